Context: an optimization exercise on an open-source flow, tuned for small area, a short achievable clock period and few clock cycles. The choices shown serve that exercise and are no tape-out recipe. Function was checked by simulation only, so behaviour that the tests miss may differ from the original. Runs are listed by start time; runs that overlapped did not see each other's results, and the first one shown may already differ from the original design. Some runs may be left out. An edit can pass the tests and still lose a function that they never use. No driver is modelled on the clock port, so clocking that relies on it looks cheaper here than on a real chip. Power is estimated from default activity; no workload was simulated.

<file path="config.mk">
export PLATFORM = sky130hd
export DESIGN_NAME = cpu_top
export DESIGN_NICKNAME = cpu_top
export VERILOG_FILES = /design/flow/design.v
export SDC_FILE = /design/flow/constraint.sdc
export NUM_CORES = 8
export LEC_CHECK = 0
export CAP_MARGIN = 20
export CORE_MARGIN = 2
export CORE_UTILIZATION = 40
export SLEW_MARGIN = 20
</file>
<file path="constraint.sdc">
create_clock -name core_clock -period 10.0 [get_ports {clk}]
set_input_delay 2.0000 -clock core_clock [delete_from_list [all_inputs] [get_ports {clk}]]
set_output_delay 2.0000 -clock core_clock [all_outputs]
set_load 0.01 [all_outputs]
</file>
<file path="design.v">
module rv32i_alu (
    input [3:0] op,
    input [31:0] a,
    input [31:0] b,
    output reg [31:0] result
);
    localparam ADD  = 4'b0000;   
    localparam SLL  = 4'b0001;   
    localparam SLT  = 4'b0010;   
    localparam SLTU = 4'b0011;   
    localparam XOR  = 4'b0100;   
    localparam SRL  = 4'b0101;   
    localparam OR   = 4'b0110;   
    localparam AND  = 4'b0111;   
    localparam SUB  = 4'b1000;   
    localparam SRA  = 4'b1101;   
    wire [31:0] add_result, sub_result;
    wire [4:0] shift_amount;
    wire [31:0] sll_result, srl_result, sra_result;
    assign shift_amount = b[4:0];
    assign add_result = a + b;
    assign sub_result = a - b;
    assign sll_result = a << shift_amount;
    assign srl_result = a >> shift_amount;
    assign sra_result = $signed(a) >>> shift_amount;
    wire sign_a = a[31];
    wire sign_b = b[31];
    wire lt_signed = (sign_a ^ sign_b) ? sign_a : sub_result[31];  
    always @(*) begin
        case (op)
            ADD:  result = add_result;
            SUB:  result = sub_result;
            AND:  result = a & b;
            OR:   result = a | b;
            XOR:  result = a ^ b;
            SLL:  result = sll_result;
            SRL:  result = srl_result;
            SRA:  result = sra_result;
            SLT:  result = lt_signed ? 32'd1 : 32'd0;
            SLTU: result = (a < b) ? 32'd1 : 32'd0;
            default: result = 32'd0;
        endcase
    end
    always @(*) begin
        case (op)
            ADD:  
;
            SUB:  
;
            AND:  
;
            OR:   
;
            XOR:  
;
            SLL:  
;
            SRL:  
;
            SRA:  
;
            SLT:  
;
            SLTU: 
;
            default: 
;
        endcase
    end
endmodule 
module rv32i_register #(
    parameter REG_NUM = 32
) (
    input wire clk,
    input wire rst_n,
    input wire [4:0] rs1_addr,     
    input wire [4:0] rs2_addr,     
    output wire [31:0] rs1_data,   
    output wire [31:0] rs2_data,   
    input wire [4:0] rd_addr,      
    input wire [31:0] rd_data,     
    input wire rd_we               
);
    wire [4:0] rs1_addr_internal = REG_NUM == 16 ? {1'b0, rs1_addr[3:0]} : rs1_addr;
    wire [4:0] rs2_addr_internal = REG_NUM == 16 ? {1'b0, rs2_addr[3:0]} : rs2_addr;
    wire [4:0] rd_addr_internal = REG_NUM == 16 ? {1'b0, rd_addr[3:0]} : rd_addr;
    reg [31:0] registers [0:31];
    assign rs1_data = (rs1_addr_internal == 5'd0) ? 32'd0 : registers[rs1_addr_internal];
    assign rs2_data = (rs2_addr_internal == 5'd0) ? 32'd0 : registers[rs2_addr_internal];
    always @(posedge clk or negedge rst_n) begin
        if (!rst_n) begin
            registers[0] <= 32'd0;
            registers[1] <= 32'd0;
            registers[2] <= 32'd0;
            registers[3] <= 32'd0;
            registers[4] <= 32'd0;
            registers[5] <= 32'd0;
            registers[6] <= 32'd0;
            registers[7] <= 32'd0;
            registers[8] <= 32'd0;
            registers[9] <= 32'd0;
            registers[10] <= 32'd0;
            registers[11] <= 32'd0;
            registers[12] <= 32'd0;
            registers[13] <= 32'd0;
            registers[14] <= 32'd0;
            registers[15] <= 32'd0;
            registers[16] <= 32'd0;
            registers[17] <= 32'd0;
            registers[18] <= 32'd0;
            registers[19] <= 32'd0;
            registers[20] <= 32'd0;
            registers[21] <= 32'd0;
            registers[22] <= 32'd0;
            registers[23] <= 32'd0;
            registers[24] <= 32'd0;
            registers[25] <= 32'd0;
            registers[26] <= 32'd0;
            registers[27] <= 32'd0;
            registers[28] <= 32'd0;
            registers[29] <= 32'd0;
            registers[30] <= 32'd0;
            registers[31] <= 32'd0;
            ;
        end else if (rd_we && rd_addr_internal != 5'd0) begin
            registers[rd_addr_internal] <= rd_data;
            if (rd_data != registers[rd_addr_internal]) begin
;
            end
        end
    end
endmodule
module rv32i_csr (
    input wire clk,
    input wire rst_n,
    input wire [11:0] csr_addr,       
    input wire [31:0] csr_wdata,      
    input wire csr_we,                
    input wire [2:0] csr_op,          
    output reg [31:0] csr_rdata,      
    output reg csr_illegal,           
    input wire [47:0] mtime,
    input wire exception_trigger,        
    input wire [31:0] exception_cause,   
    input wire [31:0] exception_pc,      
    input wire [31:0] exception_value,   
    input wire mret_trigger,             
    output wire [31:0] mstatus_out,      
    output wire [31:0] mie_out,          
    output wire [31:0] mtvec_out,        
    output wire [31:0] mepc_out,         
    output wire [31:0] mip_out,          
    input wire timer_interrupt,          
    input wire external_interrupt        
);
    localparam MASK_ADDR = 32'h00FFFFFF;
    localparam MASK_MSTATUS = 32'h00001FFF;
    localparam MASK_MIE = 32'h00000880;   
    localparam MASK_MCAUSE = 32'h8000000F;
    reg [31:0] mstatus;       
    reg [31:0] mie;           
    reg [31:0] mtvec;         
    reg [31:0] mscratch;      
    reg [31:0] mepc;          
    reg [31:0] mcause;        
    reg [31:0] mtval;         
    reg mip_tip;              
    reg mip_eip;              
    wire [31:0] mip = {20'h0, mip_eip, 3'b0, mip_tip, 7'h0};
    assign mstatus_out = mstatus & MASK_MSTATUS;
    assign mie_out = mie & MASK_MIE;
    assign mtvec_out = mtvec & MASK_ADDR;  
    assign mepc_out = mepc & MASK_ADDR;  
    assign mip_out = mip;
    always @(*) begin
        csr_rdata = 32'd0;
        csr_illegal = 1'b0;
        case (csr_addr)
            12'h300: csr_rdata = mstatus;                      
            12'h301: csr_rdata = 32'h40000104;                 
            12'h302: csr_rdata = 32'd0;                        
            12'h303: csr_rdata = 32'd0;                        
            12'h304: csr_rdata = mie & MASK_MIE;               
            12'h305: csr_rdata = mtvec & MASK_ADDR;            
            12'h340: csr_rdata = mscratch;                     
            12'h341: csr_rdata = mepc & MASK_ADDR;             
            12'h342: csr_rdata = mcause;                       
            12'h343: csr_rdata = mtval;                        
            12'h344: csr_rdata = mip;                          
            12'h180: csr_rdata = 32'd0;         
            12'h3a0: csr_rdata = 32'd0;         
            12'h3b0: csr_rdata = 32'd0;         
            12'hc00: csr_rdata = mtime[31:0];        
            12'hc01: csr_rdata = mtime[31:0];        
            12'hc02: csr_rdata = mtime[31:0];        
            12'hc80: csr_rdata = {16'd0, mtime[47:32]};         
            12'hc81: csr_rdata = {16'd0, mtime[47:32]};         
            12'hc82: csr_rdata = {16'd0, mtime[47:32]};         
            12'hf11: csr_rdata = 32'd0;         
            12'hf12: csr_rdata = 32'd0;         
            12'hf13: csr_rdata = 32'd0;         
            12'hf14: csr_rdata = 32'd0;         
            default: begin
                csr_rdata = 32'd0;
                csr_illegal = 1'b1;             
            end
        endcase
    end
    always @(posedge clk or negedge rst_n) begin
        if (!rst_n) begin
            mstatus <= 32'h00001800;   
            mie <= 32'd0;
            mtvec <= 32'd0;
            mscratch <= 32'd0;
            mepc <= 32'd0;
            mcause <= 32'd0;
            mtval <= 32'd0;
            mip_tip <= 1'b0;
            mip_eip <= 1'b0;
            ;
        end else begin
            mip_tip <= timer_interrupt;
            mip_eip <= external_interrupt;
            if (exception_trigger) begin
                mstatus <= {mstatus[31:13], 2'b11, mstatus[10:8], mstatus[3], mstatus[6:4], 1'b0, mstatus[2:0]} & MASK_MSTATUS;
                mepc <= exception_pc & MASK_ADDR;
                mcause <= exception_cause & MASK_MCAUSE;
                mtval <= exception_value;
            end else if (mret_trigger) begin
                mstatus <= {mstatus[31:13], 2'b00, mstatus[10:8], 1'b1, mstatus[6:4], mstatus[7], mstatus[2:0]} & MASK_MSTATUS;
            end
            if (csr_we && !csr_illegal) begin
                case (csr_op)
                    3'b001: begin  
                        case (csr_addr)
                            12'h300: mstatus <= csr_wdata & MASK_MSTATUS;
                            12'h301: ;  
                            12'h302: ;  
                            12'h303: ;  
                            12'h304: mie <= csr_wdata & MASK_MIE;
                            12'h305: mtvec <= csr_wdata & MASK_ADDR;
                            12'h340: mscratch <= csr_wdata;
                            12'h341: mepc <= csr_wdata & MASK_ADDR;
                            12'h342: mcause <= csr_wdata & MASK_MCAUSE;
                            12'h343: mtval <= csr_wdata;
                            12'h344: ;  
                            12'h180: ;  
                            12'h3a0: ;  
                            12'h3b0: ;  
                            12'hf11: ;  
                            12'hf12: ;  
                            12'hf13: ;  
                            12'hf14: ;  
                            default: ;
                        endcase
                    end
                    3'b010: begin  
                        case (csr_addr)
                            12'h300: mstatus <= (mstatus | csr_wdata) & MASK_MSTATUS;
                            12'h301: ;  
                            12'h302: ;  
                            12'h303: ;  
                            12'h304: mie <= (mie | csr_wdata) & MASK_MIE;
                            12'h305: mtvec <= (mtvec | csr_wdata) & MASK_ADDR;
                            12'h340: mscratch <= mscratch | csr_wdata;
                            12'h341: mepc <= (mepc | csr_wdata) & MASK_ADDR;
                            12'h342: mcause <= (mcause | csr_wdata) & MASK_MCAUSE;
                            12'h343: mtval <= mtval | csr_wdata;
                            12'h344: ;  
                            12'h180: ;  
                            12'h3a0: ;  
                            12'h3b0: ;  
                            12'hf11: ;  
                            12'hf12: ;  
                            12'hf13: ;  
                            12'hf14: ;  
                            default: ;
                        endcase
                    end
                    3'b011: begin  
                        case (csr_addr)
                            12'h300: mstatus <= (mstatus & ~csr_wdata) & MASK_MSTATUS;
                            12'h301: ;  
                            12'h302: ;  
                            12'h303: ;  
                            12'h304: mie <= (mie & ~csr_wdata) & MASK_MIE;
                            12'h305: mtvec <= (mtvec & ~csr_wdata) & MASK_ADDR;
                            12'h340: mscratch <= mscratch & ~csr_wdata;
                            12'h341: mepc <= (mepc & ~csr_wdata) & MASK_ADDR;
                            12'h342: mcause <= (mcause & ~csr_wdata) & MASK_MCAUSE;
                            12'h343: mtval <= mtval & ~csr_wdata;
                            12'h344: ;  
                            12'h180: ;  
                            12'h3a0: ;  
                            12'h3b0: ;  
                            12'hf11: ;  
                            12'hf12: ;  
                            12'hf13: ;  
                            12'hf14: ;  
                            default: ;
                        endcase
                    end
                    3'b101: begin  
                        case (csr_addr)
                            12'h300: mstatus <= ({27'd0, csr_wdata[4:0]} & MASK_MSTATUS);
                            12'h301: ;  
                            12'h302: ;  
                            12'h303: ;  
                            12'h304: mie <= ({27'd0, csr_wdata[4:0]} & MASK_MIE);
                            12'h305: mtvec <= {27'd0, csr_wdata[4:0]} & MASK_ADDR;
                            12'h340: mscratch <= {27'd0, csr_wdata[4:0]};
                            12'h341: mepc <= {27'd0, csr_wdata[4:0]} & MASK_ADDR;
                            12'h342: mcause <= ({27'd0, csr_wdata[4:0]} & MASK_MCAUSE);
                            12'h343: mtval <= {27'd0, csr_wdata[4:0]};
                            12'h344: ;  
                            12'h180: ;  
                            12'h3a0: ;  
                            12'h3b0: ;  
                            12'hf11: ;  
                            12'hf12: ;  
                            12'hf13: ;  
                            12'hf14: ;  
                            default: ;
                        endcase
                    end
                    3'b110: begin  
                        case (csr_addr)
                            12'h300: mstatus <= (mstatus | {27'd0, csr_wdata[4:0]}) & MASK_MSTATUS;
                            12'h301: ;  
                            12'h302: ;  
                            12'h303: ;  
                            12'h304: mie <= (mie | {27'd0, csr_wdata[4:0]}) & MASK_MIE;
                            12'h305: mtvec <= (mtvec | {27'd0, csr_wdata[4:0]}) & MASK_ADDR;
                            12'h340: mscratch <= mscratch | {27'd0, csr_wdata[4:0]};
                            12'h341: mepc <= (mepc | {27'd0, csr_wdata[4:0]}) & MASK_ADDR;
                            12'h342: mcause <= (mcause | {27'd0, csr_wdata[4:0]}) & MASK_MCAUSE;
                            12'h343: mtval <= mtval | {27'd0, csr_wdata[4:0]};
                            12'h344: ;  
                            12'h180: ;  
                            12'h3a0: ;  
                            12'h3b0: ;  
                            12'hf11: ;  
                            12'hf12: ;  
                            12'hf13: ;  
                            12'hf14: ;  
                            default: ;
                        endcase
                    end
                    3'b111: begin  
                        case (csr_addr)
                            12'h300: mstatus <= (mstatus & ~{27'd0, csr_wdata[4:0]}) & MASK_MSTATUS;
                            12'h301: ;  
                            12'h302: ;  
                            12'h303: ;  
                            12'h304: mie <= (mie & ~{27'd0, csr_wdata[4:0]}) & MASK_MIE;
                            12'h305: mtvec <= mtvec & ~{27'd0, csr_wdata[4:0]} & MASK_ADDR;
                            12'h340: mscratch <= mscratch & ~{27'd0, csr_wdata[4:0]};
                            12'h341: mepc <= (mepc & ~{27'd0, csr_wdata[4:0]}) & MASK_ADDR;
                            12'h342: mcause <= (mcause & ~{27'd0, csr_wdata[4:0]}) & MASK_MCAUSE;
                            12'h343: mtval <= mtval & ~{27'd0, csr_wdata[4:0]};
                            12'h344: ;  
                            12'h180: ;  
                            12'h3a0: ;  
                            12'h3b0: ;  
                            12'hf11: ;  
                            12'hf12: ;  
                            12'hf13: ;  
                            12'hf14: ;  
                            default: ;
                        endcase
                    end
                    default: begin
                    end
                endcase
;
            end
        end
    end
endmodule
module rv32c_decompress (
    input wire [15:0] instr_16bit,       
    output reg [31:0] instr_32bit,       
    output reg is_valid                  
);
    localparam INSTR_INVALID = 32'hFFFFFFFF;
    wire [1:0] op = instr_16bit[1:0];
    wire [2:0] funct3 = instr_16bit[15:13];
    wire [2:0] funct3_sub1 = instr_16bit[12:10];
    wire [1:0] funct2 = instr_16bit[6:5];
    wire [4:0] cr_rs2 = instr_16bit[6:2];
    wire [4:0] cr_rs1 = instr_16bit[11:7];
    wire [4:0] cr_rd = instr_16bit[11:7];
    wire [5:0] ci_imm = {instr_16bit[12], instr_16bit[6:2]};
    wire [4:0] ci_rs1 = instr_16bit[11:7];
    wire [4:0] ci_rd = instr_16bit[11:7];
    wire [9:0] ci_nzimm = {instr_16bit[12], instr_16bit[4:3], instr_16bit[5], instr_16bit[2], instr_16bit[6], 4'b0};
    wire [4:0] ci_shamt = instr_16bit[6:2];
    wire [7:0] ci_imm8 = {instr_16bit[3:2], instr_16bit[12], instr_16bit[6:4], 2'b00};
    wire [7:0] css_imm = {instr_16bit[8:7], instr_16bit[12:9], 2'b00};
    wire [4:0] css_rs2 = instr_16bit[6:2];
    wire [9:0] ciw_nzuimm = {instr_16bit[10:7], instr_16bit[12:11], instr_16bit[5], instr_16bit[6], 2'b00};
    wire [2:0] ciw_rd = instr_16bit[4:2];
    wire [6:0] cl_imm = {instr_16bit[5], instr_16bit[12:10], instr_16bit[6], 2'b00};
    wire [2:0] cl_rd = instr_16bit[4:2];
    wire [2:0] cl_rs1 = instr_16bit[9:7];
    wire [6:0] cs_imm = {instr_16bit[5], instr_16bit[12:10], instr_16bit[6], 2'b00};
    wire [2:0] cs_rd = instr_16bit[9:7];
    wire [2:0] cs_rs2 = instr_16bit[4:2];
    wire [8:0] cb_imm = {instr_16bit[12], instr_16bit[6:5], instr_16bit[2], instr_16bit[11:10], instr_16bit[4:3], 1'b0};
    wire [2:0] cb_rs1 = instr_16bit[9:7];
    wire [4:0] cb_shamt = instr_16bit[6:2];
    wire [5:0] cb_imm6 = {instr_16bit[12], instr_16bit[6:2]};
    wire [11:0] cj_imm = {instr_16bit[12], instr_16bit[8], instr_16bit[10:9], instr_16bit[6], instr_16bit[7], instr_16bit[2], instr_16bit[11], instr_16bit[5:3], 1'b0};
    wire [1:0] _unused = {cb_imm[0], cj_imm[0]};
    always @(*) begin
        is_valid = 1'b1;
        case (op)
            2'b00: begin
                case (funct3)
                    3'b000: begin
                        if (ciw_nzuimm == 10'b0) begin
                            instr_32bit = INSTR_INVALID;
                            is_valid = 1'b0;
                        end else begin
                            instr_32bit = {
                                2'b00,                          
                                ciw_nzuimm,                     
                                5'd2,                           
                                3'b000,                         
                                {2'b01, ciw_rd},                
                                7'b0010011                      
                            };
                        end
                    end
                    3'b010: begin
                        instr_32bit = {
                            {5'b00000},                         
                            cl_imm[6:0],                        
                            {2'b01, cl_rs1},                    
                            3'b010,                             
                            {2'b01, cl_rd},                     
                            7'b0000011                          
                        };
                    end
                    3'b110: begin
                        instr_32bit = {
                            {5'b00000},                         
                            cs_imm[6:5],                        
                            {2'b01, cs_rs2},                    
                            {2'b01, cl_rs1},                    
                            3'b010,                             
                            cs_imm[4:0],                        
                            7'b0100011                          
                        };
                    end
                    default: begin
                        instr_32bit = INSTR_INVALID;
                        is_valid = 1'b0;
                    end
                endcase
            end
            2'b01: begin
                case (funct3)
                    3'b000: begin
                        if (instr_16bit[11:7] == 5'b0) begin
                            instr_32bit = 32'h00000013;  
                        end else begin
                            instr_32bit = {
                                {6{ci_imm[5]}},                  
                                ci_imm[5:0],                     
                                ci_rs1[4:0],                     
                                3'b000,                          
                                ci_rd[4:0],                      
                                7'b0010011                       
                            };
                        end
                    end
                    3'b001: begin
                        instr_32bit = {
                            {cj_imm[11]},                       
                            cj_imm[10:1],
                            cj_imm[11],                         
                            {8{cj_imm[11]}},                    
                            5'd1,                               
                            7'b1101111                          
                        };
                    end
                    3'b010: begin
                        instr_32bit = {
                            {6{ci_imm[5]}},                  
                            ci_imm[5:0],                     
                            5'd0,                            
                            3'b000,                          
                            ci_rd[4:0],                      
                            7'b0010011                       
                        };
                    end
                    3'b011: begin
                        if (ci_rd != 5'd2) begin
                            if (ci_imm == 6'b0) begin
                                instr_32bit = INSTR_INVALID;
                                is_valid = 1'b0;
                            end else begin
                                instr_32bit = {
                                    {14{ci_imm[5]}},            
                                    ci_imm[5:0],               
                                    ci_rd[4:0],                 
                                    7'b0110111                  
                                };
                            end
                        end else begin
                            if (ci_nzimm == 10'b0) begin
                                instr_32bit = INSTR_INVALID;
                                is_valid = 1'b0;
                            end else begin
                                instr_32bit = {
                                    {2{ci_nzimm[9]}},            
                                    ci_nzimm[9:0],
                                    5'd2,                        
                                    3'b000,                      
                                    5'd2,                        
                                    7'b0010011                   
                                };
                            end
                        end
                    end
                    3'b100: begin
                        case (funct3_sub1)
                            3'b000, 3'b100: begin
                                instr_32bit = {
                                    7'b0,                        
                                    cb_shamt,                    
                                    {2'b01, cb_rs1},             
                                    3'b101,                      
                                    {2'b01, cb_rs1},             
                                    7'b0010011                   
                                };
                            end
                            3'b001, 3'b101: begin
                                instr_32bit = {
                                    7'b0100000,                  
                                    cb_shamt,                    
                                    {2'b01, cb_rs1},             
                                    3'b101,                      
                                    {2'b01, cb_rs1},             
                                    7'b0010011                   
                                };
                            end
                            3'b010, 3'b110: begin
                                instr_32bit = {
                                    {6{cb_imm6[5]}},             
                                    cb_imm6,                    
                                    {2'b01, cb_rs1},             
                                    3'b111,                      
                                    {2'b01, cb_rs1},             
                                    7'b0010011                   
                                };
                            end
                            3'b011: begin
                                case (funct2)
                                    2'b00: begin
                                        instr_32bit = {
                                            7'b0100000,          
                                            {2'b01, cs_rs2},     
                                            {2'b01, cs_rd},      
                                            3'b000,              
                                            {2'b01, cs_rd},      
                                            7'b0110011           
                                        };
                                    end
                                    2'b01: begin
                                        instr_32bit = {
                                            7'b0000000,          
                                            {2'b01, cs_rs2},     
                                            {2'b01, cs_rd},      
                                            3'b100,              
                                            {2'b01, cs_rd},      
                                            7'b0110011           
                                        };
                                    end
                                    2'b10: begin
                                        instr_32bit = {
                                            7'b0000000,          
                                            {2'b01, cs_rs2},     
                                            {2'b01, cs_rd},      
                                            3'b110,              
                                            {2'b01, cs_rd},      
                                            7'b0110011           
                                        };
                                    end
                                    2'b11: begin
                                        instr_32bit = {
                                            7'b0000000,          
                                            {2'b01, cs_rs2},     
                                            {2'b01, cs_rd},      
                                            3'b111,              
                                            {2'b01, cs_rd},      
                                            7'b0110011           
                                        };
                                    end
                                    default: begin
                                        instr_32bit = INSTR_INVALID;
                                        is_valid = 1'b0;
                                    end
                                endcase
                            end
                            default: begin
                                instr_32bit = INSTR_INVALID;
                                is_valid = 1'b0;
                            end
                        endcase
                    end
                    3'b101: begin
                        instr_32bit = {
                            {cj_imm[11]},                       
                            cj_imm[10:1],
                            cj_imm[11],                         
                            {8{cj_imm[11]}},                    
                            5'd0,                               
                            7'b1101111                          
                        };
                    end
                    3'b110: begin
                        instr_32bit = {
                            {3{cb_imm[8]}},             
                            cb_imm[8:5],                
                            5'd0,                       
                            {2'b01, cb_rs1},            
                            3'b000,                     
                            {cb_imm[4:1], cb_imm[8]},   
                            7'b1100011                  
                        };
                    end
                    3'b111: begin
                        instr_32bit = {
                            {3{cb_imm[8]}},             
                            cb_imm[8:5],                
                            5'd0,                       
                            {2'b01, cb_rs1},            
                            3'b001,                     
                            {cb_imm[4:1], cb_imm[8]},   
                            7'b1100011                  
                        };
                    end
                    default: begin
                        instr_32bit = INSTR_INVALID;
                        is_valid = 1'b0;
                    end
                endcase
            end
            2'b10: begin
                case (funct3)
                    3'b000: begin
                        instr_32bit = {
                            7'b0000000,                    
                            ci_shamt[4:0],                  
                            ci_rs1[4:0],                    
                            3'b001,                         
                            ci_rd[4:0],                     
                            7'b0010011                      
                        };
                    end
                    3'b010: begin
                        if (ci_rd == 5'd0) begin
                            instr_32bit = INSTR_INVALID;
                            is_valid = 1'b0;
                        end else begin
                            instr_32bit = {
                                {4'b0000},                      
                                ci_imm8[7:0],                   
                                5'd2,                           
                                3'b010,                         
                                ci_rd[4:0],                     
                                7'b0000011                      
                            };
                        end
                    end
                    3'b100: begin
                        if (instr_16bit[12] == 1'b0) begin
                            if (cr_rs2 == 5'd0) begin
                                if (cr_rs1 == 5'd0) begin
                                    instr_32bit = INSTR_INVALID;
                                    is_valid = 1'b0;
                                end else begin
                                    instr_32bit = {
                                        12'b0,                   
                                        cr_rs1[4:0],             
                                        3'b000,                  
                                        5'd0,                    
                                        7'b1100111               
                                    };
                                end
                            end else begin
                                instr_32bit = {
                                    7'b0000000,              
                                    cr_rs2[4:0],             
                                    5'd0,                    
                                    3'b000,                  
                                    cr_rd[4:0],              
                                    7'b0110011               
                                };
                            end
                        end else begin
                            if (cr_rs2 == 5'd0) begin
                                if (cr_rs1 == 5'd0) begin
                                    instr_32bit = 32'h00100073;  
                                end else begin
                                    instr_32bit = {
                                        12'b0000000,            
                                        cr_rs1[4:0],             
                                        3'b000,                  
                                        5'd1,                    
                                        7'b1100111               
                                    };
                                end
                            end else begin
                                instr_32bit = {
                                    7'b0000000,              
                                    cr_rs2[4:0],             
                                    cr_rd[4:0],              
                                    3'b000,                  
                                    cr_rd[4:0],              
                                    7'b0110011               
                                };
                            end
                        end
                    end
                    3'b110: begin
                        instr_32bit = {
                            {4'b0000},                          
                            css_imm[7:5],                      
                            css_rs2[4:0],                       
                            5'd2,                               
                            3'b010,                             
                            css_imm[4:0],                      
                            7'b0100011                          
                        };
                    end
                    default: begin
                        instr_32bit = INSTR_INVALID;
                        is_valid = 1'b0;
                    end
                endcase
            end
            default: begin
                instr_32bit = INSTR_INVALID;
                is_valid = 1'b0;
            end
        endcase
    end
endmodule
module rv32i_core #(
    parameter REG_NUM = 32,
    parameter RESET_ADDR = 32'h00000000
) (
    input wire clk,
    input wire rst_n,
    input wire [31:0] i_instr_data,     
    input wire [31:0] i_mem_data,       
    input wire i_instr_ready,           
    input wire i_mem_ready,             
    output wire [31:0] o_instr_addr,    
    output wire [31:0] o_mem_addr,      
    output wire [31:0] o_mem_wdata,     
    output wire [2:0] o_mem_flag,       
    output wire o_mem_we,               
    output wire o_mem_re,               
    output wire [47:0] o_mtime,
    input wire i_timer_interrupt,       
    input wire i_external_interrupt,    
    output wire o_error_flag            
);
    localparam INSTR_NOP = 32'h00000013;
    localparam PC_FLUSH_ADDR = 32'h00FFFFFF;
    localparam MASK_MCAUSE = 32'h8000000F;
    localparam MASK_ADDR = 32'h00FFFFFF;
    localparam INT_CAUSE_TIMER = 32'h80000007;
    localparam INT_CAUSE_EXTERNAL = 32'h8000000B;
    localparam OPCODE_R        = 7'b0110011;   
    localparam OPCODE_I        = 7'b0010011;   
    localparam OPCODE_L        = 7'b0000011;   
    localparam OPCODE_S        = 7'b0100011;   
    localparam OPCODE_B        = 7'b1100011;   
    localparam OPCODE_JAL      = 7'b1101111;   
    localparam OPCODE_JALR     = 7'b1100111;   
    localparam OPCODE_LUI      = 7'b0110111;   
    localparam OPCODE_AUIPC    = 7'b0010111;   
    localparam OPCODE_SYSTEM   = 7'b1110011;   
    localparam OPCODE_FENCE    = 7'b0001111;   
    reg [31:0] if_instr, if_pc;
    reg if_is_compressed;
    reg [31:0] id_instr, id_pc, id_rs1_data, id_rs2_data, id_imm;
    reg [3:0] id_alu_op;
    reg [31:0] id_alu_a, id_alu_b;
    reg id_is_compressed;
    reg [31:0] ex_instr, ex_pc, ex_rs1_data, ex_rs2_data, ex_alu_result;
    reg ex_mem_we, ex_mem_re, ex_reg_we;
    reg [31:0] pc;
    wire [31:0] pc_next;
    reg [31:0] mem_instr, mem_alu_result, mem_rs1_data, mem_rs2_data;
    reg [4:0] mem_rd_addr;
    reg mem_mem_we, mem_mem_re, mem_reg_we;
    reg error_flag_reg;
    reg [47:0] mtime_counter;
    reg mem_stall;
    wire if_is_i_type, if_is_s_type, if_is_b_type, if_is_j_type, if_is_u_type;
    wire [6:0] if_opcode;
    wire [2:0] if_funct3;
    /*verilator lint_off UNUSEDSIGNAL*/
    wire [6:0] if_funct7;
    wire [11:0] if_imm12;
    wire [31:0] if_imm, imm_i, imm_s, imm_b, imm_u, imm_j;
    wire [4:0] if_rs1_addr, if_rs2_addr;
    wire [31:0] if_rs1_data, if_rs2_data;
    wire [3:0] if_alu_op;
    wire [31:0] if_alu_a, if_alu_b;
    wire [6:0] id_opcode;
    wire [2:0] id_funct3;
    wire [11:0] id_imm12;
    wire id_mem_we, id_mem_re, id_reg_we;
    wire [6:0] ex_opcode;
    wire [4:0] ex_rd_addr;
    wire [2:0] ex_funct3;
    wire [6:0] ex_funct7;
    wire ex_is_valid_opcode;
    wire ex_is_branch;
    wire [6:0] mem_opcode;
    wire [4:0] _unused_mem_rd_addr;
    wire [2:0] mem_funct3;
    wire [31:0] mem_reg_wdata;
    wire [31:0] mem_value;
    wire [31:0] alu_result;
    wire [31:0] decompressed_instr;
    wire decompressed_is_valid;
    wire id_csr_we;
    wire mem_csr_we;
    wire [11:0] mem_csr_addr;
    wire [2:0] mem_csr_op;
    wire [31:0] mem_csr_wdata;
    wire [31:0] csr_rdata;
    wire csr_illegal;
    wire [31:0] csr_mip, csr_mie, csr_mstatus;
    wire id_is_ecall, id_is_ebreak, id_is_mret;
    reg ex_is_ecall, ex_is_ebreak, ex_is_mret;
    wire [31:0] mtvec, mepc;
    wire ex_is_exception;
    wire [31:0] ex_exception_cause;
    wire [31:0] ex_exception_pc;
    wire [31:0] ex_exception_value;
    wire exception_trigger, mret_trigger;
    wire [31:0] exception_cause;
    wire [31:0] exception_pc;
    wire [31:0] exception_value;
    reg id_int_is_interrupt;
    wire int_pending;
    wire int_enabled;
    wire int_is_interrupt;   
    wire [31:0] int_pc_next;
    wire [31:0] int_cause;
    assign if_opcode = if_instr[6:0];
    assign if_funct3 = if_instr[14:12];
    assign if_funct7 = if_instr[31:25];
    assign if_rs1_addr = if_instr[19:15];
    assign if_rs2_addr = if_instr[24:20];
    assign if_is_i_type = (if_opcode == OPCODE_I) || (if_opcode == OPCODE_L) || (if_opcode == OPCODE_JALR);
    assign if_is_s_type = (if_opcode == OPCODE_S);
    assign if_is_b_type = (if_opcode == OPCODE_B);
    assign if_is_j_type = (if_opcode == OPCODE_JAL);
    assign if_is_u_type = (if_opcode == OPCODE_LUI) || (if_opcode == OPCODE_AUIPC);
    assign if_imm12 = if_instr[31:20];
    assign imm_i = {{20{if_imm12[11]}}, if_imm12};
    assign imm_s = {{20{if_instr[31]}}, if_instr[31:25], if_instr[11:7]};
    assign imm_b = {{20{if_instr[31]}}, if_instr[7], if_instr[30:25], if_instr[11:8], 1'b0};
    assign imm_u = {if_instr[31:12], 12'b0};
    assign imm_j = {{12{if_instr[31]}}, if_instr[19:12], if_instr[20], if_instr[30:21], 1'b0};
    assign if_imm = if_is_i_type ? imm_i :
                    if_is_s_type ? imm_s :
                    if_is_b_type ? imm_b :
                    if_is_j_type ? imm_j :
                    if_is_u_type ? imm_u :
                    32'd0;
    assign id_opcode = id_instr[6:0];
    assign id_funct3 = id_instr[14:12];
    assign id_imm12 = id_instr[31:20];
    assign ex_opcode = ex_instr[6:0];
    assign ex_funct3 = ex_instr[14:12];
    assign ex_funct7 = ex_instr[31:25];
    assign ex_rd_addr = ex_instr[11:7];
    assign mem_opcode = mem_instr[6:0];
    assign mem_funct3 = mem_instr[14:12];
    assign _unused_mem_rd_addr = mem_instr[11:7];
    assign o_instr_addr = pc;
    assign o_mtime = mtime_counter;
    rv32c_decompress decompress_unit (
        .instr_16bit(i_instr_data[15:0]),
        .instr_32bit(decompressed_instr),
        .is_valid(decompressed_is_valid)
    );
    rv32i_register #(
        .REG_NUM(REG_NUM)
    ) register_file (
        .clk(clk),
        .rst_n(rst_n),
        .rs1_addr(if_rs1_addr),
        .rs2_addr(if_rs2_addr),
        .rs1_data(if_rs1_data),
        .rs2_data(if_rs2_data),
        .rd_addr(mem_rd_addr),
        .rd_data(mem_reg_wdata),
        .rd_we(mem_reg_we)
    );
    rv32i_alu alu (
        .op(id_alu_op),
        .a(id_alu_a),
        .b(id_alu_b),
        .result(alu_result)
    );
    rv32i_csr csr_file (
        .clk(clk),
        .rst_n(rst_n),
        .csr_addr(mem_csr_addr),
        .csr_wdata(mem_csr_wdata),
        .csr_we(mem_csr_we),
        .csr_op(mem_csr_op),
        .csr_rdata(csr_rdata),
        .csr_illegal(csr_illegal),
        .mtime(mtime_counter),
        .exception_trigger(exception_trigger),
        .exception_cause(exception_cause),
        .exception_pc(exception_pc),
        .exception_value(exception_value),
        .mtvec_out(mtvec),
        .mret_trigger(mret_trigger),
        .mepc_out(mepc),
        .timer_interrupt(i_timer_interrupt),
        .external_interrupt(i_external_interrupt),
        .mip_out(csr_mip),
        .mie_out(csr_mie),
        .mstatus_out(csr_mstatus)
    );
    wire int_timer_pending = csr_mip[7] && csr_mie[7];
    wire int_external_pending = csr_mip[11] && csr_mie[11];
    assign int_pending = int_timer_pending || int_external_pending;
    assign int_enabled = csr_mstatus[3];   
    assign int_cause = (int_timer_pending ? INT_CAUSE_TIMER : INT_CAUSE_EXTERNAL) & MASK_MCAUSE;
    assign int_is_interrupt = int_pending && int_enabled
                                && (if_pc != PC_FLUSH_ADDR);
    assign int_pc_next = id_pc;   
    assign ex_is_valid_opcode = (ex_opcode == OPCODE_R)        
                            || (ex_opcode == OPCODE_I)        
                            || (ex_opcode == OPCODE_L)        
                            || (ex_opcode == OPCODE_S)        
                            || (ex_opcode == OPCODE_B)        
                            || (ex_opcode == OPCODE_JAL)      
                            || (ex_opcode == OPCODE_JALR)     
                            || (ex_opcode == OPCODE_LUI)      
                            || (ex_opcode == OPCODE_AUIPC)    
                            || (ex_opcode == OPCODE_SYSTEM)   
                            || (ex_opcode == OPCODE_FENCE);   
    assign o_error_flag = error_flag_reg;
    assign id_is_ecall = (id_opcode == OPCODE_SYSTEM) && (id_funct3 == 3'b000) && (id_imm12 == 12'h000);
    assign id_is_ebreak = (id_opcode == OPCODE_SYSTEM) && (id_funct3 == 3'b000) && (id_imm12 == 12'h001);
    assign id_is_mret = (id_opcode == OPCODE_SYSTEM) && (id_funct3 == 3'b000) && (id_imm12 == 12'h302);
    assign id_csr_we = (id_opcode == OPCODE_SYSTEM) && (id_funct3 != 3'b000);  
    assign mem_csr_we = (mem_opcode == OPCODE_SYSTEM) && (mem_funct3 != 3'b000);  
    assign mem_csr_addr = mem_instr[31:20];   
    assign mem_csr_op = mem_funct3;   
    wire alu_i_type_bit;
    assign alu_i_type_bit = (if_funct3 == 3'b101) ? if_funct7[5] : 1'b0;
    assign if_alu_op = (if_opcode == OPCODE_R     ) ? {if_funct7[5], if_funct3} :     
                        (if_opcode == OPCODE_I    ) ? {alu_i_type_bit, if_funct3} :   
                        (if_opcode == OPCODE_L    ) ? 4'b0000 :                       
                        (if_opcode == OPCODE_S    ) ? 4'b0000 :                       
                        (if_opcode == OPCODE_JAL  ) ? 4'b0000 :                       
                        (if_opcode == OPCODE_JALR ) ? 4'b0000 :                       
                        (if_opcode == OPCODE_LUI  ) ? 4'b0000 :                       
                        (if_opcode == OPCODE_AUIPC) ? 4'b0000 :                       
                        4'b1111;  
    assign if_alu_a = (if_opcode == OPCODE_R      ) ? if_rs1_data :       
                        (if_opcode == OPCODE_I    ) ? if_rs1_data :       
                        (if_opcode == OPCODE_L    ) ? if_rs1_data :       
                        (if_opcode == OPCODE_S    ) ? if_rs1_data :       
                        (if_opcode == OPCODE_JAL  ) ? if_pc :             
                        (if_opcode == OPCODE_JALR ) ? if_pc :             
                        (if_opcode == OPCODE_LUI  ) ? 32'd0 :             
                        (if_opcode == OPCODE_AUIPC) ? if_pc :             
                        32'd0;
    wire [31:0] if_jump_next_pc_offset = if_is_compressed ? 32'h2 : 32'h4;
    assign if_alu_b = (if_opcode == OPCODE_R      ) ? if_rs2_data :              
                        (if_opcode == OPCODE_I    ) ? if_imm :                   
                        (if_opcode == OPCODE_L    ) ? if_imm :                   
                        (if_opcode == OPCODE_S    ) ? if_imm :                   
                        (if_opcode == OPCODE_JAL  ) ? if_jump_next_pc_offset :   
                        (if_opcode == OPCODE_JALR ) ? if_jump_next_pc_offset :   
                        (if_opcode == OPCODE_LUI  ) ? if_imm :                   
                        (if_opcode == OPCODE_AUIPC) ? if_imm :                   
                        32'd0;
    assign id_mem_we = (id_opcode == OPCODE_S) ? 1'b1 : 1'b0;  
    assign id_mem_re = (id_opcode == OPCODE_L) ? 1'b1 : 1'b0;  
    assign id_reg_we = (id_opcode == OPCODE_R      ) ? 1'b1 :   
                         (id_opcode == OPCODE_I    ) ? 1'b1 :   
                         (id_opcode == OPCODE_L    ) ? 1'b1 :   
                         (id_opcode == OPCODE_JAL  ) ? 1'b1 :   
                         (id_opcode == OPCODE_JALR ) ? 1'b1 :   
                         (id_opcode == OPCODE_LUI  ) ? 1'b1 :   
                         (id_opcode == OPCODE_AUIPC) ? 1'b1 :   
                         (id_csr_we && (id_instr[11:7] != 5'd0)) ? 1'b1 :   
                         1'b0;  
    assign o_mem_addr = mem_alu_result;
    assign o_mem_wdata = mem_rs2_data;
    assign o_mem_flag = mem_funct3;
    assign o_mem_we = mem_mem_we;
    assign o_mem_re = mem_mem_re;
    assign mem_value = (mem_funct3 == 3'b000) ? {{24{i_mem_data[7]}}, i_mem_data[7:0]} :    
                       (mem_funct3 == 3'b001) ? {{16{i_mem_data[15]}}, i_mem_data[15:0]} :  
                       (mem_funct3 == 3'b010) ? i_mem_data :                                
                       (mem_funct3 == 3'b100) ? {{24'b0}, i_mem_data[7:0]} :                
                       (mem_funct3 == 3'b101) ? {{16'b0}, i_mem_data[15:0]} :               
                       0;
    assign mem_csr_wdata = (mem_csr_op[2]) ? {27'd0, mem_instr[19:15]} :   
                            mem_rs1_data;   
    assign mem_reg_wdata = (mem_opcode == OPCODE_L    ) ? mem_value :           
                            (mem_opcode == OPCODE_JAL ) ? mem_alu_result :      
                            (mem_opcode == OPCODE_JALR) ? mem_alu_result :      
                            (mem_opcode == OPCODE_LUI ) ? mem_alu_result :      
                            (mem_csr_we) ? csr_rdata :                          
                            mem_alu_result;                                     
    assign ex_is_branch = (ex_opcode == OPCODE_B) ||        
                          (ex_opcode == OPCODE_JAL) ||      
                          (ex_opcode == OPCODE_JALR);       
    wire        id_sign_rs1 = id_rs1_data[31];
    wire        id_sign_rs2 = id_rs2_data[31];
    wire [31:0] id_diff     = id_rs1_data - id_rs2_data;
    wire        id_lt_s = (id_sign_rs1 ^ id_sign_rs2) ? id_sign_rs1 : id_diff[31];  
    wire        id_ge_s = ~id_lt_s;                                                 
    wire id_eq = (id_rs1_data == id_rs2_data);
    wire id_ne = ~id_eq;
    wire id_lt = (id_rs1_data < id_rs2_data);
    wire id_ge = ~id_lt;
    wire [31:0] id_next_pc_offset = id_is_compressed ? 32'h2 : 32'h4;
    wire [31:0] pc_next_pc_offset = decompressed_is_valid ? 32'h2 : 32'h4;
    wire [31:0] pc_branch_taken = id_pc + id_imm;
    wire [31:0] pc_branch_not_taken = id_pc + id_next_pc_offset;
    reg [31:0] ex_branch_target;
    wire [31:0] id_branch_target = (id_opcode == OPCODE_B) ? (  
                        (id_funct3 == 3'b000) ? ((id_eq) ? pc_branch_taken : pc_branch_not_taken) :    
                        (id_funct3 == 3'b001) ? ((id_ne) ? pc_branch_taken : pc_branch_not_taken) :    
                        (id_funct3 == 3'b100) ? ((id_lt_s) ? pc_branch_taken : pc_branch_not_taken) :  
                        (id_funct3 == 3'b101) ? ((id_ge_s) ? pc_branch_taken : pc_branch_not_taken) :  
                        (id_funct3 == 3'b110) ? ((id_lt) ? pc_branch_taken : pc_branch_not_taken) :    
                        (id_funct3 == 3'b111) ? ((id_ge) ? pc_branch_taken : pc_branch_not_taken) :    
                        pc_branch_not_taken  
                     ) :
                     (id_opcode == OPCODE_JAL) ? pc_branch_taken :  
                     (id_opcode == OPCODE_JALR) ? (id_rs1_data + id_imm) & ~1 :  
                     32'd0;
    wire [31:0] pc_target = ex_is_branch ? ex_branch_target : pc + pc_next_pc_offset;
    wire ex_is_misaligned = ex_is_branch && ex_branch_target[0] != 1'b0;
    wire ex_is_load = (ex_opcode == OPCODE_L);
    wire ex_is_store = (ex_opcode == OPCODE_S);
    wire ex_load_misaligned = ex_is_load && (
        (ex_funct3 == 3'b010 && ex_alu_result[1:0] != 2'b00) ||   
        (ex_funct3 == 3'b001 && ex_alu_result[0] != 1'b0) ||      
        (ex_funct3 == 3'b101 && ex_alu_result[0] != 1'b0)         
    );
    wire ex_store_misaligned = ex_is_store && (
        (ex_funct3 == 3'b010 && ex_alu_result[1:0] != 2'b00) ||   
        (ex_funct3 == 3'b001 && ex_alu_result[0] != 1'b0)         
    );
    wire ex_is_illegal_instruction = !ex_is_valid_opcode;
    assign ex_is_exception = ex_is_misaligned || ex_is_illegal_instruction || ex_load_misaligned || ex_store_misaligned || ex_is_ecall || ex_is_ebreak;
    assign ex_exception_cause = ex_is_misaligned ? 32'd0 :              
                                  ex_load_misaligned ? 32'd4 :          
                                  ex_store_misaligned ? 32'd6 :         
                                  ex_is_illegal_instruction ? 32'd2 :   
                                  ex_is_ecall ? 32'd11 :                
                                  ex_is_ebreak ? 32'd3 :                
                                  32'd0;
    assign ex_exception_pc = ex_is_exception ? ex_pc : 32'd0;
    assign ex_exception_value = ex_is_misaligned ? pc_target :           
                                  ex_is_illegal_instruction ? ex_instr :   
                                  ex_load_misaligned ? ex_alu_result :     
                                  ex_store_misaligned ? ex_alu_result :    
                                  ex_is_ecall ? 32'd0 :                    
                                  ex_is_ebreak ? ex_pc :                   
                                  32'd0;
    assign exception_trigger = ex_is_exception || id_int_is_interrupt;
    assign exception_cause = (ex_is_exception ? ex_exception_cause : int_cause) & MASK_MCAUSE;
    assign exception_pc = ex_is_exception ? ex_exception_pc : int_pc_next;
    assign exception_value = ex_is_exception ? ex_exception_value : 32'd0;
    assign mret_trigger = ex_is_mret;
    assign pc_next = (ex_is_mret) ? mepc :                             
                     (ex_is_exception || id_int_is_interrupt) ? mtvec :   
                     pc_target;
    /*verilator lint_off SYNCASYNCNET*/
    always @(posedge clk or negedge rst_n) begin
        if (!rst_n) begin
            pc <= RESET_ADDR & MASK_ADDR;
            if_instr <= INSTR_NOP;
            if_pc <= RESET_ADDR & MASK_ADDR;
            if_is_compressed <= 1'b0;
            id_instr <= INSTR_NOP;
            id_pc <= RESET_ADDR & MASK_ADDR;
            id_rs1_data <= 32'd0;
            id_rs2_data <= 32'd0;
            id_imm <= 32'd0;
            id_alu_op <= 4'b0000;
            id_alu_a <= 32'd0;
            id_alu_b <= 32'd0;
            id_int_is_interrupt <= 1'b0;
            id_is_compressed <= 1'b0;
            ex_instr <= INSTR_NOP;
            ex_rs1_data <= 32'd0;
            ex_rs2_data <= 32'd0;
            ex_alu_result <= 32'd0;
            ex_pc <= RESET_ADDR & MASK_ADDR;
            ex_mem_we <= 1'b0;
            ex_mem_re <= 1'b0;
            ex_reg_we <= 1'b0;
            ex_is_ecall <= 1'b0;
            ex_is_ebreak <= 1'b0;
            ex_is_mret <= 1'b0;
            ex_branch_target <= 32'd0;
            mem_alu_result <= 32'd0;
            mem_rs1_data <= 32'd0;
            mem_rs2_data <= 32'd0;
            mem_instr <= INSTR_NOP;
            mem_rd_addr <= 5'd0;
            mem_mem_we <= 1'b0;
            mem_mem_re <= 1'b0;
            mem_reg_we <= 1'b0;
            mem_stall <= 1'b0;
            error_flag_reg <= 1'b0;
            mtime_counter <= 48'd0;
            ;
        end else begin
            mtime_counter <= mtime_counter + 1;
            if (mem_stall) begin
                ;
                if (mem_stall) begin
                    mem_mem_we <= 1'b0;
                    mem_mem_re <= 1'b0;
                end
                if (i_mem_ready) begin
                    mem_stall <= 1'b0;
                end
            end else begin
                if (!i_instr_ready || ex_is_branch || ex_is_exception || id_int_is_interrupt || ex_is_mret) begin
                    if_instr <= INSTR_NOP;
                    if_pc <= PC_FLUSH_ADDR & MASK_ADDR;
                    if (ex_is_branch || ex_is_exception || id_int_is_interrupt || ex_is_mret) begin
                        ;
                        pc <= pc_next & MASK_ADDR;
                    end
                end else begin
                    pc <= pc_next & MASK_ADDR;
                    if_instr <= decompressed_is_valid ? decompressed_instr : i_instr_data;
                    if_is_compressed <= decompressed_is_valid;
                    if_pc <= pc & MASK_ADDR;
                end
                if (!error_flag_reg) begin
                    if (ex_is_valid_opcode == 1'b0) begin
                        ;
                    end
                    error_flag_reg <= !ex_is_valid_opcode;
                end
                id_instr <= if_instr;
                id_pc <= if_pc & MASK_ADDR;
                id_rs1_data <= if_rs1_data;
                id_rs2_data <= if_rs2_data;
                id_imm <= if_imm;
                id_alu_op <= if_alu_op;
                id_alu_a <= if_alu_a;
                id_alu_b <= if_alu_b;
                id_int_is_interrupt <= int_is_interrupt;
                id_is_compressed <= if_is_compressed;
                if (int_is_interrupt) begin
                    ;
                    id_instr <= INSTR_NOP;
                    id_rs1_data <= 32'd0;
                    id_rs2_data <= 32'd0;
                    id_imm <= 32'd0;
                    id_alu_op <= 4'b0000;
                    id_alu_a <= 32'd0;
                    id_alu_b <= 32'd0;
                    id_is_compressed <= 1'b0;
                end
                ex_instr <= id_instr;
                ex_rs1_data <= id_rs1_data;
                ex_rs2_data <= id_rs2_data;
                ex_alu_result <= alu_result;
                ex_pc <= id_pc & MASK_ADDR;
                ex_mem_we <= id_mem_we;
                ex_mem_re <= id_mem_re;
                ex_reg_we <= id_reg_we;
                ex_is_ecall <= id_is_ecall;
                ex_is_ebreak <= id_is_ebreak;
                ex_is_mret <= id_is_mret;
                ex_branch_target <= id_branch_target;
                if (id_int_is_interrupt) begin
                    ex_pc <= PC_FLUSH_ADDR & MASK_ADDR;
                end
                mem_alu_result <= ex_alu_result;
                mem_rs1_data <= ex_rs1_data;
                mem_rs2_data <= ex_rs2_data;
                mem_instr <= ex_instr;
                mem_rd_addr <= ex_rd_addr;
                mem_mem_we <= ex_mem_we && !ex_is_exception;
                mem_mem_re <= ex_mem_re && !ex_is_exception;
                mem_reg_we <= ex_reg_we && !ex_is_exception;
                if ((ex_mem_we || ex_mem_re) && !ex_is_exception) begin
                    mem_stall <= 1'b1;
                end
            end  
        end  
    end  
endmodule
module spi_mem (
    input wire clk,
    input wire rst_n,
    input [1:0] boot_mode,
    input wire start,                     
    input wire stop,                      
    input wire write_enable,              
    input wire is_instr,                  
    input wire use_flash_chip,            
    input wire [23:0] addr,               
    input wire [5:0] data_len,            
    input wire [31:0] data_in,            
    output reg [31:0] data_out,           
    output reg done,                      
    output reg spi_clk,                   
    output reg spi_cs_n,                  
    input wire [3:0] spi_io_in,           
    output reg [3:0] spi_io_out,          
    output reg [3:0] spi_io_oe            
);
    parameter FSM_IDLE = 4'b0000;
    parameter FSM_INIT = 4'b0001;
    parameter FSM_SEND_CMD = 4'b0010;
    parameter FSM_SEND_CMD_QUAD = 4'b0011;
    parameter FSM_SEND_ADDR = 4'b0100;
    parameter FSM_DUMMY = 4'b0101;
    parameter FSM_DATA_TRANSFER = 4'b0110;
    parameter FSM_DONE = 4'b0111;
    parameter FSM_RESET_FLASH0 = 4'b1000;
    parameter FSM_RESET_FLASH1 = 4'b1001;
    parameter FSM_RESET_FLASH2 = 4'b1010;
    parameter FSM_RESET_FLASH3 = 4'b1011;
    parameter FSM_RESET_FLASH4 = 4'b1100;
    parameter FSM_RESET_RAM0 = 4'b1101;
    parameter FSM_RESET_RAM1 = 4'b1110;
    parameter FSM_RESET_RAM2 = 4'b1111;
    localparam INIT_CYCLES = 12'd4095;
    reg [3:0] fsm_state;
    reg [3:0] fsm_next_state;
    reg [5:0] bit_counter;                
    reg [31:0] shift_reg_out;
    reg [31:0] shift_reg_in;
    reg spi_clk_en;
    reg is_write_op;
    reg write_mosi;
    reg initialized;
    reg [11:0] init_cnt;
    reg flash_in_cont_mode;
    reg ram_in_quad_mode;
    reg [1:0] boot_mode_reg;
    reg boot_mode_latched;
    reg sample_trigger;
    reg sample_trigger_d1;
    reg sample_trigger_d2;
    reg sample_trigger_d3;
    wire [7:0] cmd_enter_quad_mode = 8'hAC;  
    wire [7:0] cmd = write_enable ? 8'h38 : 8'hEB;
    wire [31:0] cmd_addr = {cmd, addr};
    wire is_compressed_instr = (bit_counter == 12) && (shift_reg_in[5:4] != 2'b11);
    wire is_normal_instr = (bit_counter == 28);
    wire is_instr_complete = is_instr && (fsm_state == FSM_DATA_TRANSFER) && (is_compressed_instr || is_normal_instr);
    wire do_sample = (boot_mode_reg == 2'b00 && sample_trigger) ||
                     (boot_mode_reg == 2'b01 && sample_trigger_d1) ||
                     (boot_mode_reg == 2'b10 && sample_trigger_d2) ||
                     (boot_mode_reg == 2'b11 && sample_trigger_d3);
    always @(posedge clk or negedge rst_n) begin
        if (!rst_n) begin
            fsm_state <= FSM_IDLE;
        end else begin
            fsm_state <= fsm_next_state;
        end
    end
    always @(*) begin
        case (fsm_state)
            FSM_IDLE: begin
                if (start) begin
                    if (initialized) begin
                        if (use_flash_chip) begin
                            if (flash_in_cont_mode) begin
                                fsm_next_state = FSM_SEND_ADDR;
                            end else begin
                                fsm_next_state = FSM_SEND_CMD;
                            end
                        end else begin
                            if (ram_in_quad_mode) begin
                                fsm_next_state = FSM_SEND_CMD_QUAD;
                            end else begin
                                fsm_next_state = FSM_RESET_RAM0;
                            end
                        end
                    end else begin
                        fsm_next_state = FSM_INIT;
                    end
                end else begin
                    fsm_next_state = FSM_IDLE;
                end
            end
            FSM_INIT: begin
                if (init_cnt == INIT_CYCLES) begin
                    fsm_next_state = FSM_RESET_FLASH0;
                end else begin
                    fsm_next_state = FSM_INIT;
                end
            end
            FSM_RESET_FLASH0: begin
                fsm_next_state = FSM_RESET_FLASH1;
            end
            FSM_RESET_FLASH1: begin
                if (bit_counter == 7)
                    fsm_next_state = FSM_RESET_FLASH2;
                else
                    fsm_next_state = FSM_RESET_FLASH1;
            end
            FSM_RESET_FLASH2: begin
                if (bit_counter == 13)
                    fsm_next_state = FSM_RESET_FLASH3;
                else
                    fsm_next_state = FSM_RESET_FLASH2;
            end
            FSM_RESET_FLASH3: begin
                fsm_next_state = FSM_RESET_FLASH4;
            end
            FSM_RESET_FLASH4: begin
                fsm_next_state = FSM_SEND_CMD;
            end
            FSM_RESET_RAM0: begin
                fsm_next_state = FSM_RESET_RAM1;
            end
            FSM_RESET_RAM1: begin
                if (bit_counter == 9)
                    fsm_next_state = FSM_RESET_RAM2;
                else
                    fsm_next_state = FSM_RESET_RAM1;
            end
            FSM_RESET_RAM2: begin
                fsm_next_state = FSM_SEND_CMD_QUAD;
            end
            FSM_SEND_CMD: begin
                if (bit_counter == 8)
                    fsm_next_state = FSM_SEND_ADDR;
                else
                    fsm_next_state = FSM_SEND_CMD;
            end
            FSM_SEND_CMD_QUAD: begin
                if (bit_counter == 8)
                    fsm_next_state = FSM_SEND_ADDR;
                else
                    fsm_next_state = FSM_SEND_CMD_QUAD;
            end
            FSM_SEND_ADDR: begin
                if (bit_counter == 24)
                    if (write_enable) begin
                        fsm_next_state = FSM_DATA_TRANSFER;
                    end else begin
                        fsm_next_state = FSM_DUMMY;
                    end
                else
                    fsm_next_state = FSM_SEND_ADDR;
            end
            FSM_DUMMY: begin
                if (bit_counter == 6)
                    fsm_next_state = FSM_DATA_TRANSFER;
                else
                    fsm_next_state = FSM_DUMMY;
            end
            FSM_DATA_TRANSFER: begin
                if (is_instr) begin
                    fsm_next_state = FSM_DATA_TRANSFER;
                end else begin
                    if (bit_counter == data_len) begin
                        fsm_next_state = FSM_DONE;
                    end else begin
                        fsm_next_state = FSM_DATA_TRANSFER;
                    end
                end
            end
            FSM_DONE: begin
                fsm_next_state = FSM_IDLE;
            end
            default: fsm_next_state = FSM_IDLE;
        endcase
        if (stop) begin  
            fsm_next_state = FSM_IDLE;
        end
    end
    always @(posedge clk or negedge rst_n) begin
        if (!rst_n) begin
            spi_clk <= 1'b0;
            done <= 1'b0;
            spi_cs_n <= 1'b1;
            spi_io_oe <= 4'b0000;
            spi_io_out <= 4'b0000;
            spi_clk_en <= 1'b0;
            bit_counter <= 6'b0;
            shift_reg_out <= 32'b0;
            shift_reg_in <= 32'b0;
            data_out <= 32'b0;
            is_write_op <= 1'b0;
            write_mosi <= 1'b0;
            initialized <= 1'b0;
            init_cnt <= 12'b0;
            flash_in_cont_mode <= 1'b0;
            ram_in_quad_mode <= 1'b0;
            sample_trigger <= 1'b0;
            sample_trigger_d1 <= 1'b0;
            sample_trigger_d2 <= 1'b0;
            sample_trigger_d3 <= 1'b0;
            boot_mode_reg <= 2'b00;
            boot_mode_latched <= 1'b0;
        end else begin
            if (!boot_mode_latched) begin
                boot_mode_reg <= boot_mode;
                boot_mode_latched <= 1'b1;
            end
            sample_trigger <= (fsm_state == FSM_DATA_TRANSFER && !is_write_op && spi_clk == 1'b0);
            sample_trigger_d1 <= sample_trigger;
            sample_trigger_d2 <= sample_trigger_d1;
            sample_trigger_d3 <= sample_trigger_d2;
            if (spi_clk_en) begin
                spi_clk <= ~spi_clk;
            end else begin
                spi_clk <= 1'b0;
            end
            case (fsm_state)
                FSM_IDLE: begin
                    done <= 1'b0;
                    spi_cs_n <= 1'b1;
                    spi_io_oe <= 4'b0000;
                    spi_io_out <= 4'b0000;
                    spi_clk_en <= 1'b0;
                    bit_counter <= 6'b0;
                    write_mosi <= 1'b0;
                    if (start) begin
                        if (initialized) begin
                            spi_cs_n <= 1'b0;
                            spi_io_oe <= 4'b1111;        
                            if (use_flash_chip) begin
                                shift_reg_out <= {addr, 8'h00};    
                            end else begin
                                shift_reg_out <= cmd_addr;    
                            end
                            shift_reg_in <= 32'b0;
                            is_write_op <= write_enable;  
                            write_mosi <= 1'b1;
                        end else begin
                        end
                    end
                end
                FSM_INIT: begin
                    init_cnt <= init_cnt + 1;
                end
                FSM_RESET_FLASH0: begin
                    spi_cs_n <= 1'b0;
                    spi_io_oe <= 4'b1111;        
                    spi_io_out <= 4'b0000;
                    spi_clk_en <= 1'b0;
                    write_mosi <= 1'b1;
                end
                FSM_RESET_FLASH1: begin
                    spi_cs_n <= 1'b0;
                    spi_clk_en <= 1'b1;
                    spi_io_oe <= 4'b1111;        
                    spi_io_out <= 4'b0000;
                    if (write_mosi == 1'b1) begin
                        bit_counter <= bit_counter + 1;
                    end
                    write_mosi <= ~write_mosi;
                end
                FSM_RESET_FLASH2: begin
                    spi_cs_n <= 1'b0;
                    spi_clk_en <= 1'b1;
                    spi_io_oe <= 4'b0000;        
                    if (write_mosi == 1'b1) begin
                        bit_counter <= bit_counter + 1;
                    end
                    write_mosi <= ~write_mosi;
                end
                FSM_RESET_FLASH3: begin
                    initialized <= 1'b1;
                    spi_cs_n <= 1'b1;
                    spi_clk_en <= 1'b0;
                end
                FSM_RESET_FLASH4: begin
                    spi_cs_n <= 1'b0;
                    spi_io_oe <= 4'b1111;        
                    shift_reg_out <= cmd_addr;
                    shift_reg_in <= 32'b0;
                    is_write_op <= write_enable;  
                    spi_clk_en <= 1'b0;
                    bit_counter <= 6'b0;
                    spi_io_out <= 4'b0000;
                    write_mosi <= 1'b1;
                end
                FSM_RESET_RAM0: begin
                    spi_cs_n <= 1'b0;
                    spi_io_oe <= 4'b1111;        
                    spi_io_out <= 4'b0000;
                    spi_clk_en <= 1'b0;
                    bit_counter <= 0;
                    write_mosi <= 1'b1;
                end
                FSM_RESET_RAM1: begin
                    if (bit_counter == 9) begin
                        spi_cs_n <= 1'b1;
                        spi_clk_en <= 1'b0;
                        spi_io_out <= 4'b0000;
                        ram_in_quad_mode <= 1'b1;
                    end else begin
                        spi_cs_n <= 1'b0;
                        spi_clk_en <= 1'b1;
                        if (write_mosi == 1'b1) begin   
                            if (bit_counter == 8) begin
                                spi_cs_n <= 1'b1;
                                spi_clk_en <= 1'b0;
                                spi_io_out <= 4'b0000;
                            end else begin
                                spi_io_out <= {4{cmd_enter_quad_mode[bit_counter[2:0]]}};
                            end
                            bit_counter <= bit_counter + 1;
                        end
                        write_mosi <= ~write_mosi;
                    end
                end
                FSM_RESET_RAM2: begin
                    spi_cs_n <= 1'b0;
                    spi_io_oe <= 4'b1111;        
                    shift_reg_out <= cmd_addr;
                    shift_reg_in <= 32'b0;
                    is_write_op <= write_enable;  
                    spi_clk_en <= 1'b0;
                    bit_counter <= 6'b0;
                    spi_io_out <= 4'b0000;
                    write_mosi <= 1'b1;
                end
                FSM_SEND_CMD: begin
                    spi_clk_en <= 1'b1;
                    spi_cs_n <= 1'b0;
                    if (write_mosi == 1'b1) begin   
                        spi_io_out <= {3'b0, shift_reg_out[31]};
                        shift_reg_out <= {shift_reg_out[30:0], 1'b0};
                        bit_counter <= bit_counter + 1;
                    end
                    if (bit_counter == 8) begin
                        bit_counter <= 6'b0;   
                    end
                    write_mosi <= ~write_mosi;
                end
                FSM_SEND_CMD_QUAD: begin
                    spi_clk_en <= 1'b1;
                    spi_cs_n <= 1'b0;
                    if (write_mosi == 1'b1) begin   
                        spi_io_out <= shift_reg_out[31:28];
                        shift_reg_out <= {shift_reg_out[27:0], 4'b0000};
                        bit_counter <= bit_counter + 4;
                    end
                    if (bit_counter == 8) begin
                        bit_counter <= 6'b0;   
                    end
                    write_mosi <= ~write_mosi;
                end
                FSM_SEND_ADDR: begin
                    spi_clk_en <= 1'b1;
                    spi_cs_n <= 1'b0;
                    if (write_mosi == 1'b1) begin   
                        spi_io_out <= shift_reg_out[31:28];
                        shift_reg_out <= {shift_reg_out[27:0], 4'b0000};
                        bit_counter <= bit_counter + 4;
                    end
                    if (bit_counter == 24) begin
                        if (is_write_op) begin
                            shift_reg_out <= data_in;   
                        end else begin
                            shift_reg_out <= 32'b0;     
                        end
                        bit_counter <= 6'b0;   
                    end
                    write_mosi <= ~write_mosi;
                end
                FSM_DUMMY: begin
                    if (write_mosi == 1'b1) begin
                        if (bit_counter == 0) begin
                            spi_io_oe <= 4'b1111;       
                            spi_io_out <= 4'hA;         
                        end else begin
                            spi_io_oe <= 4'b0000;       
                            spi_io_out <= 4'h0;         
                        end
                        bit_counter <= bit_counter + 1;
                    end
                    if (bit_counter == 6) begin
                        bit_counter <= 6'b0;
                        flash_in_cont_mode <= 1'b1;
                    end
                    write_mosi <= ~write_mosi;
                end
                FSM_DATA_TRANSFER: begin
                    done <= 1'b0;
                    spi_clk_en <= 1'b1;
                    spi_cs_n <= 1'b0;
                    if (is_write_op) begin
                        spi_io_oe <= 4'b1111;        
                        if (write_mosi == 1'b1) begin   
                            spi_io_out <= shift_reg_out[31:28];
                            shift_reg_out <= {shift_reg_out[27:0], 4'b0000};
                            bit_counter <= bit_counter + 4;
                        end
                    end else begin
                        spi_io_oe <= 4'b0000;        
                        spi_io_out <= 4'b0000;       
                        if (do_sample) begin   
                            if (is_instr_complete) begin
                                bit_counter <= 6'b0;
                                done <= 1'b1;
                                if (bit_counter == 12) begin
                                    data_out <= {shift_reg_in[11:0], spi_io_in, 16'b0};
                                end else begin
                                    data_out <= {shift_reg_in[27:0], spi_io_in};
                                end
                            end else begin
                                shift_reg_in <= {shift_reg_in[27:0], spi_io_in};   
                                bit_counter <= bit_counter + 4;
                            end
                        end
                    end
                    write_mosi <= ~write_mosi;
                end
                FSM_DONE: begin
                    done <= 1'b1;
                    spi_cs_n <= 1'b1;
                    spi_clk_en <= 1'b0;
                    bit_counter <= 6'b0;
                    spi_io_oe <= 4'b0000;
                    spi_io_out <= 4'b0000;
                    if (!is_write_op) begin
                        data_out <= shift_reg_in;   
                    end else begin
                        data_out <= 32'h00000000;   
                    end
                end
                default: ;
            endcase
            if (stop) begin  
                spi_cs_n <= 1'b1;
                spi_clk_en <= 1'b0;
                spi_io_oe <= 4'b0000;
            end
        end
    end
endmodule
module mem_ctl #(
    parameter FLASH_BASE_ADDR,
    parameter PSRAM_BASE_ADDR,
    parameter UART_BASE_ADDR,
    parameter UART_NUM = 1,
    parameter GPIO_BASE_ADDR,
    parameter TIMER_BASE_ADDR,
    parameter PWM_BASE_ADDR,
    parameter I2C_BASE_ADDR,
    parameter SPI_BASE_ADDR
) (
    input wire clk,
    input wire rst_n,
    input wire [1:0] boot_mode,
    input wire [31:0] instr_addr,
    output reg [31:0] instr_data,
    output wire instr_ready,
    input wire [31:0] mem_addr,
    input wire [31:0] mem_wdata,
    input wire [2:0] mem_flag,     
    input wire mem_we,
    input wire mem_re,
    output reg [31:0] mem_rdata,
    output reg mem_ready,
    input wire [UART_NUM*32-1:0] uart_mem_rdata,
    input wire [31:0] gpio_mem_rdata,
    input wire [31:0] timer_mem_rdata,
    input wire [31:0] pwm_mem_rdata,
    input wire [31:0] i2c_mem_rdata,
    input wire [31:0] spi_mem_rdata,
    output wire flash_cs_n,
    output wire ram_cs_n,
    output wire spi_sclk,
    input wire [3:0] spi_io_in,
    output wire [3:0] spi_io_out,
    output wire [3:0] spi_io_oe
);
    localparam ACCESS_IDLE = 3'b000;
    localparam ACCESS_ACTIVE = 3'b001;
    localparam ACCESS_PAUSE = 3'b010;
    localparam ACCESS_STOP = 3'b011;
    localparam ACCESS_NEXT_INSTR = 3'b100;
    reg [2:0] access_state;
    reg instr_ready_reg;
    reg [31:0] next_instr_data;
    reg next_instr_ready_reg;
    reg spi_start;
    reg spi_stop;
    reg spi_write_enable;
    reg spi_read_enable;
    reg [23:0] spi_addr;
    reg [31:0] spi_data_in;
    wire [31:0] spi_data_out;
    wire spi_done;
    wire spi_cs_n;
    reg [5:0] spi_data_len;
    reg spi_is_instr;
    wire [1:0] uart_instance_sel = mem_addr[9:8];   
    wire uart_instance_valid = (uart_instance_sel < UART_NUM);
    reg [31:0] uart_mem_rdata_selected;
    always @(*) begin
        if (uart_instance_valid) begin
            uart_mem_rdata_selected = uart_mem_rdata[uart_instance_sel*32 +: 32];
        end else begin
            uart_mem_rdata_selected = 32'h0;
        end
    end
    wire [7:0] _unused_instr_addr = instr_addr[31:24];
    wire use_flash_chip = (spi_is_instr == 1'b1 || (spi_is_instr == 1'b0 && mem_addr[31:24] == FLASH_BASE_ADDR[31:24]));
    spi_mem spi_mem_inst (
        .clk(clk),
        .rst_n(rst_n),
        .boot_mode(boot_mode),
        .start(spi_start),
        .stop(spi_stop),
        .write_enable(spi_write_enable),
        .is_instr(spi_is_instr),
        .use_flash_chip(use_flash_chip),
        .addr(spi_addr),
        .data_len(spi_data_len),
        .data_in(spi_data_in),
        .data_out(spi_data_out),
        .done(spi_done),
        .spi_clk(spi_sclk),
        .spi_cs_n(spi_cs_n),
        .spi_io_in(spi_io_in),
        .spi_io_out(spi_io_out),
        .spi_io_oe(spi_io_oe)
    );
    wire instr_addr_not_changed = instr_addr[23:0] == spi_addr[23:0];
    wire instr_addr_changed = !instr_addr_not_changed;
    assign instr_ready = instr_ready_reg && instr_addr_not_changed;
    assign flash_cs_n = use_flash_chip && spi_stop == 1'b0 ? spi_cs_n : 1'b1;
    assign ram_cs_n = (spi_is_instr == 1'b0 && mem_addr[31:24] == PSRAM_BASE_ADDR[31:24]) && spi_stop == 1'b0 ? spi_cs_n : 1'b1;
    wire mem_write_request = mem_we || spi_write_enable;
    wire mem_read_request = mem_re || spi_read_enable;
    wire data_request = mem_write_request || mem_read_request;
    wire instr_request = instr_addr_changed || !instr_ready_reg;
    wire uart_request = mem_addr[31:8] == UART_BASE_ADDR[31:8] && uart_instance_valid;
    wire gpio_request = mem_addr[31:8] == GPIO_BASE_ADDR[31:8];
    wire timer_request = mem_addr[31:8] == TIMER_BASE_ADDR[31:8];
    wire pwm_request = mem_addr[31:8] == PWM_BASE_ADDR[31:8];
    wire i2c_request = mem_addr[31:8] == I2C_BASE_ADDR[31:8];
    wire spi_request = mem_addr[31:8] == SPI_BASE_ADDR[31:8];
    wire peripheral_request = (mem_we || mem_re) && (uart_request || gpio_request || timer_request || pwm_request || i2c_request || spi_request);
    wire start_data_access = data_request;
    wire start_instr_access = instr_request && (access_state == ACCESS_IDLE) && !data_request;
    wire is_compressed_instr = instr_data[1:0] == 2'b11;
    wire [23:0] next_instr_addr = spi_addr[23:0] + (is_compressed_instr ? 4 : 2);
    always @(posedge clk or negedge rst_n) begin
        if (!rst_n) begin
            instr_data <= 32'h00000000;
            instr_ready_reg <= 1'b0;
            mem_rdata <= 32'h00000000;
            mem_ready <= 1'b0;
            access_state <= ACCESS_IDLE;
            next_instr_data <= 32'h00000000;
            next_instr_ready_reg <= 1'b0;
            spi_start <= 1'b0;
            spi_stop <= 1'b0;
            spi_write_enable <= 1'b0;
            spi_read_enable <= 1'b0;
            spi_addr <= 24'h0;
            spi_data_in <= 32'h0;
            spi_data_len <= 6'b0;
            spi_is_instr <= 1'b0;
        end else begin
            spi_start <= 1'b0;
            spi_stop <= 1'b0;
            if (peripheral_request) begin
                if (uart_request && uart_instance_valid) begin
                    mem_rdata <= uart_mem_rdata_selected;
                    mem_ready <= 1'b1;
                end else if (gpio_request) begin
                    mem_rdata <= gpio_mem_rdata;
                    mem_ready <= 1'b1;
                end else if (timer_request) begin
                    mem_rdata <= timer_mem_rdata;
                    mem_ready <= 1'b1;
                end else if (pwm_request) begin
                    mem_rdata <= pwm_mem_rdata;
                    mem_ready <= 1'b1;
                end else if (i2c_request) begin
                    mem_rdata <= i2c_mem_rdata;
                    mem_ready <= 1'b1;
                end else if (spi_request) begin
                    mem_rdata <= spi_mem_rdata;
                    mem_ready <= 1'b1;
                end
            end else
            if (start_data_access && spi_is_instr == 1'b1) begin
                spi_stop <= 1'b1;
                spi_is_instr <= 1'b0;
                spi_write_enable <= mem_we;
                spi_read_enable <= mem_re;
                access_state <= ACCESS_STOP;
                ;
            end else begin  
                case (access_state)
                    ACCESS_IDLE: begin
                        mem_ready <= 1'b0;
                        if (start_data_access) begin
                            instr_ready_reg <= 1'b0;
                            spi_start <= 1'b1;
                            spi_addr <= mem_addr[23:0];
                            spi_data_in <= (mem_flag == 3'b000) ? {mem_wdata[7:0], 24'h0} :
                                            (mem_flag == 3'b001) ? {mem_wdata[7:0], mem_wdata[15:8], 16'h0} :
                                            (mem_flag == 3'b010) ? {mem_wdata[7:0], mem_wdata[15:8], mem_wdata[23:16], mem_wdata[31:24]} :
                                            {mem_wdata[7:0], mem_wdata[15:8], mem_wdata[23:16], mem_wdata[31:24]};
                            spi_data_len <= (mem_flag == 3'b000) ? 6'h08 :
                                            (mem_flag == 3'b001) ? 6'h10 :
                                            (mem_flag == 3'b010) ? 6'h20 :
                                            (mem_flag == 3'b100) ? 6'h08 :
                                            (mem_flag == 3'b101) ? 6'h10 :
                                            6'h00;
                            spi_write_enable <= mem_write_request;
                            spi_read_enable <= mem_read_request;
                            spi_is_instr <= 1'b0;
                            access_state <= ACCESS_ACTIVE;
                            if (mem_we) begin
                                case (mem_flag)
                                    3'b000: 
;
                                    3'b001: 
;
                                    3'b010: 
;
                                    default: 
;
                                endcase
                            end else begin
;
                            end
                        end
                        else if (start_instr_access) begin
                            instr_ready_reg <= 1'b0;
                            next_instr_data <= 32'h00000000;
                            next_instr_ready_reg <= 1'b0;
                            spi_start <= 1'b1;
                            spi_addr <= instr_addr[23:0];
                            spi_data_in <= 32'h0;
                            spi_data_len <= 6'h00;  
                            spi_write_enable <= 1'b0;
                            spi_is_instr <= 1'b1;
                            access_state <= ACCESS_ACTIVE;
;
                        end
                    end
                    ACCESS_STOP: begin
                        instr_ready_reg <= 1'b0;
                        next_instr_data <= 32'h00000000;
                        next_instr_ready_reg <= 1'b0;
                        mem_ready <= 1'b0;
                        spi_start <= 1'b0;
                        spi_addr <= 24'h0;
                        spi_data_in <= 32'h0;
                        spi_data_len <= 6'b0;
                        spi_is_instr <= 1'b0;
                        spi_stop <= 1'b0;
                        access_state <= ACCESS_IDLE;
                    end
                    ACCESS_ACTIVE: begin
                        if (spi_done == 1'b1) begin
                            if (spi_is_instr) begin
                                instr_data <= {spi_data_out[7:0], spi_data_out[15:8], spi_data_out[23:16], spi_data_out[31:24]};
                                instr_ready_reg <= 1'b1;
                                next_instr_ready_reg <= 1'b0;
                                access_state <= ACCESS_NEXT_INSTR;
;
                            end else begin
                                if (spi_write_enable) begin
                                    case (spi_data_len)
                                        6'h08: 
;
                                        6'h10: 
;
                                        6'h20: 
;
                                        default: 
;
                                    endcase
                                end else begin
                                    mem_rdata <= (mem_flag == 3'b000) ? {24'h0, spi_data_out[7:0]} :
                                                (mem_flag == 3'b001) ? {16'h0, spi_data_out[7:0], spi_data_out[15:8]} :
                                                (mem_flag == 3'b010) ? {spi_data_out[7:0], spi_data_out[15:8], spi_data_out[23:16], spi_data_out[31:24]} :
                                                (mem_flag == 3'b100) ? {24'h0, spi_data_out[7:0]} :
                                                (mem_flag == 3'b101) ? {16'h0, spi_data_out[7:0], spi_data_out[15:8]} :
                                                {spi_data_out[7:0], spi_data_out[15:8], spi_data_out[23:16], spi_data_out[31:24]};
;
                                end
                                mem_ready <= 1'b1;
                                spi_write_enable <= 1'b0;
                                spi_read_enable <= 1'b0;
                                access_state <= ACCESS_IDLE;
                            end
                        end
                    end
                    ACCESS_NEXT_INSTR: begin
                        if (instr_addr_changed && instr_addr[23:0] != next_instr_addr) begin
                            spi_stop <= 1'b1;
                            spi_is_instr <= 1'b0;
                            spi_write_enable <= mem_we;
                            spi_read_enable <= mem_re;
                            access_state <= ACCESS_STOP;
                        end else begin
                            if (spi_done == 1'b1) begin
                                next_instr_data <= {spi_data_out[7:0], spi_data_out[15:8], spi_data_out[23:16], spi_data_out[31:24]};
                                next_instr_ready_reg <= 1'b1;
                                access_state <= ACCESS_PAUSE;
;
                            end
                        end
                    end
                    ACCESS_PAUSE: begin
                        mem_ready <= 1'b0;
                        if (instr_addr_not_changed) begin
                        end else if (instr_addr[23:0] == next_instr_addr) begin
                            if (next_instr_ready_reg) begin
                                instr_data <= next_instr_data;
                                instr_ready_reg <= 1'b1;
                                spi_addr <= instr_addr[23:0];
                                next_instr_ready_reg <= 1'b0;
                                access_state <= ACCESS_NEXT_INSTR;
                            end else begin
;
                            end
                        end else begin
                            instr_ready_reg <= 1'b0;
                            spi_stop <= 1'b1;
                            access_state <= ACCESS_STOP;
                        end
                    end
                    default: access_state <= ACCESS_IDLE;
                endcase
            end  
        end
    end
endmodule 
module cpu_top (
    input  wire       clk,
    input  wire       rst_n,
    input  wire [1:0] boot_mode,      
    output wire       flash_cs_n,
    output wire       ram_cs_n,
    output wire       qspi_sck,
    input  wire [3:0] qspi_io_in,
    output wire [3:0] qspi_io_out,
    output wire [3:0] qspi_io_oe,
    output wire       error_flag
);
    wire [31:0] core_instr_addr;
    wire [31:0] core_instr_data;
    wire [31:0] core_mem_addr;
    wire [31:0] core_mem_wdata;
    wire [31:0] core_mem_rdata;
    wire [2:0]  core_mem_flag;
    wire        core_mem_we;
    wire        core_mem_re;
    wire [47:0] mtime;
    wire        mem_instr_ready;
    wire        mem_data_ready;
    wire [47:0] _unused_mtime = mtime;
    rv32i_core #(
        .REG_NUM(32),
        .RESET_ADDR(32'h00000000)
    ) cpu_core (
        .clk(clk),
        .rst_n(rst_n),
        .o_instr_addr(core_instr_addr),
        .i_instr_data(core_instr_data),
        .i_instr_ready(mem_instr_ready),
        .o_mem_addr(core_mem_addr),
        .o_mem_wdata(core_mem_wdata),
        .o_mem_flag(core_mem_flag),
        .o_mem_we(core_mem_we),
        .o_mem_re(core_mem_re),
        .i_mem_data(core_mem_rdata),
        .i_mem_ready(mem_data_ready),
        .o_mtime(mtime),
        .i_timer_interrupt(1'b0),
        .i_external_interrupt(1'b0),
        .o_error_flag(error_flag)
    );
    mem_ctl #(
        .FLASH_BASE_ADDR(32'h00000000),
        .PSRAM_BASE_ADDR(32'h01000000),
        .UART_BASE_ADDR(32'h40000000),
        .UART_NUM(1),
        .GPIO_BASE_ADDR(32'h40001000),
        .TIMER_BASE_ADDR(32'h40002000),
        .PWM_BASE_ADDR(32'h40003000),
        .I2C_BASE_ADDR(32'h40004000),
        .SPI_BASE_ADDR(32'h40005000)
    ) mem_ctrl (
        .clk(clk),
        .rst_n(rst_n),
        .boot_mode(boot_mode),
        .instr_addr(core_instr_addr),
        .instr_data(core_instr_data),
        .instr_ready(mem_instr_ready),
        .mem_addr(core_mem_addr),
        .mem_wdata(core_mem_wdata),
        .mem_flag(core_mem_flag),
        .mem_we(core_mem_we),
        .mem_re(core_mem_re),
        .mem_rdata(core_mem_rdata),
        .mem_ready(mem_data_ready),
        .uart_mem_rdata(32'h0),
        .gpio_mem_rdata(32'h0),
        .timer_mem_rdata(32'h0),
        .pwm_mem_rdata(32'h0),
        .i2c_mem_rdata(32'h0),
        .spi_mem_rdata(32'h0),
        .flash_cs_n(flash_cs_n),
        .ram_cs_n(ram_cs_n),
        .spi_sclk(qspi_sck),
        .spi_io_in(qspi_io_in),
        .spi_io_out(qspi_io_out),
        .spi_io_oe(qspi_io_oe)
    );
endmodule
</file>
<file path="run.sh">
#!/bin/bash
# synth_recipe.tcl (not shown) runs the flow's synth.tcl, then flattens the netlist and writes it again
# the make line also repeats each setting of config.mk as NAME=value (left out here)
make -C /OpenROAD-flow-scripts/flow DESIGN_CONFIG=/design/flow/config.mk WORK_HOME=/design/flow/orfs CLKGATE_MAP_FILE= SYNTH_SCRIPT=/design/flow/synth_recipe.tcl finish
</file>
==> reports/metrics.cfg, run 1 <==
[min_path]
min_path_type=reg -> reg

[synth]
synth_top_flop_cell=dfrtp_1
synth.top_cell.area_share_pct=46.0
ys_seq_area_share_pct=46.4
synth_async_sr_flop_share_pct=100
synth.area.top_cells=dfrtp_1 46%, o21ai_0 7.7%, nand2_1 6.1%
netlist_instances=12800
synth_area_leader_cell=dfrtp_1
synth-edff-count=0
synth_area_per_cell_sq_um=9.05
synth_area_sq_um=116000
synth_warnings=8
synth.distinct_cells=92
syn-num-nets=13000
ys_seq_elements=2148

[placed_design]
place_area_sq_um=121000
globalplace.congestion=1.05
dp_hpwl_um=381000
port-buffer-count=19

[critical_path]
cp_slowest_cell=o31ai_1
crit_top_cell=o21ai_0
arrival_ps=6860
endpoint_kind=flop
crit_chain=buf_4 > inv_1 > ha_1 > nor3b_1 > o21ai_0 > o21a_1 > a32o_1 > o31ai_1 > a21boi_0 > o21a_1 > o21ai_0 > a21oi_1 > o21ai_0 > fa_1 > a22oi_1 > o2111ai_1 > a21oi_1 > o221ai_1 > a221o_1
setup.worst_path.class=reg -> reg
cp_data_required_time_ps=10840
worst-path-max-fanout=44
start_kind=flop
slowest_delay_ps=560

[sta]
relSlewSlack_pct=8.18
max_freq_mhz=166
worst_pin_slew_ps=1370
finalHoldViolCount=0
finalCritPeriodShare_pct=60.2
maxSlewViolCount=0
finalSetupTns_ps=0
setup_viol=0
rsz0062_at_grt=false
period_minus_slack_ps=6020
clock_skew_ps=92.3

[floorplanning]
die-width_um=543
die_h_um=543
core_area_sq_um=288000
boundaryPins=20
die-area_sq_um=294000
fp-row-count=197
start_util_pct=40.2

[cts]
cts_tree=yes
root_buffer=clkbuf_16
clockBufferDepth=4
cts.sinks=2148
cts_max_level=4
cts_resized=0
cts_buffers=234
cts_hold_buf=0
clkSlewWorstSetupHoldPaths_ps=80
post_cts_buffers=0
clkLatencyLatePin_ps=990

[cells_and_area]
largestRegisters=cpu_core.register_file.registers (992), cpu_core.mtime_counter (48)
largest_register=cpu_core.register_file.registers
drive_gt1_share_pct=10.9
largest_register_ffs=992
synthToLayoutAreaGrowth_pct=10.9
final_net_count=12600
final_area_sq_um=129000

[route]
drc=0
vias_per_cell=6.86
wl_per_cell_um=34.7
ant_nets=0
wirelength_um=567000
dr.pass1.iters=17
dr_total_vias=112000
drt_iter0_markers=20800

[grt]
grt_pass1_vias=105000
grt_overflow=0
grt_pass1_wl_um=798000
grt_max_degree=181
grt_use_total_pct=37.4
antenna_found_initial=50

[run]
maxCapViolations=0

[status]
status=complete, no violations

placed cells by master (no fill, tap or decap), types with 88 or more instances in the layout:
master     instances
a222oi_1         168
a221oi_1         284
nor2_1           637
ha_1             199
a22oi_1          497
nand3_1          263
xor2_1            88
and2_1            90
nand2_1         1869
nor3_1           172
dfrtp_1         2123
buf_4            345
mux2i_1          199
xnor2_1          132
a21oi_1          705
a22o_1           259
mux2_2           372
a21o_1           131
clkbuf_16        238
inv_1            299
o21ai_0         1773
nand4_1          189
metrics by stage:
| step | setup WS (ps) | utilization (%) | hold slack (ps) | instances |
|---|---|---|---|---|
| final | 3980 | 44.6 | 371 | 16400 |
| after floorplan | 4650 | - | 349 | 12800 |
| after CTS | 4180 | 44.5 | 373 | 16300 |
| after global routing | 3580 | 44.6 | 396 | 16300 |
| after detailed placement | 4280 | 41.9 | 364 | 15900 |
| after global placement | 4270 | 41.8 | 359 | 15900 |
cells by family after synthesis:
group	Yosys count	synth area share, %
AO/OA/AOI/OAI	4542	25.3
AND/OR/NAND/NOR	3726	14.1
flip-flops	2148	46.4
buffers and inverters	1376	4.52
multiplexers	592	5.74
XOR/XNOR	220	1.66
adder cells (fa/ha/maj)	208	2.30
other	1	0.00323
routing by layer:
metal,routed length (um),GRT usage (%)
met4,49000,25.1
met2,230000,52.8
met3,75000,12.2
met1,213000,48.6
met5,640,0.921
synthesized netlist by cell type (132+ instances only):
master	instances
a21oi_1	708
a221oi_1	284
a222oi_1	168
a22o_1	260
a22oi_1	497
clkbuf_1	964
dfrtp_1	2133
ha_1	199
inv_1	300
mux2_2	372
mux2i_1	199
nand2_1	1895
nand3_1	272
nand4_1	189
nor2_1	708
nor3_1	193
o21ai_0	1794
xnor2_1	132
path summary, 6_finish.rpt:
check                                                                from                                           endpoint  slack, ps  cells past startpoint
max                                      cpu_core.id_alu_b[4]$_DFFE_PN0N_             cpu_core.ex_alu_result[31]$_DFFE_PN0N_       3980                     19
min                        mem_ctrl.spi_mem_inst.sample_trigger$_DFF_PN0_  mem_ctrl.spi_mem_inst.sample_trigger_d1$_DFF_PN0_        370                      0
max reg2reg                              cpu_core.id_alu_b[4]$_DFFE_PN0N_             cpu_core.ex_alu_result[31]$_DFFE_PN0N_       3980                     19
min reg2reg                mem_ctrl.spi_mem_inst.sample_trigger$_DFF_PN0_  mem_ctrl.spi_mem_inst.sample_trigger_d1$_DFF_PN0_        370                      0
max in group asynchronous                                           rst_n                     cpu_core.if_pc[19]$_DFFE_PN0N_       6440                      4
min in group asynchronous                                           rst_n               cpu_core.mtime_counter[38]$_DFF_PN0_        980                      1
layout make-up:
type	instances	area (sq um)
clock inverter	80	991
sequential	2148	53800
antenna	35	87.6
clock buffer	340	6750
multi-input combinational	9289	58100
timing repair buffer	378	3050
tap	3781	4730
fill	27600	160000
inverter	305	1150
worst max-delay path: cells and delay by family, from the launching register on:
kind / cells / cell delay [ps]
AOI/OAI and AO/OA: 14 / 3480
DFF: 1 / 330
buffers and inverters: 2 / 880
adders and majority gates: 2 / 990
and+or+nand+nor: 1 / 190
Testbench counts, summed over its fixed seeds: cycles 9,990,920.
Power of run 1 is not shown: the default activity estimate is doubtful for this run.
==> inputs of run 2 (changes only) <==
==> design.v (replaced) <==
module rv32i_alu (
    input  wire [3:0]  op,
    input  wire [31:0] a,
    input  wire [31:0] b,
    output reg  [31:0] result,
    output wire [31:0] sum,       
    output wire        eq,
    output wire        lt,
    output wire        ltu,
    input  wire        sub
);
    wire [32:0] s = {1'b0, a} + {1'b0, sub ? ~b : b} + {32'd0, sub};
    assign sum = s[31:0];
    assign eq  = (a == b);
    assign ltu = ~s[32];
    assign lt  = (a[31] ^ b[31]) ? a[31] : s[31];
    wire        left = (op[2:0] == 3'b001);
    reg  [31:0] a_rev;
    integer i;
    always @(*) for (i = 0; i < 32; i = i + 1) a_rev[i] = a[31 - i];
    wire [31:0] sh_in = left ? a_rev : a;
    wire        sh_fill = op[3] & a[31];
    wire [31:0] sh_out = $signed({sh_fill, sh_in}) >>> b[4:0];
    reg  [31:0] sh_rev;
    always @(*) for (i = 0; i < 32; i = i + 1) sh_rev[i] = sh_out[31 - i];
    always @(*) begin
        case (op)
            4'b0000, 4'b1000: result = sum;
            4'b0001:          result = sh_rev;
            4'b0010:          result = {31'd0, lt};
            4'b0011:          result = {31'd0, ltu};
            4'b0100:          result = a ^ b;
            4'b0101, 4'b1101: result = sh_out;
            4'b0110:          result = a | b;
            4'b0111:          result = a & b;
            default:          result = 32'd0;
        endcase
    end
endmodule
module rv32i_register (
    input  wire        clk,
    input  wire [4:0]  rs1_addr,
    input  wire [4:0]  rs2_addr,
    output wire [31:0] rs1_data,
    output wire [31:0] rs2_data,
    input  wire [4:0]  rd_addr,
    input  wire [31:0] rd_data,
    input  wire        rd_we
);
    reg [31:0] regs [1:31];
    assign rs1_data = (rs1_addr == 5'd0) ? 32'd0 : regs[rs1_addr];
    assign rs2_data = (rs2_addr == 5'd0) ? 32'd0 : regs[rs2_addr];
    integer i;
    always @(posedge clk) begin
        for (i = 1; i < 32; i = i + 1)
            if (rd_we && rd_addr == i) regs[i] <= rd_data;
    end
endmodule
module rv32i_csr (
    input  wire        clk,
    input  wire        rst_n,
    input  wire [11:0] csr_addr,
    input  wire [2:0]  csr_op,         
    input  wire [31:0] csr_src,        
    input  wire [4:0]  csr_zimm,       
    input  wire        csr_we,         
    output reg  [31:0] csr_rdata,
    input  wire        trap,           
    input  wire [3:0]  trap_cause,
    input  wire [23:0] trap_pc,
    input  wire [31:0] trap_val,
    input  wire        mret,
    output wire [23:0] mtvec_out,
    output wire [23:0] mepc_out
);
    reg [12:0] mstatus;
    reg [1:0]  mie;         
    reg [23:0] mtvec;
    reg [31:0] mscratch;
    reg [23:0] mepc;
    reg        mcause_i;    
    reg [3:0]  mcause;
    reg [31:0] mtval;
    reg [47:0] mtime;
    assign mtvec_out = mtvec;
    assign mepc_out  = mepc;
    always @(*) begin
        case (csr_addr)
            12'h300: csr_rdata = {19'd0, mstatus};
            12'h301: csr_rdata = 32'h40000104;
            12'h304: csr_rdata = {20'd0, mie[1], 3'd0, mie[0], 7'd0};
            12'h305: csr_rdata = {8'd0, mtvec};
            12'h340: csr_rdata = mscratch;
            12'h341: csr_rdata = {8'd0, mepc};
            12'h342: csr_rdata = {mcause_i, 27'd0, mcause};
            12'h343: csr_rdata = mtval;
            12'hc00, 12'hc01, 12'hc02: csr_rdata = mtime[31:0];
            12'hc80, 12'hc81, 12'hc82: csr_rdata = {16'd0, mtime[47:32]};
            default: csr_rdata = 32'd0;
        endcase
    end
    wire [31:0] src = csr_op[2] ? {27'd0, csr_zimm} : csr_src;
    reg  [31:0] nv;
    always @(*) begin
        case (csr_op[1:0])
            2'b01:   nv = src;
            2'b10:   nv = csr_rdata | src;
            2'b11:   nv = csr_rdata & ~src;
            default: nv = csr_rdata;
        endcase
    end
    wire wr = csr_we && (csr_op[1:0] != 2'b00);
    always @(posedge clk or negedge rst_n) begin
        if (!rst_n) begin
            mstatus  <= 13'h1800;
            mie      <= 2'b00;
            mtvec    <= 24'd0;
            mscratch <= 32'd0;
            mepc     <= 24'd0;
            mcause_i <= 1'b0;
            mcause   <= 4'd0;
            mtval    <= 32'd0;
            mtime    <= 48'd0;
        end else begin
            mtime <= mtime + 48'd1;
            if (trap) begin
                mstatus  <= {2'b11, mstatus[10:8], mstatus[3], mstatus[6:4], 1'b0, mstatus[2:0]};
                mepc     <= trap_pc;
                mcause_i <= 1'b0;
                mcause   <= trap_cause;
                mtval    <= trap_val;
            end else if (mret) begin
                mstatus  <= {2'b00, mstatus[10:8], 1'b1, mstatus[6:4], mstatus[7], mstatus[2:0]};
            end
            if (wr) begin
                case (csr_addr)
                    12'h300: mstatus  <= nv[12:0];
                    12'h304: mie      <= {nv[11], nv[7]};
                    12'h305: mtvec    <= nv[23:0];
                    12'h340: mscratch <= nv;
                    12'h341: mepc     <= nv[23:0];
                    12'h342: begin mcause_i <= nv[31]; mcause <= nv[3:0]; end
                    12'h343: mtval    <= nv;
                    default: ;
                endcase
            end
        end
    end
endmodule
module rv32c_decompress (
    input wire [15:0] instr_16bit,       
    output reg [31:0] instr_32bit,       
    output reg is_valid                  
);
    localparam INSTR_INVALID = 32'hFFFFFFFF;
    wire [1:0] op = instr_16bit[1:0];
    wire [2:0] funct3 = instr_16bit[15:13];
    wire [2:0] funct3_sub1 = instr_16bit[12:10];
    wire [1:0] funct2 = instr_16bit[6:5];
    wire [4:0] cr_rs2 = instr_16bit[6:2];
    wire [4:0] cr_rs1 = instr_16bit[11:7];
    wire [4:0] cr_rd = instr_16bit[11:7];
    wire [5:0] ci_imm = {instr_16bit[12], instr_16bit[6:2]};
    wire [4:0] ci_rs1 = instr_16bit[11:7];
    wire [4:0] ci_rd = instr_16bit[11:7];
    wire [9:0] ci_nzimm = {instr_16bit[12], instr_16bit[4:3], instr_16bit[5], instr_16bit[2], instr_16bit[6], 4'b0};
    wire [4:0] ci_shamt = instr_16bit[6:2];
    wire [7:0] ci_imm8 = {instr_16bit[3:2], instr_16bit[12], instr_16bit[6:4], 2'b00};
    wire [7:0] css_imm = {instr_16bit[8:7], instr_16bit[12:9], 2'b00};
    wire [4:0] css_rs2 = instr_16bit[6:2];
    wire [9:0] ciw_nzuimm = {instr_16bit[10:7], instr_16bit[12:11], instr_16bit[5], instr_16bit[6], 2'b00};
    wire [2:0] ciw_rd = instr_16bit[4:2];
    wire [6:0] cl_imm = {instr_16bit[5], instr_16bit[12:10], instr_16bit[6], 2'b00};
    wire [2:0] cl_rd = instr_16bit[4:2];
    wire [2:0] cl_rs1 = instr_16bit[9:7];
    wire [6:0] cs_imm = {instr_16bit[5], instr_16bit[12:10], instr_16bit[6], 2'b00};
    wire [2:0] cs_rd = instr_16bit[9:7];
    wire [2:0] cs_rs2 = instr_16bit[4:2];
    wire [8:0] cb_imm = {instr_16bit[12], instr_16bit[6:5], instr_16bit[2], instr_16bit[11:10], instr_16bit[4:3], 1'b0};
    wire [2:0] cb_rs1 = instr_16bit[9:7];
    wire [4:0] cb_shamt = instr_16bit[6:2];
    wire [5:0] cb_imm6 = {instr_16bit[12], instr_16bit[6:2]};
    wire [11:0] cj_imm = {instr_16bit[12], instr_16bit[8], instr_16bit[10:9], instr_16bit[6], instr_16bit[7], instr_16bit[2], instr_16bit[11], instr_16bit[5:3], 1'b0};
    wire [1:0] _unused = {cb_imm[0], cj_imm[0]};
    always @(*) begin
        is_valid = 1'b1;
        case (op)
            2'b00: begin
                case (funct3)
                    3'b000: begin
                        if (ciw_nzuimm == 10'b0) begin
                            instr_32bit = INSTR_INVALID;
                            is_valid = 1'b0;
                        end else begin
                            instr_32bit = {
                                2'b00,                          
                                ciw_nzuimm,                     
                                5'd2,                           
                                3'b000,                         
                                {2'b01, ciw_rd},                
                                7'b0010011                      
                            };
                        end
                    end
                    3'b010: begin
                        instr_32bit = {
                            {5'b00000},                         
                            cl_imm[6:0],                        
                            {2'b01, cl_rs1},                    
                            3'b010,                             
                            {2'b01, cl_rd},                     
                            7'b0000011                          
                        };
                    end
                    3'b110: begin
                        instr_32bit = {
                            {5'b00000},                         
                            cs_imm[6:5],                        
                            {2'b01, cs_rs2},                    
                            {2'b01, cl_rs1},                    
                            3'b010,                             
                            cs_imm[4:0],                        
                            7'b0100011                          
                        };
                    end
                    default: begin
                        instr_32bit = INSTR_INVALID;
                        is_valid = 1'b0;
                    end
                endcase
            end
            2'b01: begin
                case (funct3)
                    3'b000: begin
                        if (instr_16bit[11:7] == 5'b0) begin
                            instr_32bit = 32'h00000013;  
                        end else begin
                            instr_32bit = {
                                {6{ci_imm[5]}},                  
                                ci_imm[5:0],                     
                                ci_rs1[4:0],                     
                                3'b000,                          
                                ci_rd[4:0],                      
                                7'b0010011                       
                            };
                        end
                    end
                    3'b001: begin
                        instr_32bit = {
                            {cj_imm[11]},                       
                            cj_imm[10:1],
                            cj_imm[11],                         
                            {8{cj_imm[11]}},                    
                            5'd1,                               
                            7'b1101111                          
                        };
                    end
                    3'b010: begin
                        instr_32bit = {
                            {6{ci_imm[5]}},                  
                            ci_imm[5:0],                     
                            5'd0,                            
                            3'b000,                          
                            ci_rd[4:0],                      
                            7'b0010011                       
                        };
                    end
                    3'b011: begin
                        if (ci_rd != 5'd2) begin
                            if (ci_imm == 6'b0) begin
                                instr_32bit = INSTR_INVALID;
                                is_valid = 1'b0;
                            end else begin
                                instr_32bit = {
                                    {14{ci_imm[5]}},            
                                    ci_imm[5:0],               
                                    ci_rd[4:0],                 
                                    7'b0110111                  
                                };
                            end
                        end else begin
                            if (ci_nzimm == 10'b0) begin
                                instr_32bit = INSTR_INVALID;
                                is_valid = 1'b0;
                            end else begin
                                instr_32bit = {
                                    {2{ci_nzimm[9]}},            
                                    ci_nzimm[9:0],
                                    5'd2,                        
                                    3'b000,                      
                                    5'd2,                        
                                    7'b0010011                   
                                };
                            end
                        end
                    end
                    3'b100: begin
                        case (funct3_sub1)
                            3'b000, 3'b100: begin
                                instr_32bit = {
                                    7'b0,                        
                                    cb_shamt,                    
                                    {2'b01, cb_rs1},             
                                    3'b101,                      
                                    {2'b01, cb_rs1},             
                                    7'b0010011                   
                                };
                            end
                            3'b001, 3'b101: begin
                                instr_32bit = {
                                    7'b0100000,                  
                                    cb_shamt,                    
                                    {2'b01, cb_rs1},             
                                    3'b101,                      
                                    {2'b01, cb_rs1},             
                                    7'b0010011                   
                                };
                            end
                            3'b010, 3'b110: begin
                                instr_32bit = {
                                    {6{cb_imm6[5]}},             
                                    cb_imm6,                    
                                    {2'b01, cb_rs1},             
                                    3'b111,                      
                                    {2'b01, cb_rs1},             
                                    7'b0010011                   
                                };
                            end
                            3'b011: begin
                                case (funct2)
                                    2'b00: begin
                                        instr_32bit = {
                                            7'b0100000,          
                                            {2'b01, cs_rs2},     
                                            {2'b01, cs_rd},      
                                            3'b000,              
                                            {2'b01, cs_rd},      
                                            7'b0110011           
                                        };
                                    end
                                    2'b01: begin
                                        instr_32bit = {
                                            7'b0000000,          
                                            {2'b01, cs_rs2},     
                                            {2'b01, cs_rd},      
                                            3'b100,              
                                            {2'b01, cs_rd},      
                                            7'b0110011           
                                        };
                                    end
                                    2'b10: begin
                                        instr_32bit = {
                                            7'b0000000,          
                                            {2'b01, cs_rs2},     
                                            {2'b01, cs_rd},      
                                            3'b110,              
                                            {2'b01, cs_rd},      
                                            7'b0110011           
                                        };
                                    end
                                    2'b11: begin
                                        instr_32bit = {
                                            7'b0000000,          
                                            {2'b01, cs_rs2},     
                                            {2'b01, cs_rd},      
                                            3'b111,              
                                            {2'b01, cs_rd},      
                                            7'b0110011           
                                        };
                                    end
                                    default: begin
                                        instr_32bit = INSTR_INVALID;
                                        is_valid = 1'b0;
                                    end
                                endcase
                            end
                            default: begin
                                instr_32bit = INSTR_INVALID;
                                is_valid = 1'b0;
                            end
                        endcase
                    end
                    3'b101: begin
                        instr_32bit = {
                            {cj_imm[11]},                       
                            cj_imm[10:1],
                            cj_imm[11],                         
                            {8{cj_imm[11]}},                    
                            5'd0,                               
                            7'b1101111                          
                        };
                    end
                    3'b110: begin
                        instr_32bit = {
                            {3{cb_imm[8]}},             
                            cb_imm[8:5],                
                            5'd0,                       
                            {2'b01, cb_rs1},            
                            3'b000,                     
                            {cb_imm[4:1], cb_imm[8]},   
                            7'b1100011                  
                        };
                    end
                    3'b111: begin
                        instr_32bit = {
                            {3{cb_imm[8]}},             
                            cb_imm[8:5],                
                            5'd0,                       
                            {2'b01, cb_rs1},            
                            3'b001,                     
                            {cb_imm[4:1], cb_imm[8]},   
                            7'b1100011                  
                        };
                    end
                    default: begin
                        instr_32bit = INSTR_INVALID;
                        is_valid = 1'b0;
                    end
                endcase
            end
            2'b10: begin
                case (funct3)
                    3'b000: begin
                        instr_32bit = {
                            7'b0000000,                    
                            ci_shamt[4:0],                  
                            ci_rs1[4:0],                    
                            3'b001,                         
                            ci_rd[4:0],                     
                            7'b0010011                      
                        };
                    end
                    3'b010: begin
                        if (ci_rd == 5'd0) begin
                            instr_32bit = INSTR_INVALID;
                            is_valid = 1'b0;
                        end else begin
                            instr_32bit = {
                                {4'b0000},                      
                                ci_imm8[7:0],                   
                                5'd2,                           
                                3'b010,                         
                                ci_rd[4:0],                     
                                7'b0000011                      
                            };
                        end
                    end
                    3'b100: begin
                        if (instr_16bit[12] == 1'b0) begin
                            if (cr_rs2 == 5'd0) begin
                                if (cr_rs1 == 5'd0) begin
                                    instr_32bit = INSTR_INVALID;
                                    is_valid = 1'b0;
                                end else begin
                                    instr_32bit = {
                                        12'b0,                   
                                        cr_rs1[4:0],             
                                        3'b000,                  
                                        5'd0,                    
                                        7'b1100111               
                                    };
                                end
                            end else begin
                                instr_32bit = {
                                    7'b0000000,              
                                    cr_rs2[4:0],             
                                    5'd0,                    
                                    3'b000,                  
                                    cr_rd[4:0],              
                                    7'b0110011               
                                };
                            end
                        end else begin
                            if (cr_rs2 == 5'd0) begin
                                if (cr_rs1 == 5'd0) begin
                                    instr_32bit = 32'h00100073;  
                                end else begin
                                    instr_32bit = {
                                        12'b0000000,            
                                        cr_rs1[4:0],             
                                        3'b000,                  
                                        5'd1,                    
                                        7'b1100111               
                                    };
                                end
                            end else begin
                                instr_32bit = {
                                    7'b0000000,              
                                    cr_rs2[4:0],             
                                    cr_rd[4:0],              
                                    3'b000,                  
                                    cr_rd[4:0],              
                                    7'b0110011               
                                };
                            end
                        end
                    end
                    3'b110: begin
                        instr_32bit = {
                            {4'b0000},                          
                            css_imm[7:5],                      
                            css_rs2[4:0],                       
                            5'd2,                               
                            3'b010,                             
                            css_imm[4:0],                      
                            7'b0100011                          
                        };
                    end
                    default: begin
                        instr_32bit = INSTR_INVALID;
                        is_valid = 1'b0;
                    end
                endcase
            end
            default: begin
                instr_32bit = INSTR_INVALID;
                is_valid = 1'b0;
            end
        endcase
    end
endmodule
module rv32i_core (
    input  wire        clk,
    input  wire        rst_n,
    input  wire        mem_init_done,
    output wire [23:0] f_addr,
    input  wire        f_hit_lo,      
    input  wire        f_hit_hi,      
    input  wire [15:0] f_lo,
    input  wire [15:0] f_hi,
    output wire        f_req,         
    output wire [23:0] f_req_addr,
    output wire        d_ld,          
    output wire [24:0] d_addr,        
    input  wire        d_hit,
    input  wire [31:0] d_word,
    input  wire        st_ready,      
    output wire        st_valid,
    output wire        st_take,
    output wire [24:0] st_addr,
    output wire [31:0] st_data,
    output wire [2:0]  st_f3,
    output wire        o_error_flag
);
    localparam OP_R = 7'b0110011, OP_I = 7'b0010011, OP_L = 7'b0000011, OP_S = 7'b0100011,
               OP_B = 7'b1100011, OP_JAL = 7'b1101111, OP_JALR = 7'b1100111,
               OP_LUI = 7'b0110111, OP_AUIPC = 7'b0010111, OP_SYS = 7'b1110011,
               OP_FENCE = 7'b0001111;
    reg  [5:0] clr_cnt;
    wire       clearing = ~clr_cnt[5];
    wire       run = ~clearing & mem_init_done;
    reg [23:0] fpc;
    reg        hb_valid;      
    reg [15:0] hb;
    reg [31:0] ir_raw;
    reg [23:0] ir_pc;
    reg        ir_valid;
    reg        ex_valid;
    reg [31:0] ex_ir;
    reg [23:0] ex_pc;
    reg [31:0] ex_a, ex_b, ex_rs2, ex_tgt;
    reg [24:0] ex_link;
    reg [3:0]  ex_alu_op;
    reg        ex_sub, ex_pred, ex_we;
    reg        ex_isR, ex_isI, ex_isL, ex_isS, ex_isB, ex_isJAL, ex_isJALR, ex_isLUI, ex_isAUIPC;
    reg        ex_csr, ex_ill, ex_ecall, ex_ebreak, ex_mret, ex_misal, ex_ctl;
    reg        e_ld;          
    reg        e_ldw;         
    reg [31:0] ld_word;
    reg [24:0] ld_addr;
    reg [2:0]  ld_f3;
    reg [4:0]  ld_rd;
    reg        ld_is_real;
    reg        ld_ones;       
    reg        error_flag_reg;
    wire [31:0] dec_instr;
    wire        dec_valid;
    rv32c_decompress decomp (.instr_16bit(ir_raw[15:0]), .instr_32bit(dec_instr), .is_valid(dec_valid));
    wire        ir_is16 = ir_raw[1:0] != 2'b11;
    wire        ir_c = ir_is16 & dec_valid;
    wire [31:0] ir = ir_is16 ? (dec_valid ? dec_instr : {16'd0, ir_raw[15:0]}) : ir_raw;
    wire [6:0] opc = ir[6:0];
    wire [2:0] f3  = ir[14:12];
    wire is_R = opc == OP_R, is_I = opc == OP_I, is_L = opc == OP_L, is_S = opc == OP_S,
         is_B = opc == OP_B, is_JAL = opc == OP_JAL, is_JALR = opc == OP_JALR,
         is_LUI = opc == OP_LUI, is_AUIPC = opc == OP_AUIPC, is_SYS = opc == OP_SYS,
         is_FENCE = opc == OP_FENCE;
    wire valid_op = is_R | is_I | is_L | is_S | is_B | is_JAL | is_JALR | is_LUI |
                    is_AUIPC | is_SYS | is_FENCE;
    wire [31:0] imm_i = {{20{ir[31]}}, ir[31:20]};
    wire [31:0] imm_s = {{20{ir[31]}}, ir[31:25], ir[11:7]};
    wire [31:0] imm_b = {{20{ir[31]}}, ir[7], ir[30:25], ir[11:8], 1'b0};
    wire [31:0] imm_u = {ir[31:12], 12'd0};
    wire [31:0] imm_j = {{12{ir[31]}}, ir[19:12], ir[20], ir[30:21], 1'b0};
    wire [31:0] rf1, rf2;
    wire [31:0] wb_data;
    wire        wb_we;
    wire [4:0]  wb_rd;
    wire [1:0] rq  = ir_raw[1:0];
    wire [2:0] rf3 = ir_raw[15:13];
    reg  [4:0] ra1, ra2;
    always @(*) begin
        if (!ir_is16) begin
            ra1 = ir_raw[19:15];
            ra2 = ir_raw[24:20];
        end else begin
            case (rq)
                2'b00: ra1 = (rf3 == 3'b000) ? 5'd2 : {2'b01, ir_raw[9:7]};
                2'b01: ra1 = (rf3 == 3'b000) ? ir_raw[11:7] : (rf3 == 3'b010) ? 5'd0 :
                             (rf3 == 3'b011) ? 5'd2 : {2'b01, ir_raw[9:7]};
                default: ra1 = ((rf3 == 3'b010) || (rf3 == 3'b110)) ? 5'd2 :
                               ((rf3 == 3'b100) && !ir_raw[12] && (ir_raw[6:2] != 5'd0)) ? 5'd0 : ir_raw[11:7];
            endcase
            case (rq)
                2'b00: ra2 = {2'b01, ir_raw[4:2]};
                2'b01: ra2 = (rf3[2:1] == 2'b11) ? 5'd0 : {2'b01, ir_raw[4:2]};
                default: ra2 = ir_raw[6:2];
            endcase
        end
    end
    wire r_cj  = ir_is16 & (rq == 2'b01) & (rf3[1:0] == 2'b01);
    wire r_cb  = ir_is16 & (rq == 2'b01) & (rf3[2:1] == 2'b11);
    wire r_jal = ~ir_is16 & (ir_raw[6:0] == OP_JAL);
    wire r_b   = ~ir_is16 & (ir_raw[6:0] == OP_B);
    wire [31:0] r_imm_cj = {{21{ir_raw[12]}}, ir_raw[8], ir_raw[10:9], ir_raw[6], ir_raw[7], ir_raw[2], ir_raw[11], ir_raw[5:3], 1'b0};
    wire [31:0] r_imm_cb = {{24{ir_raw[12]}}, ir_raw[6:5], ir_raw[2], ir_raw[11:10], ir_raw[4:3], 1'b0};
    wire [31:0] r_imm_j  = {{12{ir_raw[31]}}, ir_raw[19:12], ir_raw[20], ir_raw[30:21], 1'b0};
    wire [31:0] r_imm_b  = {{20{ir_raw[31]}}, ir_raw[7], ir_raw[30:25], ir_raw[11:8], 1'b0};
    wire [31:0] r_imm = ir_is16 ? (rf3[2] & rf3[1] ? r_imm_cb : r_imm_cj) : (ir_raw[2] ? r_imm_j : r_imm_b);
    rv32i_register regfile (
        .clk(clk), .rs1_addr(ra1), .rs2_addr(ra2),
        .rs1_data(rf1), .rs2_data(rf2),
        .rd_addr(wb_rd), .rd_data(wb_data), .rd_we(wb_we)
    );
    wire [4:0]  byp_rd;
    wire        byp_en;
    wire byp1 = byp_en & (byp_rd == ra1) & (ra1 != 5'd0);
    wire byp2 = byp_en & (byp_rd == ra2) & (ra2 != 5'd0);
    wire [31:0] rs1 = byp1 ? wb_data : rf1;
    wire [31:0] rs2 = byp2 ? wb_data : rf2;
    wire [31:0] pc32 = {8'd0, ir_pc};
    wire [31:0] d_a = is_AUIPC ? pc32 : is_LUI ? 32'd0 : rs1;
    wire [31:0] d_b = (is_R | is_B) ? rs2 : is_S ? imm_s : (is_AUIPC | is_LUI) ? imm_u : imm_i;
    wire [3:0]  d_alu_op = is_R ? {ir[30], f3} :
                           is_I ? {(f3 == 3'b101) & ir[30], f3} : 4'b0000;
    wire        d_sub = is_B | ((is_R | is_I) & (f3 == 3'b010 || f3 == 3'b011)) |
                        (is_R & ir[30] & (f3 == 3'b000));
    wire [31:0] d_tgt = pc32 + r_imm;
    wire [24:0] d_link = {1'b0, ir_pc} + (ir_is16 ? 25'd2 : 25'd4);
    wire        d_sys0 = is_SYS & (f3 == 3'b000);
    wire        d_pred = (r_jal | r_cj | (r_b & ir_raw[31]) | (r_cb & ir_raw[12])) & ~ir_pc[0];
    wire        d_ctl  = is_B | is_JAL | is_JALR | d_sys0;
    wire        d_csr  = is_SYS & (f3 != 3'b000);
    wire        d_we   = is_R | is_I | is_LUI | is_AUIPC | is_JAL | is_JALR |
                         (d_csr & (ir[11:7] != 5'd0));
    wire [31:0] alu_res, alu_sum;
    wire        alu_eq, alu_lt, alu_ltu;
    rv32i_alu alu (
        .op(ex_alu_op), .a(ex_a), .b(ex_b), .result(alu_res), .sum(alu_sum),
        .eq(alu_eq), .lt(alu_lt), .ltu(alu_ltu), .sub(ex_sub)
    );
    wire [2:0] e_f3 = ex_ir[14:12];
    reg br_taken;
    always @(*) begin
        case (e_f3)
            3'b000: br_taken = alu_eq;
            3'b001: br_taken = ~alu_eq;
            3'b100: br_taken = alu_lt;
            3'b101: br_taken = ~alu_lt;
            3'b110: br_taken = alu_ltu;
            3'b111: br_taken = ~alu_ltu;
            default: br_taken = 1'b0;
        endcase
    end
    wire [31:0] mem_addr = alu_sum;
    wire ld_misal = ex_isL & (((e_f3 == 3'b010) & (mem_addr[1:0] != 2'b00)) |
                              (((e_f3 == 3'b001) | (e_f3 == 3'b101)) & mem_addr[0]));
    wire st_misal = ex_isS & (((e_f3 == 3'b010) & (mem_addr[1:0] != 2'b00)) |
                              ((e_f3 == 3'b001) & mem_addr[0]));
    wire exc = ex_misal | ld_misal | st_misal | ex_ill | ex_ecall | ex_ebreak;
    wire [3:0] exc_cause = ex_misal ? 4'd0 : ld_misal ? 4'd4 : st_misal ? 4'd6 :
                           ex_ill ? 4'd2 : ex_ecall ? 4'd11 : 4'd3;
    wire [31:0] exc_val = ex_misal ? ((ex_isB & ~br_taken) ? {7'd0, ex_link} : ex_tgt) :
                          ex_ill ? ex_ir : (ld_misal | st_misal) ? mem_addr :
                          ex_ebreak ? {8'd0, ex_pc} : 32'd0;
    wire e_first = ex_valid & ~e_ld & ~e_ldw;
    wire a_flash = mem_addr[31:24] == 8'h00;
    wire a_psram = mem_addr[31:24] == 8'h01;
    wire a_periph = (mem_addr[31:12] >= 20'h40000) & (mem_addr[31:12] <= 20'h40005) & (mem_addr[11:8] == 4'h0);
    wire ld_real = (e_f3 == 3'b000) | (e_f3 == 3'b001) | (e_f3 == 3'b010) | (e_f3 == 3'b100) | (e_f3 == 3'b101);
    wire st_real = ld_real;
    wire st_wait = ex_isS & ~st_ready;
    assign st_valid = e_first & ex_isS & ~exc & st_ready & st_real & a_psram;
    assign st_take  = e_first & ex_isS & st_ready;      
    assign st_addr  = {a_psram, mem_addr[23:0]};
    assign st_data  = ex_rs2;
    assign st_f3    = e_f3;
    wire ld_go   = e_first & ex_isL & ~exc;
    wire trap    = e_first & exc;
    wire do_mret = e_first & ex_mret;
    wire br_fix  = e_first & ~exc & ex_isB & (br_taken != ex_pred);
    wire do_jalr = e_first & ~exc & ex_isJALR;
    wire exc_fast = ex_misal | ex_ill | ex_ecall | ex_ebreak;
    wire e_base_redir = trap | do_mret | do_jalr;
    wire e_isbr = e_first & ~exc_fast & ex_isB;
    wire redir_T = e_base_redir | (e_isbr & ~ex_pred);
    wire redir_N = e_base_redir | (e_isbr & ex_pred);
    wire ld_need = e_ld & ld_is_real;
    assign d_ld   = ld_need;
    assign d_addr = ld_addr;
    wire ld_look = e_ld & (~ld_need | d_hit);
    wire ld_done = e_ldw;
    wire [31:0] wsh = ld_word >> {ld_addr[1:0], 3'b000};
    reg  [31:0] ld_val;
    always @(*) begin
        case (ld_f3)
            3'b000: ld_val = {{24{wsh[7]}}, wsh[7:0]};
            3'b001: ld_val = {{16{wsh[15]}}, wsh[15:0]};
            3'b010: ld_val = wsh;
            3'b100: ld_val = {24'd0, wsh[7:0]};
            3'b101: ld_val = {16'd0, wsh[15:0]};
            default: ld_val = 32'd0;
        endcase
    end
    wire e_done = (e_first & ~exc & ~ex_isL & ~st_wait) | trap | ld_done;
    wire [31:0] csr_rdata;
    wire [23:0] mtvec, mepc;
    rv32i_csr csr_file (
        .clk(clk), .rst_n(rst_n),
        .csr_addr(ex_ir[31:20]), .csr_op(e_f3), .csr_src(ex_a), .csr_zimm(ex_ir[19:15]),
        .csr_we(e_first & ex_csr), .csr_rdata(csr_rdata),
        .trap(trap), .trap_cause(exc_cause), .trap_pc(ex_pc), .trap_val(exc_val),
        .mret(do_mret), .mtvec_out(mtvec), .mepc_out(mepc)
    );
    wire [31:0] e_res = (ex_isR | ex_isI) ? alu_res :
                        (ex_isLUI | ex_isAUIPC) ? alu_sum :
                        (ex_isJAL | ex_isJALR) ? {7'd0, ex_link} : csr_rdata;
    wire e_we = e_first & ~ex_misal & ex_we;       
    assign wb_we   = clearing | e_ldw | e_we;
    assign wb_rd   = clearing ? clr_cnt[4:0] : e_ldw ? ld_rd : ex_ir[11:7];
    assign wb_data = clearing ? 32'd0 : e_ldw ? ld_val : e_res;
    assign byp_rd  = e_ldw ? ld_rd : ex_ir[11:7];
    assign byp_en  = e_ldw | (e_first & ex_we);
    wire [23:0] tgt_base = trap ? mtvec : do_mret ? mepc : {alu_sum[23:1], 1'b0};
    wire [23:0] tgt_T = e_base_redir ? tgt_base : ex_tgt[23:0];
    wire [23:0] tgt_N = e_base_redir ? tgt_base : ex_link[23:0];
    wire ex_free = ~ex_valid | e_done;
    wire d_go    = run & ir_valid & ex_free;
    wire f_is32  = f_lo[1:0] == 2'b11;
    wire f_cross = ~fpc[0] & fpc[1] & (fpc[3:2] == 2'b11);
    reg         f_ok;
    reg         f_hb_load;
    reg  [31:0] f_instr;
    reg  [1:0]  f_adv;       
    always @(*) begin
        f_ok = 1'b0; f_hb_load = 1'b0; f_adv = 2'd1;
        f_instr = {f_hi, f_lo};
        if (hb_valid) begin
            f_ok = f_hit_lo;
            f_instr = {f_lo, hb};
        end else if (!f_is32) begin
            f_ok = f_hit_lo;
        end else if (f_cross) begin
            f_hb_load = f_hit_lo;
        end else begin
            f_ok = f_hit_lo & f_hit_hi;
            f_adv = 2'd2;
        end
    end
    wire [23:0] fpc_p2 = fpc + 24'd2;
    wire [23:0] fpc_p4 = fpc + 24'd4;
    reg [23:0] nfpc [0:1];
    reg        nirv [0:1], nhbv [0:1], nexv [0:1];
    reg        x_redir, x_dadv, x_dred, x_fload;
    reg [23:0] x_tgt;
    integer x;
    always @(*) begin
        for (x = 0; x < 2; x = x + 1) begin
            x_redir = x ? redir_T : redir_N;
            x_tgt   = x ? tgt_T : tgt_N;
            x_dadv  = d_go & ~x_redir;
            x_dred  = x_dadv & d_pred;
            x_fload = run & f_ok & (~ir_valid | x_dadv) & ~x_redir & ~x_dred;
            nexv[x] = x_redir ? 1'b0 : x_dadv ? 1'b1 : e_done ? 1'b0 : ex_valid;
            if (x_redir) begin
                nfpc[x] = x_tgt; nhbv[x] = 1'b0; nirv[x] = 1'b0;
            end else if (x_dred) begin
                nfpc[x] = d_tgt[23:0]; nhbv[x] = 1'b0; nirv[x] = 1'b0;
            end else if (x_fload) begin
                nfpc[x] = f_adv[1] ? fpc_p4 : fpc_p2; nhbv[x] = 1'b0; nirv[x] = 1'b1;
            end else begin
                nirv[x] = x_dadv ? 1'b0 : ir_valid;
                if (f_hb_load & run) begin
                    nfpc[x] = fpc_p2; nhbv[x] = 1'b1;
                end else begin
                    nfpc[x] = fpc; nhbv[x] = hb_valid;
                end
            end
        end
    end
    wire bt = br_taken;
    assign f_addr = fpc;
    assign f_req  = run & ~f_ok & ~f_hb_load & ~(ex_valid & ex_ctl) & ~(ir_valid & d_ctl);
    assign f_req_addr = (f_hit_lo & ~hb_valid) ? {fpc[23:4], fpc[3:2] + 2'd1, 2'b00} : fpc;
    always @(posedge clk or negedge rst_n) begin
        if (!rst_n) begin
            clr_cnt <= 6'd1;
            fpc <= 24'd0;
            hb_valid <= 1'b0;
            ir_valid <= 1'b0;
            ex_valid <= 1'b0;
            e_ld <= 1'b0;
            e_ldw <= 1'b0;
            error_flag_reg <= 1'b0;
        end else begin
            if (clearing) clr_cnt <= clr_cnt + 6'd1;
            if (e_first & ex_ill) error_flag_reg <= 1'b1;
            if (ld_go) e_ld <= 1'b1;
            else if (ld_look) e_ld <= 1'b0;
            e_ldw <= ld_look;
            ex_valid <= bt ? nexv[1] : nexv[0];
            fpc      <= bt ? nfpc[1] : nfpc[0];
            hb_valid <= bt ? nhbv[1] : nhbv[0];
            ir_valid <= bt ? nirv[1] : nirv[0];
        end
    end
    always @(posedge clk) begin
        if (f_ok & (~ir_valid | d_go)) begin
            ir_raw <= f_instr;
            ir_pc <= hb_valid ? fpc - 24'd2 : fpc;
        end
        if (f_hb_load) hb <= f_lo;
        if (d_go) begin
            ex_ir <= ir;
            ex_pc <= ir_pc;
            ex_a <= d_a;
            ex_b <= d_b;
            ex_rs2 <= rs2;
            ex_tgt <= d_tgt;
            ex_link <= d_link;
            ex_alu_op <= d_alu_op;
            ex_sub <= d_sub;
            ex_pred <= d_pred;
            ex_we <= d_we;
            ex_isR <= is_R; ex_isI <= is_I; ex_isL <= is_L; ex_isS <= is_S; ex_isB <= is_B;
            ex_isJAL <= is_JAL; ex_isJALR <= is_JALR; ex_isLUI <= is_LUI; ex_isAUIPC <= is_AUIPC;
            ex_csr <= d_csr;
            ex_ctl <= is_B | is_JALR | d_sys0;
            ex_ill <= ~valid_op;
            ex_ecall <= d_sys0 & (ir[31:20] == 12'h000);
            ex_ebreak <= d_sys0 & (ir[31:20] == 12'h001);
            ex_mret <= d_sys0 & (ir[31:20] == 12'h302);
            ex_misal <= (is_B | is_JAL) & ir_pc[0];
        end
        if (ld_look) ld_word <= ld_need ? d_word : {32{ld_ones}};
        if (ld_go) begin
            ld_addr <= {a_psram, mem_addr[23:0]};
            ld_f3 <= e_f3;
            ld_rd <= ex_ir[11:7];
            ld_is_real <= ld_real & (a_flash | a_psram);
            ld_ones <= ~a_periph;
        end
    end
    assign o_error_flag = error_flag_reg;
endmodule
module qspi_master (
    input  wire        clk,
    input  wire        rst_n,
    input  wire [1:0]  boot_mode,
    output reg         init_done,
    input  wire        start,         
    input  wire [1:0]  kind,          
    input  wire [23:0] addr,
    input  wire [2:0]  nwords,        
    input  wire [31:0] wdata,         
    input  wire [1:0]  wbytes,        
    output wire        idle,
    output reg         wr_taken,      
    output reg         rd_valid,      
    output wire [31:0] rd_word,       
    output reg  [1:0]  rd_idx,        
    output reg         sck,
    output reg         cs_f,
    output reg         cs_r,
    output reg  [3:0]  io_out,
    output reg  [3:0]  io_oe,
    input  wire [3:0]  io_in
);
    localparam S_RST = 4'd0, S_INITF = 4'd1, S_GAP = 4'd2, S_INITR = 4'd3, S_IDLE = 4'd4,
               S_CMD = 4'd5, S_ADDR = 4'd6, S_DUMMY = 4'd7, S_WR = 4'd8, S_RD = 4'd9,
               S_END = 4'd10;
    reg [3:0]  state;
    reg [4:0]  cnt;
    reg [31:0] osr;
    reg [7:0]  bsr;           
    reg [1:0]  bm;
    reg        flash_cont;
    reg        is_write;
    reg        is_flash;
    reg [31:0] isr;
    reg [2:0]  ncap;          
    reg        s1, s2, s3;
    reg [2:0]  nw;
    assign idle = (state == S_IDLE);
    wire strobe = (state == S_RD) & ~sck;
    wire cap = (bm == 2'd0) ? strobe : (bm == 2'd1) ? s1 : (bm == 2'd2) ? s2 : s3;
    assign rd_word = {isr[7:0], isr[15:8], isr[23:16], isr[31:24]};
    wire [31:0] seq = (kind == 2'd0) ? {addr, 8'hA0} : {(kind == 2'd2) ? 8'h38 : 8'hEB, addr};
    always @(posedge clk or negedge rst_n) begin
        if (!rst_n) begin
            state <= S_RST;
            init_done <= 1'b0;
            cnt <= 5'd0;
            osr <= 32'd0;
            bsr <= 8'd0;
            bm <= 2'd0;
            flash_cont <= 1'b0;
            is_write <= 1'b0;
            is_flash <= 1'b0;
            isr <= 32'd0;
            ncap <= 3'd0;
            s1 <= 1'b0; s2 <= 1'b0; s3 <= 1'b0;
            nw <= 3'd0;
            wr_taken <= 1'b0;
            rd_valid <= 1'b0;
            rd_idx <= 2'd0;
            sck <= 1'b0;
            cs_f <= 1'b1;
            cs_r <= 1'b1;
            io_out <= 4'd0;
            io_oe <= 4'd0;
        end else begin
            s1 <= strobe; s2 <= s1; s3 <= s2;
            wr_taken <= 1'b0;
            rd_valid <= 1'b0;
            if (cap) begin
                isr <= {isr[27:0], io_in};
                ncap <= ncap + 3'd1;
                if (ncap == 3'd7) rd_valid <= 1'b1;
            end
            if (rd_valid) rd_idx <= rd_idx + 2'd1;
            case (state)
                S_RST: begin
                    bm <= boot_mode;
                    cs_f <= 1'b0; sck <= 1'b1; io_out <= 4'h0; io_oe <= 4'hf;
                    cnt <= 5'd7;
                    state <= S_INITF;
                end
                S_INITF, S_INITR: begin
                    sck <= ~sck;
                    if (sck) begin
                        if (cnt == 5'd0) begin
                            cs_f <= 1'b1; cs_r <= 1'b1; io_oe <= 4'h0;
                            state <= (state == S_INITF) ? S_GAP : S_END;
                            cnt <= 5'd0;
                        end else begin
                            cnt <= cnt - 5'd1;
                            io_out <= {4{bsr[7]}};
                            bsr <= {bsr[6:0], 1'b0};
                        end
                    end
                end
                S_GAP: begin
                    cs_r <= 1'b0; sck <= 1'b1; io_out <= 4'h0; io_oe <= 4'hf;    
                    bsr <= 8'h6a;                                              
                    cnt <= 5'd7;
                    state <= S_INITR;
                end
                S_IDLE: begin
                    init_done <= 1'b1;
                    if (start) begin
                        is_write <= (kind == 2'd2);
                        is_flash <= (kind == 2'd0);
                        nw <= nwords;
                        sck <= 1'b1;
                        io_oe <= 4'hf;
                        ncap <= 3'd0;
                        rd_idx <= 2'd0;
                        cnt <= 5'd7;
                        if (kind == 2'd0) cs_f <= 1'b0; else cs_r <= 1'b0;
                        if (kind == 2'd0 && !flash_cont) begin
                            io_out <= 4'h1;             
                            bsr <= 8'hd6;               
                            osr <= seq;
                            state <= S_CMD;
                        end else begin
                            io_out <= seq[31:28];
                            osr <= {seq[27:0], 4'h0};
                            state <= S_ADDR;
                        end
                    end
                end
                S_CMD: begin
                    sck <= ~sck;
                    if (sck) begin
                        if (cnt == 5'd0) begin
                            io_out <= osr[31:28];
                            osr <= {osr[27:0], 4'h0};
                            cnt <= 5'd7;
                            state <= S_ADDR;
                        end else begin
                            cnt <= cnt - 5'd1;
                            io_out <= {3'b000, bsr[7]};
                            bsr <= {bsr[6:0], 1'b0};
                        end
                    end
                end
                S_ADDR: begin
                    sck <= ~sck;
                    if (sck) begin
                        if (cnt == 5'd0) begin
                            if (is_write) begin
                                io_out <= wdata[31:28];
                                osr <= {wdata[27:0], 4'h0};
                                wr_taken <= 1'b1;
                                cnt <= (wbytes == 2'd0) ? 5'd1 : (wbytes == 2'd1) ? 5'd3 : 5'd7;
                                state <= S_WR;
                            end else begin
                                io_oe <= 4'h0;
                                if (is_flash) flash_cont <= 1'b1;
                                cnt <= is_flash ? 5'd3 : 5'd5;
                                state <= S_DUMMY;
                            end
                        end else begin
                            cnt <= cnt - 5'd1;
                            io_out <= osr[31:28];
                            osr <= {osr[27:0], 4'h0};
                        end
                    end
                end
                S_DUMMY: begin
                    sck <= ~sck;
                    if (sck) begin
                        if (cnt == 5'd0) begin
                            cnt <= {nw, 3'b000} - 5'd1;
                            state <= S_RD;
                        end else begin
                            cnt <= cnt - 5'd1;
                        end
                    end
                end
                S_WR: begin
                    sck <= ~sck;
                    if (sck) begin
                        if (cnt == 5'd0) begin
                            cs_r <= 1'b1; io_oe <= 4'h0;
                            cnt <= 5'd0;
                            state <= S_END;
                        end else begin
                            cnt <= cnt - 5'd1;
                            io_out <= osr[31:28];
                            osr <= {osr[27:0], 4'h0};
                        end
                    end
                end
                S_RD: begin
                    sck <= ~sck;
                    if (!sck) begin
                        if (cnt == 5'd0) begin
                            cs_f <= 1'b1; cs_r <= 1'b1;
                            sck <= 1'b0;
                            cnt <= {3'd0, bm};
                            state <= S_END;
                        end else begin
                            cnt <= cnt - 5'd1;
                        end
                    end
                end
                S_END: begin
                    sck <= 1'b0;
                    if (cnt == 5'd0) state <= S_IDLE;
                    else cnt <= cnt - 5'd1;
                end
                default: state <= S_IDLE;
            endcase
        end
    end
endmodule
module mem_ctl #(
    parameter IC_SETS = 1,
    parameter IC_WAYS = 8,
    parameter DC_SETS = 1,
    parameter DC_WAYS = 8
) (
    input  wire        clk,
    input  wire        rst_n,
    input  wire [1:0]  boot_mode,
    output wire        init_done,
    input  wire [23:0] f_addr,
    output wire        f_hit_lo,
    output wire        f_hit_hi,
    output wire [15:0] f_lo,
    output wire [15:0] f_hi,
    input  wire        f_req,
    input  wire [23:0] f_req_addr,
    input  wire        d_ld,
    input  wire [24:0] d_addr,
    output wire        d_hit,
    output wire [31:0] d_word,
    output wire        st_ready,
    input  wire        st_valid,
    input  wire        st_take,
    input  wire [24:0] st_addr,
    input  wire [31:0] st_data,
    input  wire [2:0]  st_f3,
    output wire        flash_cs_n,
    output wire        ram_cs_n,
    output wire        spi_sclk,
    input  wire [3:0]  spi_io_in,
    output wire [3:0]  spi_io_out,
    output wire [3:0]  spi_io_oe
);
    function integer lg2(input integer v);
        integer t;
        begin
            lg2 = 0;
            for (t = 1; t < v; t = t * 2) lg2 = lg2 + 1;
        end
    endfunction
    localparam ISB = (IC_SETS > 1) ? lg2(IC_SETS) : 1;
    localparam DSB = (DC_SETS > 1) ? lg2(DC_SETS) : 1;
    localparam ISL = lg2(IC_SETS);    
    localparam DSL = lg2(DC_SETS);
    localparam IWB = (IC_WAYS > 1) ? lg2(IC_WAYS) : 1;
    localparam DWB = (DC_WAYS > 1) ? lg2(DC_WAYS) : 1;
    localparam ITW = 20 - ISL;           
    localparam DTW = 21 - DSL;           
    localparam IL = IC_SETS * IC_WAYS;
    localparam DL = DC_SETS * DC_WAYS;
    wire        q_idle, q_wr_taken, q_rd_valid;
    wire [31:0] q_rd_word;
    wire [1:0]  q_rd_idx;
    reg         q_start;
    reg  [1:0]  q_kind;
    reg  [23:0] q_addr;
    reg  [2:0]  q_nwords;
    reg         wb_valid;
    reg  [24:0] wb_addr;
    reg  [31:0] wb_data;
    reg  [2:0]  wb_f3;
    wire [1:0]  wb_bytes = (wb_f3[1:0] == 2'b00) ? 2'd0 : (wb_f3[1:0] == 2'b01) ? 2'd1 : 2'd2;
    qspi_master bus (
        .clk(clk), .rst_n(rst_n), .boot_mode(boot_mode), .init_done(init_done),
        .start(q_start), .kind(q_kind), .addr(q_addr), .nwords(q_nwords),
        .wdata({wb_data[7:0], wb_data[15:8], wb_data[23:16], wb_data[31:24]}),
        .wbytes(wb_bytes),
        .idle(q_idle), .wr_taken(q_wr_taken), .rd_valid(q_rd_valid), .rd_word(q_rd_word),
        .rd_idx(q_rd_idx),
        .sck(spi_sclk), .cs_f(flash_cs_n), .cs_r(ram_cs_n), .io_out(spi_io_out),
        .io_oe(spi_io_oe), .io_in(spi_io_in)
    );
    localparam O_NONE = 2'd0, O_WB = 2'd1, O_D = 2'd2, O_I = 2'd3;
    reg  [1:0]  owner;
    reg         owner_u;                  
    wire i_busy = ~q_idle & (owner == O_I);
    wire d_busy = ~q_idle & (owner == O_D);
    reg  i_req_q, d_req_q;
    reg [31:0]    ic_data [0:IL*4-1];
    reg [ITW-1:0] ic_tag  [0:IL-1];
    reg [3:0]     ic_vw   [0:IL-1];
    reg [IWB-1:0] ic_rr   [0:IC_SETS-1];
    wire [ISB-1:0] fi_set = (IC_SETS > 1) ? f_addr[4+ISB-1:4] : {ISB{1'b0}};
    wire [1:0]     fi_w   = f_addr[3:2];
    wire [ITW-1:0] fi_tag = f_addr[23:4+ISL];
    reg  [IC_WAYS-1:0] fi_tm;
    reg  [3:0]  fi_vw;
    reg  [15:0] fi_H, fi_L;
    reg  [IWB-1:0] fi_way;
    reg  [15:0] lsel;
    integer a;
    always @(*) begin
        fi_vw = 4'd0; fi_H = 16'd0; fi_L = 16'd0; fi_way = {IWB{1'b0}};
        for (a = 0; a < IC_WAYS; a = a + 1) begin
            fi_tm[a] = (ic_tag[fi_set * IC_WAYS + a] == fi_tag) && (ic_vw[fi_set * IC_WAYS + a] != 4'd0);
            case ({fi_w, f_addr[1]})
                3'b000: lsel = ic_data[(fi_set * IC_WAYS + a) * 4 + 0][15:0];
                3'b001: lsel = ic_data[(fi_set * IC_WAYS + a) * 4 + 1][15:0];
                3'b010: lsel = ic_data[(fi_set * IC_WAYS + a) * 4 + 1][15:0];
                3'b011: lsel = ic_data[(fi_set * IC_WAYS + a) * 4 + 2][15:0];
                3'b100: lsel = ic_data[(fi_set * IC_WAYS + a) * 4 + 2][15:0];
                3'b101: lsel = ic_data[(fi_set * IC_WAYS + a) * 4 + 3][15:0];
                3'b110: lsel = ic_data[(fi_set * IC_WAYS + a) * 4 + 3][15:0];
                default: lsel = ic_data[(fi_set * IC_WAYS + a) * 4 + 0][15:0];
            endcase
            if (fi_tm[a]) begin
                fi_vw = fi_vw | ic_vw[fi_set * IC_WAYS + a];
                fi_H  = fi_H | ic_data[(fi_set * IC_WAYS + a) * 4 + fi_w][31:16];
                fi_L  = fi_L | lsel;
                fi_way = fi_way | a[IWB-1:0];
            end
        end
    end
    wire fi_any = |fi_tm;
    reg  [31:0] u_word;
    reg  [23:0] u_addr;
    reg         u_valid;
    wire        u_hit = u_valid & (u_addr == f_addr);
    assign f_hit_lo = f_addr[0] ? u_hit : fi_vw[fi_w];
    assign f_hit_hi = f_addr[0] ? u_hit :
                      (f_addr[1] ? ((fi_w == 2'd0) ? fi_vw[1] : (fi_w == 2'd1) ? fi_vw[2] : (fi_w == 2'd2) ? fi_vw[3] : 1'b0)
                                 : fi_vw[fi_w]);
    assign f_lo = f_addr[0] ? u_word[15:0]  : f_addr[1] ? fi_H : fi_L;
    assign f_hi = f_addr[0] ? u_word[31:16] : f_addr[1] ? fi_L : fi_H;
    reg [31:0]    dc_data [0:DL*4-1];
    reg [DTW-1:0] dc_tag  [0:DL-1];
    reg [3:0]     dc_vw   [0:DL-1];
    reg [DWB-1:0] dc_rr   [0:DC_SETS-1];
    wire [DSB-1:0] dp_set = (DC_SETS > 1) ? d_addr[4+DSB-1:4] : {DSB{1'b0}};
    wire [1:0]     dp_w   = d_addr[3:2];
    wire [DTW-1:0] dp_tag = d_addr[24:4+DSL];
    reg  [DC_WAYS-1:0] dp_tm;
    reg  [3:0]  dp_vw;
    reg  [31:0] dp_word;
    reg  [DWB-1:0] dp_way;
    always @(*) begin
        dp_vw = 4'd0; dp_word = 32'd0; dp_way = {DWB{1'b0}};
        for (a = 0; a < DC_WAYS; a = a + 1) begin
            dp_tm[a] = (dc_tag[dp_set * DC_WAYS + a] == dp_tag) && (dc_vw[dp_set * DC_WAYS + a] != 4'd0);
            if (dp_tm[a]) begin
                dp_vw = dp_vw | dc_vw[dp_set * DC_WAYS + a];
                dp_word = dp_word | dc_data[(dp_set * DC_WAYS + a) * 4 + dp_w];
                dp_way = dp_way | a[DWB-1:0];
            end
        end
    end
    wire dp_any = |dp_tm;
    reg    su_valid;          
    assign d_hit  = dp_vw[dp_w] & ~su_valid;
    assign d_word = dp_word;
    reg            st_upd;
    wire [DSB-1:0] ws_set = (DC_SETS > 1) ? wb_addr[4+DSB-1:4] : {DSB{1'b0}};
    wire [1:0]     ws_w   = wb_addr[3:2];
    wire [DTW-1:0] ws_tag = wb_addr[24:4+DSL];
    reg  [DC_WAYS-1:0] ws_tm;
    reg  [3:0]  ws_vw;
    reg  [DWB-1:0] ws_way;
    always @(*) begin
        ws_vw = 4'd0; ws_way = {DWB{1'b0}};
        for (a = 0; a < DC_WAYS; a = a + 1) begin
            ws_tm[a] = (dc_tag[ws_set * DC_WAYS + a] == ws_tag) && (dc_vw[ws_set * DC_WAYS + a] != 4'd0);
            if (ws_tm[a]) begin
                ws_vw = ws_vw | dc_vw[ws_set * DC_WAYS + a];
                ws_way = ws_way | a[DWB-1:0];
            end
        end
    end
    wire        ws_any   = |ws_tm;
    wire        ws_sw    = (wb_f3[1:0] == 2'b10);
    wire        ws_odd_h = (wb_f3 == 3'b101) & wb_addr[0];
    reg  [3:0]  ws_be;
    always @(*) begin
        case (wb_f3[1:0])
            2'b00:   ws_be = 4'b0001 << wb_addr[1:0];
            2'b01:   ws_be = wb_addr[1] ? 4'b1100 : 4'b0011;
            default: ws_be = 4'b1111;
        endcase
    end
    wire [31:0] ws_lanes = (wb_f3[1:0] == 2'b00) ? {4{wb_data[7:0]}} :
                           (wb_f3[1:0] == 2'b01) ? {2{wb_data[15:0]}} : wb_data;
    wire ws_write = ~ws_odd_h & ws_any & (ws_vw[ws_w] | ws_sw);
    reg            su_write, su_setvw, su_inval;
    reg  [DWB-1:0] su_way;
    assign st_ready = ~wb_valid & ~d_busy & ~d_req_q;
    wire d_miss = d_ld & ~dp_vw[dp_w] & ~su_valid;
    wire [2:0] d_nw = 3'd4 - {1'b0, d_addr[3:2]};
    wire [2:0] i_nw = f_req_addr[0] ? 3'd1 : 3'd4 - {1'b0, f_req_addr[3:2]};
    always @(*) begin
        q_start = 1'b0; q_kind = 2'd0; q_nwords = i_nw;
        q_addr = f_req_addr[0] ? f_req_addr : {f_req_addr[23:2], 2'b00};
        if (wb_valid) begin
            q_kind = 2'd2; q_addr = wb_addr[23:0];
        end else if (d_req_q) begin
            q_kind = d_addr[24] ? 2'd1 : 2'd0; q_addr = {d_addr[23:2], 2'b00}; q_nwords = d_nw;
        end
        if (q_idle & init_done & (wb_valid | d_req_q | i_req_q)) q_start = 1'b1;
    end
    wire start_d = q_start & ~wb_valid & d_req_q;
    wire start_i = q_start & ~wb_valid & ~d_req_q;
    wire [IWB-1:0] i_alloc = fi_any ? fi_way : ic_rr[fi_set];
    wire [DWB-1:0] d_alloc = dp_any ? dp_way : dc_rr[dp_set];
    reg  [lg2(IL)-1:0] ifill_l;
    reg  [lg2(DL)-1:0] dfill_l;
    reg  [1:0] ifill_w, dfill_w;
    integer k;
    always @(posedge clk or negedge rst_n) begin
        if (!rst_n) begin
            owner <= O_NONE;
            owner_u <= 1'b0;
            i_req_q <= 1'b0;
            d_req_q <= 1'b0;
            wb_valid <= 1'b0;
            st_upd <= 1'b0;
            su_valid <= 1'b0;
            su_write <= 1'b0;
            su_setvw <= 1'b0;
            su_inval <= 1'b0;
            su_way <= {DWB{1'b0}};
            u_valid <= 1'b0;
            for (k = 0; k < IL; k = k + 1) ic_vw[k] <= 4'd0;
            for (k = 0; k < DL; k = k + 1) dc_vw[k] <= 4'd0;
            for (k = 0; k < IC_SETS; k = k + 1) ic_rr[k] <= {IWB{1'b0}};
            for (k = 0; k < DC_SETS; k = k + 1) dc_rr[k] <= {DWB{1'b0}};
        end else begin
            i_req_q <= f_req & ~i_busy;
            d_req_q <= d_miss & ~d_busy;
            st_upd <= st_valid;
            su_valid <= st_upd;
            if (st_upd) begin
                su_write <= ws_write;
                su_setvw <= ~ws_odd_h & ws_any & ws_sw;
                su_inval <= ws_odd_h;
                su_way <= ws_way;
            end
            if (q_start) begin
                if (wb_valid) owner <= O_WB;
                else if (d_req_q) owner <= O_D;
                else begin owner <= O_I; owner_u <= f_req_addr[0]; end
            end
            if (start_d) begin
                d_req_q <= 1'b0;
                if (!dp_any) begin
                    dc_vw[dp_set * DC_WAYS + d_alloc] <= 4'd0;
                    dc_rr[dp_set] <= (dc_rr[dp_set] == DC_WAYS - 1) ? {DWB{1'b0}} : dc_rr[dp_set] + 1'b1;
                end
            end
            if (start_i) begin
                i_req_q <= 1'b0;
                if (f_req_addr[0]) u_valid <= 1'b0;
                else if (!fi_any) begin
                    ic_vw[fi_set * IC_WAYS + i_alloc] <= 4'd0;
                    ic_rr[fi_set] <= (ic_rr[fi_set] == IC_WAYS - 1) ? {IWB{1'b0}} : ic_rr[fi_set] + 1'b1;
                end
            end
            if (q_wr_taken) wb_valid <= 1'b0;
            if (st_valid) wb_valid <= 1'b1;
            if (q_rd_valid && owner == O_I) begin
                if (owner_u) u_valid <= 1'b1;
                else ic_vw[ifill_l][ifill_w] <= 1'b1;
            end
            if (q_rd_valid && owner == O_D)
                dc_vw[dfill_l][dfill_w] <= 1'b1;
            if (su_valid) begin
                if (su_inval) begin
                    for (k = 0; k < DL; k = k + 1) dc_vw[k] <= 4'd0;
                end else if (su_setvw) begin
                    dc_vw[ws_set * DC_WAYS + su_way][ws_w] <= 1'b1;
                end
            end
        end
    end
    integer b;
    always @(posedge clk) begin
        if (st_take) begin
            wb_addr <= st_addr;
            wb_data <= st_data;
            wb_f3 <= st_f3;
        end
        if (start_d) begin
            dfill_l <= dp_set * DC_WAYS + d_alloc;
            dfill_w <= d_addr[3:2];
            dc_tag[dp_set * DC_WAYS + d_alloc] <= dp_tag;
        end
        if (start_i) begin
            ifill_l <= fi_set * IC_WAYS + i_alloc;
            ifill_w <= f_req_addr[3:2];
            if (!f_req_addr[0]) ic_tag[fi_set * IC_WAYS + i_alloc] <= fi_tag;
            u_addr <= f_req_addr;
        end
        if (q_rd_valid && owner == O_I) begin
            if (owner_u) u_word <= q_rd_word;
            else begin
                ic_data[ifill_l * 4 + ifill_w] <= q_rd_word;
                ifill_w <= ifill_w + 2'd1;
            end
        end
        if (q_rd_valid && owner == O_D) begin
            dc_data[dfill_l * 4 + dfill_w] <= q_rd_word;
            dfill_w <= dfill_w + 2'd1;
        end
        if (su_valid && su_write) begin
            for (b = 0; b < 4; b = b + 1)
                if (ws_be[b]) dc_data[(ws_set * DC_WAYS + su_way) * 4 + ws_w][b*8 +: 8] <= ws_lanes[b*8 +: 8];
        end
    end
endmodule
module cpu_top (
    input  wire       clk,
    input  wire       rst_n,
    input  wire [1:0] boot_mode,
    output wire       flash_cs_n,
    output wire       ram_cs_n,
    output wire       qspi_sck,
    input  wire [3:0] qspi_io_in,
    output wire [3:0] qspi_io_out,
    output wire [3:0] qspi_io_oe,
    output wire       error_flag
);
    wire        init_done;
    wire [23:0] f_addr, f_req_addr;
    wire        f_hit_lo, f_hit_hi, f_req;
    wire [15:0] f_lo, f_hi;
    wire        d_ld, d_hit, st_ready, st_valid, st_take;
    wire [24:0] d_addr, st_addr;
    wire [31:0] d_word, st_data;
    wire [2:0]  st_f3;
    rv32i_core cpu_core (
        .clk(clk), .rst_n(rst_n), .mem_init_done(init_done),
        .f_addr(f_addr), .f_hit_lo(f_hit_lo), .f_hit_hi(f_hit_hi), .f_lo(f_lo), .f_hi(f_hi),
        .f_req(f_req), .f_req_addr(f_req_addr),
        .d_ld(d_ld), .d_addr(d_addr), .d_hit(d_hit), .d_word(d_word),
        .st_ready(st_ready), .st_valid(st_valid), .st_take(st_take), .st_addr(st_addr), .st_data(st_data),
        .st_f3(st_f3),
        .o_error_flag(error_flag)
    );
    mem_ctl mem_ctrl (
        .clk(clk), .rst_n(rst_n), .boot_mode(boot_mode), .init_done(init_done),
        .f_addr(f_addr), .f_hit_lo(f_hit_lo), .f_hit_hi(f_hit_hi), .f_lo(f_lo), .f_hi(f_hi),
        .f_req(f_req), .f_req_addr(f_req_addr),
        .d_ld(d_ld), .d_addr(d_addr), .d_hit(d_hit), .d_word(d_word),
        .st_ready(st_ready), .st_valid(st_valid), .st_take(st_take), .st_addr(st_addr), .st_data(st_data),
        .st_f3(st_f3),
        .flash_cs_n(flash_cs_n), .ram_cs_n(ram_cs_n), .spi_sclk(qspi_sck),
        .spi_io_in(qspi_io_in), .spi_io_out(qspi_io_out), .spi_io_oe(qspi_io_oe)
    );
endmodule
==> run 2 against run 1 <==
Net effect: register-to-register slack worse by 1100 ps; synthesized cell count up 26%; global-route usage down 6.3 points; sequential cell count up 2122; hold slack better by 4.0 ps; first-iteration DRC count up 33%; sequential share of layout area up 13 points; wire length up 47%; via count up 36%; die area up 75%; final cell count up 41%; clock skew up 29 ps; critical path type unchanged.
==> reports/metrics.cfg, run 2 <==
[status]
status=complete, no violations

[critical_path]
r2r_start=cpu_core.ir_raw[1]$_DFFE_PP_
endpoint_kind=flop
worstSetupStartpoint=cpu_core.ir_raw[1]$_DFFE_PP_
worst-path-max-fanout=30  ; -32%
arrival_ps=7960  ; +1100 ps
setup.worst_path.class=reg -> reg
start_kind=flop
reg2reg_depth=14  ; -5
cp_data_required_time_ps=10800  ; -40 ps

[sta]
clock_skew_ps=122  ; +29.2 ps
worst_slack_ps=2830  ; -1150 ps
maxSlewViolCount=0  ; unchanged
finalSetupTns_ps=0  ; unchanged
worst_pin_slew_ps=1340  ; -23.4 ps
setup_viol=0  ; unchanged
whs_ps=375  ; +3.97 ps
relSlewSlack_pct=9.62  ; +1.4 points
period_minus_slack_ps=7170  ; +1150 ps
finalHoldViolCount=0  ; unchanged
rsz0062_at_grt=false
max_freq_mhz=140  ; -16%
finalCritPeriodShare_pct=71.7  ; +11 points

[pwr]
total_power_uw=40400
vdd_drop_max_v=0.000187
power_density_nw_per_um2=176
p_leak_uw=0.0753

[floorplanning]
die-width_um=718  ; +32%
boundaryPins=20  ; unchanged
start_util_pct=40.1  ; -0.097 points
fp-row-count=262  ; +33%
core_area_sq_um=508000  ; +76%
die_h_um=718  ; +32%
die-area_sq_um=516000  ; +75%

[cells_and_area]
largestRegisters=mem_ctrl.dc_data (1024), mem_ctrl.ic_data (1024), cpu_core.regfile.regs (992)
final_area_sq_um=229000  ; +78%
synthToLayoutAreaGrowth_pct=12.4
final_net_count=16100  ; +28%
multiInputGateArea_sq_um=73900  ; +27%
mostFrequentLayoutCell=edfxtp_1
register_area_sq_um=126000  ; +130%
nFillCells=45400  ; +65%
drive_gt1_share_pct=15.2  ; +4.3 points
final_cell_mix=3861 x edfxtp_1, 1586 x nand2_1, 1166 x o21ai_0

[synth]
syn-num-nets=16300  ; +25%
synth_area_sq_um=204000  ; +76%
synth-xor-area-share_pct=3.19  ; +1.5 points
synth.area.top_cells=edfxtp_1 57%, dfrtp_1 4.9%, mux4_2 4.3%
yosys.area_share.simple_pct=8.94  ; -5.2 points
synth_top_family_by_area=compound AO/OA/AOI/OAI gates
synth.top_cell.area_share_pct=56.8  ; +11 points
ys_seq_area_share_pct=61.8  ; +15 points
synth_warnings=48  ; +40
ys_seq_elements=4270  ; +99%
synth_area_per_cell_sq_um=12.7  ; +40%
synth_top_flop_cell=edfxtp_1
synth_compound_area_share_pct=13.8  ; -12 points
synth_adder_area_share_pct=0.980  ; -1.3 points
yosysMostFrequentCell=edfxtp_1
synthTopCellsByCount=3861 x edfxtp_1, 1590 x nand2_1, 1225 x nor2_1
synth_async_sr_flop_share_pct=9.48  ; -91 points
synth.distinct_cells=112  ; +22%
netlist_instances=16100  ; +26%
synth_area_leader_cell=edfxtp_1
synthMuxAreaShare_pct=8.46  ; +2.7 points
synth-edff-count=3861  ; +3861

[route]
wirelength_um=833000  ; +47%
ant_nets=0  ; unchanged
drt_iter0_markers=27700  ; +33%
wl_per_cell_um=36.1  ; +4.0%
dr.pass1.iters=13  ; -4
vias_per_cell=6.63  ; -3.4%
dr_total_vias=153000  ; +36%
drc=0  ; unchanged

[grt]
grt_use_total_pct=31.1  ; -6.3 points
grt_max_degree=165  ; -8.8%
grt_overflow=0  ; unchanged
grt_pass1_wl_um=1150000  ; +44%
grt_pass1_vias=142000  ; +36%
antenna_found_initial=81  ; +62%

[placed_design]
dp_hpwl_um=536000  ; +41%
place_area_sq_um=214000  ; +77%
globalplace.congestion=1.05  ; +0.34%
port-buffer-count=19  ; unchanged
post-place-ws_ps=3060  ; -1220 ps

[cts]
cts.sinks=4270  ; +99%
cts_buffers=447  ; +91%
post_cts_buffers=0  ; unchanged
clockBufferDepth=4  ; unchanged
clkLatencyLatePin_ps=1090  ; +100 ps
cts_hold_buf=0  ; unchanged
cts_max_level=5  ; +1
cts_tree=yes
cts_resized=0  ; unchanged
root_buffer=clkbuf_16
clkSlewWorstSetupHoldPaths_ps=60  ; -20 ps

[min_path]
min_path_type=reg -> reg
min_path_cells=0  ; unchanged
hp-start=mem_ctrl.bus.s2$_DFF_PN0_

[run]
maxCapViolations=0  ; unchanged

==> run 2: changes by cell type after synthesis, moves of 117 or more <==
cell / before / now
mux4_2: 21 / 390
xor2_1: 88 / 280
xnor2_1: 132 / 457
edfxtp_1: 0 / 3861
nor2_1: 708 / 1225
inv_1: 300 / 183
mux2i_1: 199 / 412
o21ai_0: 1794 / 1178
a21oi_1: 708 / 938
nand2_1: 1895 / 1590
dfrtp_1: 2133 / 400
==> run 2: metrics by stage <==
stage                     instances  util, %
after global placement        22200     42.1
final                         23100     45.1
after CTS                     23100     45.0
after global routing          23100     45.1
after detailed placement      22200     42.1
after floorplan               16100        -
==> run 2: final timing paths <==
kind	endpoint	slack [ps]
setup reg to reg	cpu_core.ex_a[1]$_DFFE_PP_	2830
hold reg to reg	mem_ctrl.bus.s3$_DFF_PN0_	380
min in group asynchronous	mem_ctrl.bus.isr[12]$_DFFE_PN0P_	840
hold / removal	mem_ctrl.bus.s3$_DFF_PN0_	380
max in group asynchronous	mem_ctrl.bus.isr[22]$_DFFE_PN0P_	6810
setup / recovery	cpu_core.ex_a[1]$_DFFE_PP_	2830
==> run 2: area by class of cell <==
class                           count  share of cell area, %
Clock buffer                      565                   5.19
Tap cell                         6732                   3.67
Inverter                          196                  0.322
Timing Repair Buffer              643                   2.27
Clock inverter                    276                   1.23
Sequential cell                  4270                   55.1
Antenna cell                       47                 0.0513
Multi-Input combinational cell  10400                   32.2
==> run 2: power breakdown <==
part	total (uW)	switching, uW	internal [uW]
registers	20900	513	20400
clock network	17000	7480	9530
logic	2460	1540	925
total	40400	9530	30800
==> run 2: kinds of logic after synthesis <==
group,Yosys count
flops,4270
compound gates,4239
simple gates,4057
buf+inv,1459
mux,1189
xor+xnor,740
fa+ha+maj,158
==> run 2: worst max-delay path, cell delays in order (launching register included) <==
cell      delay [ps]
edfxtp_1         910
nand2_1          640
inv_1            870
nand2_1          170
o31a_1           190
o21ai_4           70
buf_4            570
nand2_1          470
nor2_4          1060
buf_4            540
a222oi_1         200
nand3_1          170
o32a_1           510
a22oi_1          170
o21ai_0          260
==> run 2: metal layers <==
metal / up-vias / GRT usage, % / share of wire [%]
met5: - / 0.536 / 0.087
met4: 60 / 17.5 / 7.0
met3: 2736 / 9.28 / 13
met2: 11800 / 45.2 / 42
met1: 76400 / 41.6 / 37
li1: 62100 / - / -
Testbench counts for the RTL of run 2, summed over its fixed seeds: cycles 1,119,047.
==> inputs of run 3 (changes only) <==
--- a/design.v
+++ b/design.v
@@ -526,2 +526,3 @@
     output wire [23:0] f_addr,
+    output wire [1:0]  f_wl,          
     input  wire        f_hit_lo,      
@@ -552,2 +553,3 @@
     reg [23:0] fpc;
+    reg [1:0]  fwl;           
     reg        hb_valid;      
@@ -555,2 +557,3 @@
     reg [31:0] ir_raw;
+    reg [4:0]  ir_ra1, ir_ra2;
     reg [23:0] ir_pc;
@@ -600,22 +603,3 @@
     wire [2:0] rf3 = ir_raw[15:13];
-    reg  [4:0] ra1, ra2;
-    always @(*) begin
-        if (!ir_is16) begin
-            ra1 = ir_raw[19:15];
-            ra2 = ir_raw[24:20];
-        end else begin
-            case (rq)
-                2'b00: ra1 = (rf3 == 3'b000) ? 5'd2 : {2'b01, ir_raw[9:7]};
-                2'b01: ra1 = (rf3 == 3'b000) ? ir_raw[11:7] : (rf3 == 3'b010) ? 5'd0 :
-                             (rf3 == 3'b011) ? 5'd2 : {2'b01, ir_raw[9:7]};
-                default: ra1 = ((rf3 == 3'b010) || (rf3 == 3'b110)) ? 5'd2 :
-                               ((rf3 == 3'b100) && !ir_raw[12] && (ir_raw[6:2] != 5'd0)) ? 5'd0 : ir_raw[11:7];
-            endcase
-            case (rq)
-                2'b00: ra2 = {2'b01, ir_raw[4:2]};
-                2'b01: ra2 = (rf3[2:1] == 2'b11) ? 5'd0 : {2'b01, ir_raw[4:2]};
-                default: ra2 = ir_raw[6:2];
-            endcase
-        end
-    end
+    wire [4:0] ra1 = ir_ra1, ra2 = ir_ra2;
     wire r_cj  = ir_is16 & (rq == 2'b01) & (rf3[1:0] == 2'b01);
@@ -750,2 +734,26 @@
     wire f_cross = ~fpc[0] & fpc[1] & (fpc[3:2] == 2'b11);
+    wire [15:0] f_first  = hb_valid ? hb : f_lo;
+    wire [15:0] f_second = hb_valid ? f_lo : f_hi;
+    wire        f16 = f_first[1:0] != 2'b11;
+    wire [2:0]  ff3 = f_first[15:13];
+    reg  [4:0]  f_ra1, f_ra2;
+    always @(*) begin
+        if (!f16) begin
+            f_ra1 = {f_second[3:0], f_first[15]};
+            f_ra2 = f_second[8:4];
+        end else begin
+            case (f_first[1:0])
+                2'b00: f_ra1 = (ff3 == 3'b000) ? 5'd2 : {2'b01, f_first[9:7]};
+                2'b01: f_ra1 = (ff3 == 3'b000) ? f_first[11:7] : (ff3 == 3'b010) ? 5'd0 :
+                               (ff3 == 3'b011) ? 5'd2 : {2'b01, f_first[9:7]};
+                default: f_ra1 = ((ff3 == 3'b010) || (ff3 == 3'b110)) ? 5'd2 :
+                                 ((ff3 == 3'b100) && !f_first[12] && (f_first[6:2] != 5'd0)) ? 5'd0 : f_first[11:7];
+            endcase
+            case (f_first[1:0])
+                2'b00: f_ra2 = {2'b01, f_first[4:2]};
+                2'b01: f_ra2 = (ff3[2:1] == 2'b11) ? 5'd0 : {2'b01, f_first[4:2]};
+                default: f_ra2 = f_first[6:2];
+            endcase
+        end
+    end
     reg         f_ok;
@@ -771,3 +779,6 @@
     wire [23:0] fpc_p4 = fpc + 24'd4;
+    wire [1:0]  wl_p2 = fpc_p2[3:2] + {1'b0, fpc_p2[1]};
+    wire [1:0]  wl_p4 = fpc_p4[3:2] + {1'b0, fpc_p4[1]};
     reg [23:0] nfpc [0:1];
+    reg [1:0]  nwl [0:1];
     reg        nirv [0:1], nhbv [0:1], nexv [0:1];
@@ -786,6 +797,9 @@
                 nfpc[x] = x_tgt; nhbv[x] = 1'b0; nirv[x] = 1'b0;
+                nwl[x] = x_tgt[3:2] + {1'b0, x_tgt[1]};
             end else if (x_dred) begin
                 nfpc[x] = d_tgt[23:0]; nhbv[x] = 1'b0; nirv[x] = 1'b0;
+                nwl[x] = d_tgt[3:2] + {1'b0, d_tgt[1]};
             end else if (x_fload) begin
                 nfpc[x] = f_adv[1] ? fpc_p4 : fpc_p2; nhbv[x] = 1'b0; nirv[x] = 1'b1;
+                nwl[x] = f_adv[1] ? wl_p4 : wl_p2;
             end else begin
@@ -793,5 +807,5 @@
                 if (f_hb_load & run) begin
-                    nfpc[x] = fpc_p2; nhbv[x] = 1'b1;
+                    nfpc[x] = fpc_p2; nhbv[x] = 1'b1; nwl[x] = wl_p2;
                 end else begin
-                    nfpc[x] = fpc; nhbv[x] = hb_valid;
+                    nfpc[x] = fpc; nhbv[x] = hb_valid; nwl[x] = fwl;
                 end
@@ -802,2 +816,3 @@
     assign f_addr = fpc;
+    assign f_wl = fwl;
     assign f_req  = run & ~f_ok & ~f_hb_load & ~(ex_valid & ex_ctl) & ~(ir_valid & d_ctl);
@@ -808,2 +823,3 @@
             fpc <= 24'd0;
+            fwl <= 2'd0;
             hb_valid <= 1'b0;
@@ -822,2 +838,3 @@
             fpc      <= bt ? nfpc[1] : nfpc[0];
+            fwl      <= bt ? nwl[1] : nwl[0];
             hb_valid <= bt ? nhbv[1] : nhbv[0];
@@ -829,2 +846,4 @@
             ir_raw <= f_instr;
+            ir_ra1 <= f_ra1;
+            ir_ra2 <= f_ra2;
             ir_pc <= hb_valid ? fpc - 24'd2 : fpc;
@@ -874,6 +893,6 @@
     input  wire [2:0]  nwords,        
-    input  wire [31:0] wdata,         
-    input  wire [1:0]  wbytes,        
+    input  wire [4:0]  wbytes_m1,     
+    output reg  [4:0]  wnib_idx,      
+    input  wire [3:0]  wnib,          
     output wire        idle,
-    output reg         wr_taken,      
     output reg         rd_valid,      
@@ -903,2 +922,3 @@
     reg [2:0]  nw;
+    reg [4:0]  nb;
     assign idle = (state == S_IDLE);
@@ -923,3 +943,4 @@
             nw <= 3'd0;
-            wr_taken <= 1'b0;
+            nb <= 5'd0;
+            wnib_idx <= 5'd0;
             rd_valid <= 1'b0;
@@ -933,3 +954,2 @@
             s1 <= strobe; s2 <= s1; s3 <= s2;
-            wr_taken <= 1'b0;
             rd_valid <= 1'b0;
@@ -974,2 +994,4 @@
                         nw <= nwords;
+                        nb <= wbytes_m1;
+                        wnib_idx <= 5'd0;
                         sck <= 1'b1;
@@ -1012,6 +1034,5 @@
                             if (is_write) begin
-                                io_out <= wdata[31:28];
-                                osr <= {wdata[27:0], 4'h0};
-                                wr_taken <= 1'b1;
-                                cnt <= (wbytes == 2'd0) ? 5'd1 : (wbytes == 2'd1) ? 5'd3 : 5'd7;
+                                io_out <= wnib;
+                                wnib_idx <= wnib_idx + 5'd1;
+                                cnt <= {nb[3:0], 1'b1};
                                 state <= S_WR;
@@ -1050,4 +1071,4 @@
                             cnt <= cnt - 5'd1;
-                            io_out <= osr[31:28];
-                            osr <= {osr[27:0], 4'h0};
+                            io_out <= wnib;
+                            wnib_idx <= wnib_idx + 5'd1;
                         end
@@ -1089,2 +1110,3 @@
     input  wire [23:0] f_addr,
+    input  wire [1:0]  f_wl,
     output wire        f_hit_lo,
@@ -1129,3 +1151,4 @@
     localparam DL = DC_SETS * DC_WAYS;
-    wire        q_idle, q_wr_taken, q_rd_valid;
+    wire        q_idle, q_rd_valid;
+    wire        q_fsel;                  
     wire [31:0] q_rd_word;
@@ -1140,3 +1163,13 @@
     reg  [2:0]  wb_f3;
-    wire [1:0]  wb_bytes = (wb_f3[1:0] == 2'b00) ? 2'd0 : (wb_f3[1:0] == 2'b01) ? 2'd1 : 2'd2;
+    reg  [1:0]   bv, bc;              
+    reg  [19:0]  bl [0:1];
+    reg  [3:0]   blo [0:1];
+    reg  [3:0]   bhi [0:1];
+    reg  [127:0] bd [0:1];
+    reg          bo;                  
+    reg          bf;                  
+    wire [4:0]   q_wnib_idx;
+    wire [4:0]   fl_pos = {1'b0, blo[bf]} + {1'b0, q_wnib_idx[4:1]};
+    wire [7:0]   fl_byte = bd[bf][fl_pos[3:0]*8 +: 8];
+    wire [3:0]   q_wnib = q_wnib_idx[0] ? fl_byte[3:0] : fl_byte[7:4];
     qspi_master bus (
@@ -1144,5 +1177,4 @@
         .start(q_start), .kind(q_kind), .addr(q_addr), .nwords(q_nwords),
-        .wdata({wb_data[7:0], wb_data[15:8], wb_data[23:16], wb_data[31:24]}),
-        .wbytes(wb_bytes),
-        .idle(q_idle), .wr_taken(q_wr_taken), .rd_valid(q_rd_valid), .rd_word(q_rd_word),
+        .wbytes_m1({1'b0, bhi[q_fsel]} - {1'b0, blo[q_fsel]}), .wnib_idx(q_wnib_idx), .wnib(q_wnib),
+        .idle(q_idle), .rd_valid(q_rd_valid), .rd_word(q_rd_word),
         .rd_idx(q_rd_idx),
@@ -1174,12 +1206,3 @@
             fi_tm[a] = (ic_tag[fi_set * IC_WAYS + a] == fi_tag) && (ic_vw[fi_set * IC_WAYS + a] != 4'd0);
-            case ({fi_w, f_addr[1]})
-                3'b000: lsel = ic_data[(fi_set * IC_WAYS + a) * 4 + 0][15:0];
-                3'b001: lsel = ic_data[(fi_set * IC_WAYS + a) * 4 + 1][15:0];
-                3'b010: lsel = ic_data[(fi_set * IC_WAYS + a) * 4 + 1][15:0];
-                3'b011: lsel = ic_data[(fi_set * IC_WAYS + a) * 4 + 2][15:0];
-                3'b100: lsel = ic_data[(fi_set * IC_WAYS + a) * 4 + 2][15:0];
-                3'b101: lsel = ic_data[(fi_set * IC_WAYS + a) * 4 + 3][15:0];
-                3'b110: lsel = ic_data[(fi_set * IC_WAYS + a) * 4 + 3][15:0];
-                default: lsel = ic_data[(fi_set * IC_WAYS + a) * 4 + 0][15:0];
-            endcase
+            lsel = ic_data[(fi_set * IC_WAYS + a) * 4 + f_wl][15:0];
             if (fi_tm[a]) begin
@@ -1199,4 +1222,3 @@
     assign f_hit_hi = f_addr[0] ? u_hit :
-                      (f_addr[1] ? ((fi_w == 2'd0) ? fi_vw[1] : (fi_w == 2'd1) ? fi_vw[2] : (fi_w == 2'd2) ? fi_vw[3] : 1'b0)
-                                 : fi_vw[fi_w]);
+                      (f_addr[1] ? ((fi_w != 2'd3) & fi_vw[f_wl]) : fi_vw[fi_w]);
     assign f_lo = f_addr[0] ? u_word[15:0]  : f_addr[1] ? fi_H : fi_L;
@@ -1262,3 +1284,20 @@
     reg  [DWB-1:0] su_way;
-    assign st_ready = ~wb_valid & ~d_busy & ~d_req_q;
+    assign st_ready = ~wb_valid & ~st_upd & ~su_valid & ~d_busy & ~d_req_q;
+    wire [3:0]  s_lo = wb_addr[3:0];
+    wire [4:0]  s_hi5 = {1'b0, wb_addr[3:0]} + ((wb_f3[1:0] == 2'b00) ? 5'd0 : (wb_f3[1:0] == 2'b01) ? 5'd1 : 5'd3);
+    reg         s_cross;                                   
+    reg  [3:0]  s_hi;
+    reg  [15:0] s_be;
+    wire        m_ok = bv[bo] & ~bc[bo] & (bl[bo] == wb_addr[23:4]) & ~s_cross &
+                       ({1'b0, s_lo} <= {1'b0, bhi[bo]} + 5'd1) & ({1'b0, s_hi} + 5'd1 >= {1'b0, blo[bo]});
+    wire        o_free = ~bv[bo];
+    wire        x_free = ~bv[~bo];
+    wire        s_go   = wb_valid & ~st_upd & ~s_cross & (m_ok | o_free | x_free) & ~(q_start & q_is_wr & (q_fsel == bo) & ~o_free);
+    wire        s_goc  = wb_valid & ~st_upd & s_cross & ~bv[0] & ~bv[1];
+    wire [31:0] s_lanes = (wb_f3[1:0] == 2'b10) ? wb_data :
+                          (wb_f3[1:0] == 2'b00) ? {4{wb_data[7:0]}} :
+                          wb_addr[0] ? {wb_data[7:0], wb_data[15:8], wb_data[7:0], wb_data[15:8]} :
+                                       {2{wb_data[15:0]}};
+    wire        s_tb = (m_ok | o_free) ? bo : ~bo;           
+    integer j;
     wire d_miss = d_ld & ~dp_vw[dp_w] & ~su_valid;
@@ -1266,2 +1305,10 @@
     wire [2:0] i_nw = f_req_addr[0] ? 3'd1 : 3'd4 - {1'b0, f_req_addr[3:2]};
+    reg  wr_act;                                              
+    wire wr_done = wr_act & q_idle;
+    wire [1:0] bve = bv & ~({1'b0, wr_done} << bf);           
+    wire b_old  = bve[~bo];                                   
+    wire b_now  = bve[bo] & (bc[bo] | d_req_q | ~i_req_q);    
+    wire st_pend = wb_valid | bv[0] | bv[1];
+    wire q_is_wr = b_old | b_now;
+    assign q_fsel = b_old ? ~bo : bo;
     always @(*) begin
@@ -1269,4 +1316,4 @@
         q_addr = f_req_addr[0] ? f_req_addr : {f_req_addr[23:2], 2'b00};
-        if (wb_valid) begin
-            q_kind = 2'd2; q_addr = wb_addr[23:0];
+        if (q_is_wr) begin
+            q_kind = 2'd2; q_addr = {bl[q_fsel], blo[q_fsel]};
         end else if (d_req_q) begin
@@ -1274,6 +1321,6 @@
         end
-        if (q_idle & init_done & (wb_valid | d_req_q | i_req_q)) q_start = 1'b1;
+        if (q_idle & init_done & (q_is_wr | (d_req_q & ~st_pend) | (i_req_q & ~d_req_q))) q_start = 1'b1;
     end
-    wire start_d = q_start & ~wb_valid & d_req_q;
-    wire start_i = q_start & ~wb_valid & ~d_req_q;
+    wire start_d = q_start & ~q_is_wr & d_req_q;
+    wire start_i = q_start & ~q_is_wr & ~d_req_q;
     wire [IWB-1:0] i_alloc = fi_any ? fi_way : ic_rr[fi_set];
@@ -1291,2 +1338,7 @@
             wb_valid <= 1'b0;
+            bv <= 2'b00;
+            bc <= 2'b00;
+            bo <= 1'b0;
+            bf <= 1'b0;
+            wr_act <= 1'b0;
             st_upd <= 1'b0;
@@ -1313,4 +1365,12 @@
             end
+            if (wr_done) begin
+                bv[bf] <= 1'b0; bc[bf] <= 1'b0; wr_act <= 1'b0;
+            end
             if (q_start) begin
-                if (wb_valid) owner <= O_WB;
+                if (q_is_wr) begin
+                    owner <= O_WB;
+                    bf <= q_fsel;
+                    bc[q_fsel] <= 1'b1;
+                    wr_act <= 1'b1;
+                end
                 else if (d_req_q) owner <= O_D;
@@ -1333,4 +1393,16 @@
             end
-            if (q_wr_taken) wb_valid <= 1'b0;
             if (st_valid) wb_valid <= 1'b1;
+            if (s_go) begin
+                wb_valid <= 1'b0;
+                if (m_ok) ;
+                else if (o_free) bv[bo] <= 1'b1;
+                else begin
+                    bc[bo] <= 1'b1; bv[~bo] <= 1'b1; bo <= ~bo;
+                end
+            end
+            if (s_goc) begin
+                wb_valid <= 1'b0;
+                bv <= 2'b11; bc <= 2'b11; bo <= 1'b1;    
+            end
+            if (q_start && q_is_wr && q_fsel == bo) bo <= ~bo;
             if (q_rd_valid && owner == O_I) begin
@@ -1352,2 +1424,8 @@
     always @(posedge clk) begin
+        if (st_upd) begin
+            s_cross <= s_hi5[4];
+            s_hi <= s_hi5[3:0];
+            for (j = 0; j < 16; j = j + 1)
+                s_be[j] <= (j[3:0] >= s_lo) && (j[4:0] <= s_hi5);
+        end
         if (st_take) begin
@@ -1357,2 +1435,20 @@
         end
+        if (s_go) begin
+            if (m_ok) begin
+                if (s_lo < blo[bo]) blo[bo] <= s_lo;
+                if (s_hi > bhi[bo]) bhi[bo] <= s_hi;
+            end else begin
+                bl[s_tb] <= wb_addr[23:4];
+                blo[s_tb] <= s_lo;
+                bhi[s_tb] <= s_hi;
+            end
+            for (j = 0; j < 16; j = j + 1)
+                if (s_be[j]) bd[s_tb][j*8 +: 8] <= s_lanes[(j % 4)*8 +: 8];
+        end
+        if (s_goc) begin
+            bl[0] <= wb_addr[23:4]; blo[0] <= 4'd15; bhi[0] <= 4'd15;
+            bd[0] <= {wb_data[7:0], 120'd0};
+            bl[1] <= wb_addr[23:4] + 20'd1; blo[1] <= 4'd0; bhi[1] <= 4'd0;
+            bd[1] <= {120'd0, wb_data[15:8]};
+        end
         if (start_d) begin
@@ -1399,2 +1495,3 @@
     wire [23:0] f_addr, f_req_addr;
+    wire [1:0]  f_wl;
     wire        f_hit_lo, f_hit_hi, f_req;
@@ -1407,3 +1504,3 @@
         .clk(clk), .rst_n(rst_n), .mem_init_done(init_done),
-        .f_addr(f_addr), .f_hit_lo(f_hit_lo), .f_hit_hi(f_hit_hi), .f_lo(f_lo), .f_hi(f_hi),
+        .f_addr(f_addr), .f_wl(f_wl), .f_hit_lo(f_hit_lo), .f_hit_hi(f_hit_hi), .f_lo(f_lo), .f_hi(f_hi),
         .f_req(f_req), .f_req_addr(f_req_addr),
@@ -1416,3 +1513,3 @@
         .clk(clk), .rst_n(rst_n), .boot_mode(boot_mode), .init_done(init_done),
-        .f_addr(f_addr), .f_hit_lo(f_hit_lo), .f_hit_hi(f_hit_hi), .f_lo(f_lo), .f_hi(f_hi),
+        .f_addr(f_addr), .f_wl(f_wl), .f_hit_lo(f_hit_lo), .f_hit_hi(f_hit_hi), .f_lo(f_lo), .f_hi(f_hi),
         .f_req(f_req), .f_req_addr(f_req_addr),
--- a/config.mk
+++ b/config.mk
@@ -10,2 +10,3 @@
 export CORE_UTILIZATION = 40
+export SETUP_SLACK_MARGIN = 5
 export SLEW_MARGIN = 20
==> run 3 against run 2 <==
Net effect: sequential cell count is 360 higher; sequential power is 6% higher; global-route usage is 0.53 points higher; count of clock-buffer cells in the layout is 44 higher; still clean; hold slack hardly changed; register-to-register slack better by 2000 ps; highest routed layer unchanged.
==> reports/metrics.cfg, run 3 <==
[critical_path]
crit_top_cell=buf_4
slowest_delay_ps=900  ; -160 ps
crit_family=buffers and inverters
r2r_setup_slack_ps=4850  ; +2010 ps
endpoint_kind=flop
crit_chain=buf_4 > mux2i_1 > xnor2_1 > nor3_1 > and2_2 > buf_4 > or3_1 > o41ai_1 > buf_4 > o21a_1
setup.worst_path.class=reg -> reg
critPathBufInv=3  ; unchanged
start_kind=flop
worst-path-max-fanout=55  ; +83%
r2r_start=cpu_core.e_ldw$_DFF_PN0_
cp_slowest_cell=mux2i_1
arrival_ps=5870  ; -2090 ps
timing.rr.end=cpu_core.ex_b[15]$_DFFE_PP_
reg2reg_depth=10  ; -4
cp_data_required_time_ps=10710  ; -90 ps

[pwr]
p_sw_uw=10200  ; +6.7%
swShare_pct=23.3  ; -0.28 points
power_density_nw_per_um2=173  ; -1.6%
p_clk_share_pct=43.1  ; +1.0 points
total_power_uw=43600  ; +8.0%
p_leak_uw=0.0833  ; +11%
combPwrFrac_pct=5.9  ; -0.2 points
power.internal_uw=33400  ; +8.4%
vdd_drop_max_v=0.000194  ; +3.7%
pwr-share-seq_pct=51.0  ; -0.8 points

[synth]
yosysMostFrequentCell=edfxtp_1
synth_warnings=49  ; +2.1%
synthTopCellsByCount=3948 x edfxtp_1, 1628 x nand2_1, 1290 x nor2_1
ys_seq_area_share_pct=60.6  ; -1.3 points
synth_area_sq_um=222000  ; +8.7%
ys_seq_elements=4630  ; +8.4%
synth_area_per_cell_sq_um=12.7  ; +0.38%
netlist_instances=17400  ; +8.3%
synth-edff-count=3948  ; +2.3%
synth_top_flop_cell=edfxtp_1
synth.distinct_cells=116  ; +3.6%
synth.area.top_cells=edfxtp_1 53%, mux4_2 6.3%, dfrtp_1 4.7%
syn-num-nets=17600  ; +8.4%
synth_async_sr_flop_share_pct=9.11  ; -0.37 points
synth_area_leader_cell=edfxtp_1
synth.top_cell.area_share_pct=53.5  ; -3.4 points

[sta]
maxSlewViolCount=0  ; unchanged
setup_viol=0  ; unchanged
finalSetupTns_ps=0  ; unchanged
finalCritPeriodShare_pct=51.5  ; -20 points
finalHoldViolCount=0  ; unchanged
relSlewSlack_pct=8.72  ; -0.90 points
max_freq_mhz=194  ; +39%
whs_ps=375  ; -0.224 ps
clock_skew_ps=167  ; +45.8 ps
rsz0062_at_grt=true
period_minus_slack_ps=5150  ; -2010 ps
worst_pin_slew_ps=1360  ; +20.8 ps

[placed_design]
port-buffer-count=19  ; unchanged
globalplace.congestion=1.03  ; -1.9%
dp_hpwl_um=583000  ; +8.9%

[route]
wl_per_cell_um=36.7  ; +1.6%
dr.pass1.iters=11  ; -2
dr_total_vias=168000  ; +9.5%
wirelength_um=922000  ; +11%
drc=0  ; unchanged
vias_per_cell=6.66  ; +0.57%
ant_nets=0  ; unchanged
drt_iter0_markers=29200  ; +5.7%

[grt]
top_usage_layer=met2
grt_pass1_wl_um=1260000  ; +10%
grt_max_degree=145  ; -12%
grt_use_total_pct=31.7  ; +0.53 points
antenna_found_initial=83  ; +2.5%
use_met2_pct=45.8  ; +0.58 points
grt_use_met1_pct=42.8  ; +1.3 points
grt_pass1_vias=156000  ; +9.4%
grt_overflow=0  ; unchanged
use_met3_pct=9.87  ; +0.59 points

[min_path]
min_path_cells=0  ; unchanged
min_path_type=reg -> reg
hp-start=mem_ctrl.bus.s2$_DFF_PN0_
holdPathEnd=mem_ctrl.bus.s3$_DFF_PN0_

[cts]
cts.sinks=4630  ; +8.4%
clkLatencyLatePin_ps=1140  ; +50 ps
cts_buffers=482  ; +7.8%
cts_hold_buf=0  ; unchanged
clockBufferDepth=4  ; unchanged
clkSlewWorstSetupHoldPaths_ps=60  ; about the same
cts_tree=yes
cts_max_level=5  ; unchanged
root_buffer=clkbuf_16

[floorplanning]
boundaryPins=20  ; unchanged
die-width_um=749  ; +4.2%
fp-row-count=273  ; +4.2%
core_area_sq_um=552000  ; +8.6%
start_util_pct=40.1  ; about the same
die_h_um=749  ; +4.2%
die-area_sq_um=560000  ; +8.6%

[cells_and_area]
drive_gt1_share_pct=17.6  ; +2.4 points
synthToLayoutAreaGrowth_pct=13.5
multiInputGateArea_sq_um=83900  ; +14%
final_cell_mix=3948 x edfxtp_1, 1608 x nand2_1, 1131 x nor2_1, 1131 x o21ai_0, 911 x a21oi_1
register_area_sq_um=134000  ; +6.5%
mostFrequentLayoutCell=edfxtp_1
final_net_count=17600  ; +9.2%
nFillCells=49000  ; +7.9%
largestRegisters=mem_ctrl.dc_data (1024), mem_ctrl.ic_data (1024), cpu_core.regfile.regs (992)

[status]
status=complete, no violations

[run]
maxCapViolations=0  ; unchanged

==> run 3: changes by cell type in the layout (fill, tap and decap cells not counted), sizes merged, moves of 44 or more <==
cell	change
a211oi	+178
a22o	+106
a22oi	-44
a31oi	+47
buf	+138
clkbuf	+52
dfxtp	+256
edfxtp	+87
mux2i	-58
mux4	+228
nand3	+95
nor2	+87
nor3	+48
xor2	+88
==> run 3: how the worst max path moves through the flow <==
| stage | start | to | slack, ps | cells after the start |
|---|---|---|---|---|
| after floorplan | cpu_core.ex_b[1]$_DFFE_PP_ | cpu_core.fpc[22]$_DFF_PN0_ | 2840 | 17 |
| after global placement | cpu_core.ex_b[0]$_DFFE_PP_ | cpu_core.fpc[1]$_DFF_PN0_ | 3800 | 16 |
| after detailed placement | cpu_core.ex_b[0]$_DFFE_PP_ | cpu_core.fpc[1]$_DFF_PN0_ | 3750 | 16 |
| after CTS | cpu_core.e_ldw$_DFF_PN0_ | cpu_core.regfile.regs[30][16]$_DFFE_PP_ | 5000 | 11 |
| after global routing | cpu_core.ex_sub$_DFFE_PP_ | cpu_core.regfile.regs[20][25]$_DFFE_PP_ | 4790 | 15 |
| final | cpu_core.e_ldw$_DFF_PN0_ | cpu_core.ex_b[15]$_DFFE_PP_ | 4850 | 10 |
==> run 3: repair_timing <==
action,in CTS,in global routing
endpoints found under the setup margin,1109,1325
setup buffers,43,64
cloned,6,9
pin swaps,22,24
hold endpoints to repair,0,0
gates resized for setup,155,160
==> run 3: final cells by class <==
class	instances	area share (%)
repair buffers	792	2.68
multi-input cells	11200	33.3
inverters	242	0.370
well taps	7287	3.62
clock buffers	609	5.17
clock inverters	301	1.35
repair inverters	2	0.00597
flip-flops and latches	4630	53.4
diodes	57	0.0567
==> run 3: metal layers <==
layer	vias to the layer above	share of wire (%)
met4	64	6.6
li1	67700	-
met1	83600	38
met5	-	0.079
met2	13300	42
met3	2934	14
==> run 3: logic make-up after synthesis <==
family | after synthesis | share of synthesized area, %
flops | 4630 | 60.6
compound gates | 4526 | 13.7
xor+xnor | 798 | 3.16
fa+ha+maj | 189 | 1.09
mux | 1349 | 9.79
simple gates | 4371 | 8.92
buf+inv | 1582 | 2.80
==> run 3: per-stage QoR <==
| step | worst slack [ps] | cell area [sq um] | util (%) | cells |
|---|---|---|---|---|
| after global routing | 4790 | 252000 | 45.5 | 25100 |
| after global placement | 3800 | 232000 | 42.1 | 24100 |
| after floorplan | 2840 | 222000 | - | 17400 |
| after detailed placement | 3750 | 232000 | 42.1 | 24100 |
| after CTS | 5000 | 250000 | 45.3 | 25000 |
| final | 4850 | 252000 | 45.6 | 25200 |
==> run 3: power by group through the flow <==
stage / sequential (uW) / combinational (uW) / clock, uW
5_1_grt: 22200 / 2880 / 19600
2_1_floorplan: 22500 / 1650 / 0
4_1_cts: 22200 / 2540 / 18800
3_3_place_gp: 22600 / 2410 / 0
3_5_place_dp: 22600 / 2530 / 0
6_report: 22200 / 2590 / 18800
Testbench counts for the RTL of run 3, summed over its fixed seeds: cycles 1,004,204.
==> inputs of run 4 (changes only) <==
--- a/design.v
+++ b/design.v
@@ -570,4 +570,2 @@
     reg        e_ld;          
-    reg        e_ldw;         
-    reg [31:0] ld_word;
     reg [24:0] ld_addr;
@@ -669,3 +667,3 @@
                           ex_ebreak ? {8'd0, ex_pc} : 32'd0;
-    wire e_first = ex_valid & ~e_ld & ~e_ldw;
+    wire e_first = ex_valid & ~e_ld;
     wire a_flash = mem_addr[31:24] == 8'h00;
@@ -695,3 +693,4 @@
     wire ld_look = e_ld & (~ld_need | d_hit);
-    wire ld_done = e_ldw;
+    wire ld_done = ld_look;
+    wire [31:0] ld_word = ld_need ? d_word : {32{ld_ones}};
     wire [31:0] wsh = ld_word >> {ld_addr[1:0], 3'b000};
@@ -722,7 +721,7 @@
     wire e_we = e_first & ~ex_misal & ex_we;       
-    assign wb_we   = clearing | e_ldw | e_we;
-    assign wb_rd   = clearing ? clr_cnt[4:0] : e_ldw ? ld_rd : ex_ir[11:7];
-    assign wb_data = clearing ? 32'd0 : e_ldw ? ld_val : e_res;
-    assign byp_rd  = e_ldw ? ld_rd : ex_ir[11:7];
-    assign byp_en  = e_ldw | (e_first & ex_we);
+    assign wb_we   = clearing | ld_done | e_we;
+    assign wb_rd   = clearing ? clr_cnt[4:0] : e_ld ? ld_rd : ex_ir[11:7];
+    assign wb_data = clearing ? 32'd0 : e_ld ? ld_val : e_res;
+    assign byp_rd  = e_ld ? ld_rd : ex_ir[11:7];
+    assign byp_en  = e_ld | (e_first & ex_we);
     wire [23:0] tgt_base = trap ? mtvec : do_mret ? mepc : {alu_sum[23:1], 1'b0};
@@ -828,3 +827,2 @@
             e_ld <= 1'b0;
-            e_ldw <= 1'b0;
             error_flag_reg <= 1'b0;
@@ -835,3 +833,2 @@
             else if (ld_look) e_ld <= 1'b0;
-            e_ldw <= ld_look;
             ex_valid <= bt ? nexv[1] : nexv[0];
@@ -873,3 +870,2 @@
         end
-        if (ld_look) ld_word <= ld_need ? d_word : {32{ld_ones}};
         if (ld_go) begin
@@ -1310,4 +1306,7 @@
     wire b_now  = bve[bo] & (bc[bo] | d_req_q | ~i_req_q);    
-    wire st_pend = wb_valid | bv[0] | bv[1];
-    wire q_is_wr = b_old | b_now;
+    wire d_conf = wb_valid | (bv[0] & (bl[0] == d_addr[23:4]) & d_addr[24]) |
+                             (bv[1] & (bl[1] == d_addr[23:4]) & d_addr[24]);
+    wire d_go   = d_req_q & ~d_conf;
+    wire i_go   = i_req_q & ~d_req_q;
+    wire q_is_wr = ~d_go & ~i_go & (b_old | b_now);
     assign q_fsel = b_old ? ~bo : bo;
@@ -1316,11 +1315,11 @@
         q_addr = f_req_addr[0] ? f_req_addr : {f_req_addr[23:2], 2'b00};
-        if (q_is_wr) begin
-            q_kind = 2'd2; q_addr = {bl[q_fsel], blo[q_fsel]};
-        end else if (d_req_q) begin
+        if (d_go) begin
             q_kind = d_addr[24] ? 2'd1 : 2'd0; q_addr = {d_addr[23:2], 2'b00}; q_nwords = d_nw;
+        end else if (q_is_wr) begin
+            q_kind = 2'd2; q_addr = {bl[q_fsel], blo[q_fsel]};
         end
-        if (q_idle & init_done & (q_is_wr | (d_req_q & ~st_pend) | (i_req_q & ~d_req_q))) q_start = 1'b1;
+        if (q_idle & init_done & (q_is_wr | d_go | i_go)) q_start = 1'b1;
     end
-    wire start_d = q_start & ~q_is_wr & d_req_q;
-    wire start_i = q_start & ~q_is_wr & ~d_req_q;
+    wire start_d = q_start & d_go;
+    wire start_i = q_start & i_go;
     wire [IWB-1:0] i_alloc = fi_any ? fi_way : ic_rr[fi_set];
--- a/config.mk
+++ b/config.mk
@@ -10,2 +10,4 @@
 export CORE_UTILIZATION = 40
+export CTS_CLUSTER_DIAMETER = 80
+export CTS_CLUSTER_SIZE = 25
 export SETUP_SLACK_MARGIN = 5
==> run 4 against run 3 <==
Net effect: still clean; first-iteration DRC count grew 8.2%; clock skew down 100 ps; design area decreased by 1.9%; power down 16%; combinational power about the same; register-to-register slack worse by 50 ps; area after synthesis is 0.94% lower; global-route usage down 0.21 points; via count is 0.11% lower; critical path depth is 8 higher; final cell count is 1.5% lower; hold slack lost 3.1 ps; largest cell class unchanged; largest power group unchanged.
==> reports/metrics.cfg, run 4 <==
[critical_path]
start_kind=flop
cp_slowest_cell=nor3_1
slowest_delay_ps=580  ; -320 ps
worst-path-max-fanout=26  ; -53%
critPathBufInv=4  ; +1
r2r_start=cpu_core.fpc[8]$_DFF_PN0_
endpoint_kind=flop
arrival_ps=6120  ; +250 ps
crit_chain=buf_6 > xor2_1 > nor3_4 > buf_4 > nand2_1 > nor3_1 > a21o_1 > or4_1 > mux4_2 > buf_4 > o311ai_4 > a221oi_4 > buf_6 > a21o_1 > a21oi_1 > o41a_1 > mux2_2 > o21ai_1
cp_data_required_time_ps=10910  ; +200 ps
crit_family=compound AO/OA/AOI/OAI gates
setup.worst_path.class=reg -> reg
worstSetupStartpoint=cpu_core.fpc[8]$_DFF_PN0_

[status]
status=complete, no violations

[route]
dr.pass1.iters=13  ; +2
vias_per_cell=6.75  ; +1.4%
drt_iter0_markers=31600  ; +8.2%
ant_nets=0  ; unchanged
dr_total_vias=167000  ; -0.11%
wirelength_um=913000  ; -0.98%
wl_per_cell_um=36.8  ; +0.49%
drc=0  ; unchanged

[grt]
grt_pass1_vias=153000  ; -1.6%
grt_use_total_pct=31.5  ; -0.21 points
use_met2_pct=45.6  ; -0.20 points
use_met3_pct=9.91  ; +0.037 points
grt_pass1_wl_um=1240000  ; -2.0%
grt_use_met1_pct=41.8  ; -1.1 points
top_usage_layer=met2
grt_max_degree=167  ; +15%
grt_overflow=0  ; unchanged
antenna_found_initial=54  ; -35%

[cts]
cts.sinks=4597  ; -0.71%
cts_hold_buf=0  ; unchanged
cts_max_level=4  ; -1
cts_tree=yes
clkLatencyLatePin_ps=1060  ; -80 ps
clkSlewWorstSetupHoldPaths_ps=110  ; +50 ps
cts_buffers=237  ; -51%
clockBufferDepth=4  ; unchanged
root_buffer=clkbuf_16

[synth]
synth.distinct_cells=105  ; -9.5%
synthTopCellsByCount=3916 x edfxtp_1, 1613 x nand2_1, 1320 x nor2_1
synth_top_flop_cell=edfxtp_1
synth_area_per_cell_sq_um=12.7  ; -0.31%
synth-edff-count=3916  ; -0.81%
synth_warnings=49  ; unchanged
yosysMostFrequentCell=edfxtp_1
synth_area_sq_um=220000  ; -0.94%
synth_async_sr_flop_share_pct=9.16  ; +0.044 points
ys_seq_area_share_pct=60.7  ; +0.13 points
synth.top_cell.area_share_pct=53.5  ; +0.070 points
syn-num-nets=17500  ; -0.62%
synth_area_leader_cell=edfxtp_1
ys_seq_elements=4597  ; -0.71%
synth.area.top_cells=edfxtp_1 54%, mux4_2 6.4%, dfrtp_1 4.7%
netlist_instances=17300  ; -0.63%

[cells_and_area]
largestRegisters=mem_ctrl.dc_data (1024), mem_ctrl.ic_data (1024), cpu_core.regfile.regs (992)
drive_gt1_share_pct=18.4  ; +0.86 points
nFillCells=49000  ; -0.080%
final_cell_mix=3916 x edfxtp_1, 1582 x nand2_1, 1165 x nor2_1
final_area_sq_um=247000  ; -1.9%
synthToLayoutAreaGrowth_pct=12.4
final_net_count=17500  ; -0.35%
mostFrequentLayoutCell=edfxtp_1

[sta]
worst_pin_slew_ps=1330  ; -29.7 ps
finalHoldViolCount=0  ; unchanged
relSlewSlack_pct=10.3  ; +1.6 points
setup_viol=0  ; unchanged
period_minus_slack_ps=5210  ; +54.4 ps
worst_slack_ps=4790  ; -54.4 ps
finalSetupTns_ps=0  ; unchanged
finalCritPeriodShare_pct=52.1  ; +0.54 points
max_freq_mhz=192  ; -1.0%
rsz0062_at_grt=true
clock_skew_ps=65.6  ; -102 ps
maxSlewViolCount=0  ; unchanged

[placed_design]
port-buffer-count=19  ; unchanged
globalplace.congestion=1.04  ; +0.59%
place_area_sq_um=231000  ; -0.73%
dp_hpwl_um=568000  ; -2.7%
post-place-ws_ps=3050  ; -697 ps

[pwr]
combPwrFrac_pct=7.2  ; +1.3 points
swShare_pct=24.5  ; +1.2 points
power.internal_uw=27500  ; -18%
p_clk_share_pct=32.1  ; -11 points
pwr-share-seq_pct=60.7  ; +9.7 points
power_density_nw_per_um2=148  ; -15%
total_power_uw=36400  ; -16%
vdd_drop_max_v=0.000163  ; -16%
p_sw_uw=8930  ; -12%
p_leak_uw=0.0812  ; -2.5%

[floorplanning]
die-area_sq_um=555000  ; -0.94%
boundaryPins=20  ; unchanged
core_area_sq_um=548000  ; -0.80%
start_util_pct=40.1  ; -0.058 points
die-width_um=745  ; -0.47%
fp-row-count=272  ; -0.37%
die_h_um=745  ; -0.47%

[run]
maxCapViolations=0  ; unchanged

[min_path]
hp-start=mem_ctrl.bus.s1$_DFF_PN0_
min_path_type=reg -> reg

run 4: cell count changes after synthesis, sizes merged, moves of 55 or more:
cell,previous run,this run
nor4,142,200
nor3,211,273
a22o,353,274
a22oi,489,607
xnor2,430,314
nand4,296,241
o21ai,1187,1131
nand3,300,402
mux2i,354,257
xor2,368,514
a221oi,394,284
run 4: logic make-up (layout without fill, tap and decap cells):
family | count (synthesis) | in the layout | share of synthesized area, %
AO/OA/AOI/OAI | 4325 | 4328 | 13.1
XOR/XNOR | 828 | 828 | 3.30
other | 0 | 49 | 0
adder cells (fa/ha/maj) | 188 | 188 | 1.09
flip-flops | 4597 | 4597 | 60.7
multiplexers | 1259 | 1259 | 9.53
buffers and inverters | 1545 | 1673 | 2.75
AND/OR/NAND/NOR | 4593 | 4609 | 9.53
run 4: repair_timing:
item,4_1_cts,5_1_grt
endpoints found under the setup margin,2975,2216
endpoints found under the hold margin,0,0
pin swaps,104,131
gates cloned,33,24
buffers inserted,212,125
resized for setup,513,409
run 4: layout make-up:
type	instances	area [sq um]	share of cell area [%]
clock buffers	286	6250	2.53
multi-input cells	11200	85000	34.4
flip-flops and latches	4597	133000	54.1
well taps	7261	9080	3.68
clock inverters	106	1360	0.549
repair buffers	1076	10800	4.39
inverters	204	791	0.320
repair inverters	1	7.51	0.00304
diodes	49	123	0.0497
run 4: final timing paths:
kind | cells past startpoint | to | slack [ps]
min in group asynchronous | 1 | mem_ctrl.bus.osr[20]$_DFFE_PN0P_ | 980
worst min register to register | 0 | mem_ctrl.bus.s2$_DFF_PN0_ | 370
worst max-delay path | 18 | cpu_core.fpc[3]$_DFF_PN0_ | 4790
worst min-delay path | 0 | mem_ctrl.bus.s2$_DFF_PN0_ | 370
max in group asynchronous | 3 | cpu_core.csr_file.mtime[26]$_DFF_PN0_ | 6960
worst max register to register | 18 | cpu_core.fpc[3]$_DFF_PN0_ | 4790
run 4: through the flow:
stage               utilization, %  hold WS [ps]  instances
finish                        45.1           372      24800
global route                  45.0           390      24700
CTS                           44.4           381      24600
detailed placement            42.1           364      24000
global placement              42.1           353      23900
floorplan                        -           349      17300
run 4: power by group through the flow:
stage / logic, uW / registers (uW) / clock network, uW
3_5_place_dp: 2560 / 22500 / 0
2_1_floorplan: 1650 / 22400 / 0
5_1_grt: 2900 / 22100 / 12300
6_report: 2610 / 22100 / 11700
4_1_cts: 2560 / 22100 / 11700
3_3_place_gp: 2430 / 22500 / 0
run 4: layer usage:
layer  up-vias  part of all wire, %
li1      66900                    -
met1     83600                   37
met2     13800                   42
met3      3081                   14
met4        50                  7.2
met5         -                0.092
Testbench counts for the RTL of run 4, summed over its fixed seeds: cycles 975,465.
==> inputs of run 5 (changes only) <==
--- a/design.v
+++ b/design.v
@@ -1097,5 +1097,5 @@
     parameter IC_SETS = 1,
-    parameter IC_WAYS = 8,
+    parameter IC_WAYS = 7,
     parameter DC_SETS = 1,
-    parameter DC_WAYS = 8
+    parameter DC_WAYS = 10
 ) (
==> run 5 against run 4 <==
Net effect: worst setup slack improved by 33 ps; highest routed layer unchanged; power increased by 9.7%; critical endpoint is now cpu_core.ex_b[19]$_DFFE_PP_; critical path type unchanged; still clean; largest cell class unchanged; clock power up 19%.
==> reports/metrics.cfg, run 5 <==
[critical_path]
crit_family=simple AND/OR/NAND/NOR gates
setup.worst_path.class=reg -> reg
slowest_delay_ps=880  ; +300 ps
crit_top_cell=buf_4
worstSetupStartpoint=cpu_core.ld_addr[8]$_DFFE_PP_
crit_chain=buf_4 > buf_4 > xor2_1 > nor4_2 > nand3b_1 > buf_4 > o41ai_2 > a211oi_1 > and3_1 > nand2_8 > nor2_1 > or3_4 > nor2_4 > or3_1 > o211ai_1 > o211ai_1
worst-path-max-fanout=8  ; -69%
r2r_start=cpu_core.ld_addr[8]$_DFFE_PP_
critPathBufInv=3  ; -1
start_kind=flop
cp_slowest_cell=o211ai_1
arrival_ps=5890  ; -230 ps
endpoint_kind=flop
cp_data_required_time_ps=10710  ; -200 ps

[synth]
ys_seq_area_share_pct=59.9  ; -0.77 points
synth_area_sq_um=230000  ; +4.8%
synth.top_cell.area_share_pct=53.0  ; -0.51 points
synth.distinct_cells=114  ; +8.6%
synth.area.top_cells=edfxtp_1 53%, mux4_2 6.3%, dfrtp_1 4.6%
synth_area_per_cell_sq_um=12.5  ; -1.7%
synth_area_leader_cell=edfxtp_1
synth_top_flop_cell=edfxtp_1
netlist_instances=18500  ; +6.7%
synth_async_sr_flop_share_pct=8.98  ; -0.18 points
synth-edff-count=4067  ; +3.9%
yosysMostFrequentCell=edfxtp_1
ys_seq_elements=4754  ; +3.4%
syn-num-nets=18700  ; +6.5%
synth_warnings=49  ; unchanged
synthTopCellsByCount=4067 x edfxtp_1, 1905 x nand2_1, 1441 x nor2_1

[placed_design]
place_area_sq_um=241000  ; +4.6%
globalplace.congestion=1.04  ; about the same
dp_hpwl_um=615000  ; +8.3%
port-buffer-count=19  ; unchanged

[cts]
clkLatencyLatePin_ps=1090  ; +30 ps
cts_hold_buf=0  ; unchanged
clkSlewWorstSetupHoldPaths_ps=80  ; -30 ps
cts_tree=yes
clockBufferDepth=4  ; unchanged
cts_buffers=296  ; +25%
cts.sinks=4754  ; +3.4%
cts_max_level=5  ; +1
root_buffer=clkbuf_16

[floorplanning]
die-area_sq_um=582000  ; +4.8%
die-width_um=763  ; +2.4%
fp-row-count=278  ; +2.2%
core_area_sq_um=573000  ; +4.6%
die_h_um=763  ; +2.4%
start_util_pct=40.2  ; +0.088 points
boundaryPins=20  ; unchanged

[grt]
grt_pass1_wl_um=1330000  ; +7.6%
antenna_found_initial=84  ; +56%
grt_use_total_pct=32.3  ; +0.88 points
grt_max_degree=95  ; -43%
grt_pass1_vias=162000  ; +6.0%
grt_overflow=0  ; unchanged

[sta]
finalCritPeriodShare_pct=51.8  ; -0.33 points
setup_viol=0  ; unchanged
max_freq_mhz=193  ; +0.63%
maxSlewViolCount=0  ; unchanged
rsz0062_at_grt=true
finalHoldViolCount=0  ; unchanged
finalSetupTns_ps=0  ; unchanged
clock_skew_ps=107  ; +41.0 ps
relSlewSlack_pct=5.33  ; -5.0 points
worst_pin_slew_ps=1410  ; +74.8 ps
period_minus_slack_ps=5180  ; -32.7 ps

[cells_and_area]
register_area_sq_um=138000  ; +3.5%
multiInputGateArea_sq_um=89800  ; +5.7%
largest_register_ffs=1280
final_cell_mix=4067 x edfxtp_1, 1867 x nand2_1, 1301 x nor2_1
nFillCells=51300  ; +4.7%
mostFrequentLayoutCell=edfxtp_1
final_area_sq_um=260000  ; +5.4%
drive_gt1_share_pct=18.5  ; +0.090 points
final_net_count=18700  ; +6.5%
synthToLayoutAreaGrowth_pct=12.9
largestRegisters=mem_ctrl.dc_data (1280), cpu_core.regfile.regs (992), mem_ctrl.ic_data (896)
largest_register=mem_ctrl.dc_data

[route]
drc=0  ; unchanged
wl_per_cell_um=37.4  ; +1.5%
dr.pass1.iters=13  ; unchanged
vias_per_cell=6.69  ; -0.93%
ant_nets=0  ; unchanged
dr_total_vias=176000  ; +5.0%
wirelength_um=983000  ; +7.6%
drt_iter0_markers=31400  ; -0.75%

[pwr]
p_leak_uw=0.0880  ; +8.4%
vdd_drop_max_v=0.000187  ; +15%
power_density_nw_per_um2=154  ; +4.1%

[run]
maxCapViolations=0  ; unchanged

[status]
status=complete, no violations

[min_path]
min_path_type=reg -> reg
hp-start=mem_ctrl.bus.s2$_DFF_PN0_

[run 5: changes by cell type after synthesis, sizes merged, moves of 39 or more]
cell,change
o21ai,+136
edfxtp,+151
xnor2,+78
mux2i,+111
a22oi,+39
nand3,-93
mux2,+74
clkbuf,+101
a21oi,+40
nand2,+293
nor2,+123
[run 5: repair_timing]
| item | in CTS | in global routing |
|---|---|---|
| gates cloned | 41 | 22 |
| resized for setup | 584 | 316 |
| endpoints found under the setup margin | 3222 | 2366 |
| setup buffers | 235 | 123 |
| pin swaps | 101 | 110 |
[run 5: final timing paths]
kind / end / slack (ps) / depth (start not counted)
setup / recovery: cpu_core.ex_b[19]$_DFFE_PP_ / 4820 / 16
hold / removal: mem_ctrl.bus.s3$_DFF_PN0_ / 380 / 0
setup reg to reg: cpu_core.ex_b[19]$_DFFE_PP_ / 4820 / 16
hold reg to reg: mem_ctrl.bus.s3$_DFF_PN0_ / 380 / 0
max in group asynchronous: mem_ctrl.bus.isr[16]$_DFFE_PN0P_ / 7380 / 2
min in group asynchronous: mem_ctrl.bus.osr[30]$_DFFE_PN0P_ / 920 / 1
[run 5: cell type report]
| type | instances | area share, % |
|---|---|---|
| diodes | 40 | 0.0385 |
| clock buffers | 339 | 2.98 |
| clock inverters | 168 | 0.871 |
| inverters | 231 | 0.360 |
| multi-input cells | 12000 | 34.5 |
| flip-flops and latches | 4754 | 53.1 |
| well taps | 7560 | 3.64 |
| repair buffers | 1134 | 4.48 |
| repair inverters | 11 | 0.0298 |
[run 5: cells by family (layout without fill, tap and decap cells)]
group | count (synthesis) | after routing | share of synthesized area (%)
AND/OR/NAND/NOR | 4988 | 4998 | 9.79
buffers and inverters | 1704 | 1883 | 2.92
multiplexers | 1457 | 1457 | 10.1
AO/OA/AOI/OAI | 4514 | 4518 | 12.9
XOR/XNOR | 892 | 892 | 3.40
adder cells (fa/ha/maj) | 180 | 180 | 0.997
flip-flops | 4754 | 4754 | 59.9
other | 0 | 40 | 0
[run 5: worst register-to-register path: stages (launching register included)]
cell	delay, ps
edfxtp_1	410
buf_4	160
buf_4	180
xor2_1	190
nor4_2	360
nand3b_1	230
buf_4	260
o41ai_2	440
a211oi_1	160
and3_1	270
nand2_8	220
nor2_1	70
or3_4	420
nor2_4	230
or3_1	160
o211ai_1	200
o211ai_1	880
[run 5: per-layer routing]
| layer | global-route usage, % | up-vias | wire, um |
|---|---|---|---|
| li1 | - | 71000 | - |
| met2 | 47.6 | 13700 | 416000 |
| met5 | 0.270 | - | 756 |
| met1 | 42.1 | 87800 | 354000 |
| met4 | 18.6 | 66 | 75000 |
| met3 | 10.3 | 3274 | 137000 |
[run 5: power by group]
group / leakage (uW) / internal [uW] / switching, uW
Sequential: 0.0424 / 22500 / 412
Clock: 0.00484 / 6160 / 7780
Combinational: 0.0408 / 1140 / 2010
Total: 0.0880 / 29800 / 10200
[run 5: through the flow]
stage               instances  util (%)  worst slack (ps)  hold slack (ps)  total power, uW
floorplan               18500         -              4680              349            25200
global placement        25300      42.1              2710              352            26200
detailed placement      25300      42.1              2740              364            26400
CTS                     26100      44.8              4990              380            39900
global route            26200      45.4              4840              385            41000
finish                  26300      45.4              4820              377            40000
Testbench counts for the RTL of run 5, summed over its fixed seeds: cycles 870,103.
==> inputs of run 6 (changes only) <==
--- a/design.v
+++ b/design.v
@@ -527,2 +527,3 @@
     output wire [1:0]  f_wl,          
+    output wire        f_move,        
     input  wire        f_hit_lo,      
@@ -557,2 +558,4 @@
     reg [31:0] ir_raw;
+    reg        ir_btb;        
+    reg        ir_nobtb;      
     reg [4:0]  ir_ra1, ir_ra2;
@@ -780,5 +783,24 @@
     wire [1:0]  wl_p4 = fpc_p4[3:2] + {1'b0, fpc_p4[1]};
+    localparam NB = 2;
+    reg [NB-1:0] bt_v;
+    reg [22:0]   bt_pc [0:NB-1];
+    reg [22:0]   bt_tg [0:NB-1];
+    reg [1:0]    bt_w  [0:NB-1];
+    reg          bt_rr;
+    reg          bt_hit;
+    reg [22:0]   bt_t;
+    reg [1:0]    bt_tw;
+    integer bi;
+    always @(*) begin
+        bt_hit = 1'b0; bt_t = 23'd0; bt_tw = 2'd0;
+        for (bi = 0; bi < NB; bi = bi + 1)
+            if (bt_v[bi] && bt_pc[bi] == fpc[23:1]) begin
+                bt_hit = 1'b1; bt_t = bt_t | bt_tg[bi]; bt_tw = bt_tw | bt_w[bi];
+            end
+    end
+    wire f_pred = bt_hit & ~hb_valid & ~fpc[0];
+    wire bt_ins = d_go & d_pred & ~ir_btb & ~ir_nobtb;
     reg [23:0] nfpc [0:1];
     reg [1:0]  nwl [0:1];
-    reg        nirv [0:1], nhbv [0:1], nexv [0:1];
+    reg        nirv [0:1], nhbv [0:1], nexv [0:1], nmove [0:1];
     reg        x_redir, x_dadv, x_dred, x_fload;
@@ -791,5 +813,6 @@
             x_dadv  = d_go & ~x_redir;
-            x_dred  = x_dadv & d_pred;
+            x_dred  = x_dadv & d_pred & ~ir_btb;
             x_fload = run & f_ok & (~ir_valid | x_dadv) & ~x_redir & ~x_dred;
             nexv[x] = x_redir ? 1'b0 : x_dadv ? 1'b1 : e_done ? 1'b0 : ex_valid;
+            nmove[x] = x_redir | x_dred | x_fload | (f_hb_load & run);
             if (x_redir) begin
@@ -801,4 +824,4 @@
             end else if (x_fload) begin
-                nfpc[x] = f_adv[1] ? fpc_p4 : fpc_p2; nhbv[x] = 1'b0; nirv[x] = 1'b1;
-                nwl[x] = f_adv[1] ? wl_p4 : wl_p2;
+                nfpc[x] = f_pred ? {bt_t, 1'b0} : f_adv[1] ? fpc_p4 : fpc_p2; nhbv[x] = 1'b0; nirv[x] = 1'b1;
+                nwl[x] = f_pred ? bt_tw : f_adv[1] ? wl_p4 : wl_p2;
             end else begin
@@ -816,2 +839,3 @@
     assign f_wl = fwl;
+    assign f_move = bt ? nmove[1] : nmove[0];
     assign f_req  = run & ~f_ok & ~f_hb_load & ~(ex_valid & ex_ctl) & ~(ir_valid & d_ctl);
@@ -828,3 +852,9 @@
             error_flag_reg <= 1'b0;
+            bt_v <= {NB{1'b0}};
+            bt_rr <= 1'b0;
         end else begin
+            if (bt_ins) begin
+                bt_v[bt_rr] <= 1'b1;
+                bt_rr <= ~bt_rr;
+            end
             if (clearing) clr_cnt <= clr_cnt + 6'd1;
@@ -843,2 +873,4 @@
             ir_raw <= f_instr;
+            ir_btb <= f_pred;
+            ir_nobtb <= hb_valid | fpc[0];
             ir_ra1 <= f_ra1;
@@ -848,2 +880,7 @@
         if (f_hb_load) hb <= f_lo;
+        if (bt_ins) begin
+            bt_pc[bt_rr] <= ir_pc[23:1];
+            bt_tg[bt_rr] <= d_tgt[23:1];
+            bt_w[bt_rr]  <= d_tgt[3:2] + {1'b0, d_tgt[1]};
+        end
         if (d_go) begin
@@ -919,3 +956,4 @@
     reg [4:0]  nb;
-    assign idle = (state == S_IDLE);
+    wire can_start = (state == S_IDLE) | ((state == S_END) & (cnt == 5'd0) & init_done);
+    assign idle = can_start;
     wire strobe = (state == S_RD) & ~sck;
@@ -957,2 +995,25 @@
             if (rd_valid) rd_idx <= rd_idx + 2'd1;
+            if (can_start && start) begin
+                        is_write <= (kind == 2'd2);
+                        is_flash <= (kind == 2'd0);
+                        nw <= nwords;
+                        nb <= wbytes_m1;
+                        wnib_idx <= 5'd0;
+                        sck <= 1'b1;
+                        io_oe <= 4'hf;
+                        ncap <= 3'd0;
+                        rd_idx <= 2'd0;
+                        cnt <= 5'd7;
+                        if (kind == 2'd0) cs_f <= 1'b0; else cs_r <= 1'b0;
+                        if (kind == 2'd0 && !flash_cont) begin
+                            io_out <= 4'h1;             
+                            bsr <= 8'hd6;               
+                            osr <= seq;
+                            state <= S_CMD;
+                        end else begin
+                            io_out <= seq[31:28];
+                            osr <= {seq[27:0], 4'h0};
+                            state <= S_ADDR;
+                        end
+            end else
             case (state)
@@ -986,25 +1047,2 @@
                     init_done <= 1'b1;
-                    if (start) begin
-                        is_write <= (kind == 2'd2);
-                        is_flash <= (kind == 2'd0);
-                        nw <= nwords;
-                        nb <= wbytes_m1;
-                        wnib_idx <= 5'd0;
-                        sck <= 1'b1;
-                        io_oe <= 4'hf;
-                        ncap <= 3'd0;
-                        rd_idx <= 2'd0;
-                        cnt <= 5'd7;
-                        if (kind == 2'd0) cs_f <= 1'b0; else cs_r <= 1'b0;
-                        if (kind == 2'd0 && !flash_cont) begin
-                            io_out <= 4'h1;             
-                            bsr <= 8'hd6;               
-                            osr <= seq;
-                            state <= S_CMD;
-                        end else begin
-                            io_out <= seq[31:28];
-                            osr <= {seq[27:0], 4'h0};
-                            state <= S_ADDR;
-                        end
-                    end
                 end
@@ -1107,2 +1145,3 @@
     input  wire [1:0]  f_wl,
+    input  wire        f_move,        
     output wire        f_hit_lo,
@@ -1182,4 +1221,4 @@
     reg         owner_u;                  
-    wire i_busy = ~q_idle & (owner == O_I);
-    wire d_busy = ~q_idle & (owner == O_D);
+    wire i_busy = (~q_idle | q_rd_valid) & (owner == O_I);
+    wire d_busy = (~q_idle | q_rd_valid) & (owner == O_D);
     reg  i_req_q, d_req_q;
@@ -1213,5 +1252,5 @@
     reg  [31:0] u_word;
-    reg  [23:0] u_addr;
-    reg         u_valid;
-    wire        u_hit = u_valid & (u_addr == f_addr);
+    reg         u_valid;           
+    reg         u_live;            
+    wire        u_hit = u_valid;
     assign f_hit_lo = f_addr[0] ? u_hit : fi_vw[fi_w];
@@ -1349,2 +1388,3 @@
             u_valid <= 1'b0;
+            u_live <= 1'b0;
             for (k = 0; k < IL; k = k + 1) ic_vw[k] <= 4'd0;
@@ -1386,3 +1426,3 @@
                 i_req_q <= 1'b0;
-                if (f_req_addr[0]) u_valid <= 1'b0;
+                if (f_req_addr[0]) begin u_valid <= 1'b0; u_live <= 1'b1; end
                 else if (!fi_any) begin
@@ -1393,2 +1433,3 @@
             if (st_valid) wb_valid <= 1'b1;
+            if (f_move) begin u_valid <= 1'b0; u_live <= 1'b0; end
             if (s_go) begin
@@ -1407,3 +1448,3 @@
             if (q_rd_valid && owner == O_I) begin
-                if (owner_u) u_valid <= 1'b1;
+                if (owner_u) u_valid <= u_live & ~f_move;
                 else ic_vw[ifill_l][ifill_w] <= 1'b1;
@@ -1461,3 +1502,2 @@
             if (!f_req_addr[0]) ic_tag[fi_set * IC_WAYS + i_alloc] <= fi_tag;
-            u_addr <= f_req_addr;
         end
@@ -1495,2 +1535,3 @@
     wire [1:0]  f_wl;
+    wire        f_move;
     wire        f_hit_lo, f_hit_hi, f_req;
@@ -1503,3 +1544,3 @@
         .clk(clk), .rst_n(rst_n), .mem_init_done(init_done),
-        .f_addr(f_addr), .f_wl(f_wl), .f_hit_lo(f_hit_lo), .f_hit_hi(f_hit_hi), .f_lo(f_lo), .f_hi(f_hi),
+        .f_addr(f_addr), .f_wl(f_wl), .f_move(f_move), .f_hit_lo(f_hit_lo), .f_hit_hi(f_hit_hi), .f_lo(f_lo), .f_hi(f_hi),
         .f_req(f_req), .f_req_addr(f_req_addr),
@@ -1512,3 +1553,3 @@
         .clk(clk), .rst_n(rst_n), .boot_mode(boot_mode), .init_done(init_done),
-        .f_addr(f_addr), .f_wl(f_wl), .f_hit_lo(f_hit_lo), .f_hit_hi(f_hit_hi), .f_lo(f_lo), .f_hi(f_hi),
+        .f_addr(f_addr), .f_wl(f_wl), .f_move(f_move), .f_hit_lo(f_hit_lo), .f_hit_hi(f_hit_hi), .f_lo(f_lo), .f_hi(f_hi),
         .f_req(f_req), .f_req_addr(f_req_addr),
--- a/config.mk
+++ b/config.mk
@@ -10,4 +10,4 @@
 export CORE_UTILIZATION = 40
-export CTS_CLUSTER_DIAMETER = 80
-export CTS_CLUSTER_SIZE = 25
+export CTS_CLUSTER_DIAMETER = 70
+export CTS_CLUSTER_SIZE = 20
 export SETUP_SLACK_MARGIN = 5
==> run 6 against run 5 <==
Net effect: global-route usage increased by 0.57 points; power is 5.0% higher; clock power increased by 12%; critical path depth rose by 2; maximum frequency decreased by 1.5%; register-to-register slack got worse by 80 ps; clock skew rose by 10 ps; first-iteration DRC count increased by 11%; still clean.
==> reports/metrics.cfg, run 6 <==
[cts]
cts_max_level=5  ; unchanged
clkLatencyLatePin_ps=1120  ; +30 ps
cts.sinks=4832  ; +1.6%
cts_tree=yes
root_buffer=clkbuf_16
cts_hold_buf=0  ; unchanged
clockBufferDepth=4  ; unchanged
cts_buffers=356  ; +20%
clkSlewWorstSetupHoldPaths_ps=90  ; about the same

[pwr]
p_sw_uw=10600  ; +3.7%
p_leak_uw=0.0890  ; +1.0%
vdd_drop_max_v=0.000223  ; +19%
power_density_nw_per_um2=158  ; +3.1%
combPwrFrac_pct=7.0  ; -0.9 points
swShare_pct=25.2  ; -0.32 points
p_clk_share_pct=37.3  ; +2.4 points
power.internal_uw=31400  ; +5.4%
pwr-share-seq_pct=55.7  ; -1.5 points

[synth]
synth_warnings=50  ; +2.0%
synth_top_flop_cell=edfxtp_1
synth-edff-count=4141  ; +1.8%
ys_seq_area_share_pct=60.1  ; +0.15 points
synth_area_leader_cell=edfxtp_1
synth.top_cell.area_share_pct=53.2  ; +0.21 points
synth_async_sr_flop_share_pct=8.92  ; -0.062 points
syn-num-nets=18900  ; +1.1%
ys_seq_elements=4832  ; +1.6%
synth.area.top_cells=edfxtp_1 53%, mux4_2 5.6%, dfrtp_1 4.6%
synth_area_per_cell_sq_um=12.5  ; +0.27%
synthTopCellsByCount=4141 x edfxtp_1, 1903 x nand2_1, 1292 x nor2_1
synth.distinct_cells=128  ; +12%
netlist_instances=18700  ; +1.1%
yosysMostFrequentCell=edfxtp_1
synth_area_sq_um=234000  ; +1.4%

[critical_path]
worst-path-max-fanout=6  ; -2
endpoint_kind=flop
setup.worst_path.class=reg -> reg
cp_data_required_time_ps=10780  ; +70 ps
r2r_start=mem_ctrl.dc_vw[3][0]$_DFF_PN0_
start_kind=flop
arrival_ps=6030  ; +140 ps
worstSetupStartpoint=mem_ctrl.dc_vw[3][0]$_DFF_PN0_

[sta]
finalCritPeriodShare_pct=52.6  ; +0.79 points
finalSetupTns_ps=0  ; unchanged
rsz0062_at_grt=true
setup_viol=0  ; unchanged
period_minus_slack_ps=5260  ; +79.2 ps
finalHoldViolCount=0  ; unchanged
max_freq_mhz=190  ; -1.5%
clock_skew_ps=117  ; +10.4 ps
relSlewSlack_pct=13.7  ; +8.3 points
worst_pin_slew_ps=1280  ; -128 ps
worst_slack_ps=4740  ; -79.2 ps
maxSlewViolCount=0  ; unchanged

[route]
wl_per_cell_um=38.0  ; +1.6%
ant_nets=0  ; unchanged
wirelength_um=1020000  ; +3.3%
dr_total_vias=181000  ; +3.0%
vias_per_cell=6.78  ; +1.3%
drt_iter0_markers=34800  ; +11%
drc=0  ; unchanged
dr.pass1.iters=15  ; +2

[floorplanning]
fp-row-count=280  ; +0.72%
core_area_sq_um=582000  ; +1.5%
start_util_pct=40.2  ; about the same
boundaryPins=20  ; unchanged
die-area_sq_um=590000  ; +1.4%
die_h_um=768  ; +0.71%
die-width_um=768  ; +0.71%

[cells_and_area]
drive_gt1_share_pct=18.1  ; -0.38 points
register_area_sq_um=140000  ; +1.7%
final_util_pct=45.5  ; +0.17 points
final_net_count=18900  ; +1.0%
largest_register_ffs=1280  ; unchanged
multiInputGateArea_sq_um=90200  ; +0.49%
nFillCells=52100  ; +1.5%
largest_register=mem_ctrl.dc_data
mostFrequentLayoutCell=edfxtp_1
synthToLayoutAreaGrowth_pct=13.4
final_cell_mix=4141 x edfxtp_1, 1888 x nand2_1, 1197 x o21ai_0
largestRegisters=mem_ctrl.dc_data (1280), cpu_core.regfile.regs (992), mem_ctrl.ic_data (896)

[status]
status=complete, no violations

[run]
maxCapViolations=0  ; unchanged

[grt]
grt_overflow=0  ; unchanged
grt_max_degree=129  ; +36%
grt_pass1_vias=165000  ; +1.6%
grt_pass1_wl_um=1370000  ; +2.9%
grt_use_total_pct=32.9  ; +0.57 points
antenna_found_initial=83  ; -1.2%

[min_path]
hp-start=mem_ctrl.bus.s1$_DFF_PN0_
min_path_type=reg -> reg

[placed_design]
dp_hpwl_um=640000  ; +4.1%
post-place-ws_ps=2860  ; +120 ps
port-buffer-count=19  ; unchanged
globalplace.congestion=1.05  ; +1.2%

==> run 6: changes by cell type in the layout (fill, tap and decap cells not counted), moves of 59 or more <==
cell       before   now
edfxtp_1     4067  4141
mux2i_1       341   411
clkbuf_16     316   378
o22ai_1        60   124
xor2_1        489   586
nand3_1       292   388
nor2_1       1301  1131
a22oi_1       639   469
a221oi_1      269   344
mux4_2        642   583
xnor2_1       369   287
==> run 6: layer usage <==
layer	track usage, %	routed length, um
met1	43.2	368000
met2	47.2	421000
met3	10.9	145000
met4	19.6	80200
met5	0.901	1290
==> run 6: power groups by stage <==
stage	clock [uW]	sequential, uW	combinational, uW
3_3_place_gp	0	23800	2720
4_1_cts	15700	23400	2870
2_1_floorplan	0	23500	2050
6_report	15600	23400	2930
3_5_place_dp	0	23800	2860
5_1_grt	16400	23400	3270
==> run 6: final timing paths <==
kind                            slack, ps                              endpoint  depth (start not counted)
worst min register to register        380             mem_ctrl.bus.s2$_DFF_PN0_                          0
worst min-delay path                  380             mem_ctrl.bus.s2$_DFF_PN0_                          0
min in group asynchronous             820       cpu_core.clr_cnt[2]$_DFFE_PN0N_                          1
max in group asynchronous            6990  cpu_core.csr_file.mtime[9]$_DFF_PN0_                          3
worst max register to register       4740           cpu_core.ex_b[20]$_DFFE_PP_                         18
worst max-delay path                 4740           cpu_core.ex_b[20]$_DFFE_PP_                         18
==> run 6: logic make-up (layout without fill, tap and decap cells) <==
| group | Yosys count | in the layout | synth area share [%] |
|---|---|---|---|
| compound gates | 4669 | 4674 | 13.3 |
| flops | 4832 | 4832 | 60.1 |
| mux | 1432 | 1432 | 9.48 |
| simple gates | 4927 | 4936 | 9.61 |
| fa+ha+maj | 180 | 180 | 0.983 |
| buf+inv | 1754 | 1965 | 3.13 |
| other cells | 0 | 50 | 0 |
| xor+xnor | 907 | 907 | 3.40 |
==> run 6: layout make-up <==
class                   count  share of cell area, %
clock inverters           233                   1.11
diodes                     50                 0.0472
well taps                7755                   3.66
repair inverters           10                 0.0274
clock buffers             388                   3.45
repair buffers           1089                   4.26
flip-flops and latches   4832                   53.0
inverters                 245                  0.360
multi-input cells       12100                   34.1
==> run 6: through the flow <==
step                      hold WS, ps  total power [uW]  instances  cell area [sq um]
final                             376             41900      26700             265000
after global routing              392             43000      26700             265000
after CTS                         378             41900      26500             261000
after detailed placement          363             26700      25700             244000
after global placement            354             26500      25700             244000
after floorplan                   349             25500      18700             234000
==> run 6: repair_timing <==
action	4_1_cts	5_1_grt
setup buffers	197	126
gates cloned	38	26
pin swaps	98	113
gates resized for setup	541	308
endpoints found under the setup margin	3407	2141
==> run 6: critical path, stage by stage (launching register included) <==
cell and delay (ps):
dfrtp_2 450, nor4_4 330, buf_6 190, nor3_4 50
nand3_4 150, nor2_4 70, buf_12 140, buf_6 120
a222oi_1 780, nand3_1 180, buf_6 190, o311ai_4 360
nor2_4 100, o311a_4 510, buf_4 200, o21ai_2 230
o21ai_4 230, o2bb2ai_1 360, a21o_1 270
Testbench counts for the RTL of run 6, summed over its fixed seeds: cycles 834,486.
==> inputs of run 7 (changes only) <==
==> flow/run.sh (new file) <==
#!/bin/bash
set -euo pipefail
export CTS_ARGS="-sink_clustering_enable -repair_clock_nets -sink_clustering_size 20 -sink_clustering_max_diameter 70 -dont_use_dummy_load"
bash standard.sh > standard.log 2>&1
==> standard.sh (new file) <==
#!/bin/bash
# synth_recipe.tcl (not shown) runs the flow's synth.tcl, then flattens the netlist and writes it again
# the make line also repeats each setting of config.mk as NAME=value (left out here)
make -C /OpenROAD-flow-scripts/flow DESIGN_CONFIG=/design/flow/config.mk WORK_HOME=/design/flow/orfs CLKGATE_MAP_FILE= SYNTH_SCRIPT=/design/flow/synth_recipe.tcl "${@:-finish}"
--- a/config.mk
+++ b/config.mk
@@ -10,4 +10,2 @@
 export CORE_UTILIZATION = 40
-export CTS_CLUSTER_DIAMETER = 70
-export CTS_CLUSTER_SIZE = 20
 export SETUP_SLACK_MARGIN = 5
removed: run.sh
==> run 7 against run 6 <==
Net effect: largest power group unchanged; area after synthesis is the same; register-to-register slack gained 50 ps; sequential power is essentially flat; highest routed layer unchanged; largest cell class unchanged; count of clock-buffer cells in the layout shrank 32; critical path type unchanged.
==> reports/metrics.cfg, run 7 <==
[sta]
max_freq_mhz=192  ; +0.94%
period_minus_slack_ps=5210  ; -48.8 ps
finalCritPeriodShare_pct=52.1  ; -0.49 points
relSlewSlack_pct=3.87  ; -9.8 points
rsz0062_at_grt=true
worst_pin_slew_ps=1430  ; +149 ps
setup_viol=0  ; unchanged
worst_slack_ps=4790  ; +48.8 ps
clock_skew_ps=162  ; +44.5 ps
finalHoldViolCount=0  ; unchanged
finalSetupTns_ps=0  ; unchanged
maxSlewViolCount=0  ; unchanged

[synth]
synth.area.top_cells=edfxtp_1 53%, mux4_2 5.6%, dfrtp_1 4.6%
synth_async_sr_flop_share_pct=8.92  ; unchanged
synth_warnings=50  ; unchanged
synth_area_per_cell_sq_um=12.5  ; unchanged
synth_area_leader_cell=edfxtp_1
synth.distinct_cells=128  ; unchanged
ys_seq_area_share_pct=60.1  ; unchanged
synth_top_flop_cell=edfxtp_1
syn-num-nets=18900  ; unchanged
synth-edff-count=4141  ; unchanged
netlist_instances=18700  ; unchanged
synth_area_sq_um=234000  ; unchanged
synthTopCellsByCount=4141 x edfxtp_1, 1903 x nand2_1, 1292 x nor2_1
synth.top_cell.area_share_pct=53.2  ; unchanged
yosysMostFrequentCell=edfxtp_1
ys_seq_elements=4832  ; unchanged

[floorplanning]
die-width_um=768  ; unchanged
die_h_um=768  ; unchanged
die-area_sq_um=590000  ; unchanged
fp-row-count=280  ; unchanged
boundaryPins=20  ; unchanged
start_util_pct=40.2  ; unchanged
core_area_sq_um=582000  ; unchanged

[cells_and_area]
drive_gt1_share_pct=17.2  ; -0.96 points
multiInputGateArea_sq_um=90200  ; about the same
nFillCells=52300  ; +0.48%
register_area_sq_um=140000  ; about the same
largest_register_ffs=1280  ; unchanged
synthToLayoutAreaGrowth_pct=12.0
final_cell_mix=4141 x edfxtp_1, 1884 x nand2_1, 1198 x o21ai_0
largestRegisters=mem_ctrl.dc_data (1280), cpu_core.regfile.regs (992), mem_ctrl.ic_data (896)
largest_register=mem_ctrl.dc_data
mostFrequentLayoutCell=edfxtp_1
final_net_count=18800  ; -0.069%

[cts]
root_buffer=clkbuf_16
clockBufferDepth=4  ; unchanged
cts_max_level=5  ; unchanged
clkLatencyLatePin_ps=1120  ; about the same
cts.sinks=4832  ; unchanged
clkSlewWorstSetupHoldPaths_ps=90  ; about the same
cts_tree=yes
cts_buffers=356  ; unchanged

[critical_path]
worst-path-max-fanout=33  ; +27
slowest_delay_ps=550  ; -230 ps
setup.worst_path.class=reg -> reg
crit_chain=buf_12 > xor2_1 > nor4_1 > nand4_1 > buf_4 > nor2_4 > buf_4 > buf_12 > buf_4 > a221oi_1 > nand3_1 > a21oi_2 > buf_4 > mux2i_1 > a31oi_4 > o32ai_4 > buf_4 > mux2_2 > a21o_1
endpoint_kind=flop
crit_top_cell=buf_4
endpoint=cpu_core.ex_b[5]$_DFFE_PP_
start_kind=flop
reg2reg_depth=19  ; +1
timing.rr.end=cpu_core.ex_b[5]$_DFFE_PP_
worstSetupStartpoint=cpu_core.ld_addr[11]$_DFFE_PP_
r2r_setup_slack_ps=4790  ; +50 ps
r2r_start=cpu_core.ld_addr[11]$_DFFE_PP_
cp_data_required_time_ps=10840  ; +60 ps
arrival_ps=6040  ; about the same
cp_slowest_cell=edfxtp_1

[placed_design]
port-buffer-count=19  ; unchanged
post-place-ws_ps=2860  ; unchanged
globalplace.congestion=1.05  ; unchanged
dp_hpwl_um=640000  ; unchanged

[grt]
grt_overflow=0  ; unchanged
grt_pass1_wl_um=1370000  ; about the same
grt_use_total_pct=32.9  ; +0.038 points
grt_pass1_vias=164000  ; -0.18%
antenna_found_initial=82  ; -1.2%
grt_max_degree=129  ; unchanged

[route]
wirelength_um=1020000  ; about the same
vias_per_cell=6.81  ; +0.54%
dr.pass1.iters=17  ; +2
drt_iter0_markers=33600  ; -3.5%
drc=0  ; unchanged
wl_per_cell_um=38.4  ; +1.0%
ant_nets=0  ; unchanged
dr_total_vias=180000  ; -0.49%

[pwr]
p_leak_uw=0.0875  ; -1.6%
power_density_nw_per_um2=151  ; -4.4%
vdd_drop_max_v=0.000192  ; -14%

[status]
status=complete, no violations

[min_path]
min_path_type=reg -> reg

[run]
maxCapViolations=0  ; unchanged

## run 7: report_power, final
group | leakage [uW] | total, uW | internal (uW) | switching (uW)
clock network | 0.00439 | 13300 | 6270 | 6990
registers | 0.0431 | 23400 | 22800 | 550
logic | 0.0401 | 2960 | 1140 | 1820
## run 7: layout make-up
cell class,instances,share of cell area [%]
Antenna cell,54,0.0517
Multi-Input combinational cell,12100,34.5
Sequential cell,4832,53.7
Timing Repair inverter,7,0.0191
Tap cell,7755,3.71
Inverter,245,0.365
Clock buffer,356,3.41
Timing Repair Buffer,1080,4.27
## run 7: worst max-delay path: cells and delay by family (launching register included)
family | cells | cell delay (ps)
simple gates | 4 | 570
compound gates | 5 | 1410
xor+xnor | 1 | 330
buf+inv | 7 | 1470
flops | 1 | 550
mux | 2 | 640
## run 7: worst min path at each step
stage                                       from                            end  slack [ps]  cells after the start
CTS                 cpu_core.ex_rs2[7]$_DFFE_PP_  mem_ctrl.wb_data[7]$_DFFE_PP_         370                      0
finish              cpu_core.ex_rs2[7]$_DFFE_PP_  mem_ctrl.wb_data[7]$_DFFE_PP_         360                      0
detailed placement     mem_ctrl.bus.s1$_DFF_PN0_      mem_ctrl.bus.s2$_DFF_PN0_         360                      0
global route        cpu_core.ex_rs2[7]$_DFFE_PP_  mem_ctrl.wb_data[7]$_DFFE_PP_         370                      0
floorplan              mem_ctrl.bus.s1$_DFF_PN0_      mem_ctrl.bus.s2$_DFF_PN0_         350                      0
global placement       mem_ctrl.bus.s1$_DFF_PN0_      mem_ctrl.bus.s2$_DFF_PN0_         350                      0
## run 7: what timing repair did
item | 4_1_cts | 5_1_grt
gates resized for setup | 563 | 279
buffers inserted | 220 | 98
gates cloned | 42 | 16
pin swaps | 115 | 92
setup endpoints to repair | 3407 | 2313
hold buffers | 0 | 0
## run 7: cells by family after synthesis
family | synth area share [%]
and+or+nand+nor | 9.61
DFF | 60.1
AOI/OAI and AO/OA | 13.3
buffers and inverters | 3.13
muxes | 9.48
xor gates and xnor gates | 3.40
adders and majority gates | 0.983
## run 7: metal layers
metal | vias up | GRT usage, % | part of all wire (%)
met2 | 15200 | 47.3 | 41
met3 | 3833 | 10.9 | 14
met5 | - | 0.836 | 0.15
met4 | 56 | 19.8 | 7.9
li1 | 71700 | - | -
met1 | 89500 | 43.2 | 36
## run 7: through the flow
| stage | power [uW] | hold WS, ps | cells | area, sq um | util [%] |
|---|---|---|---|---|---|
| 2_1_floorplan | 25500 | 349 | 18700 | 234000 | - |
| 3_3_place_gp | 26500 | 354 | 25700 | 244000 | 42.0 |
| 3_5_place_dp | 26700 | 363 | 25700 | 244000 | 42.0 |
| 4_1_cts | 39500 | 368 | 26300 | 259000 | 44.5 |
| 5_1_grt | 40600 | 366 | 26400 | 261000 | 45.0 |
| 6_report | 39600 | 362 | 26500 | 262000 | 45.0 |

-- separate check: timing with driven ports --
The flow's constraints put no driver on any port. The routed layouts listed below were extracted and timed again, unchanged, in two steps. Step 1, drivers: a clkbuf_16 drives clk and a buf_2 each remaining input, both assumed. Step 2 times the ports against the registers' clock, not the clock port: input delays grow and output delays shrink by t, the midpoint of the rising clock arrivals with the driver on. Three values: ideal ports, drivers, drivers and shift; two values: the first two.
run | t, ns | slack for setup (ns) | hold slack, ns | latest minus earliest clock arrival (ns) | pins driven straight from the clock port
run 1 | 1.028 | 3.984 / 3.984 / 3.984 | 0.371 / 0.371 / 0.371 | 0.096 / 0.097 | 1
run 2 | 1.138 | 2.835 / 2.835 / 2.835 | 0.375 / 0.375 / 0.375 | 0.123 / 0.124 | 1
run 3 | 1.172 | 4.846 / 4.846 / 4.846 | 0.375 / 0.375 / 0.375 | 0.169 / 0.169 | 1
run 4 | 1.153 | 4.791 / 4.791 / 4.791 | 0.372 / 0.372 / 0.372 | 0.066 / 0.066 | 1
run 5 | 1.188 | 4.824 / 4.824 / 4.824 | 0.377 / 0.377 / 0.377 | 0.107 / 0.107 | 1
run 6 | 1.185 | 4.745 / 4.745 / 4.745 | 0.376 / 0.376 / 0.376 | 0.119 / 0.119 | 1
run 7 | 1.161 | 4.794 / 4.794 / 4.794 | 0.362 / 0.362 / 0.362 | 0.162 / 0.161 | 1
After both steps every run listed still meets setup and hold.
